This is an optimization exercise on Yosys and OpenROAD, whose aim is small area, not a production implementation.
Where RTL was checked, it was by simulation tests only, not by an equivalence proof against the original.
The runs stand in the order in which they began. Some may have run side by side, so a run need not build on the results above it, and the first need not be the original design.
Some runs may be left out. An edit can pass the tests and still lose a function that they never use.
No functional check of the RTL was part of runs 1 and 8.
Power is estimated from default activity; no workload was simulated.

===== flow/bullet_sprite_data.mem =====
000000111111111111000000
000000111111111111000000
000000111111111111000000
000000111111111111000000
000000111111111111000000
000000111111111111000000
000000111111111111000000
000000111111111111000000

===== flow/mosquito_sprite_data.mem =====
000000000000000000000000000000000000000000000000000000000000000000000000000000000000000000000000
000000000000000000000000000000000000000000000000000000000000000000000000000000000000000000000000
000000000000000000000000000000000000000000000000000000000000000000000000000000000000000000000000
000000000000000000000000000000000000000000000000000000000000000000000000000000000000000000000000
000000000000000000000000000000000000000000000000000000000000000000000000000000000000000000000000
000000000000000000000000000000000000000000000000000000000111000111111111000000000000000000000000
000000000000000000000000000000000000000000000000000000000000000000111111000000000000000000000000
000000000000000000000000000000000000000000000000000100111100111111111111100000000000000000000000
000000000000000000000000000000000000000000000000000000000111111111000000000000000000000000000000
000000000000000000000000000000000000000000000111000000111000111111000000000000000000000000000000
000000000000000000000000000000000000000000000000000000000000000000000000000000000000000000000000
000000000000000000000000000000000000100100100100111000000111000000000000000000000000000000000000
000000000000000000000000000000000000110110110110000010000000000000101000000000000000000000000000
000000000000000000000000000100110110110110110000000010000000010010000000000000000000000000000000
000000000000000000000000000100000000110110111000000000000000010010010010010000000000000000000000
000000000000000000000000111111000111000110111000000000000000000111010010000000000000000000000000
000000000000000000000000000111000000000000000000000000000000000000000000000000000000000000000000
000000000000000000111000000101000000000000000000000000000000000000111000111000000000000000000000
000000000000000000000000000100000000000000000000000000000000000000000000000000000000000000000000
000000000000000000000000000111000000000000000000000000000000000000000000000000111111000000000000
000000000000000000000000000111000000000000000000000000000000000000000000000000000000000000000000
000000000000000000000000000000000000000000000000000000000000000000000000000000000000000000000000
000000000000000000000000000000000000000000000000000000000000000000000000000000000000000000000000
000000000000000000000000000000000000000000000000000000000000000000000000000000000000000000000000
000000000000000000000000000000000000000000000000000000000000000000000000000000000000000000000000
000000000000000000000000000000000000000000000000000000000000000000000000000000000000000000000000
000000000000000000000000000000000000000000000000000000000000000000000000000000000000000000000000
000000000000000000000000000000000000000000000000000000000000000000000000000000000000000000000000
000000000000000000000000000000000000000000000000000000000000000000000000000000000000000000000000
000000000000000000000000000000000000000000000000000000000000000000000000000000000000000000000000
000000000000000000000000000000000000000000000000000000000000000000000000000000000000000000000000
000000000000000000000000000000000000000000000000000000000000000000000000000000000000000000000000

===== flow/spider_sprite_data.mem =====
000000000000000000000000000000000000000000000000000000000000000000000000000000000000000000000011100000000000000000000000000000000000000000000000000000000000000000000000000000000000000000000000
000000000000000000000000000000000000000000000000000000000000000000000000000000000000000000000011100000000000000000000000000000000000000000000000000000000000000000000000000000000000000000000000
000000000000000000000000000000000000000000000000000000000000000000000000000000000000000000000011100000000000000000000000000000000000000000000000000000000000000000000000000000000000000000000000
000000000000000000000000000000000000000000000000000000000000000000000000000000000000000000000011100000000000000000000000000000000000000000000000000000000000000000000000000000000000000000000000
000000000000000000000000000000000000000000000000000000000000000000000000000000000000000000000011100000000000000000000000000000000000000000000000000000000000000000000000000000000000000000000000
000000000000000000000000000000000000000000000000000000000000000000000000000000000000000000000011100000000000000000000000000000000000000000000000000000000000000000000000000000000000000000000000
000000000000000000000000000000000000000000000000000000000000000000000000000000000000000000000011100000000000000000000000000000000000000000000000000000000000000000000000000000000000000000000000
000000000000000000000000000000000000000000000000000000000000000000000000000000000000000000000011100000000000000000000000000000000000000000000000000000000000000000000000000000000000000000000000
000000000000000000000000000000000000000000000000000000000000000000000000000000000000000000000011100000000000000000000000000000000000000000000000000000000000000000000000000000000000000000000000
000000000000000000000000000000000000000000000000000000000000000000000000000000000000000000000011100000000000000000000000000000000000000000000000000000000000000000000000000000000000000000000000
000000000000000000000000000000000000000000000000000000000000000000000000000000000000000000000011100000000000000000000000000000000000000000000000000000000000000000000000000000000000000000000000
000000000000000000000000000000000000000000000000000000000000000000000000000000000000000000000011100000000000000000000000000000000000000000000000000000000000000000000000000000000000000000000000
000000000000000000000000000000000000000000000000000000000000000000000000000000000000000000000011100000000000000000000000000000000000000000000000000000000000000000000000000000000000000000000000
000000000000000000000000000000000000000000000000000000000000000000000000000000000000000000000011100000000000000000000000000000000000000000000000000000000000000000000000000000000000000000000000
000000000000000000000000000000000000000000000000000000000000000000000100100000000000000000000011100000000000000000000100100000000000000000000000000000000000000000000000000000000000000000000000
000000000000000000000000000000000000000000000000000000000000000000100000000100000000000000000011100000000000000000100000000100000000000000000000000000000000000000000000000000000000000000000000
000000000000000000000000000000000000000000000000000000000000000000100000000100000000000000000011100000000000000000100000000100000000000000000000000000000000000000000000000000000000000000000000
000000000000000000000000000000000000000000000000000000000000000000100000000100000000000000000011100000000000000000100000000100000000000000000000000000000000000000000000000000000000000000000000
000000000000000000000000000000000000000000000000000000000000000000100000000100000000000000000011100000000000000000100000000100000000000000000000000000000000000000000000000000000000000000000000
000000000000000000000000000000000000000000000000000000000100000000100000000100000000000000000011100000000000000000100000000100000000100100000000000000000000000000000000000000000000000000000000
000000000000000000000000000000000000000000000000000100000000100100100000000100000000000000000011100000000000000000100000000100100100000000100000000000000000000000000000000000000000000000000000
000000000000000000000000000000000000000000000000000000000000100100000000000000000000000000000011100000000000000000000000000000100100000000000000000000000000000000000000000000000000000000000000
000000000000000000000000000000000000000000000000000100000000100100100100100000000100000000100011100100000000100100000100100100100100000000100000000000000000000000000000000000000000000000000000
000000000000000000000000000000000000000000000000000000000100000000100100100000000100100100000100100000100100100100000100100100000000100100000000000000000000000000000000000000000000000000000000
000000000000000000000000000000000000000000000000000000000100000000100100100000000100000100000100100000100000100100000100100100000000100100000000000000000000000000000000000000000000000000000000
000000000000000000000000000000000000000000000000000000000100000000100100100000000100111100000100100000100100100100000100100100000000100100000000000000000000000000000000000000000000000000000000
000000000000000000000000000000000000000000000000000000000100000000100100100000000100100100000100100000100100100100000100100100000000100100000000000000000000000000000000000000000000000000000000
000000000000000000000000000000000000000000000000000000000100000000100100100100000000100100000000000000100100000000100100100100000000100100000000000000000000000000000000000000000000000000000000
000000000000000000000000000000000000000000000000000000000000100100000100100100000100000000000000000000000000100100100100100000100100000000000000000000000000000000000000000000000000000000000000
000000000000000000000000000000000000000000000000000000000000100100000100100000000100000000000000000000000000100100000100100000100100000000000000000000000000000000000000000000000000000000000000
000000000000000000000000000000000000000000000000000000000000000000100000000000000000000000000000000000000000000000000000000100000000000000000000000000000000000000000000000000000000000000000000
000000000000000000000000000000000000000000000000000000000000000000000100100100000100000000000000000000000000100100100100100000000000000000000000000000000000000000000000000000000000000000000000
000000000000000000000000000000000000000000000000000000000000000000000100100100000100000000000000000000000000000100100100100000000000000000000000000000000000000000000000000000000000000000000000
000000000000000000000000000000000000000000000000000000000000000000100000000000000000100100000000000000100100000000000000000100000000000000000000000000000000000000000000000000000000000000000000
000000000000000000000000000000000000000000000000000000000000000000000000000000000000000000000000000000000000000000000000000000000000000000000000000000000000000000000000000000000000000000000000
000000000000000000000000000000000000000000000000000000000000100100000100100100000100000000000000000000000000100100100100100000100100000000000000000000000000000000000000000000000000000000000000
000000000000000000000000000000000000000000000000000000000000000000100100100111000000000000000000000000000000000000111100100100000000111100000000000000000000000000000000000000000000000000000000
000000000000000000000000000000000000000000000000000000000100000000000100100100000000000000000000000000000000000000100100100100000000100100000000000000000000000000000000000000000000000000000000
000000000000000000000000000000000000000000000000000000000100000000100100100000000100000000000000000000000000100100000100100100000000100100000000000000000000000000000000000000000000000000000000
000000000000000000000000000000000000000000000000000100000000100100100000000100000000000000100100100100000000000000100000000100100100000000100000000000000000000000000000000000000000000000000000
000000000000000000000000000000000000000000000000000000000000100100100000000000000000000000100100100100000000000000000000000100100100000000000000000000000000000000000000000000000000000000000000
000000000000000000000000000000000000000000000000000100000000100100100000000100000000000000000100100000000000000000100000000100100100000000100000000000000000000000000000000000000000000000000000
000000000000000000000000000000000000000000000000000000000000000000000000000000000000000000000000000000000000000000000000000000000000000000000000000000000000000000000000000000000000000000000000
000000000000000000000000000000000000000000000000000100000000100100100000000100000000000000000100100000000000000000100000000100100100000000100000000000000000000000000000000000000000000000000000
000000000000000000000000000000000000000000000000000000000100100100100000000100000000000000100100100100000000000000100000000100100100100100000000000000000000000000000000000000000000000000000000
000000000000000000000000000000000000000000000000000000000100100100100000000100000000000000100100100100000000000000100000000100100100100100000000000000000000000000000000000000000000000000000000
000000000000000000000000000000000000000000000000000000000000100100000100100000000100000000000000000000000000100100000100100000100100000000000000000000000000000000000000000000000000000000000000
000000000000000000000000000000000000000000000000000000000000100100000100100000000000100100000000000000100100000000000100100000100100000000000000000000000000000000000000000000000000000000000000
000000000000000000000000000000000000000000000000000000000000100100000100100000000000100100000000000000100100000000000100100000100100000000000000000000000000000000000000000000000000000000000000
000000000000000000000000000000000000000000000000000000000000100100000100100000000000000000100000000100000000000000000100100000100100000000000000000000000000000000000000000000000000000000000000
000000000000000000000000000000000000000000000000000000000000100100000100100000000000000000000100100000000000000000000100100000100100000000000000000000000000000000000000000000000000000000000000
000000000000000000000000000000000000000000000000000000000000000100000100100000000000000000000100100000000000000000000100100000100000000000000000000000000000000000000000000000000000000000000000
000000000000000000000000000000000000000000000000000000000000000000100000000000000000000000000000000000000000000000000000000100000000000000000000000000000000000000000000000000000000000000000000
000000000000000000000000000000000000000000000000000000000000000000100000000000000000000000000000000000000000000000000000000100000000000000000000000000000000000000000000000000000000000000000000
000000000000000000000000000000000000000000000000000000000000000000000000000000000000000000000000000000000000000000000000000000000000000000000000000000000000000000000000000000000000000000000000
000000000000000000000000000000000000000000000000000000000000000000000000000000000000000000000000000000000000000000000000000000000000000000000000000000000000000000000000000000000000000000000000
000000000000000000000000000000000000000000000000000000000000000000000000000000000000000000000000000000000000000000000000000000000000000000000000000000000000000000000000000000000000000000000000
000000000000000000000000000000000000000000000000000000000000000000000000000000000000000000000000000000000000000000000000000000000000000000000000000000000000000000000000000000000000000000000000
000000000000000000000000000000000000000000000000000000000000000000000000000000000000000000000000000000000000000000000000000000000000000000000000000000000000000000000000000000000000000000000000
000000000000000000000000000000000000000000000000000000000000000000000000000000000000000000000000000000000000000000000000000000000000000000000000000000000000000000000000000000000000000000000000
000000000000000000000000000000000000000000000000000000000000000000000000000000000000000000000000000000000000000000000000000000000000000000000000000000000000000000000000000000000000000000000000
000000000000000000000000000000000000000000000000000000000000000000000000000000000000000000000000000000000000000000000000000000000000000000000000000000000000000000000000000000000000000000000000
000000000000000000000000000000000000000000000000000000000000000000000000000000000000000000000000000000000000000000000000000000000000000000000000000000000000000000000000000000000000000000000000
000000000000000000000000000000000000000000000000000000000000000000000000000000000000000000000000000000000000000000000000000000000000000000000000000000000000000000000000000000000000000000000000

===== flow/constraint.sdc =====
create_clock -name core_clock -period 12.5 [get_ports {clk}]
set_input_delay 2.5000 -clock core_clock [delete_from_list [all_inputs] [get_ports {clk}]]
set_output_delay 2.5000 -clock core_clock [all_outputs]
set_load 0.01 [all_outputs]

===== flow/run.sh =====
#!/bin/bash
# synth_recipe.tcl (not shown) runs the flow's synth.tcl, then flattens the netlist and writes it again
# the make line also repeats each setting of config.mk as NAME=value (left out here)
make -C /OpenROAD-flow-scripts/flow DESIGN_CONFIG=/design/flow/config.mk WORK_HOME=/design/flow/orfs CLKGATE_MAP_FILE= SYNTH_SCRIPT=/design/flow/synth_recipe.tcl finish

===== flow/config.mk =====
export PLATFORM = sky130hd
export DESIGN_NAME = vga_test
export DESIGN_NICKNAME = vga_test
export VERILOG_FILES = /design/flow/design.v
export SDC_FILE = /design/flow/constraint.sdc
export NUM_CORES = 4
export LEC_CHECK = 0
export CAP_MARGIN = 20
export CORE_MARGIN = 2
export CORE_UTILIZATION = 30
export PLACE_DENSITY = 0.4
export SLEW_MARGIN = 20
export SYNTH_MEMORY_MAX_BITS = 32768

===== flow/design.v =====
`timescale 1ns / 1ps
module vga_controller(
    input clk25,  
    input rst,
    output reg hsync, vsync,
    output wire [9:0] x, y,
    output wire video_on
    );
    reg [9:0] h_count;
    reg [9:0] v_count;
    always @(posedge clk25) begin
        if (rst) begin
            h_count <= 0;
            v_count <= 0;
        end else if (h_count == 799) begin
            h_count <= 0;
            if (v_count == 524)
                v_count <= 0;
            else
                v_count <= v_count + 1;
        end else begin
            h_count <= h_count + 1;
        end
    end
    always @(posedge clk25) begin
        if (rst) begin
            hsync <= 1'b1;
            vsync <= 1'b1;
        end else begin
            hsync <= ~((h_count >= 656) && (h_count < 752));  
            vsync <= ~((v_count >= 490) && (v_count < 492));  
        end
    end
    assign x = h_count;
    assign y = v_count;
    assign video_on = (h_count < 640) && (v_count < 480);
endmodule
`timescale 1ns / 1ps
module user_sprite_controller(
    input clk25,
    input rst,
    input btn_left,
    input btn_right,
    input btn_up,
    input btn_down,
    output reg [9:0] sprite_x,
    output reg [9:0] sprite_y
);
    reg [19:0] move_counter;
    localparam SPRITE_W = 32;
    localparam SPRITE_H = 32;
    localparam SCREEN_W = 640;
    localparam SCREEN_H = 480;
    always @(posedge clk25) begin
        if (rst) begin
            move_counter <= 0;
            sprite_x <= 280;
            sprite_y <= 400;
        end else begin
            move_counter <= move_counter + 1;
            if (move_counter[5]) begin
                move_counter <= 0;
                if (btn_left  && sprite_x > 0)
                    sprite_x <= sprite_x - 1;
                else if (btn_right && sprite_x < SCREEN_W - SPRITE_W)
                    sprite_x <= sprite_x + 1;
                if (btn_up && sprite_y > 0)
                    sprite_y <= sprite_y - 1;
                else if (btn_down && sprite_y < SCREEN_H - SPRITE_H)
                    sprite_y <= sprite_y + 1;
            end
        end
    end
endmodule
`timescale 1ns / 1ps
module bullet_controller #(parameter BULLET_COUNT = 8) (
    input clk25,
    input rst,
    input btn_fire,
    input [9:0] player_x,
    input [9:0] player_y,
    input [BULLET_COUNT - 1:0] bullet_hit,
    output reg [10*BULLET_COUNT-1:0] bullet_x_flat,
    output reg [10*BULLET_COUNT-1:0] bullet_y_flat,
    output reg [BULLET_COUNT-1:0] bullet_active_flat
);
reg [19:0] bullet_timer;
reg prev_fire;
reg fired;
integer i;
always @(posedge clk25) begin
    if (rst) begin
        prev_fire <= 0;
        bullet_timer <= 0;
        bullet_active_flat <= 0;
    end else begin
        prev_fire <= btn_fire;
        fired = 0;
        if (btn_fire && !prev_fire) begin
            for (i = 0; i < BULLET_COUNT; i = i + 1) begin
                if (!bullet_active_flat[i] && !fired) begin
                    bullet_x_flat[i*10 +: 10] <= player_x + 12;
                    bullet_y_flat[i*10 +: 10] <= player_y;
                    bullet_active_flat[i] <= 1;
                    fired = 1;
                end
            end
        end
        for (i = 0; i < BULLET_COUNT; i = i + 1) begin
            if (bullet_hit[i]) begin
                bullet_active_flat[i] <= 0;
            end
        end
        bullet_timer <= bullet_timer + 1;
        if (bullet_timer[5]) begin
            bullet_timer <= 0;
            for (i = 0; i < BULLET_COUNT; i = i + 1) begin
                if (bullet_active_flat[i]) begin
                    if (bullet_y_flat[i*10 +: 10] == 0)
                        bullet_active_flat[i] <= 0;
                    else
                        bullet_y_flat[i*10 +: 10] <= bullet_y_flat[i*10 +: 10] - 1;
                end
            end
        end
    end
end
endmodule
`timescale 1ns / 1ps
module color_sprite_8 (
    input [9:0] x, y,                
    input [9:0] sprite_x, sprite_y,  
    output reg [2:0] rgb,            
    output reg valid                 
);
    reg [23:0] sprite_data [0:7];
    initial begin
        $readmemb("bullet_sprite_data.mem", sprite_data);
    end
    wire [2:0] local_x = x - sprite_x;
    wire [2:0] local_y = y - sprite_y;
    wire in_bounds = (x >= sprite_x) && (x < sprite_x + 8) &&
                     (y >= sprite_y) && (y < sprite_y + 8);
    reg [2:0] color;
    always @(*) begin
        rgb = 3'b000;
        valid = 0;
        color = 3'b000;
        if (in_bounds) begin
            color = sprite_data[local_y][(23 - local_x * 3) -: 3];
            if (color != 3'b000) begin
                rgb = color;
                valid = 1;
            end
        end
    end
endmodule
`timescale 1ns / 1ps
module color_sprite_32 #(
    parameter SPRITE_ID = 0  
)(
    input [9:0] x, y,                
    input [9:0] sprite_x, sprite_y,  
    output reg [2:0] rgb,            
    output reg valid                 
);
    reg [95:0] sprite_data [0:31];
    generate
        if (SPRITE_ID == 0) begin : user_rom
            initial $readmemb("user_sprite_data.mem", sprite_data);
        end else if (SPRITE_ID == 1) begin : fly_rom
            initial $readmemb("fly_sprite_data.mem", sprite_data);
        end else begin : mosquito_rom
            initial $readmemb("mosquito_sprite_data.mem", sprite_data);
        end
    endgenerate
    wire [5:0] local_x = x - sprite_x;
    wire [5:0] local_y = y - sprite_y;
    wire in_bounds = (x >= sprite_x) && (x < sprite_x + 32) &&
                     (y >= sprite_y) && (y < sprite_y + 32);
    reg [2:0] color;
    always @(*) begin
        rgb = 3'b000;
        valid = 0;
        color = 3'b000;
        if (in_bounds) begin
            color = sprite_data[local_y][(95 - local_x * 3) -: 3];
            if (color != 3'b000) begin
                rgb = color;
                valid = 1;
            end
        end
    end
endmodule
`timescale 1ns / 1ps
module color_sprite_64 (
    input [9:0] x, y,                
    input [9:0] sprite_x, sprite_y,  
    output reg [2:0] rgb,            
    output reg valid                 
);
    reg [191:0] sprite_data [0:63];
    initial begin
        $readmemb("spider_sprite_data.mem", sprite_data);
    end
    wire [6:0] local_x = x - sprite_x;
    wire [6:0] local_y = y - sprite_y;
    wire in_bounds = (x >= sprite_x) && (x < sprite_x + 64) &&
                     (y >= sprite_y) && (y < sprite_y + 64);
    reg [2:0] color;
    always @(*) begin
        rgb = 3'b000;
        valid = 0;
        color = 3'b000;
        if (in_bounds) begin
            color = sprite_data[local_y][(191 - local_x * 3) -: 3];
            if (color != 3'b000) begin
                rgb = color;
                valid = 1;
            end
        end
    end
endmodule
`timescale 1ns / 1ps
module fly_enemy_controller #(
    parameter FLY_COUNT = 4,
    parameter BULLET_COUNT = 8
)(
    input clk25,
    input reset,
    input [10*8-1:0] bullet_x_flat,    
    input [10*8-1:0] bullet_y_flat,
    input [7:0] bullet_active_flat,
    output reg [10*FLY_COUNT-1:0] fly_x_flat,
    output reg [10*FLY_COUNT-1:0] fly_y_flat,
    output reg [FLY_COUNT-1:0] fly_alive,
    output reg [FLY_COUNT-1:0] fly_hit,  
    output reg [BULLET_COUNT-1:0] bullet_hit
);
    integer i, j;
    reg [9:0] bullet_x[0:7], bullet_y[0:7];
    reg bullet_active[0:7];
    reg [19:0] move_counter;
    reg [FLY_COUNT-1:0] prev_alive;  
    always @(*) begin
        for (j = 0; j < 8; j = j + 1) begin
            bullet_x[j] = bullet_x_flat[j*10 +: 10];
            bullet_y[j] = bullet_y_flat[j*10 +: 10];
            bullet_active[j] = bullet_active_flat[j];
        end
    end
    always @(posedge clk25) begin
        if (reset) begin 
            move_counter <= 0;
            bullet_hit <= 0;
            fly_hit <= 0;
            for (i = 0; i < FLY_COUNT; i = i + 1) begin
                fly_x_flat[i*10 +: 10] <= 200 + i * 50;
                fly_y_flat[i*10 +: 10] <= 0;
                fly_alive[i] <= 1;
                fly_hit[i] <= 0;
            end
            prev_alive <= {FLY_COUNT{1'b1}};
        end else begin
            move_counter <= move_counter + 1;
            fly_hit <= 0;
            bullet_hit <= 0;
            if (move_counter[9]) begin
                move_counter <= 0;
                for (i = 0; i < FLY_COUNT; i = i + 1) begin
                    if (fly_alive[i]) begin
                        fly_y_flat[i*10 +: 10] <= fly_y_flat[i*10 +: 10] + 2;
                        if (fly_y_flat[i*10 +: 10] >= 480 - 32)
                            fly_y_flat[i*10 +: 10] <= 0;
                        for (j = 0; j < 8; j = j + 1) begin
                            if (bullet_active[j]) begin
                                if (bullet_x[j] >= fly_x_flat[i*10 +: 10] &&
                                    bullet_x[j] <  fly_x_flat[i*10 +: 10] + 32 &&
                                    bullet_y[j] >= fly_y_flat[i*10 +: 10] &&
                                    bullet_y[j] <  fly_y_flat[i*10 +: 10] + 32) begin
                                        fly_alive[i] <= 0;
                                        bullet_hit[j] <= 1;
                                end
                            end
                        end
                    end
                end
            end
            for (i = 0; i < FLY_COUNT; i = i + 1) begin
                if (prev_alive[i] == 1 && fly_alive[i] == 0) begin
                    fly_hit[i] <= 1;
                end
            end
        prev_alive <= fly_alive;
        end
    end
endmodule
`timescale 1ns / 1ps
module fly_sprite_drawer #(
    parameter FLY_COUNT = 16
)(
    input [9:0] x, y, 
    input [10*FLY_COUNT-1:0] fly_x_flat,
    input [10*FLY_COUNT-1:0] fly_y_flat,
    input [FLY_COUNT-1:0] fly_alive,
    output [2:0] fly_rgb_final,
    output fly_any_valid
);
    wire [9:0] fly_x[0:FLY_COUNT-1];
    wire [9:0] fly_y[0:FLY_COUNT-1];
    wire [2:0] fly_rgb[0:FLY_COUNT-1];
    wire fly_valid[0:FLY_COUNT-1];
    wire draw_fly[0:FLY_COUNT-1];
    genvar i;
    generate
        for (i = 0; i < FLY_COUNT; i = i + 1) begin : unpack
            assign fly_x[i] = fly_x_flat[i*10 +: 10];
            assign fly_y[i] = fly_y_flat[i*10 +: 10];
        end
    endgenerate
    generate
        for (i = 0; i < FLY_COUNT; i = i + 1) begin : draw
            color_sprite_32 #(.SPRITE_ID(1)) sprite (
                .x(x), .y(y),
                .sprite_x(fly_x[i]),
                .sprite_y(fly_y[i]),
                .rgb(fly_rgb[i]),
                .valid(fly_valid[i])
            );
            assign draw_fly[i] = fly_alive[i] && fly_valid[i];
        end
    endgenerate
    reg [2:0] result_rgb;
    reg valid;
    integer k;
    always @(*) begin
        result_rgb = 3'b000;
        valid = 0;
        for (k = 0; k < FLY_COUNT; k = k + 1) begin
            if (draw_fly[k] && !valid) begin
                result_rgb = fly_rgb[k];
                valid = 1;
            end
        end
    end
    assign fly_rgb_final = result_rgb;
    assign fly_any_valid = valid;
endmodule
`timescale 1ns / 1ps
module mosquito_enemy_controller #(
    parameter MOSQUITO_COUNT = 4,
    parameter BULLET_COUNT = 8
)(
    input clk25,
    input reset,
    input [10*8-1:0] bullet_x_flat,
    input [10*8-1:0] bullet_y_flat,
    input [7:0] bullet_active_flat,
    output reg [10*MOSQUITO_COUNT-1:0] mosquito_x_flat,
    output reg [10*MOSQUITO_COUNT-1:0] mosquito_y_flat,
    output reg [MOSQUITO_COUNT-1:0] mosquito_alive,
    output reg [BULLET_COUNT-1:0] bullet_hit
);
    integer i, j;
    reg [9:0] mosquito_x [0:MOSQUITO_COUNT-1];
    reg [9:0] mosquito_y [0:MOSQUITO_COUNT-1];
    reg mosquito_dir [0:MOSQUITO_COUNT-1];  
    reg [9:0] bullet_x[0:7], bullet_y[0:7];
    reg bullet_active[0:7];
    reg [19:0] move_counter;
    always @(*) begin
        for (j = 0; j < 8; j = j + 1) begin
            bullet_x[j] = bullet_x_flat[j*10 +: 10];
            bullet_y[j] = bullet_y_flat[j*10 +: 10];
            bullet_active[j] = bullet_active_flat[j];
        end
    end
    always @(posedge clk25) begin
        bullet_hit <= 0;
        if (reset) begin
            move_counter <= 0;
            for (i = 0; i < MOSQUITO_COUNT; i = i + 1) begin
                mosquito_x[i] <= 60 + i * 120;
                mosquito_y[i] <= 100;
                mosquito_alive[i] <= 1;
                mosquito_dir[i] <= 1;  
            end
        end else begin
            move_counter <= move_counter + 1;
            if (move_counter == 500) begin
                move_counter <= 0;
                for (i = 0; i < MOSQUITO_COUNT; i = i + 1) begin
                    if (mosquito_alive[i]) begin
                        if (mosquito_dir[i])
                            mosquito_x[i] <= mosquito_x[i] + 2;
                        else
                            mosquito_x[i] <= mosquito_x[i] - 2;
                        if (mosquito_x[i] <= 10)
                            mosquito_dir[i] <= 1;
                        else if (mosquito_x[i] >= 640 - 32 - 10)
                            mosquito_dir[i] <= 0;
                        for (j = 0; j < 8; j = j + 1) begin
                            if (bullet_active[j] &&
                                bullet_x[j] + 8 >= mosquito_x[i] &&
                                bullet_x[j] <= mosquito_x[i] + 31 &&
                                bullet_y[j] + 8 >= mosquito_y[i] &&
                                bullet_y[j] <= mosquito_y[i] + 31) begin
                                mosquito_alive[i] <= 0;
                                bullet_hit[j] <= 1;
                            end
                        end
                    end
                end
            end
        end
    end
    always @(*) begin
        for (i = 0; i < MOSQUITO_COUNT; i = i + 1) begin
            mosquito_x_flat[i*10 +: 10] = mosquito_x[i];
            mosquito_y_flat[i*10 +: 10] = mosquito_y[i];
        end
    end
endmodule
`timescale 1ns / 1ps
module mosquito_sprite_drawer #(
    parameter MOSQUITO_COUNT = 4
)(
    input [9:0] x, y,
    input [10*MOSQUITO_COUNT-1:0] mosquito_x_flat,
    input [10*MOSQUITO_COUNT-1:0] mosquito_y_flat,
    input [MOSQUITO_COUNT-1:0] mosquito_alive,
    output [2:0] mosquito_rgb_final,
    output mosquito_any_valid
);
    wire [9:0] mosquito_x[0:MOSQUITO_COUNT-1];
    wire [9:0] mosquito_y[0:MOSQUITO_COUNT-1];
    wire [2:0] mosquito_rgb[0:MOSQUITO_COUNT-1];
    wire mosquito_valid[0:MOSQUITO_COUNT-1];
    wire draw_mosquito[0:MOSQUITO_COUNT-1];
    genvar i;
    generate
        for (i = 0; i < MOSQUITO_COUNT; i = i + 1) begin : unpack
            assign mosquito_x[i] = mosquito_x_flat[i*10 +: 10];
            assign mosquito_y[i] = mosquito_y_flat[i*10 +: 10];
        end
    endgenerate
    generate
        for (i = 0; i < MOSQUITO_COUNT; i = i + 1) begin : draw
            color_sprite_32 #(.SPRITE_ID(2)) sprite (
                .x(x), .y(y),
                .sprite_x(mosquito_x[i]),
                .sprite_y(mosquito_y[i]),
                .rgb(mosquito_rgb[i]),
                .valid(mosquito_valid[i])
            );
            assign draw_mosquito[i] = mosquito_alive[i] && mosquito_valid[i];
        end
    endgenerate
    reg [2:0] result_rgb;
    reg valid;
    integer k;
    always @(*) begin
        result_rgb = 3'b000;
        valid = 0;
        for (k = 0; k < MOSQUITO_COUNT; k = k + 1) begin
            if (draw_mosquito[k] && !valid) begin
                result_rgb = mosquito_rgb[k];
                valid = 1;
            end
        end
    end
    assign mosquito_rgb_final = result_rgb;
    assign mosquito_any_valid = valid;
endmodule
`timescale 1ns / 1ps
module spider_enemy_controller (
    input clk25,
    input rst,
    input enable,
    input [10*8-1:0] bullet_x_flat,
    input [10*8-1:0] bullet_y_flat,
    input [7:0] bullet_active_flat,
    output reg [9:0] spider_x,
    output reg [9:0] spider_y,
    output reg spider_alive,
    output reg [7:0] bullet_hit
);
    reg [3:0] spider_hp;  
    reg [9:0] bullet_x[0:7], bullet_y[0:7];
    reg bullet_active[0:7];
    integer i;
    reg move_dir;  
    reg [19:0] move_counter;
    always @(*) begin
        for (i = 0; i < 8; i = i + 1) begin
            bullet_x[i] = bullet_x_flat[i*10 +: 10];
            bullet_y[i] = bullet_y_flat[i*10 +: 10];
            bullet_active[i] = bullet_active_flat[i];
        end
    end
    always @(posedge clk25) begin
        bullet_hit <= 8'b0;  
        if (rst || !enable) begin
            spider_x <= 320;
            spider_y <= 0;
            spider_alive <= 0;
            spider_hp <= 0;
            move_counter <= 0;
            move_dir <= 1;
        end
        else if (enable && !spider_alive) begin
            spider_alive <= 1;
            spider_hp <= 10;
            spider_x <= 320;
            spider_y <= 0;
            move_counter <= 0;
            move_dir <= 1;
        end
        else if (enable && spider_alive) begin
            move_counter <= move_counter + 1;
            if (move_counter == 500) begin
                move_counter <= 0;
                if (move_dir)
                    spider_x <= spider_x + 2;
                else
                    spider_x <= spider_x - 2;
                if (spider_x <= 10)
                    move_dir <= 1;
                else if (spider_x >= 640 - 32 - 10)
                    move_dir <= 0;
            end
            for (i = 0; i < 8; i = i + 1) begin
                if (bullet_active[i] &&
                    bullet_x[i] + 8 >= spider_x &&
                    bullet_x[i] <= spider_x + 31 &&
                    bullet_y[i] + 8 >= spider_y &&
                    bullet_y[i] <= spider_y + 31) begin  
                    bullet_hit[i] <= 1;  
                    if (spider_hp > 1) begin
                        spider_hp <= spider_hp - 1;
                    end
                    else begin
                        spider_hp <= 0;
                        spider_alive <= 0;
                    end
                end
            end
        end
    end
endmodule
`timescale 1ns / 1ps
module spider_sprite_drawer (
    input [9:0] x, y,
    input [9:0] spider_x, spider_y,
    input spider_alive,
    output [2:0] rgb,
    output valid
);
    wire [2:0] sprite_rgb;
    wire sprite_valid;
    color_sprite_64 sprite (
        .x(x), .y(y),
        .sprite_x(spider_x),
        .sprite_y(spider_y),
        .rgb(sprite_rgb),
        .valid(sprite_valid)
    );
    assign rgb   = (spider_alive && sprite_valid) ? sprite_rgb : 3'b000;
    assign valid = (spider_alive && sprite_valid);
endmodule
`timescale 1ns / 1ps
module stage_controller #(
    parameter FLY_COUNT = 4,
    parameter MOSQUITO_COUNT = 12
)(
    input clk25,
    input rst,
    input [FLY_COUNT-1:0] fly_alive,           
    input [MOSQUITO_COUNT-1:0] mosquito_alive,  
    input spider_alive,  
    output reg [1:0] stage_state,
    output reg reset_all
);
parameter STAGE_INIT   = 2'b00;
parameter STAGE_NORMAL = 2'b01;
parameter STAGE_BOSS   = 2'b10;
parameter STAGE_CLEAR   = 2'b11;
reg [25:0] clear_counter;  
reg spider_started;  
always @(posedge clk25) begin
    if (rst) begin
        stage_state <= STAGE_INIT;
        spider_started <= 0;
        reset_all <= 0;
    end else
    case (stage_state)
        STAGE_INIT: begin
            stage_state <= STAGE_NORMAL;
            spider_started <= 0;  
            reset_all <= 0;
        end
        STAGE_NORMAL: begin
            if (fly_alive == {FLY_COUNT{1'b0}} && mosquito_alive == {MOSQUITO_COUNT{1'b0}})
                stage_state <= STAGE_BOSS;
        end
        STAGE_BOSS: begin
            if (!spider_started) begin
                spider_started <= 1;  
            end else if (!spider_alive) begin
                stage_state <= STAGE_CLEAR;
                clear_counter <= 0;
            end
        end
        STAGE_CLEAR: begin
            clear_counter <= clear_counter + 1;
            if (clear_counter >= 50_000) begin
                stage_state <= STAGE_INIT;
                reset_all <= 1;
            end
        end
        default: stage_state <= STAGE_INIT;
    endcase
end
endmodule
`timescale 1ns / 1ps
module star_controller #(
    parameter STAR_COUNT = 32
)(
    input clk25,
    input rst,
    input [9:0] x, y,   
    output reg [2:0] star_rgb,
    output reg star_on
);
    localparam [320-1:0] STAR_X = {
        10'd550, 10'd500, 10'd450, 10'd400, 10'd350, 10'd300, 10'd250, 10'd200,
        10'd150, 10'd100, 10'd50,  10'd620, 10'd590, 10'd560, 10'd530, 10'd500,
        10'd470, 10'd440, 10'd410, 10'd380, 10'd350, 10'd320, 10'd290, 10'd260,
        10'd230, 10'd200, 10'd170, 10'd140, 10'd110, 10'd80,  10'd50,  10'd20 };
    localparam [320-1:0] STAR_Y_INIT = {
        10'd29, 10'd6,  10'd48, 10'd37, 10'd9,  10'd25, 10'd11, 10'd19,
        10'd56, 10'd3,  10'd61, 10'd23, 10'd45, 10'd7,  10'd21, 10'd13,
        10'd33, 10'd18, 10'd40, 10'd16, 10'd60, 10'd4,  10'd12, 10'd28,
        10'd10, 10'd20, 10'd50, 10'd1,  10'd75, 10'd8,  10'd32, 10'd5 };
    reg [9:0] star_y [0:STAR_COUNT-1];
    reg [11:0] frame_counter;
    reg initialized;
    integer i;
    always @(posedge clk25) begin
        if (rst) begin
            initialized <= 0;
            frame_counter <= 0;
            for (i = 0; i < STAR_COUNT; i = i + 1)
                star_y[i] <= STAR_Y_INIT[i*10 +: 10];
        end else if (!initialized) begin
            initialized <= 1;
        end else begin
            frame_counter <= frame_counter + 1;
            if (frame_counter == 0) begin
                for (i = 0; i < STAR_COUNT; i = i + 1) begin
                    if (star_y[i] < 479)
                        star_y[i] <= star_y[i] + 1;
                    else
                        star_y[i] <= STAR_Y_INIT[i*10 +: 10];
                end
            end
        end
    end
    always @(*) begin
        star_on = 0;
        star_rgb = 3'b000;
        for (i = 0; i < STAR_COUNT; i = i + 1) begin
            if (x == STAR_X[i*10 +: 10] && y == star_y[i]) begin
                star_on = 1;
                star_rgb = 3'b111;  
            end
        end
    end
endmodule
module clock_divider #(
    parameter div = 49_999_999
)(
    input  wire clk_in,
    input  wire reset,
    output reg  clk_out
);
    reg [25:0] counter;
    always @(posedge clk_in) begin
        if (reset) begin
            counter <= 26'd0;
            clk_out <= 1'b0;
        end else if (counter >= div) begin
            counter <= 26'd0;
            clk_out <= ~clk_out;
        end else begin
            counter <= counter + 1;
        end
    end
endmodule
module fire_sound #(
    parameter clk_100Mhz  = 100_000_000,   
    parameter NOTE_PERIOD = clk_100Mhz/20   
)(
    input  wire clk,
    input  wire reset,
    input  wire fire,        
    output wire buzz         
);
    localparam Sol_div = clk_100Mhz / 783 / 2;   
    localparam La_div  = clk_100Mhz / 880 / 2;   
    wire clk_Sol, clk_La;
    clock_divider #(.div(Sol_div)) div_sol(clk, reset, clk_Sol);
    clock_divider #(.div(La_div))  div_la(clk, reset, clk_La);
    reg        playing_r;
    reg [1:0]  state;
    reg [31:0] dur_cnt;
    always @(posedge clk) begin
        if (reset) begin
            playing_r <= 1'b0;
            state     <= 2'd0;
            dur_cnt   <= 32'd0;
        end else begin
            if (fire && !playing_r) begin
                playing_r <= 1'b1;
                state     <= 2'd0;
                dur_cnt   <= 32'd0;
            end
            if (playing_r) begin
                dur_cnt <= dur_cnt + 1;
                if (dur_cnt >= NOTE_PERIOD) begin
                    dur_cnt <= 32'd0;
                    if (state == 2'd1) begin
                        playing_r <= 1'b0;   
                    end else begin
                        state <= state + 1;
                    end
                end
            end
        end
    end
    reg buzz_tone;
    always @(*) begin
        if (!playing_r) begin
            buzz_tone = 1'b0;
        end else begin
            case (state)
                2'd0: buzz_tone = clk_Sol;   
                2'd1: buzz_tone = clk_La;    
                default: buzz_tone = 1'b0;
            endcase
        end
    end
    assign buzz = buzz_tone;
endmodule
`timescale 1ns / 1ps
module vga_test(
    input clk,                          
    input rst,                          
    input btn_right, btn_left, btn_up, btn_down,  
    input btn_fire,  
    input buzz_sw,  
    output [3:0] vga_r, vga_g, vga_b,
    output hsync, vsync, 
    output buzz
);
    integer j, k;
    genvar b, i;
    wire [9:0] x, y;  
    wire video_on;  
    wire clk25 = clk;
    wire [9:0] user_x;
    wire [9:0] user_y;
    parameter BULLET_COUNT = 8;  
    wire [9:0] bullet_x[0:BULLET_COUNT-1];
    wire [9:0] bullet_y[0:BULLET_COUNT-1];
    wire bullet_active [0:BULLET_COUNT-1];
    wire [10*BULLET_COUNT-1:0] bullet_x_flat, bullet_y_flat;
    wire [BULLET_COUNT-1:0] bullet_active_flat;
    wire [BULLET_COUNT - 1:0] bullet_hit = bullet_hit_fly | bullet_hit_mosquito | bullet_hit_spider;
    wire [2:0] user_rgb;
    wire user_valid;
    wire [2:0] bullet_rgb [0:BULLET_COUNT - 1];
    wire bullet_valid [0:BULLET_COUNT - 1];
    reg [2:0] bullet_rgb_final;
    reg any_bullet_valid;
    wire [1:0] stage_state;
    wire enable_spider = (stage_state == 2'b10);  
    wire reset_all;
    parameter FLY_COUNT = 4;
    wire [10*FLY_COUNT-1:0] fly_x_flat, fly_y_flat;
    wire [FLY_COUNT-1:0] fly_alive;
    wire [2:0] fly_rgb_final;
    wire fly_any_valid;
    wire [FLY_COUNT-1:0] fly_hit;
    wire [BULLET_COUNT-1:0] bullet_hit_fly;
    parameter MOSQUITO_COUNT = 8;
    wire [10*MOSQUITO_COUNT-1:0] mosquito_x_flat, mosquito_y_flat;
    wire [MOSQUITO_COUNT-1:0] mosquito_alive;
    wire [2:0] mosquito_rgb_final;
    wire mosquito_any_valid;
    wire [BULLET_COUNT-1:0] bullet_hit_mosquito;
    wire [9:0] spider_x, spider_y;
    wire spider_alive;
    wire [2:0] spider_rgb;
    wire spider_valid;
    wire [BULLET_COUNT-1:0] bullet_hit_spider;
    wire fire_buzz;
    wire [2:0] star_rgb; 
    wire star_on;
    vga_controller vga_inst (
        .clk25(clk25),
        .rst(rst),
        .hsync(hsync),
        .vsync(vsync),
        .x(x),
        .y(y),
        .video_on(video_on)
    );
    user_sprite_controller user_ctl (
        .clk25(clk25),
        .rst(rst),
        .btn_left(btn_left),
        .btn_right(btn_right),
        .btn_up(btn_up),
        .btn_down(btn_down),
        .sprite_x(user_x),  
        .sprite_y(user_y)  
    );
   bullet_controller #(.BULLET_COUNT(BULLET_COUNT)) bullet_ctrl (
    .clk25(clk25),
    .rst(rst),
    .btn_fire(btn_fire),
    .player_x(user_x),
    .player_y(user_y),
    .bullet_hit(bullet_hit),
    .bullet_x_flat(bullet_x_flat),
    .bullet_y_flat(bullet_y_flat),
    .bullet_active_flat(bullet_active_flat)
    );
    generate
        for (b = 0; b < BULLET_COUNT; b = b + 1) begin : bullet_unpack
            assign bullet_x[b] = bullet_x_flat[b*10 +: 10];
            assign bullet_y[b] = bullet_y_flat[b*10 +: 10];
            assign bullet_active[b] = bullet_active_flat[b];
        end
    endgenerate
    color_sprite_32 #(.SPRITE_ID(0))
    user_sprite(
        .x(x), .y(y),
        .sprite_x(user_x), .sprite_y(user_y),
        .rgb(user_rgb), .valid(user_valid)
    );
    generate
        for (i = 0; i < BULLET_COUNT; i = i + 1) begin
            color_sprite_8
            bullet_inst (
                .x(x), .y(y),
                .sprite_x(bullet_x[i]), .sprite_y(bullet_y[i]),
                .rgb(bullet_rgb[i]),
                .valid(bullet_valid[i])
            );
        end
    endgenerate
    always @(*) begin
        bullet_rgb_final = 3'b000;
        any_bullet_valid = 0;
        for (k = 0; k < BULLET_COUNT; k = k + 1) begin
            if (bullet_valid[k] && bullet_active[k] && !any_bullet_valid) begin
                bullet_rgb_final = bullet_rgb[k];
                any_bullet_valid = 1;
            end
        end
    end
stage_controller #(
    .FLY_COUNT(FLY_COUNT),
    .MOSQUITO_COUNT(MOSQUITO_COUNT)
    ) stage_ctrl (
    .clk25(clk25),
    .rst(rst),
    .fly_alive(fly_alive[FLY_COUNT*1-1:0]),
    .mosquito_alive(mosquito_alive[MOSQUITO_COUNT*1-1:0]),
    .spider_alive(spider_alive),
    .stage_state(stage_state),
    .reset_all(reset_all)
);
fly_enemy_controller #(
    .FLY_COUNT(FLY_COUNT),
    .BULLET_COUNT(BULLET_COUNT)
    ) fly_ctrl (
    .clk25(clk25),
    .reset(reset_all | rst),
    .bullet_x_flat(bullet_x_flat),
    .bullet_y_flat(bullet_y_flat),
    .bullet_active_flat(bullet_active_flat),
    .fly_x_flat(fly_x_flat),
    .fly_y_flat(fly_y_flat),
    .fly_alive(fly_alive),
    .fly_hit(fly_hit),  
    .bullet_hit(bullet_hit_fly)
);
fly_sprite_drawer #(
    .FLY_COUNT(FLY_COUNT)
    ) fly_draw (
    .x(x), .y(y),
    .fly_x_flat(fly_x_flat),
    .fly_y_flat(fly_y_flat),
    .fly_alive(fly_alive),
    .fly_rgb_final(fly_rgb_final),
    .fly_any_valid(fly_any_valid)
);
mosquito_enemy_controller #(
    .MOSQUITO_COUNT(MOSQUITO_COUNT),
    .BULLET_COUNT(BULLET_COUNT)
    ) mosquito_ctrl (
    .clk25(clk25),
    .reset(reset_all | rst),
    .bullet_x_flat(bullet_x_flat),
    .bullet_y_flat(bullet_y_flat),
    .bullet_active_flat(bullet_active_flat),
    .mosquito_x_flat(mosquito_x_flat),
    .mosquito_y_flat(mosquito_y_flat),
    .mosquito_alive(mosquito_alive),
    .bullet_hit(bullet_hit_mosquito)
);
mosquito_sprite_drawer #(
    .MOSQUITO_COUNT(MOSQUITO_COUNT)
    ) mosquito_drawer (
    .x(x), .y(y),
    .mosquito_x_flat(mosquito_x_flat),
    .mosquito_y_flat(mosquito_y_flat),
    .mosquito_alive(mosquito_alive),
    .mosquito_rgb_final(mosquito_rgb_final),
    .mosquito_any_valid(mosquito_any_valid)
);
spider_enemy_controller spider_ctrl (
    .clk25(clk25),
    .rst(rst),
    .enable(enable_spider),
    .bullet_x_flat(bullet_x_flat),
    .bullet_y_flat(bullet_y_flat),
    .bullet_active_flat(bullet_active_flat),
    .spider_x(spider_x),
    .spider_y(spider_y),
    .spider_alive(spider_alive),
    .bullet_hit(bullet_hit_spider)
);
spider_sprite_drawer spider_draw (
    .x(x), .y(y),
    .spider_x(spider_x),
    .spider_y(spider_y),
    .spider_alive(spider_alive),
    .rgb(spider_rgb),
    .valid(spider_valid)
);
star_controller star_bg (
    .clk25(clk25),
    .rst(rst),
    .x(x),
    .y(y),
    .star_rgb(star_rgb),
    .star_on(star_on)
);
fire_sound #(.clk_100Mhz(2_500_000)) sound_inst1(.clk(clk), .reset(buzz_sw | rst), .fire(btn_fire), .buzz(fire_buzz));
assign buzz = fire_buzz;
    wire [2:0] final_rgb = user_valid ? user_rgb :  
                           any_bullet_valid ? bullet_rgb_final : 
                           spider_valid ? spider_rgb :
                           mosquito_any_valid ? mosquito_rgb_final :
                           fly_any_valid ? fly_rgb_final :
                           star_on ? star_rgb :
                           3'b000;
    assign vga_r = video_on ? {4{final_rgb[2]}} : 4'b0000;
    assign vga_g = video_on ? {4{final_rgb[1]}} : 4'b0000;
    assign vga_b = video_on ? {4{final_rgb[0]}} : 4'b0000;
endmodule

===== flow/fly_sprite_data.mem =====
000000000000000000000000000000000000000000000000000000000000000000000000000000000000000000000000
000000000000000000000000000000000000000000000000000000000000000000000000000000000000000000000000
000000000000000000000000000000000000000000000000000000000000000000000000000000000000000000000000
000000000000000000000000000000000000000000000000000000000000000000000000000000000000000000000000
000000000000000000000000000000000000000000000000000000000000000000000000000000000000000000000000
000000000000000000000000000000000000000000000000000000000000000000000000000000000000000000000000
000000000000000000000000000000000000000000000000000000000000000000000000000000000000000000000000
000000000000000000000000000000000000000000000000000000000000000000000000000000000000000000000000
000000000000000000000000000000000000000000000000000000000000000000000000000000000000000000000000
000000000000000000000000000000000000000000000000000000000000000000000000000000000000000000000000
000000000000000000000000000000000000000000100100100100100000000000000000000000000000000000000000
000000000000000000000000000000000000000100100100000100100100000000000000000000000000000000000000
000000000000000000000000000000000000000000100100100100100000000000000000000000000000000000000000
000000000000000000000000000000000000000001001001001001010000000000000000000000000000000000000000
000000000000000000000000000000000000000000001001001001000000000000000000000000000000000000000000
000000000000000000000000000000000000111111010010010010010111111000000000000000000000000000000000
000000000000000000000000000000000111111111111010010010111111111111000000000000000000000000000000
000000000000000000000000000111111111111111111010010010111111111111001000000000000000000000000000
000000000000000000000000000000111111111111010010010010010111111111111111000000000000000000000000
000000000000000000000000111111111111111111010010010010010111111111111111111000000000000000000000
000000000000000000000111111111111111111010010010010010010010111111111111111111000000000000000000
000000000000000000000111111111111111111010010010010010010010111111111111111111000000000000000000
000000000000000000000111111111111111111010010010010010010010111111111111111111000000000000000000
000000000000000000000111111000111111000000010010010010010000000111111111111111000000000000000000
000000000000000000000000111000111000000000000010010010000000000000111111111111000000000000000000
000000000000000000000000000000000000000000000000000000000000000000000000000000000000000000000000
000000000000000000000000000000000000000000000000000000000000000000000000000000000000000000000000
000000000000000000000000000000000000000000000000000000000000000000000000000000000000000000000000
000000000000000000000000000000000000000000000000000000000000000000000000000000000000000000000000
000000000000000000000000000000000000000000000000000000000000000000000000000000000000000000000000
000000000000000000000000000000000000000000000000000000000000000000000000000000000000000000000000
000000000000000000000000000000000000000000000000000000000000000000000000000000000000000000000000

===== flow/user_sprite_data.mem =====
000000000000000000000000000000000000000000000000000000000000000000000000000000000000000000000000
000000000000000000000000000000000000000000000000000000000000000000000000000000000000000000000000
000000000000000000000000000000000000000000000000000000000000000000000000000000000000000000000000
000000000000000000000000000000000000000000000000000000000000000000000000000000000000000000000000
000000000000000111111111000000000000000000000000000000000000000000000000000000000000000000000000
000000000000000000000111111111000000000000000000000000000000000000000000000000000000000000000000
000000000000000000000000000000111111000000000000000000000000000000000000000000000000000000000000
000000000000111111111111000000111111000000000000000000000000000000000000000000000000000000000000
000000000000111111111111000000111111000000000000000000000000000000000000000000000000000000000000
000000000000000000000000000000111111000000000000111000000000000000000000000000000000000000000000
000000000000000000000111111111000000000000111111111111000000000000000000000000000000000000000000
000000000000000111111111000000000000000111111111111111111000000000000000000000000000000000000000
000000000000000000000000000000000000111101111011111111111111000000000000000000000000000000000000
000000000000000000000000000000000000000111111111011111011011000000000000000000000000000000000000
000000000000000000000000000000000000000111111111011111011011000000000000000000000000000000000000
000000000000000000000000000000000000000111111111011111011011000000000000000000000000000000000000
000000000000000000000000000000000000000111111111011111011011000000000000000000000000000000000000
000000000000000000000000000000000000000111111111011111011011000000000000000000000000000000000000
000000000000000000000000000000000000000111111111011111011011000000000000000000000000000000000000
000000000000000000000000000000000000000111111111011111011011000000000000000000000000000000000000
000000000000000000000000000000000000000111111111011111011011000000000000000000000000000000000000
000000000000000000000000000000000000000111111111011111011011000000000000000000000000000000000000
000000000000000000000000000000000000000111111111011111011011000000000000000000000000000000000000
000000000000000000000000000000000000000111111111011111011011000000000000000000000000000000000000
000000000000000000000000000000000000000111111111011111011011000000000000000000000000000000000000
000000000000000000000000000000000000000111111111011111011011000000000000000000000000000000000000
000000000000000000000000000000000000000111111111111111111011000000000000000000000000000000000000
000000000000000000000000000000000000000000000000000000000000000000000000000000000000000000000000
000000000000000000000000000000000000000000000000000000000000000000000000000000000000000000000000
000000000000000000000000000000000000000000000000000000000000000000000000000000000000000000000000
000000000000000000000000000000000000000000000000000000000000000000000000000000000000000000000000
000000000000000000000000000000000000000000000000000000000000000000000000000000000000000000000000

==> key figures, run 1 <==
Status
  • Status: no timing/DRC/antenna violations

Synthesis
  • Instance count of the mapped netlist: 16600
  • #FFs+latches synth: 911
  • Yosys top cell by area: ha_1
  • Asr flop ratio synth: 0
  • Post-synthesis compound-gate area fraction: 0.258
  • Post-synthesis mux area share: 0.0118
  • Largest cells by area after synthesis: ha_1, dfxtp_1, xnor2_1
  • Post-Synth Adder-Cell Area: 0.262
  • Post-Synth XOR/XNOR Area: 0.0810
  • Register area share after synthesis: 0.151
  • Largest family of logic cells by synthesized area: adder cells
  • Syn Std Cell Area: 0.133 sq mm
  • EDFF count, synth: 186
  • Top FF cell, synth: dfxtp_1
  • Yosys top cell area share: 0.254
  • Cell variety after synth: 145
  • Synth warn: 32
  • Synth Area in Simple Gates: 0.194
  • Synth Area per Inst: 7.99 sq um

Critical path
  • Crit path launch type: flop
  • R2R Setup Slk: 6.54 ns
  • Crit path DAT: 9.26 ns
  • Critical Path End: vga_r[0]
  • CP Class: reg2out
  • Setup crit end kind: primary output
  • Worst path max stage delay: 0.94 ns
  • RR Startpoint: mosquito_ctrl.mosquito_x[5][3]
  • Worst Path Max Fanout: 12
  • Req. time, crit path: 10.00 ns
  • Worst R2R End: mosquito_ctrl.bullet_hit[2]
  • Critical-path top delay cell: o21ai_0
  • CP Launch Point: vga_inst.h_count[1]
  • FF-to-FF path depth: 16

Power
  • LEAKAGE: 0.0628 uW
  • Pwr Density: 85.0 mW/mm^2
  • Worst VDD drop: 0.0981 mV

Drt
  • DR WL/cell: 30.2 um
  • Vias post-DR: 134000
  • Detailed Route WL: 686000 um
  • DRT antenna net count: 0
  • DRC Markers: 0
  • Vias per Instance: 5.90
  • First drt pass iteration count: 7
  • Iter 0 DRT Violations: 14200

Floorplan
  • Die area: 0.448 sq mm
  • Row count: 244
  • I/O Pins: 23
  • Core area: 0.441 sq mm
  • Die H: 669 um
  • Initial Utilization: 0.301
  • Die Wd: 669 um

GRT
  • Vias in the first global route: 125000
  • Largest net degree at the start of global routing: 138
  • Total grt overflow: 0
  • GR peak layer: met2
  • Initial antenna violation count: 73
  • GR Util All Layers: 0.293
  • Global Route met1 Usage: 0.408
  • GRT met3 Usage: 0.0449
  • First-pass GRT wire length: 966000 um
  • GRT met2 Usage: 0.447

Layout
  • Cell Count, Final, Fillers Out: 22700
  • Area delta synth->final: 10.9%
  • Layout cells sized above 1: 0.0691
  • Layout net count: 19400
  • Cell area after layout: 0.147 sq mm

STA
  • Final Hold Fails: 0
  • Fmax achieved: 0.0851 GHz
  • Worst rel slew slack: 0.164
  • RSZ-0062 raised after global routing: no
  • Max Transition Viols Final: 0
  • Setup TNS: 0 ns
  • Layout Skew: 0.123 ns
  • Final Cycle Share: 0.941
  • Worst-margin pin slew: 1.24 ns
  • Post-layout min period: 11.76 ns
  • Final setup vio count: 0

CTS
  • CTS buffer count: 136
  • Clock Tree Buf Depth: 4
  • Cts hold-fix bufs: 0
  • Post-CTS Resized: 0
  • CTS clock-pin slew for the worst setup and hold paths: 0.07 ns
  • CTS tree: done
  • H-tree depth: 4
  • CTS sink cnt: 911
  • CTS Root Cell: clkbuf_16
  • Worst-Skew Late Latency: 0.94 ns
  • Postcts setup bufs: 0

Placed design
  • Placed instance count: 22400
  • Detailed Place HPWL: 504000 um
  • Area post-placement: 0.143 sq mm
  • Port Buffer Count: 22
  • Gpl congestion: 0.979

Worst hold path
  • HP Class: reg2reg
  • Hold wc startpoint: spider_ctrl.bullet_hit[4]

Job
  • Max-cap viol count: 0
[layout by cell type, fill, tap and decap left out, types with 76 or more instances in the layout]
cell / n
a21oi_1: 1219
nand2b_1: 286
a21o_1: 641
o22ai_1: 89
buf_4: 554
xor2_1: 476
or3_1: 76
edfxtp_1: 186
o21a_1: 481
a311oi_1: 79
o31ai_1: 121
nor2_1: 1221
dfxtp_1: 703
xnor2_1: 652
o21ai_0: 955
a21boi_0: 91
nor3_1: 378
o211ai_1: 173
nand4_1: 360
nor4_1: 205
clkbuf_16: 139
and3_1: 212
and2_1: 80
nand2_1: 1070
a31oi_1: 214
nor2b_1: 234
ha_1: 2691
inv_1: 666
a211oi_1: 160
nand3_1: 571
[worst min-delay path by stage]
stage	end	slack (ns)	cells after the start
CTS	bullet_ctrl.bullet_active_flat[4]	0.44	2
floorplan	bullet_ctrl.bullet_timer[0]	0.42	1
finish	bullet_ctrl.bullet_active_flat[4]	0.43	2
global route	bullet_ctrl.bullet_active_flat[4]	0.46	2
global placement	sound_inst1.state[0]	0.44	1
detailed placement	sound_inst1.state[0]	0.44	1
[cell type report]
cell class,count,area (sq um)
repair buffers,587,4550
multi-input cells,14400,108000
flip-flops and latches,911,20200
clock buffers,177,3790
fillers,46800,294000
clock inverters,58,642
diodes,11,27.5
well taps,5904,7390
inverters,684,2580
[stage by stage]
step | total power [uW] | hold WS (ns) | util | setup slack [ns]
finish | 12500 | 0.433 | 0.334 | 0.743
global route | 13200 | 0.460 | 0.334 | 0.346
CTS | 12500 | 0.443 | 0.334 | 0.807
detailed placement | 8400 | 0.438 | 0.324 | 1.71
global placement | 8490 | 0.441 | 0.323 | 1.66
floorplan | 6890 | 0.420 | - | 2.51
[worst max-delay path: cells and delay by family, from the launching register on]
kind	cells	cell delay [ns]
adders and majority gates	4	1.32
buffers and inverters	6	1.85
xor gates and xnor gates	1	0.57
and+or+nand+nor	4	0.78
AOI/OAI and AO/OA	11	3.57
DFF	1	0.32
[metal layers]
| layer | part of all wire | routed length (um) |
|---|---|---|
| met1 | 0.45 | 311000 |
| met2 | 0.42 | 291000 |
| met3 | 0.074 | 50800 |
| met4 | 0.049 | 33700 |
| met5 | 0.00025 | 170 |
[cell families (layout without fill, tap and decap cells)]
group,Yosys count,count (layout)
compound gates,5153,5153
xor+xnor,1207,1207
fa+ha+maj,2752,2752
buf+inv,1388,1506
flops,911,911
mux,115,115
other cells,2,45
simple gates,5098,5098
[registers in the layout, summed over array words and instances (netlist names), 12 cells and up, named ones only]
register	count
fly_ctrl.fly_y_flat	36
star_bg.frame_counter	12
star_bg.star_y	320
mosquito_ctrl.mosquito_x	72
sound_inst1.div_la.counter	26
sound_inst1.div_sol.counter	26
bullet_ctrl.bullet_y_flat	80
bullet_ctrl.bullet_x_flat	80
mosquito_ctrl.move_counter	20
spider_ctrl.move_counter	20
sound_inst1.dur_cnt	32
stage_ctrl.clear_counter	26
[power breakdown]
part / total [uW] / switching (uW) / internal, uW
Sequential: 3240 / 153 / 3080
Combinational: 5250 / 3450 / 1800
Clock: 4030 / 1690 / 2340
[Yosys cell counts, types with 121 or more instances]
cell type and number:
ha_1 2694, nor2_1 1233, a21oi_1 1221, nand2_1 1071, o21ai_0 958, dfxtp_1 725
xnor2_1 706, inv_1 672, a21o_1 641, nand3_1 572, clkbuf_1 497, xor2_1 484
o21a_1 481, nor3_1 381, nand4_1 360, nand2b_1 287, nor2b_1 236, a31oi_1 215
nor4_1 214, and3_1 213, edfxtp_1 186, o211ai_1 173, a211oi_1 166, o31ai_1 121
==> run 2, diff against run 1 <==
==> flow/design.v (replaced) <==
`timescale 1ns / 1ps
module vga_test(
    input clk,
    input rst,
    input btn_right, btn_left, btn_up, btn_down,
    input btn_fire,
    input buzz_sw,
    output [3:0] vga_r, vga_g, vga_b,
    output hsync, vsync,
    output buzz
);
  function [15:0] addc;             
    input [15:0] a, b; input cin;
    integer i; reg c;
    begin
      c = cin;
      for (i = 0; i < 16; i = i + 1) begin
        addc[i] = a[i] ^ b[i] ^ c;
        c = (a[i] & b[i]) | (a[i] & c) | (b[i] & c);
      end
    end
  endfunction
  function [15:0] sub16; input [15:0] a, b; sub16 = addc(a, ~b, 1'b1); endfunction
  function [15:0] inc16; input [15:0] a; inc16 = addc(a, 16'd0, 1'b1); endfunction
  function [15:0] dec16; input [15:0] a; dec16 = addc(a, 16'hffff, 1'b0); endfunction
  function ge16;                    
    input [15:0] a, b;
    integer i; reg c;
    begin
      c = 1'b1;
      for (i = 0; i < 16; i = i + 1) c = (a[i] & ~b[i]) | (a[i] & c) | (~b[i] & c);
      ge16 = c;
    end
  endfunction
  function [8:0] inc9; input [8:0] a; reg [15:0] t; begin t = inc16({7'd0, a}); inc9 = t[8:0]; end endfunction
  function [2:0] rom_user;
    input [4:0] r;
    input [4:0] c;
    begin
      case ({r, c})
        10'd133: rom_user = 3'd7;
        10'd134: rom_user = 3'd7;
        10'd135: rom_user = 3'd7;
        10'd167: rom_user = 3'd7;
        10'd168: rom_user = 3'd7;
        10'd169: rom_user = 3'd7;
        10'd202: rom_user = 3'd7;
        10'd203: rom_user = 3'd7;
        10'd228: rom_user = 3'd7;
        10'd229: rom_user = 3'd7;
        10'd230: rom_user = 3'd7;
        10'd231: rom_user = 3'd7;
        10'd234: rom_user = 3'd7;
        10'd235: rom_user = 3'd7;
        10'd260: rom_user = 3'd7;
        10'd261: rom_user = 3'd7;
        10'd262: rom_user = 3'd7;
        10'd263: rom_user = 3'd7;
        10'd266: rom_user = 3'd7;
        10'd267: rom_user = 3'd7;
        10'd298: rom_user = 3'd7;
        10'd299: rom_user = 3'd7;
        10'd304: rom_user = 3'd7;
        10'd327: rom_user = 3'd7;
        10'd328: rom_user = 3'd7;
        10'd329: rom_user = 3'd7;
        10'd334: rom_user = 3'd7;
        10'd335: rom_user = 3'd7;
        10'd336: rom_user = 3'd7;
        10'd337: rom_user = 3'd7;
        10'd357: rom_user = 3'd7;
        10'd358: rom_user = 3'd7;
        10'd359: rom_user = 3'd7;
        10'd365: rom_user = 3'd7;
        10'd366: rom_user = 3'd7;
        10'd367: rom_user = 3'd7;
        10'd368: rom_user = 3'd7;
        10'd369: rom_user = 3'd7;
        10'd370: rom_user = 3'd7;
        10'd396: rom_user = 3'd7;
        10'd397: rom_user = 3'd5;
        10'd398: rom_user = 3'd7;
        10'd399: rom_user = 3'd3;
        10'd400: rom_user = 3'd7;
        10'd401: rom_user = 3'd7;
        10'd402: rom_user = 3'd7;
        10'd403: rom_user = 3'd7;
        10'd429: rom_user = 3'd7;
        10'd430: rom_user = 3'd7;
        10'd431: rom_user = 3'd7;
        10'd432: rom_user = 3'd3;
        10'd433: rom_user = 3'd7;
        10'd434: rom_user = 3'd3;
        10'd435: rom_user = 3'd3;
        10'd461: rom_user = 3'd7;
        10'd462: rom_user = 3'd7;
        10'd463: rom_user = 3'd7;
        10'd464: rom_user = 3'd3;
        10'd465: rom_user = 3'd7;
        10'd466: rom_user = 3'd3;
        10'd467: rom_user = 3'd3;
        10'd493: rom_user = 3'd7;
        10'd494: rom_user = 3'd7;
        10'd495: rom_user = 3'd7;
        10'd496: rom_user = 3'd3;
        10'd497: rom_user = 3'd7;
        10'd498: rom_user = 3'd3;
        10'd499: rom_user = 3'd3;
        10'd525: rom_user = 3'd7;
        10'd526: rom_user = 3'd7;
        10'd527: rom_user = 3'd7;
        10'd528: rom_user = 3'd3;
        10'd529: rom_user = 3'd7;
        10'd530: rom_user = 3'd3;
        10'd531: rom_user = 3'd3;
        10'd557: rom_user = 3'd7;
        10'd558: rom_user = 3'd7;
        10'd559: rom_user = 3'd7;
        10'd560: rom_user = 3'd3;
        10'd561: rom_user = 3'd7;
        10'd562: rom_user = 3'd3;
        10'd563: rom_user = 3'd3;
        10'd589: rom_user = 3'd7;
        10'd590: rom_user = 3'd7;
        10'd591: rom_user = 3'd7;
        10'd592: rom_user = 3'd3;
        10'd593: rom_user = 3'd7;
        10'd594: rom_user = 3'd3;
        10'd595: rom_user = 3'd3;
        10'd621: rom_user = 3'd7;
        10'd622: rom_user = 3'd7;
        10'd623: rom_user = 3'd7;
        10'd624: rom_user = 3'd3;
        10'd625: rom_user = 3'd7;
        10'd626: rom_user = 3'd3;
        10'd627: rom_user = 3'd3;
        10'd653: rom_user = 3'd7;
        10'd654: rom_user = 3'd7;
        10'd655: rom_user = 3'd7;
        10'd656: rom_user = 3'd3;
        10'd657: rom_user = 3'd7;
        10'd658: rom_user = 3'd3;
        10'd659: rom_user = 3'd3;
        10'd685: rom_user = 3'd7;
        10'd686: rom_user = 3'd7;
        10'd687: rom_user = 3'd7;
        10'd688: rom_user = 3'd3;
        10'd689: rom_user = 3'd7;
        10'd690: rom_user = 3'd3;
        10'd691: rom_user = 3'd3;
        10'd717: rom_user = 3'd7;
        10'd718: rom_user = 3'd7;
        10'd719: rom_user = 3'd7;
        10'd720: rom_user = 3'd3;
        10'd721: rom_user = 3'd7;
        10'd722: rom_user = 3'd3;
        10'd723: rom_user = 3'd3;
        10'd749: rom_user = 3'd7;
        10'd750: rom_user = 3'd7;
        10'd751: rom_user = 3'd7;
        10'd752: rom_user = 3'd3;
        10'd753: rom_user = 3'd7;
        10'd754: rom_user = 3'd3;
        10'd755: rom_user = 3'd3;
        10'd781: rom_user = 3'd7;
        10'd782: rom_user = 3'd7;
        10'd783: rom_user = 3'd7;
        10'd784: rom_user = 3'd3;
        10'd785: rom_user = 3'd7;
        10'd786: rom_user = 3'd3;
        10'd787: rom_user = 3'd3;
        10'd813: rom_user = 3'd7;
        10'd814: rom_user = 3'd7;
        10'd815: rom_user = 3'd7;
        10'd816: rom_user = 3'd3;
        10'd817: rom_user = 3'd7;
        10'd818: rom_user = 3'd3;
        10'd819: rom_user = 3'd3;
        10'd845: rom_user = 3'd7;
        10'd846: rom_user = 3'd7;
        10'd847: rom_user = 3'd7;
        10'd848: rom_user = 3'd7;
        10'd849: rom_user = 3'd7;
        10'd850: rom_user = 3'd7;
        10'd851: rom_user = 3'd3;
        default: rom_user = 3'd0;
      endcase
    end
  endfunction
  function [2:0] rom_fly;
    input [4:0] r;
    input [4:0] c;
    begin
      case ({r, c})
        10'd334: rom_fly = 3'd4;
        10'd335: rom_fly = 3'd4;
        10'd336: rom_fly = 3'd4;
        10'd337: rom_fly = 3'd4;
        10'd338: rom_fly = 3'd4;
        10'd365: rom_fly = 3'd4;
        10'd366: rom_fly = 3'd4;
        10'd367: rom_fly = 3'd4;
        10'd369: rom_fly = 3'd4;
        10'd370: rom_fly = 3'd4;
        10'd371: rom_fly = 3'd4;
        10'd398: rom_fly = 3'd4;
        10'd399: rom_fly = 3'd4;
        10'd400: rom_fly = 3'd4;
        10'd401: rom_fly = 3'd4;
        10'd402: rom_fly = 3'd4;
        10'd429: rom_fly = 3'd1;
        10'd430: rom_fly = 3'd1;
        10'd431: rom_fly = 3'd1;
        10'd432: rom_fly = 3'd1;
        10'd433: rom_fly = 3'd1;
        10'd434: rom_fly = 3'd2;
        10'd462: rom_fly = 3'd1;
        10'd463: rom_fly = 3'd1;
        10'd464: rom_fly = 3'd1;
        10'd465: rom_fly = 3'd1;
        10'd492: rom_fly = 3'd7;
        10'd493: rom_fly = 3'd7;
        10'd494: rom_fly = 3'd2;
        10'd495: rom_fly = 3'd2;
        10'd496: rom_fly = 3'd2;
        10'd497: rom_fly = 3'd2;
        10'd498: rom_fly = 3'd2;
        10'd499: rom_fly = 3'd7;
        10'd500: rom_fly = 3'd7;
        10'd523: rom_fly = 3'd7;
        10'd524: rom_fly = 3'd7;
        10'd525: rom_fly = 3'd7;
        10'd526: rom_fly = 3'd7;
        10'd527: rom_fly = 3'd2;
        10'd528: rom_fly = 3'd2;
        10'd529: rom_fly = 3'd2;
        10'd530: rom_fly = 3'd7;
        10'd531: rom_fly = 3'd7;
        10'd532: rom_fly = 3'd7;
        10'd533: rom_fly = 3'd7;
        10'd553: rom_fly = 3'd7;
        10'd554: rom_fly = 3'd7;
        10'd555: rom_fly = 3'd7;
        10'd556: rom_fly = 3'd7;
        10'd557: rom_fly = 3'd7;
        10'd558: rom_fly = 3'd7;
        10'd559: rom_fly = 3'd2;
        10'd560: rom_fly = 3'd2;
        10'd561: rom_fly = 3'd2;
        10'd562: rom_fly = 3'd7;
        10'd563: rom_fly = 3'd7;
        10'd564: rom_fly = 3'd7;
        10'd565: rom_fly = 3'd7;
        10'd566: rom_fly = 3'd1;
        10'd586: rom_fly = 3'd7;
        10'd587: rom_fly = 3'd7;
        10'd588: rom_fly = 3'd7;
        10'd589: rom_fly = 3'd7;
        10'd590: rom_fly = 3'd2;
        10'd591: rom_fly = 3'd2;
        10'd592: rom_fly = 3'd2;
        10'd593: rom_fly = 3'd2;
        10'd594: rom_fly = 3'd2;
        10'd595: rom_fly = 3'd7;
        10'd596: rom_fly = 3'd7;
        10'd597: rom_fly = 3'd7;
        10'd598: rom_fly = 3'd7;
        10'd599: rom_fly = 3'd7;
        10'd616: rom_fly = 3'd7;
        10'd617: rom_fly = 3'd7;
        10'd618: rom_fly = 3'd7;
        10'd619: rom_fly = 3'd7;
        10'd620: rom_fly = 3'd7;
        10'd621: rom_fly = 3'd7;
        10'd622: rom_fly = 3'd2;
        10'd623: rom_fly = 3'd2;
        10'd624: rom_fly = 3'd2;
        10'd625: rom_fly = 3'd2;
        10'd626: rom_fly = 3'd2;
        10'd627: rom_fly = 3'd7;
        10'd628: rom_fly = 3'd7;
        10'd629: rom_fly = 3'd7;
        10'd630: rom_fly = 3'd7;
        10'd631: rom_fly = 3'd7;
        10'd632: rom_fly = 3'd7;
        10'd647: rom_fly = 3'd7;
        10'd648: rom_fly = 3'd7;
        10'd649: rom_fly = 3'd7;
        10'd650: rom_fly = 3'd7;
        10'd651: rom_fly = 3'd7;
        10'd652: rom_fly = 3'd7;
        10'd653: rom_fly = 3'd2;
        10'd654: rom_fly = 3'd2;
        10'd655: rom_fly = 3'd2;
        10'd656: rom_fly = 3'd2;
        10'd657: rom_fly = 3'd2;
        10'd658: rom_fly = 3'd2;
        10'd659: rom_fly = 3'd2;
        10'd660: rom_fly = 3'd7;
        10'd661: rom_fly = 3'd7;
        10'd662: rom_fly = 3'd7;
        10'd663: rom_fly = 3'd7;
        10'd664: rom_fly = 3'd7;
        10'd665: rom_fly = 3'd7;
        10'd679: rom_fly = 3'd7;
        10'd680: rom_fly = 3'd7;
        10'd681: rom_fly = 3'd7;
        10'd682: rom_fly = 3'd7;
        10'd683: rom_fly = 3'd7;
        10'd684: rom_fly = 3'd7;
        10'd685: rom_fly = 3'd2;
        10'd686: rom_fly = 3'd2;
        10'd687: rom_fly = 3'd2;
        10'd688: rom_fly = 3'd2;
        10'd689: rom_fly = 3'd2;
        10'd690: rom_fly = 3'd2;
        10'd691: rom_fly = 3'd2;
        10'd692: rom_fly = 3'd7;
        10'd693: rom_fly = 3'd7;
        10'd694: rom_fly = 3'd7;
        10'd695: rom_fly = 3'd7;
        10'd696: rom_fly = 3'd7;
        10'd697: rom_fly = 3'd7;
        10'd711: rom_fly = 3'd7;
        10'd712: rom_fly = 3'd7;
        10'd713: rom_fly = 3'd7;
        10'd714: rom_fly = 3'd7;
        10'd715: rom_fly = 3'd7;
        10'd716: rom_fly = 3'd7;
        10'd717: rom_fly = 3'd2;
        10'd718: rom_fly = 3'd2;
        10'd719: rom_fly = 3'd2;
        10'd720: rom_fly = 3'd2;
        10'd721: rom_fly = 3'd2;
        10'd722: rom_fly = 3'd2;
        10'd723: rom_fly = 3'd2;
        10'd724: rom_fly = 3'd7;
        10'd725: rom_fly = 3'd7;
        10'd726: rom_fly = 3'd7;
        10'd727: rom_fly = 3'd7;
        10'd728: rom_fly = 3'd7;
        10'd729: rom_fly = 3'd7;
        10'd743: rom_fly = 3'd7;
        10'd744: rom_fly = 3'd7;
        10'd746: rom_fly = 3'd7;
        10'd747: rom_fly = 3'd7;
        10'd750: rom_fly = 3'd2;
        10'd751: rom_fly = 3'd2;
        10'd752: rom_fly = 3'd2;
        10'd753: rom_fly = 3'd2;
        10'd754: rom_fly = 3'd2;
        10'd757: rom_fly = 3'd7;
        10'd758: rom_fly = 3'd7;
        10'd759: rom_fly = 3'd7;
        10'd760: rom_fly = 3'd7;
        10'd761: rom_fly = 3'd7;
        10'd776: rom_fly = 3'd7;
        10'd778: rom_fly = 3'd7;
        10'd783: rom_fly = 3'd2;
        10'd784: rom_fly = 3'd2;
        10'd785: rom_fly = 3'd2;
        10'd790: rom_fly = 3'd7;
        10'd791: rom_fly = 3'd7;
        10'd792: rom_fly = 3'd7;
        10'd793: rom_fly = 3'd7;
        default: rom_fly = 3'd0;
      endcase
    end
  endfunction
  function [95:0] row_mosq;
    input [4:0] r;
    begin
      case (r)
        5'd5: row_mosq = 96'hff8e00000000000000;
        5'd6: row_mosq = 96'hfc0000000000000000;
        5'd7: row_mosq = 96'h4fff9e0000000000000;
        5'd8: row_mosq = 96'h3fe00000000000000;
        5'd9: row_mosq = 96'h3f1c0e00000000000;
        5'd11: row_mosq = 96'he07924000000000;
        5'd12: row_mosq = 96'h140010db6000000000;
        5'd13: row_mosq = 96'h120101b6da0000000;
        5'd14: row_mosq = 96'h24920001f6020000000;
        5'd15: row_mosq = 96'h4b80001f0e3f000000;
        5'd16: row_mosq = 96'h38000000;
        5'd17: row_mosq = 96'h71c00000000281c0000;
        5'd18: row_mosq = 96'h20000000;
        5'd19: row_mosq = 96'hfc0000000000038000000;
        5'd20: row_mosq = 96'h38000000;
        default: row_mosq = 96'h0;
      endcase
    end
  endfunction
  function [2:0] rom_spider;
    input [5:0] r;
    input [5:0] c;
    begin
      case ({r, c})
        12'd31: rom_spider = 3'd3;
        12'd32: rom_spider = 3'd4;
        12'd95: rom_spider = 3'd3;
        12'd96: rom_spider = 3'd4;
        12'd159: rom_spider = 3'd3;
        12'd160: rom_spider = 3'd4;
        12'd223: rom_spider = 3'd3;
        12'd224: rom_spider = 3'd4;
        12'd287: rom_spider = 3'd3;
        12'd288: rom_spider = 3'd4;
        12'd351: rom_spider = 3'd3;
        12'd352: rom_spider = 3'd4;
        12'd415: rom_spider = 3'd3;
        12'd416: rom_spider = 3'd4;
        12'd479: rom_spider = 3'd3;
        12'd480: rom_spider = 3'd4;
        12'd543: rom_spider = 3'd3;
        12'd544: rom_spider = 3'd4;
        12'd607: rom_spider = 3'd3;
        12'd608: rom_spider = 3'd4;
        12'd671: rom_spider = 3'd3;
        12'd672: rom_spider = 3'd4;
        12'd735: rom_spider = 3'd3;
        12'd736: rom_spider = 3'd4;
        12'd799: rom_spider = 3'd3;
        12'd800: rom_spider = 3'd4;
        12'd863: rom_spider = 3'd3;
        12'd864: rom_spider = 3'd4;
        12'd919: rom_spider = 3'd4;
        12'd920: rom_spider = 3'd4;
        12'd927: rom_spider = 3'd3;
        12'd928: rom_spider = 3'd4;
        12'd935: rom_spider = 3'd4;
        12'd936: rom_spider = 3'd4;
        12'd982: rom_spider = 3'd4;
        12'd985: rom_spider = 3'd4;
        12'd991: rom_spider = 3'd3;
        12'd992: rom_spider = 3'd4;
        12'd998: rom_spider = 3'd4;
        12'd1001: rom_spider = 3'd4;
        12'd1046: rom_spider = 3'd4;
        12'd1049: rom_spider = 3'd4;
        12'd1055: rom_spider = 3'd3;
        12'd1056: rom_spider = 3'd4;
        12'd1062: rom_spider = 3'd4;
        12'd1065: rom_spider = 3'd4;
        12'd1110: rom_spider = 3'd4;
        12'd1113: rom_spider = 3'd4;
        12'd1119: rom_spider = 3'd3;
        12'd1120: rom_spider = 3'd4;
        12'd1126: rom_spider = 3'd4;
        12'd1129: rom_spider = 3'd4;
        12'd1174: rom_spider = 3'd4;
        12'd1177: rom_spider = 3'd4;
        12'd1183: rom_spider = 3'd3;
        12'd1184: rom_spider = 3'd4;
        12'd1190: rom_spider = 3'd4;
        12'd1193: rom_spider = 3'd4;
        12'd1235: rom_spider = 3'd4;
        12'd1238: rom_spider = 3'd4;
        12'd1241: rom_spider = 3'd4;
        12'd1247: rom_spider = 3'd3;
        12'd1248: rom_spider = 3'd4;
        12'd1254: rom_spider = 3'd4;
        12'd1257: rom_spider = 3'd4;
        12'd1260: rom_spider = 3'd4;
        12'd1261: rom_spider = 3'd4;
        12'd1297: rom_spider = 3'd4;
        12'd1300: rom_spider = 3'd4;
        12'd1301: rom_spider = 3'd4;
        12'd1302: rom_spider = 3'd4;
        12'd1305: rom_spider = 3'd4;
        12'd1311: rom_spider = 3'd3;
        12'd1312: rom_spider = 3'd4;
        12'd1318: rom_spider = 3'd4;
        12'd1321: rom_spider = 3'd4;
        12'd1322: rom_spider = 3'd4;
        12'd1323: rom_spider = 3'd4;
        12'd1326: rom_spider = 3'd4;
        12'd1364: rom_spider = 3'd4;
        12'd1365: rom_spider = 3'd4;
        12'd1375: rom_spider = 3'd3;
        12'd1376: rom_spider = 3'd4;
        12'd1386: rom_spider = 3'd4;
        12'd1387: rom_spider = 3'd4;
        12'd1425: rom_spider = 3'd4;
        12'd1428: rom_spider = 3'd4;
        12'd1429: rom_spider = 3'd4;
        12'd1430: rom_spider = 3'd4;
        12'd1431: rom_spider = 3'd4;
        12'd1432: rom_spider = 3'd4;
        12'd1435: rom_spider = 3'd4;
        12'd1438: rom_spider = 3'd4;
        12'd1439: rom_spider = 3'd3;
        12'd1440: rom_spider = 3'd4;
        12'd1441: rom_spider = 3'd4;
        12'd1444: rom_spider = 3'd4;
        12'd1445: rom_spider = 3'd4;
        12'd1447: rom_spider = 3'd4;
        12'd1448: rom_spider = 3'd4;
        12'd1449: rom_spider = 3'd4;
        12'd1450: rom_spider = 3'd4;
        12'd1451: rom_spider = 3'd4;
        12'd1454: rom_spider = 3'd4;
        12'd1491: rom_spider = 3'd4;
        12'd1494: rom_spider = 3'd4;
        12'd1495: rom_spider = 3'd4;
        12'd1496: rom_spider = 3'd4;
        12'd1499: rom_spider = 3'd4;
        12'd1500: rom_spider = 3'd4;
        12'd1501: rom_spider = 3'd4;
        12'd1503: rom_spider = 3'd4;
        12'd1504: rom_spider = 3'd4;
        12'd1506: rom_spider = 3'd4;
        12'd1507: rom_spider = 3'd4;
        12'd1508: rom_spider = 3'd4;
        12'd1509: rom_spider = 3'd4;
        12'd1511: rom_spider = 3'd4;
        12'd1512: rom_spider = 3'd4;
        12'd1513: rom_spider = 3'd4;
        12'd1516: rom_spider = 3'd4;
        12'd1517: rom_spider = 3'd4;
        12'd1555: rom_spider = 3'd4;
        12'd1558: rom_spider = 3'd4;
        12'd1559: rom_spider = 3'd4;
        12'd1560: rom_spider = 3'd4;
        12'd1563: rom_spider = 3'd4;
        12'd1565: rom_spider = 3'd4;
        12'd1567: rom_spider = 3'd4;
        12'd1568: rom_spider = 3'd4;
        12'd1570: rom_spider = 3'd4;
        12'd1572: rom_spider = 3'd4;
        12'd1573: rom_spider = 3'd4;
        12'd1575: rom_spider = 3'd4;
        12'd1576: rom_spider = 3'd4;
        12'd1577: rom_spider = 3'd4;
        12'd1580: rom_spider = 3'd4;
        12'd1581: rom_spider = 3'd4;
        12'd1619: rom_spider = 3'd4;
        12'd1622: rom_spider = 3'd4;
        12'd1623: rom_spider = 3'd4;
        12'd1624: rom_spider = 3'd4;
        12'd1627: rom_spider = 3'd4;
        12'd1628: rom_spider = 3'd7;
        12'd1629: rom_spider = 3'd4;
        12'd1631: rom_spider = 3'd4;
        12'd1632: rom_spider = 3'd4;
        12'd1634: rom_spider = 3'd4;
        12'd1635: rom_spider = 3'd4;
        12'd1636: rom_spider = 3'd4;
        12'd1637: rom_spider = 3'd4;
        12'd1639: rom_spider = 3'd4;
        12'd1640: rom_spider = 3'd4;
        12'd1641: rom_spider = 3'd4;
        12'd1644: rom_spider = 3'd4;
        12'd1645: rom_spider = 3'd4;
        12'd1683: rom_spider = 3'd4;
        12'd1686: rom_spider = 3'd4;
        12'd1687: rom_spider = 3'd4;
        12'd1688: rom_spider = 3'd4;
        12'd1691: rom_spider = 3'd4;
        12'd1692: rom_spider = 3'd4;
        12'd1693: rom_spider = 3'd4;
        12'd1695: rom_spider = 3'd4;
        12'd1696: rom_spider = 3'd4;
        12'd1698: rom_spider = 3'd4;
        12'd1699: rom_spider = 3'd4;
        12'd1700: rom_spider = 3'd4;
        12'd1701: rom_spider = 3'd4;
        12'd1703: rom_spider = 3'd4;
        12'd1704: rom_spider = 3'd4;
        12'd1705: rom_spider = 3'd4;
        12'd1708: rom_spider = 3'd4;
        12'd1709: rom_spider = 3'd4;
        12'd1747: rom_spider = 3'd4;
        12'd1750: rom_spider = 3'd4;
        12'd1751: rom_spider = 3'd4;
        12'd1752: rom_spider = 3'd4;
        12'd1753: rom_spider = 3'd4;
        12'd1756: rom_spider = 3'd4;
        12'd1757: rom_spider = 3'd4;
        12'd1762: rom_spider = 3'd4;
        12'd1763: rom_spider = 3'd4;
        12'd1766: rom_spider = 3'd4;
        12'd1767: rom_spider = 3'd4;
        12'd1768: rom_spider = 3'd4;
        12'd1769: rom_spider = 3'd4;
        12'd1772: rom_spider = 3'd4;
        12'd1773: rom_spider = 3'd4;
        12'd1812: rom_spider = 3'd4;
        12'd1813: rom_spider = 3'd4;
        12'd1815: rom_spider = 3'd4;
        12'd1816: rom_spider = 3'd4;
        12'd1817: rom_spider = 3'd4;
        12'd1819: rom_spider = 3'd4;
        12'd1828: rom_spider = 3'd4;
        12'd1829: rom_spider = 3'd4;
        12'd1830: rom_spider = 3'd4;
        12'd1831: rom_spider = 3'd4;
        12'd1832: rom_spider = 3'd4;
        12'd1834: rom_spider = 3'd4;
        12'd1835: rom_spider = 3'd4;
        12'd1876: rom_spider = 3'd4;
        12'd1877: rom_spider = 3'd4;
        12'd1879: rom_spider = 3'd4;
        12'd1880: rom_spider = 3'd4;
        12'd1883: rom_spider = 3'd4;
        12'd1892: rom_spider = 3'd4;
        12'd1893: rom_spider = 3'd4;
        12'd1895: rom_spider = 3'd4;
        12'd1896: rom_spider = 3'd4;
        12'd1898: rom_spider = 3'd4;
        12'd1899: rom_spider = 3'd4;
        12'd1942: rom_spider = 3'd4;
        12'd1961: rom_spider = 3'd4;
        12'd2007: rom_spider = 3'd4;
        12'd2008: rom_spider = 3'd4;
        12'd2009: rom_spider = 3'd4;
        12'd2011: rom_spider = 3'd4;
        12'd2020: rom_spider = 3'd4;
        12'd2021: rom_spider = 3'd4;
        12'd2022: rom_spider = 3'd4;
        12'd2023: rom_spider = 3'd4;
        12'd2024: rom_spider = 3'd4;
        12'd2071: rom_spider = 3'd4;
        12'd2072: rom_spider = 3'd4;
        12'd2073: rom_spider = 3'd4;
        12'd2075: rom_spider = 3'd4;
        12'd2085: rom_spider = 3'd4;
        12'd2086: rom_spider = 3'd4;
        12'd2087: rom_spider = 3'd4;
        12'd2088: rom_spider = 3'd4;
        12'd2134: rom_spider = 3'd4;
        12'd2140: rom_spider = 3'd4;
        12'd2141: rom_spider = 3'd4;
        12'd2146: rom_spider = 3'd4;
        12'd2147: rom_spider = 3'd4;
        12'd2153: rom_spider = 3'd4;
        12'd2260: rom_spider = 3'd4;
        12'd2261: rom_spider = 3'd4;
        12'd2263: rom_spider = 3'd4;
        12'd2264: rom_spider = 3'd4;
        12'd2265: rom_spider = 3'd4;
        12'd2267: rom_spider = 3'd4;
        12'd2276: rom_spider = 3'd4;
        12'd2277: rom_spider = 3'd4;
        12'd2278: rom_spider = 3'd4;
        12'd2279: rom_spider = 3'd4;
        12'd2280: rom_spider = 3'd4;
        12'd2282: rom_spider = 3'd4;
        12'd2283: rom_spider = 3'd4;
        12'd2326: rom_spider = 3'd4;
        12'd2327: rom_spider = 3'd4;
        12'd2328: rom_spider = 3'd4;
        12'd2329: rom_spider = 3'd7;
        12'd2342: rom_spider = 3'd7;
        12'd2343: rom_spider = 3'd4;
        12'd2344: rom_spider = 3'd4;
        12'd2345: rom_spider = 3'd4;
        12'd2348: rom_spider = 3'd7;
        12'd2349: rom_spider = 3'd4;
        12'd2387: rom_spider = 3'd4;
        12'd2391: rom_spider = 3'd4;
        12'd2392: rom_spider = 3'd4;
        12'd2393: rom_spider = 3'd4;
        12'd2406: rom_spider = 3'd4;
        12'd2407: rom_spider = 3'd4;
        12'd2408: rom_spider = 3'd4;
        12'd2409: rom_spider = 3'd4;
        12'd2412: rom_spider = 3'd4;
        12'd2413: rom_spider = 3'd4;
        12'd2451: rom_spider = 3'd4;
        12'd2454: rom_spider = 3'd4;
        12'd2455: rom_spider = 3'd4;
        12'd2456: rom_spider = 3'd4;
        12'd2459: rom_spider = 3'd4;
        12'd2468: rom_spider = 3'd4;
        12'd2469: rom_spider = 3'd4;
        12'd2471: rom_spider = 3'd4;
        12'd2472: rom_spider = 3'd4;
        12'd2473: rom_spider = 3'd4;
        12'd2476: rom_spider = 3'd4;
        12'd2477: rom_spider = 3'd4;
        12'd2513: rom_spider = 3'd4;
        12'd2516: rom_spider = 3'd4;
        12'd2517: rom_spider = 3'd4;
        12'd2518: rom_spider = 3'd4;
        12'd2521: rom_spider = 3'd4;
        12'd2526: rom_spider = 3'd4;
        12'd2527: rom_spider = 3'd4;
        12'd2528: rom_spider = 3'd4;
        12'd2529: rom_spider = 3'd4;
        12'd2534: rom_spider = 3'd4;
        12'd2537: rom_spider = 3'd4;
        12'd2538: rom_spider = 3'd4;
        12'd2539: rom_spider = 3'd4;
        12'd2542: rom_spider = 3'd4;
        12'd2580: rom_spider = 3'd4;
        12'd2581: rom_spider = 3'd4;
        12'd2582: rom_spider = 3'd4;
        12'd2590: rom_spider = 3'd4;
        12'd2591: rom_spider = 3'd4;
        12'd2592: rom_spider = 3'd4;
        12'd2593: rom_spider = 3'd4;
        12'd2601: rom_spider = 3'd4;
        12'd2602: rom_spider = 3'd4;
        12'd2603: rom_spider = 3'd4;
        12'd2641: rom_spider = 3'd4;
        12'd2644: rom_spider = 3'd4;
        12'd2645: rom_spider = 3'd4;
        12'd2646: rom_spider = 3'd4;
        12'd2649: rom_spider = 3'd4;
        12'd2655: rom_spider = 3'd4;
        12'd2656: rom_spider = 3'd4;
        12'd2662: rom_spider = 3'd4;
        12'd2665: rom_spider = 3'd4;
        12'd2666: rom_spider = 3'd4;
        12'd2667: rom_spider = 3'd4;
        12'd2670: rom_spider = 3'd4;
        12'd2769: rom_spider = 3'd4;
        12'd2772: rom_spider = 3'd4;
        12'd2773: rom_spider = 3'd4;
        12'd2774: rom_spider = 3'd4;
        12'd2777: rom_spider = 3'd4;
        12'd2783: rom_spider = 3'd4;
        12'd2784: rom_spider = 3'd4;
        12'd2790: rom_spider = 3'd4;
        12'd2793: rom_spider = 3'd4;
        12'd2794: rom_spider = 3'd4;
        12'd2795: rom_spider = 3'd4;
        12'd2798: rom_spider = 3'd4;
        12'd2835: rom_spider = 3'd4;
        12'd2836: rom_spider = 3'd4;
        12'd2837: rom_spider = 3'd4;
        12'd2838: rom_spider = 3'd4;
        12'd2841: rom_spider = 3'd4;
        12'd2846: rom_spider = 3'd4;
        12'd2847: rom_spider = 3'd4;
        12'd2848: rom_spider = 3'd4;
        12'd2849: rom_spider = 3'd4;
        12'd2854: rom_spider = 3'd4;
        12'd2857: rom_spider = 3'd4;
        12'd2858: rom_spider = 3'd4;
        12'd2859: rom_spider = 3'd4;
        12'd2860: rom_spider = 3'd4;
        12'd2861: rom_spider = 3'd4;
        12'd2899: rom_spider = 3'd4;
        12'd2900: rom_spider = 3'd4;
        12'd2901: rom_spider = 3'd4;
        12'd2902: rom_spider = 3'd4;
        12'd2905: rom_spider = 3'd4;
        12'd2910: rom_spider = 3'd4;
        12'd2911: rom_spider = 3'd4;
        12'd2912: rom_spider = 3'd4;
        12'd2913: rom_spider = 3'd4;
        12'd2918: rom_spider = 3'd4;
        12'd2921: rom_spider = 3'd4;
        12'd2922: rom_spider = 3'd4;
        12'd2923: rom_spider = 3'd4;
        12'd2924: rom_spider = 3'd4;
        12'd2925: rom_spider = 3'd4;
        12'd2964: rom_spider = 3'd4;
        12'd2965: rom_spider = 3'd4;
        12'd2967: rom_spider = 3'd4;
        12'd2968: rom_spider = 3'd4;
        12'd2971: rom_spider = 3'd4;
        12'd2980: rom_spider = 3'd4;
        12'd2981: rom_spider = 3'd4;
        12'd2983: rom_spider = 3'd4;
        12'd2984: rom_spider = 3'd4;
        12'd2986: rom_spider = 3'd4;
        12'd2987: rom_spider = 3'd4;
        12'd3028: rom_spider = 3'd4;
        12'd3029: rom_spider = 3'd4;
        12'd3031: rom_spider = 3'd4;
        12'd3032: rom_spider = 3'd4;
        12'd3036: rom_spider = 3'd4;
        12'd3037: rom_spider = 3'd4;
        12'd3042: rom_spider = 3'd4;
        12'd3043: rom_spider = 3'd4;
        12'd3047: rom_spider = 3'd4;
        12'd3048: rom_spider = 3'd4;
        12'd3050: rom_spider = 3'd4;
        12'd3051: rom_spider = 3'd4;
        12'd3092: rom_spider = 3'd4;
        12'd3093: rom_spider = 3'd4;
        12'd3095: rom_spider = 3'd4;
        12'd3096: rom_spider = 3'd4;
        12'd3100: rom_spider = 3'd4;
        12'd3101: rom_spider = 3'd4;
        12'd3106: rom_spider = 3'd4;
        12'd3107: rom_spider = 3'd4;
        12'd3111: rom_spider = 3'd4;
        12'd3112: rom_spider = 3'd4;
        12'd3114: rom_spider = 3'd4;
        12'd3115: rom_spider = 3'd4;
        12'd3156: rom_spider = 3'd4;
        12'd3157: rom_spider = 3'd4;
        12'd3159: rom_spider = 3'd4;
        12'd3160: rom_spider = 3'd4;
        12'd3166: rom_spider = 3'd4;
        12'd3169: rom_spider = 3'd4;
        12'd3175: rom_spider = 3'd4;
        12'd3176: rom_spider = 3'd4;
        12'd3178: rom_spider = 3'd4;
        12'd3179: rom_spider = 3'd4;
        12'd3220: rom_spider = 3'd4;
        12'd3221: rom_spider = 3'd4;
        12'd3223: rom_spider = 3'd4;
        12'd3224: rom_spider = 3'd4;
        12'd3231: rom_spider = 3'd4;
        12'd3232: rom_spider = 3'd4;
        12'd3239: rom_spider = 3'd4;
        12'd3240: rom_spider = 3'd4;
        12'd3242: rom_spider = 3'd4;
        12'd3243: rom_spider = 3'd4;
        12'd3285: rom_spider = 3'd4;
        12'd3287: rom_spider = 3'd4;
        12'd3288: rom_spider = 3'd4;
        12'd3295: rom_spider = 3'd4;
        12'd3296: rom_spider = 3'd4;
        12'd3303: rom_spider = 3'd4;
        12'd3304: rom_spider = 3'd4;
        12'd3306: rom_spider = 3'd4;
        12'd3350: rom_spider = 3'd4;
        12'd3369: rom_spider = 3'd4;
        12'd3414: rom_spider = 3'd4;
        12'd3433: rom_spider = 3'd4;
        default: rom_spider = 3'd0;
      endcase
    end
  endfunction
  localparam [1:0] S_INIT = 2'd0, S_NORMAL = 2'd1, S_BOSS = 2'd2, S_CLEAR = 2'd3;
  reg [9:0] h, v;
  reg hs, vs;
  wire [9:0] x = h, y = v;
  wire [15:0] h_inc = inc16({6'd0, h});
  wire [15:0] v_inc = inc16({6'd0, v});
  always @(posedge clk) begin
    if (rst) begin
      h <= 10'd0; v <= 10'd0;
    end else if (h == 10'd799) begin
      h <= 10'd0;
      v <= (v == 10'd524) ? 10'd0 : v_inc[9:0];
    end else
      h <= h_inc[9:0];
  end
  always @(posedge clk) begin
    if (rst) begin
      hs <= 1'b1; vs <= 1'b1;
    end else begin
      hs <= ~(ge16({6'd0, h}, 16'd656) & ~ge16({6'd0, h}, 16'd752));
      vs <= ~(v[9:1] == 9'd245);
    end
  end
  assign hsync = hs;
  assign vsync = vs;
  wire video_on = ~ge16({6'd0, h}, 16'd640) & ~ge16({6'd0, v}, 16'd480);
  reg [5:0] t33;
  wire tk33 = t33[5];
  wire [15:0] t33_inc = inc16({10'd0, t33});
  always @(posedge clk)
    if (rst || tk33) t33 <= 6'd0; else t33 <= t33_inc[5:0];
  reg [9:0] px;
  reg [8:0] py;
  wire [15:0] px_inc = inc16({6'd0, px}), px_dec = dec16({6'd0, px});
  wire [15:0] py_inc = inc16({7'd0, py}), py_dec = dec16({7'd0, py});
  always @(posedge clk) begin
    if (rst) begin
      px <= 10'd280; py <= 9'd400;
    end else if (tk33) begin
      if (btn_left && px != 10'd0) px <= px_dec[9:0];
      else if (btn_right && !ge16({6'd0, px}, 16'd608)) px <= px_inc[9:0];
      if (btn_up && py != 9'd0) py <= py_dec[8:0];
      else if (btn_down && !ge16({7'd0, py}, 16'd448)) py <= py_inc[8:0];
    end
  end
  reg [1:0] st;
  reg started, rall;
  reg [15:0] kc;                   
  reg [8:0] mc;                    
  reg sp_alive;
  reg [3:0] hp;
  reg [3:0] fa;
  reg [7:0] ma;
  wire enemy_rst = rst | rall;
  wire ftick = kc[9];
  wire mtick = (mc & 9'd500) == 9'd500;
  wire [15:0] kc_inc = inc16(kc);
  wire [15:0] mc_inc = inc16({7'd0, mc});
  always @(posedge clk) begin
    if (rst) begin
      st <= S_INIT; started <= 1'b0; rall <= 1'b0;
    end else case (st)
      S_INIT: begin st <= S_NORMAL; started <= 1'b0; rall <= 1'b0; end
      S_NORMAL: if (fa == 4'd0 && ma == 8'd0) st <= S_BOSS;
      S_BOSS: if (!started) started <= 1'b1; else if (!sp_alive) st <= S_CLEAR;
      S_CLEAR: if ((kc & 16'd50000) == 16'd50000) begin st <= S_INIT; rall <= 1'b1; end
    endcase
  end
  always @(posedge clk) begin
    if (rst || st == S_BOSS || (st == S_INIT && rall) || (st != S_CLEAR && ftick)) kc <= 16'd0;
    else kc <= kc_inc;
    if (enemy_rst || st == S_CLEAR || (st == S_BOSS && !sp_alive) || mtick) mc <= 9'd0;
    else mc <= mc_inc[8:0];
  end
  reg [7:0] act;
  reg [9:0] bs [0:7];              
  reg [8:0] by [0:7];
  reg [7:0] hit;                   
  reg prev_fire;
  wire fire = btn_fire & ~prev_fire;
  wire [15:0] px20 = addc({6'd0, px}, 16'd20, 1'b0);
  wire [7:0] fire_j;
  genvar j;
  generate for (j = 0; j < 8; j = j + 1) begin : bl
    if (j == 0) assign fire_j[j] = fire & ~act[0];
    else assign fire_j[j] = fire & ~act[j] & (&act[j-1:0]);
    wire [15:0] by_dec = dec16({7'd0, by[j]});
    wire by_zero = (by[j] == 9'd0);
    always @(posedge clk) begin
      if (rst) act[j] <= 1'b0;
      else if (hit[j]) act[j] <= 1'b0;
      else if (fire_j[j]) act[j] <= 1'b1;
      else if (tk33 && act[j] && by_zero) act[j] <= 1'b0;
      if (!act[j]) begin
        bs[j] <= px20[9:0];
        by[j] <= py;
      end else if (tk33 && !by_zero)
        by[j] <= by_dec[8:0];
    end
  end endgenerate
  always @(posedge clk)
    if (rst) prev_fire <= 1'b0; else prev_fire <= btn_fire;
  reg [7:0] fy;                    
  wire [15:0] fy_inc = inc16({8'd0, fy});
  wire [3:0] fcol [0:7];
  wire [7:0] fyin;
  wire [7:0] fly_bhit;
  wire [3:0] fly_kill_m [0:7];
  generate for (j = 0; j < 8; j = j + 1) begin : fb
    wire [15:0] d = sub16({8'd0, by[j][8:1]}, {8'd0, fy});
    assign fyin[j] = (d[7:4] == 4'd0);
    genvar i;
    for (i = 0; i < 4; i = i + 1) begin : fc
      assign fcol[j][i] = ge16({6'd0, bs[j]}, 208 + 50*i) & ~ge16({6'd0, bs[j]}, 240 + 50*i);
    end
    assign fly_kill_m[j] = (act[j] & fyin[j]) ? fcol[j] : 4'd0;
    assign fly_bhit[j] = act[j] & fyin[j] & ((fcol[j] & fa) != 4'd0);
  end endgenerate
  wire [3:0] fly_kill = fly_kill_m[0] | fly_kill_m[1] | fly_kill_m[2] | fly_kill_m[3] |
                        fly_kill_m[4] | fly_kill_m[5] | fly_kill_m[6] | fly_kill_m[7];
  always @(posedge clk) begin
    if (enemy_rst) begin
      fy <= 8'd0; fa <= 4'b1111;
    end else if (ftick) begin
      fy <= ge16({8'd0, fy}, 16'd224) ? 8'd0 : fy_inc[7:0];
      fa <= fa & ~fly_kill;
    end
  end
  reg [8:0] mq [0:7];              
  reg [7:0] mdir;
  wire [7:0] xm [0:7];             
  wire [7:0] mqy, spy;
  generate for (j = 0; j < 8; j = j + 1) begin : my
    assign mqy[j] = ge16({7'd0, by[j]}, 16'd92) & ~ge16({7'd0, by[j]}, 16'd132);
    assign spy[j] = ~ge16({7'd0, by[j]}, 16'd32);
  end endgenerate
  wire [7:0] mq_kill;
  wire [7:0] mq_bhit_m [0:7];
  genvar i;
  generate for (i = 0; i < 8; i = i + 1) begin : mo
    for (j = 0; j < 8; j = j + 1) begin : pr
      wire [15:0] d = sub16({7'd0, bs[j][9:1]}, {7'd0, mq[i]});
      assign xm[i][j] = (d[8:5] == 4'd0) & ~(d[4] & (d[3] | d[2]));
    end
    wire [7:0] hv = xm[i] & act & mqy;
    assign mq_kill[i] = ma[i] & (hv != 8'd0);
    assign mq_bhit_m[i] = ma[i] ? hv : 8'd0;
    wire [15:0] m_inc = inc16({7'd0, mq[i]}), m_dec = dec16({7'd0, mq[i]});
    always @(posedge clk) begin
      if (enemy_rst) begin
        mq[i] <= 30 + 60*i; mdir[i] <= 1'b1; ma[i] <= 1'b1;
      end else if (i == 0 && st == S_BOSS && !sp_alive) begin
        mq[i] <= 9'd160; mdir[i] <= 1'b1;
      end else if (mtick) begin
        mq[i] <= mdir[i] ? m_inc[8:0] : m_dec[8:0];
        if (!ge16({7'd0, mq[i]}, 16'd6)) mdir[i] <= 1'b1;
        else if (ge16({7'd0, mq[i]}, 16'd299)) mdir[i] <= 1'b0;
        if (mq_kill[i]) ma[i] <= 1'b0;
      end
    end
  end endgenerate
  wire [7:0] mq_bhit = mq_bhit_m[0] | mq_bhit_m[1] | mq_bhit_m[2] | mq_bhit_m[3] |
                       mq_bhit_m[4] | mq_bhit_m[5] | mq_bhit_m[6] | mq_bhit_m[7];
  wire sp_on = (st == S_BOSS) & sp_alive;
  wire [7:0] sp_bhit = sp_on ? (xm[0] & act & spy) : 8'd0;
  always @(posedge clk) begin
    if (rst || st != S_BOSS) begin
      sp_alive <= 1'b0; hp <= 4'd0;
    end else if (!sp_alive) begin
      sp_alive <= 1'b1; hp <= 4'd10;
    end else if (sp_bhit != 8'd0) begin
      if (hp[3:1] != 3'd0) hp <= dec16({12'd0, hp});
      else begin hp <= 4'd0; sp_alive <= 1'b0; end
    end
  end
  always @(posedge clk)
    hit <= (enemy_rst ? 8'd0 : ((ftick ? fly_bhit : 8'd0) | (mtick ? mq_bhit : 8'd0))) |
           (rst ? 8'd0 : sp_bhit);
  reg [11:0] fc;                   
  wire [15:0] fc_inc = inc16({4'd0, fc});
  always @(posedge clk) if (rst) fc <= 12'hfff; else fc <= fc_inc[11:0];
  wire swin = (fc != 12'd0) & ~ge16({4'd0, fc}, 16'd33) ;    
  reg [8:0] ring [0:31];
  wire star_on;
  wire [8:0] ring_init [0:31];
  assign ring_init[0] = 9'd5;   
  assign ring_init[1] = 9'd4;   
  assign ring_init[2] = 9'd48;   
  assign ring_init[3] = 9'd12;   
  assign ring_init[4] = 9'd3;   
  assign ring_init[5] = 9'd28;   
  assign ring_init[6] = 9'd29;   
  assign ring_init[7] = 9'd10;   
  assign ring_init[8] = 9'd19;   
  assign ring_init[9] = 9'd20;   
  assign ring_init[10] = 9'd60;   
  assign ring_init[11] = 9'd50;   
  assign ring_init[12] = 9'd25;   
  assign ring_init[13] = 9'd23;   
  assign ring_init[14] = 9'd45;   
  assign ring_init[15] = 9'd75;   
  assign ring_init[16] = 9'd37;   
  assign ring_init[17] = 9'd7;   
  assign ring_init[18] = 9'd61;   
  assign ring_init[19] = 9'd21;   
  assign ring_init[20] = 9'd6;   
  assign ring_init[21] = 9'd13;   
  assign ring_init[22] = 9'd56;   
  assign ring_init[23] = 9'd33;   
  assign ring_init[24] = 9'd1;   
  assign ring_init[25] = 9'd18;   
  assign ring_init[26] = 9'd11;   
  assign ring_init[27] = 9'd40;   
  assign ring_init[28] = 9'd8;   
  assign ring_init[29] = 9'd16;   
  assign ring_init[30] = 9'd32;   
  assign ring_init[31] = 9'd9;   
  wire own0 = OWN0[h[4:0]];
  localparam [31:0] OWN0 = 32'h04555154;
  wire vis0 = (h == 10'd50) | (h == 10'd100) | (h == 10'd150) | (h == 10'd200) | (h == 10'd250) | (h == 10'd300) | (h == 10'd400) | (h == 10'd450) | (h == 10'd500) | (h == 10'd550) | (h == 10'd590);
  reg [8:0] tinit0;
  always @* begin
    case (h[4:0])
      5'd2: tinit0 = 9'd48;
      5'd4: tinit0 = 9'd3;
      5'd6: tinit0 = 9'd29;
      5'd8: tinit0 = 9'd19;
      5'd12: tinit0 = 9'd25;
      5'd14: tinit0 = 9'd45;
      5'd16: tinit0 = 9'd37;
      5'd18: tinit0 = 9'd61;
      5'd20: tinit0 = 9'd6;
      5'd22: tinit0 = 9'd56;
      5'd26: tinit0 = 9'd11;
      default: tinit0 = 9'bx;
    endcase
  end
  wire [8:0] tq0 = ring[0];
  wire [8:0] tu0 = (swin & own0) ? ((tq0 == 9'd479) ? tinit0 : inc9(tq0)) : tq0;
  wire ton0 = vis0 & (y == {1'b0, tu0});
  wire own1 = OWN1[h[4:0]];
  localparam [31:0] OWN1 = 32'h55555555;
  wire vis1 = (h == 10'd110) | (h == 10'd170) | (h == 10'd200) | (h == 10'd230) | (h == 10'd260) | (h == 10'd290) | (h == 10'd320) | (h == 10'd350) | (h == 10'd380) | (h == 10'd410) | (h == 10'd440) | (h == 10'd470) | (h == 10'd500) | (h == 10'd530) | (h == 10'd560) | (h == 10'd620);
  reg [8:0] tinit1;
  always @* begin
    case (h[4:0])
      5'd0: tinit1 = 9'd4;
      5'd2: tinit1 = 9'd12;
      5'd4: tinit1 = 9'd28;
      5'd6: tinit1 = 9'd10;
      5'd8: tinit1 = 9'd20;
      5'd10: tinit1 = 9'd50;
      5'd12: tinit1 = 9'd23;
      5'd14: tinit1 = 9'd75;
      5'd16: tinit1 = 9'd7;
      5'd18: tinit1 = 9'd21;
      5'd20: tinit1 = 9'd13;
      5'd22: tinit1 = 9'd33;
      5'd24: tinit1 = 9'd18;
      5'd26: tinit1 = 9'd40;
      5'd28: tinit1 = 9'd16;
      5'd30: tinit1 = 9'd9;
      default: tinit1 = 9'bx;
    endcase
  end
  wire [8:0] tq1 = ring[1];
  wire [8:0] tu1 = (swin & own1) ? ((tq1 == 9'd479) ? tinit1 : inc9(tq1)) : tq1;
  wire ton1 = vis1 & (y == {1'b0, tu1});
  wire own2 = OWN2[h[4:0]];
  localparam [31:0] OWN2 = 32'h40151000;
  wire vis2 = (h == 10'd20) | (h == 10'd50) | (h == 10'd80) | (h == 10'd140) | (h == 10'd350);
  reg [8:0] tinit2;
  always @* begin
    case (h[4:0])
      5'd12: tinit2 = 9'd1;
      5'd16: tinit2 = 9'd8;
      5'd18: tinit2 = 9'd32;
      5'd20: tinit2 = 9'd5;
      5'd30: tinit2 = 9'd60;
      default: tinit2 = 9'bx;
    endcase
  end
  wire [8:0] tq2 = ring[12];
  wire [8:0] tu2 = (swin & own2) ? ((tq2 == 9'd479) ? tinit2 : inc9(tq2)) : tq2;
  wire ton2 = vis2 & (y == {1'b0, tu2});
  assign star_on = ton0 | ton1 | ton2;
  integer k;
  always @(posedge clk) begin
    for (k = 0; k < 32; k = k + 1) begin
      if (rst) ring[k] <= ring_init[k];
      else ring[k] <= ring[(k + 1) % 32];
    end
    if (!rst) ring[31] <= tu0;
    if (!rst) ring[0] <= tu1;
    if (!rst) ring[11] <= tu2;
  end
  reg [10:0] csol, cla;
  reg tsol, tla, playing, note;
  reg [16:0] dur;
  wire srst = rst | buzz_sw;
  wire [15:0] csol_inc = inc16({5'd0, csol}), cla_inc = inc16({5'd0, cla}), dur_inc = inc16(dur[15:0]);
  always @(posedge clk) begin
    if (srst) begin
      csol <= 11'd0; tsol <= 1'b0; cla <= 11'd0; tla <= 1'b0;
    end else begin
      if (ge16({5'd0, csol}, 16'd1596)) begin csol <= 11'd0; tsol <= ~tsol; end else csol <= csol_inc[10:0];
      if (ge16({5'd0, cla}, 16'd1420)) begin cla <= 11'd0; tla <= ~tla; end else cla <= cla_inc[10:0];
    end
  end
  wire dur_end = (dur & 17'd125000) == 17'd125000;
  always @(posedge clk) begin
    if (srst) begin
      playing <= 1'b0; note <= 1'b0; dur <= 17'd0;
    end else begin
      if (btn_fire && !playing) begin
        playing <= 1'b1; note <= 1'b0; dur <= 17'd0;
      end
      if (playing) begin
        if (dur_end) begin
          dur <= 17'd0;
          if (note) playing <= 1'b0; else note <= 1'b1;
        end else
          dur <= {dur[16] ^ (&dur[15:0]), dur_inc[15:0]};
      end
    end
  end
  assign buzz = playing & (note ? tla : tsol);
  wire [15:0] ux = sub16({6'd0, x}, {6'd0, px});
  wire [15:0] uy = sub16({6'd0, y}, {7'd0, py});
  wire [2:0] ucol = (ux[9:5] == 5'd0 && uy[9:5] == 5'd0) ? rom_user(uy[4:0], ux[4:0]) : 3'd0;
  wire [7:0] bv;
  generate for (j = 0; j < 8; j = j + 1) begin : bd
    wire [15:0] dx = sub16({6'd0, bs[j]}, {6'd0, x});
    wire [15:0] dy = sub16({6'd0, y}, {7'd0, by[j]});
    assign bv[j] = act[j] & (dx[9:3] == 7'd0) & (dx[2:0] >= 3'd3) & (dx[2:0] <= 3'd6) & (dy[9:3] == 7'd0);
  end endgenerate
  wire bval = (bv != 8'd0);
  wire [15:0] sx = sub16({7'd0, x[9:1]}, {7'd0, mq[0]});
  wire [2:0] scol = (sp_alive && y[9:6] == 4'd0 && sx[8:5] == 4'd0) ? rom_spider(y[5:0], {sx[4:0], x[0]}) : 3'd0;
  wire [15:0] qy = sub16({6'd0, y}, 16'd100);
  wire [95:0] qrow = (qy[9:5] == 5'd0) ? row_mosq(qy[4:0]) : 96'd0;
  wire [2:0] qpair [0:15];
  generate for (j = 0; j < 16; j = j + 1) begin : qp
    assign qpair[j] = x[0] ? qrow[6*j+5:6*j+3] : qrow[6*j+2:6*j];
  end endgenerate
  wire [2:0] qcol [0:7];
  generate for (i = 0; i < 8; i = i + 1) begin : qd
    wire [15:0] dx = sub16({7'd0, x[9:1]}, {7'd0, mq[i]});
    assign qcol[i] = (ma[i] && dx[8:4] == 5'd0) ? qpair[dx[3:0]] : 3'd0;
  end endgenerate
  wire [2:0] mcol = (qcol[0] != 0) ? qcol[0] : (qcol[1] != 0) ? qcol[1] : (qcol[2] != 0) ? qcol[2] :
                    (qcol[3] != 0) ? qcol[3] : (qcol[4] != 0) ? qcol[4] : (qcol[5] != 0) ? qcol[5] :
                    (qcol[6] != 0) ? qcol[6] : qcol[7];
  wire [15:0] fdy = sub16({6'd0, y}, {7'd0, fy, 1'b0});
  wire [3:0] fin;
  generate for (i = 0; i < 4; i = i + 1) begin : fd
    assign fin[i] = fa[i] & ge16({6'd0, x}, 200 + 50*i) & ~ge16({6'd0, x}, 232 + 50*i);
  end endgenerate
  wire [4:0] flx = fin[0] ? x[4:0] - 5'd8 : fin[1] ? x[4:0] - 5'd26 : fin[2] ? x[4:0] - 5'd12 : x[4:0] - 5'd30;
  wire [2:0] fcolr = (fin != 4'd0 && fdy[9:5] == 5'd0) ? rom_fly(fdy[4:0], flx) : 3'd0;
  wire [2:0] rgb = (ucol != 0) ? ucol : bval ? 3'd7 : (scol != 0) ? scol : (mcol != 0) ? mcol :
                   (fcolr != 0) ? fcolr : star_on ? 3'd7 : 3'd0;
  assign vga_r = {4{video_on & rgb[2]}};
  assign vga_g = {4{video_on & rgb[1]}};
  assign vga_b = {4{video_on & rgb[0]}};
endmodule
--- a/flow/config.mk
+++ b/flow/config.mk
@@ -5,6 +5,7 @@
 export SDC_FILE = /design/flow/constraint.sdc
 export NUM_CORES = 4
 export LEC_CHECK = 0
+export ABC_AREA = 1
 export CAP_MARGIN = 20
 export CORE_MARGIN = 2
 export CORE_UTILIZATION = 30
removed: flow/bullet_sprite_data.mem
removed: flow/fly_sprite_data.mem
removed: flow/mosquito_sprite_data.mem
removed: flow/spider_sprite_data.mem
removed: flow/user_sprite_data.mem
==> run 2 against run 1 <==
Against the previous run:
- die area decreased by 57%
- utilization up 0.50 points
- first-iteration DRC count down 66%
- via count down 63%
- non-clock buffer count shrank 355
- count of clock-buffer cells in the layout fell by 60
- sequential cell count fell by 205
- sequential power shrank 24%
- synthesized cell count shrank 59%
- register-to-register slack got worse by 0.68 ns
- worst setup slack gained 0.65 ns
- sequential share of layout area grew 11 points
- largest cell class unchanged
==> key figures, run 2 <==
Critical path
  • Crit path launch type: flop
  • Worst Path Max Fanout: 19
  • CP Class: reg2out
  • R2R Setup Slk: 5.86 ns
  • Worst path max stage delay: 0.76 ns
  • Critical-path top delay cell: dfxtp_1
  • Crit path top cell by count: nand2_1
  • Setup crit end kind: primary output
  • Crit path DAT: 8.60 ns
  • Req. time, crit path: 10.00 ns

STA
  • Fmax achieved: 0.0901 GHz
  • Worst rel slew slack: 0.147
  • Final setup vio count: 0
  • RSZ-0062 raised after global routing: no
  • Setup TNS: 0 ns
  • Final Cycle Share: 0.888
  • Setup ws final: 1.40 ns
  • Post-layout min period: 11.10 ns
  • Fin Hold WS: 0.366 ns
  • Max Transition Viols Final: 0
  • Layout Skew: 0.0708 ns
  • Final Hold Fails: 0
  • Worst-margin pin slew: 1.28 ns

CTS
  • H-tree depth: 3
  • Cts hold-fix bufs: 0
  • Clock Tree Buf Depth: 3
  • Worst-Skew Late Latency: 0.77 ns
  • CTS buffer count: 90
  • CTS Root Cell: clkbuf_16
  • Postcts setup bufs: 0
  • Post-CTS Resized: 0
  • CTS tree: done
  • CTS sink cnt: 706
  • CTS clock-pin slew for the worst setup and hold paths: 0.06 ns

Floorplan
  • Row count: 160
  • Initial Utilization: 0.302
  • I/O Pins: 23
  • Core area: 0.190 sq mm
  • Die area: 0.194 sq mm
  • Die H: 441 um
  • Die Wd: 441 um

Layout
  • Layout net count: 7949
  • Max reg flops: 288
  • Top Registers: ring x288, bs x80
  • Cell area after layout: 0.0643 sq mm
  • Fillcell total: 20000
  • Fin util: 0.339
  • Area delta synth->final: 12.3%
  • Most common cell after layout, fill and taps aside: inv_1
  • Largest Register: ring
  • Layout cells sized above 1: 0.0732
  • Most frequent cells in the layout: inv_1, nor2_1, nand2_1

Drt
  • Vias per Instance: 5.19
  • First drt pass iteration count: 8
  • DRT antenna net count: 0
  • DRC Markers: 0
  • Vias post-DR: 49600
  • DR WL/cell: 25.9 um
  • Detailed Route WL: 248000 um
  • Iter 0 DRT Violations: 4812

GRT
  • GR Util All Layers: 0.255
  • Largest net degree at the start of global routing: 108
  • First-pass GRT wire length: 356000 um
  • Vias in the first global route: 48300
  • Total grt overflow: 0
  • Initial antenna violation count: 9

Synthesis
  • Synth Area per Inst: 8.32 sq um
  • Asr flop ratio synth: 0
  • Top FF cell, synth: dfxtp_1
  • Register area share after synthesis: 0.274
  • Yosys top cell area share: 0.210
  • Yosys top cell by area: fa_1
  • Most instantiated cells after synthesis: inv_1, nor2_1, nand2_1
  • Syn Std Cell Area: 0.0572 sq mm
  • EDFF count, synth: 152
  • #FFs+latches synth: 706
  • Instance count of the mapped netlist: 6882
  • Synth warn: 5
  • Top-count cell post-synth: inv_1
  • Cell variety after synth: 80
  • Largest cells by area after synthesis: fa_1, dfxtp_1, ha_1

Placed design
  • Area post-placement: 0.0613 sq mm
  • Gpl congestion: 0.976
  • Port Buffer Count: 22
  • Detailed Place HPWL: 182000 um
  • Dpl ws: 2.21 ns

Worst hold path
  • HP Class: reg2reg

Status
  • Status: no timing/DRC/antenna violations

Job
  • Max-cap viol count: 0

Power
  • Worst VDD drop: 0.105 mV
  • LEAKAGE: 0.0274 uW
  • Pwr Density: 91.3 mW/mm^2
[run 2: through the flow]
step                      total power, uW  std cells
after floorplan                      2970       6882
after global placement               3250       9391
after detailed placement             3260       9392
after CTS                            5950       9550
after global routing                 6140       9551
final                                5870       9561
[run 2: critical path, delay by kind of cell (launching register included)]
family                   cells  cell delay (ns)
AO/OA/AOI/OAI                1             0.29
adder cells (fa/ha/maj)      6             1.39
buffers and inverters        5             1.40
flip-flops                   1             0.76
AND/OR/NAND/NOR             32             4.00
[run 2: logic make-up (layout without fill, tap and decap cells)]
group	Yosys count	count (layout)	synth area share
AOI/OAI and AO/OA	1264	1264	0.136
xor gates and xnor gates	169	169	0.0259
adders and majority gates	968	968	0.290
buffers and inverters	1371	1528	0.0915
DFF	706	706	0.274
muxes	16	16	0.00291
other	0	11	0
and+or+nand+nor	2388	2388	0.180
[run 2: cell type report]
type                    count  area, sq um  area share
multi-input cells        4805        36400       0.566
flip-flops and latches    706        15700       0.244
inverters                1138         4280      0.0666
well taps                2511         3140      0.0489
clock buffers             117         2470      0.0385
repair buffers            232         1810      0.0281
clock inverters            41          502     0.00780
diodes                     11         27.5    0.000428
[run 2: final timing paths]
kind,start,endpoint,cells after the start
hold reg to reg,ring[10][0],ring[9][0],2
setup / recovery,v[3],vga_r[3],44
hold / removal,ring[10][0],ring[9][0],2
setup reg to reg,bs[7][2],hit[7],20
[run 2: routing by layer]
layer / wire, um / share of wire / track usage
met3: 18800 / 0.076 / 0.0545
met5: 0 / 0 / 0
met2: 107000 / 0.43 / 0.388
met1: 112000 / 0.45 / 0.353
met4: 9890 / 0.040 / 0.0942
[run 2: power breakdown]
group / total, uW / internal (uW) / switching (uW)
Clock: 2650 / 1500 / 1150
Combinational: 775 / 236 / 539
Sequential: 2450 / 2400 / 50.0
Total: 5870 / 4130 / 1740
==> run 3, diff against run 2 <==
--- a/flow/design.v
+++ b/flow/design.v
@@ -909,7 +909,7 @@
   wire fire = btn_fire & ~prev_fire;
   wire [15:0] px20 = addc({6'd0, px}, 16'd20, 1'b0);
   wire [7:0] fire_j;
-  genvar j;
+  genvar j, i;
   generate for (j = 0; j < 8; j = j + 1) begin : bl
     if (j == 0) assign fire_j[j] = fire & ~act[0];
     else assign fire_j[j] = fire & ~act[j] & (&act[j-1:0]);
@@ -938,7 +938,6 @@
   generate for (j = 0; j < 8; j = j + 1) begin : fb
     wire [15:0] d = sub16({8'd0, by[j][8:1]}, {8'd0, fy});
     assign fyin[j] = (d[7:4] == 4'd0);
-    genvar i;
     for (i = 0; i < 4; i = i + 1) begin : fc
       assign fcol[j][i] = ge16({6'd0, bs[j]}, 208 + 50*i) & ~ge16({6'd0, bs[j]}, 240 + 50*i);
     end
@@ -963,14 +962,37 @@
     assign mqy[j] = ge16({7'd0, by[j]}, 16'd92) & ~ge16({7'd0, by[j]}, 16'd132);
     assign spy[j] = ~ge16({7'd0, by[j]}, 16'd32);
   end endgenerate
+  function xov;
+    input [8:0] a, m;
+    reg [15:0] d;
+    begin
+      d = sub16({7'd0, a}, {7'd0, m});
+      xov = (d[8:5] == 4'd0) & ~(d[4] & (d[3] | d[2]));
+    end
+  endfunction
+  generate for (j = 0; j < 8; j = j + 1) begin : x0
+    assign xm[0][j] = xov(bs[j][9:1], mq[0]);
+  end endgenerate
+  reg [2:0] rc;                    
+  reg [7:1] mask [0:7];
+  wire [9:0] eng_s = fire ? px20[9:0] : bs[rc];
+  wire [7:1] eng_x;
+  generate for (i = 1; i < 8; i = i + 1) begin : en
+    assign eng_x[i] = xov(eng_s[9:1], mq[i]);
+  end endgenerate
+  wire [15:0] rc_inc = inc16({13'd0, rc});
+  always @(posedge clk)
+    if (rst) rc <= 3'd0; else if (!fire) rc <= rc_inc[2:0];
+  generate for (j = 0; j < 8; j = j + 1) begin : mk
+    always @(posedge clk)
+      if (fire ? fire_j[j] : (rc == j)) mask[j] <= eng_x;
+    for (i = 1; i < 8; i = i + 1) begin : mb
+      assign xm[i][j] = mask[j][i];
+    end
+  end endgenerate
   wire [7:0] mq_kill;
   wire [7:0] mq_bhit_m [0:7];
-  genvar i;
   generate for (i = 0; i < 8; i = i + 1) begin : mo
-    for (j = 0; j < 8; j = j + 1) begin : pr
-      wire [15:0] d = sub16({7'd0, bs[j][9:1]}, {7'd0, mq[i]});
-      assign xm[i][j] = (d[8:5] == 4'd0) & ~(d[4] & (d[3] | d[2]));
-    end
     wire [7:0] hv = xm[i] & act & mqy;
     assign mq_kill[i] = ma[i] & (hv != 8'd0);
     assign mq_bhit_m[i] = ma[i] ? hv : 8'd0;
@@ -1011,39 +1033,6 @@
   wire swin = (fc != 12'd0) & ~ge16({4'd0, fc}, 16'd33) ;    
   reg [8:0] ring [0:31];
   wire star_on;
-  wire [8:0] ring_init [0:31];
-  assign ring_init[0] = 9'd5;   
-  assign ring_init[1] = 9'd4;   
-  assign ring_init[2] = 9'd48;   
-  assign ring_init[3] = 9'd12;   
-  assign ring_init[4] = 9'd3;   
-  assign ring_init[5] = 9'd28;   
-  assign ring_init[6] = 9'd29;   
-  assign ring_init[7] = 9'd10;   
-  assign ring_init[8] = 9'd19;   
-  assign ring_init[9] = 9'd20;   
-  assign ring_init[10] = 9'd60;   
-  assign ring_init[11] = 9'd50;   
-  assign ring_init[12] = 9'd25;   
-  assign ring_init[13] = 9'd23;   
-  assign ring_init[14] = 9'd45;   
-  assign ring_init[15] = 9'd75;   
-  assign ring_init[16] = 9'd37;   
-  assign ring_init[17] = 9'd7;   
-  assign ring_init[18] = 9'd61;   
-  assign ring_init[19] = 9'd21;   
-  assign ring_init[20] = 9'd6;   
-  assign ring_init[21] = 9'd13;   
-  assign ring_init[22] = 9'd56;   
-  assign ring_init[23] = 9'd33;   
-  assign ring_init[24] = 9'd1;   
-  assign ring_init[25] = 9'd18;   
-  assign ring_init[26] = 9'd11;   
-  assign ring_init[27] = 9'd40;   
-  assign ring_init[28] = 9'd8;   
-  assign ring_init[29] = 9'd16;   
-  assign ring_init[30] = 9'd32;   
-  assign ring_init[31] = 9'd9;   
   wire own0 = OWN0[h[4:0]];
   localparam [31:0] OWN0 = 32'h04555154;
   wire vis0 = (h == 10'd50) | (h == 10'd100) | (h == 10'd150) | (h == 10'd200) | (h == 10'd250) | (h == 10'd300) | (h == 10'd400) | (h == 10'd450) | (h == 10'd500) | (h == 10'd550) | (h == 10'd590);
@@ -1112,16 +1101,53 @@
   wire [8:0] tq2 = ring[12];
   wire [8:0] tu2 = (swin & own2) ? ((tq2 == 9'd479) ? tinit2 : inc9(tq2)) : tq2;
   wire ton2 = vis2 & (y == {1'b0, tu2});
-  assign star_on = ton0 | ton1 | ton2;
+  reg initing;
+  always @(posedge clk) if (rst) initing <= 1'b1; else if (h == 10'd799) initing <= 1'b0;
+  reg [8:0] ins;
+  always @* begin
+    case (h[4:0])
+      5'd0: ins = 9'd33;
+      5'd1: ins = 9'd10;
+      5'd2: ins = 9'd6;
+      5'd3: ins = 9'd5;
+      5'd4: ins = 9'd49;
+      5'd5: ins = 9'd13;
+      5'd6: ins = 9'd4;
+      5'd7: ins = 9'd29;
+      5'd8: ins = 9'd30;
+      5'd9: ins = 9'd11;
+      5'd10: ins = 9'd20;
+      5'd11: ins = 9'd21;
+      5'd12: ins = 9'd61;
+      5'd13: ins = 9'd51;
+      5'd14: ins = 9'd26;
+      5'd15: ins = 9'd24;
+      5'd16: ins = 9'd46;
+      5'd17: ins = 9'd76;
+      5'd18: ins = 9'd38;
+      5'd19: ins = 9'd8;
+      5'd20: ins = 9'd62;
+      5'd21: ins = 9'd22;
+      5'd22: ins = 9'd7;
+      5'd23: ins = 9'd14;
+      5'd24: ins = 9'd57;
+      5'd25: ins = 9'd34;
+      5'd26: ins = 9'd2;
+      5'd27: ins = 9'd19;
+      5'd28: ins = 9'd12;
+      5'd29: ins = 9'd41;
+      5'd30: ins = 9'd9;
+      5'd31: ins = 9'd17;
+    endcase
+  end
+  assign star_on = (ton0 | ton1 | ton2) & ~initing;
   integer k;
   always @(posedge clk) begin
-    for (k = 0; k < 32; k = k + 1) begin
-      if (rst) ring[k] <= ring_init[k];
-      else ring[k] <= ring[(k + 1) % 32];
-    end
-    if (!rst) ring[31] <= tu0;
-    if (!rst) ring[0] <= tu1;
-    if (!rst) ring[11] <= tu2;
+    for (k = 0; k < 32; k = k + 1) ring[k] <= ring[(k + 1) % 32];
+    ring[31] <= tu0;
+    ring[0] <= tu1;
+    ring[11] <= tu2;
+    ring[29] <= initing ? ins : ring[30];
   end
   reg [10:0] csol, cla;
   reg tsol, tla, playing, note;
@@ -1172,14 +1198,20 @@
   generate for (j = 0; j < 16; j = j + 1) begin : qp
     assign qpair[j] = x[0] ? qrow[6*j+5:6*j+3] : qrow[6*j+2:6*j];
   end endgenerate
-  wire [2:0] qcol [0:7];
+  wire [15:0] qnz;
+  generate for (j = 0; j < 16; j = j + 1) begin : qn
+    assign qnz[j] = (qpair[j] != 3'd0);
+  end endgenerate
+  wire [7:0] qc;
+  wire [3:0] qlx [0:7];
   generate for (i = 0; i < 8; i = i + 1) begin : qd
     wire [15:0] dx = sub16({7'd0, x[9:1]}, {7'd0, mq[i]});
-    assign qcol[i] = (ma[i] && dx[8:4] == 5'd0) ? qpair[dx[3:0]] : 3'd0;
+    assign qlx[i] = dx[3:0];
+    assign qc[i] = ma[i] & (dx[8:4] == 5'd0) & qnz[dx[3:0]];
   end endgenerate
-  wire [2:0] mcol = (qcol[0] != 0) ? qcol[0] : (qcol[1] != 0) ? qcol[1] : (qcol[2] != 0) ? qcol[2] :
-                    (qcol[3] != 0) ? qcol[3] : (qcol[4] != 0) ? qcol[4] : (qcol[5] != 0) ? qcol[5] :
-                    (qcol[6] != 0) ? qcol[6] : qcol[7];
+  wire [3:0] qwin = qc[0] ? qlx[0] : qc[1] ? qlx[1] : qc[2] ? qlx[2] : qc[3] ? qlx[3] :
+                    qc[4] ? qlx[4] : qc[5] ? qlx[5] : qc[6] ? qlx[6] : qlx[7];
+  wire [2:0] mcol = (qc != 8'd0) ? qpair[qwin] : 3'd0;
   wire [15:0] fdy = sub16({6'd0, y}, {7'd0, fy, 1'b0});
   wire [3:0] fin;
   generate for (i = 0; i < 4; i = i + 1) begin : fd
==> run 3 against run 2 <==
Against the previous run:
- clock power up 11%
- synthesized area is 15% lower
- routed wire length down 26%
- hold slack lost 0.067 ns
- count of clock-buffer cells in the layout increased by 11
- critical path type unchanged
- highest routed layer is now met5
==> key figures, run 3 <==
STA
  • Max Transition Viols Final: 0
  • Worst rel slew slack: 0.167
  • Final Cycle Share: 0.897
  • Post-layout min period: 11.21 ns
  • Worst-margin pin slew: 1.24 ns
  • Setup ws final: 1.29 ns
  • RSZ-0062 raised after global routing: no
  • Setup TNS: 0 ns
  • Fmax achieved: 0.0892 GHz
  • Final Hold Fails: 0
  • Layout Skew: 0.0517 ns
  • Final setup vio count: 0

Synthesis
  • Yosys top cell area share: 0.233
  • Top-count cell post-synth: nand2_1
  • Yosys top cell by area: dfxtp_1
  • EDFF count, synth: 208
  • Largest cells by area after synthesis: dfxtp_1, edfxtp_1, fa_1
  • Syn Std Cell Area: 0.0486 sq mm
  • Instance count of the mapped netlist: 5583
  • Cell variety after synth: 80
  • Synth Area per Inst: 8.71 sq um
  • Synth warn: 6
  • #FFs+latches synth: 773
  • Asr flop ratio synth: 0
  • Most instantiated cells after synthesis: nand2_1, inv_1, dfxtp_1
  • Register area share after synthesis: 0.361
  • Top FF cell, synth: dfxtp_1

Drt
  • DRT antenna net count: 0
  • First drt pass iteration count: 6
  • DR WL/cell: 23.2 um
  • Iter 0 DRT Violations: 3491
  • Detailed Route WL: 183000 um
  • DRC Markers: 0
  • Vias per Instance: 5.10
  • Vias post-DR: 40400

Layout
  • Fin util: 0.343
  • Layout cells sized above 1: 0.0790
  • Most frequent cells in the layout: nand2_1, inv_1, dfxtp_1
  • Layout net count: 6361
  • Max reg flops: 288
  • Cell Count, Final, Fillers Out: 7910
  • Area delta synth->final: 13.5%
  • Most common cell after layout, fill and taps aside: nand2_1
  • Largest Register: ring
  • Fillcell total: 16900
  • Top Registers: ring x288, bs x80

GRT
  • Largest net degree at the start of global routing: 93
  • Initial antenna violation count: 8
  • GR Util All Layers: 0.221
  • Total grt overflow: 0
  • First-pass GRT wire length: 269000 um
  • Vias in the first global route: 39500

Placed design
  • Dpl ws: 2.00 ns
  • Placed instance count: 7728
  • Detailed Place HPWL: 139000 um
  • Gpl congestion: 0.985
  • Port Buffer Count: 22

Critical path
  • Setup crit end kind: primary output
  • Critical path cell sequence: inv_1 -> buf_4 -> fa_1 -> inv_1 -> fa_1 -> fa_1 -> fa_1 -> fa_1 -> fa_1 -> fa_1 -> fa_1 -> nand4_1 -> a2111oi_1 -> o2111ai_1 -> o41ai_1 -> nor2_1 -> nand2_1 -> nor2b_1 -> nand2_1 -> nand2_1 -> a21oi_1 -> clkdlybuf4s50_1
  • Worst Path Max Fanout: 11
  • Crit path launch type: flop
  • CP Class: reg2out
  • Worst path max stage delay: 0.87 ns
  • Crit path DAT: 8.71 ns
  • Req. time, crit path: 10.00 ns
  • Crit path top cell by count: fa_1
  • Critical-path top delay cell: a2111oi_1

Floorplan
  • Die Wd: 407 um
  • I/O Pins: 23
  • Core area: 0.161 sq mm
  • Initial Utilization: 0.302
  • Die area: 0.165 sq mm
  • Die H: 407 um
  • Row count: 147

CTS
  • CTS tree: done
  • Post-CTS Resized: 0
  • H-tree depth: 3
  • CTS sink cnt: 773
  • CTS clock-pin slew for the worst setup and hold paths: 0.06 ns
  • Worst-Skew Late Latency: 0.76 ns
  • Cts hold-fix bufs: 0
  • CTS Root Cell: clkbuf_16
  • Clock Tree Buf Depth: 3
  • CTS buffer count: 94
  • Postcts setup bufs: 0

Power
  • LEAKAGE: 0.0232 uW
  • Design Power: 6700 uW
  • Worst VDD drop: 0.139 mV
  • Pwr Density: 121 mW/mm^2

Worst hold path
  • HP Class: reg2reg

Status
  • Status: no timing/DRC/antenna violations

Job
  • Max-cap viol count: 0
[run 3: kinds of logic (layout without fill, tap and decap cells)]
logic type / Yosys count / in the layout / share of synthesized area
xor gates and xnor gates: 106 / 106 / 0.0191
muxes: 5 / 5 / 0.00111
AOI/OAI and AO/OA: 1148 / 1148 / 0.144
adders and majority gates: 694 / 694 / 0.225
and+or+nand+nor: 1907 / 1907 / 0.174
buffers and inverters: 950 / 1115 / 0.0757
DFF: 773 / 773 / 0.361
other: 0 / 2 / 0
[run 3: final timing paths]
check | cells after the start | slack, ns | from | endpoint
max | 22 | 1.29 | h[1] | vga_r[0]
max reg2reg | 22 | 6.21 | mq[0][1] | hit[1]
min reg2reg | 0 | 0.30 | ring[7][8] | ring[6][8]
min | 0 | 0.30 | ring[7][8] | ring[6][8]
[run 3: layout make-up]
type                       count  area [sq um]  area share
inverter                     801          3020      0.0546
antenna                        2          5.00   0.0000907
tap                         2160          2700      0.0490
sequential                   773         17600       0.318
multi-input combinational   3860         27500       0.498
timing repair buffer         136          1080      0.0195
clock inverter                50           718      0.0130
clock buffer                 128          2640      0.0478
[run 3: power breakdown]
group | switching [uW] | internal, uW
registers | 70.9 | 2730
clock network | 1200 | 1750
logic | 651 | 299
[run 3: stage by stage]
step	area, sq um	hold WS [ns]
6_report	55200	0.298
5_1_grt	55200	0.309
4_1_cts	55200	0.289
3_5_place_dp	51800	0.312
3_3_place_gp	51800	0.310
2_1_floorplan	48600	0.310
[run 3: worst max-delay path: cells and delay by family (launching register included)]
family | cells | cell delay (ns)
compound gates | 4 | 1.97
fa+ha+maj | 8 | 3.00
buf+inv | 4 | 1.93
flops | 1 | 0.41
simple gates | 6 | 0.68
[run 3: layer usage]
metal  track usage  vias up  wire (um)  share of wire
met5             0        -         27        0.00015
met4        0.0718        4       6070          0.033
met3        0.0296      274       9370          0.051
met2         0.361     1183      84200           0.46
met1         0.301    19800      83500           0.46
li1              -    19100          -              -
==> run 4, diff against run 3 <==
--- a/flow/design.v
+++ b/flow/design.v
@@ -32,6 +32,17 @@
       ge16 = c;
     end
   endfunction
+  function [8:0] updn9;             
+    input [8:0] a; input up;
+    integer i; reg c;
+    begin
+      c = 1'b1;
+      for (i = 0; i < 9; i = i + 1) begin
+        updn9[i] = a[i] ^ c;
+        c = c & ~(a[i] ^ up);
+      end
+    end
+  endfunction
   function [8:0] inc9; input [8:0] a; reg [15:0] t; begin t = inc16({7'd0, a}); inc9 = t[8:0]; end endfunction
   function [2:0] rom_user;
     input [4:0] r;
@@ -932,12 +943,12 @@
   reg [7:0] fy;                    
   wire [15:0] fy_inc = inc16({8'd0, fy});
   wire [3:0] fcol [0:7];
+  wire [15:0] fy16 = addc({8'd0, fy}, 16'd16, 1'b0);
   wire [7:0] fyin;
   wire [7:0] fly_bhit;
   wire [3:0] fly_kill_m [0:7];
   generate for (j = 0; j < 8; j = j + 1) begin : fb
-    wire [15:0] d = sub16({8'd0, by[j][8:1]}, {8'd0, fy});
-    assign fyin[j] = (d[7:4] == 4'd0);
+    assign fyin[j] = ge16({8'd0, by[j][8:1]}, {8'd0, fy}) & ~ge16({8'd0, by[j][8:1]}, fy16);
     for (i = 0; i < 4; i = i + 1) begin : fc
       assign fcol[j][i] = ge16({6'd0, bs[j]}, 208 + 50*i) & ~ge16({6'd0, bs[j]}, 240 + 50*i);
     end
@@ -962,23 +973,18 @@
     assign mqy[j] = ge16({7'd0, by[j]}, 16'd92) & ~ge16({7'd0, by[j]}, 16'd132);
     assign spy[j] = ~ge16({7'd0, by[j]}, 16'd32);
   end endgenerate
-  function xov;
-    input [8:0] a, m;
-    reg [15:0] d;
-    begin
-      d = sub16({7'd0, a}, {7'd0, m});
-      xov = (d[8:5] == 4'd0) & ~(d[4] & (d[3] | d[2]));
-    end
-  endfunction
+  wire [15:0] m0p20 = addc({7'd0, mq[0]}, 16'd20, 1'b0);
   generate for (j = 0; j < 8; j = j + 1) begin : x0
-    assign xm[0][j] = xov(bs[j][9:1], mq[0]);
+    assign xm[0][j] = ge16({7'd0, bs[j][9:1]}, {7'd0, mq[0]}) & ~ge16({7'd0, bs[j][9:1]}, {6'd0, m0p20[9:0]});
   end endgenerate
   reg [2:0] rc;                    
   reg [7:1] mask [0:7];
   wire [9:0] eng_s = fire ? px20[9:0] : bs[rc];
   wire [7:1] eng_x;
+  wire [15:0] eng_a19 = sub16({7'd0, eng_s[9:1]}, 16'd19);
+  wire eng_lo = ~ge16({7'd0, eng_s[9:1]}, 16'd19);
   generate for (i = 1; i < 8; i = i + 1) begin : en
-    assign eng_x[i] = xov(eng_s[9:1], mq[i]);
+    assign eng_x[i] = ge16({7'd0, eng_s[9:1]}, {7'd0, mq[i]}) & (eng_lo | ge16({7'd0, mq[i]}, {7'd0, eng_a19[8:0]}));
   end endgenerate
   wire [15:0] rc_inc = inc16({13'd0, rc});
   always @(posedge clk)
@@ -996,14 +1002,13 @@
     wire [7:0] hv = xm[i] & act & mqy;
     assign mq_kill[i] = ma[i] & (hv != 8'd0);
     assign mq_bhit_m[i] = ma[i] ? hv : 8'd0;
-    wire [15:0] m_inc = inc16({7'd0, mq[i]}), m_dec = dec16({7'd0, mq[i]});
     always @(posedge clk) begin
       if (enemy_rst) begin
         mq[i] <= 30 + 60*i; mdir[i] <= 1'b1; ma[i] <= 1'b1;
       end else if (i == 0 && st == S_BOSS && !sp_alive) begin
         mq[i] <= 9'd160; mdir[i] <= 1'b1;
       end else if (mtick) begin
-        mq[i] <= mdir[i] ? m_inc[8:0] : m_dec[8:0];
+        mq[i] <= updn9(mq[i], mdir[i]);
         if (!ge16({7'd0, mq[i]}, 16'd6)) mdir[i] <= 1'b1;
         else if (ge16({7'd0, mq[i]}, 16'd299)) mdir[i] <= 1'b0;
         if (mq_kill[i]) ma[i] <= 1'b0;
@@ -1030,124 +1035,65 @@
   reg [11:0] fc;                   
   wire [15:0] fc_inc = inc16({4'd0, fc});
   always @(posedge clk) if (rst) fc <= 12'hfff; else fc <= fc_inc[11:0];
-  wire swin = (fc != 12'd0) & ~ge16({4'd0, fc}, 16'd33) ;    
   reg [8:0] ring [0:31];
   wire star_on;
-  wire own0 = OWN0[h[4:0]];
-  localparam [31:0] OWN0 = 32'h04555154;
-  wire vis0 = (h == 10'd50) | (h == 10'd100) | (h == 10'd150) | (h == 10'd200) | (h == 10'd250) | (h == 10'd300) | (h == 10'd400) | (h == 10'd450) | (h == 10'd500) | (h == 10'd550) | (h == 10'd590);
-  reg [8:0] tinit0;
+  wire [8:0] head_in = ring[12];
+  reg [8:0] head_init;
+  reg [1:0] head_tap;
   always @* begin
     case (h[4:0])
-      5'd2: tinit0 = 9'd48;
-      5'd4: tinit0 = 9'd3;
-      5'd6: tinit0 = 9'd29;
-      5'd8: tinit0 = 9'd19;
-      5'd12: tinit0 = 9'd25;
-      5'd14: tinit0 = 9'd45;
-      5'd16: tinit0 = 9'd37;
-      5'd18: tinit0 = 9'd61;
-      5'd20: tinit0 = 9'd6;
-      5'd22: tinit0 = 9'd56;
-      5'd26: tinit0 = 9'd11;
-      default: tinit0 = 9'bx;
+      5'd0: begin head_init = 9'd25; head_tap = 2'd0; end
+      5'd1: begin head_init = 9'd23; head_tap = 2'd1; end
+      5'd2: begin head_init = 9'd45; head_tap = 2'd0; end
+      5'd3: begin head_init = 9'd75; head_tap = 2'd1; end
+      5'd4: begin head_init = 9'd37; head_tap = 2'd0; end
+      5'd5: begin head_init = 9'd7; head_tap = 2'd1; end
+      5'd6: begin head_init = 9'd61; head_tap = 2'd0; end
+      5'd7: begin head_init = 9'd21; head_tap = 2'd1; end
+      5'd8: begin head_init = 9'd6; head_tap = 2'd0; end
+      5'd9: begin head_init = 9'd13; head_tap = 2'd1; end
+      5'd10: begin head_init = 9'd56; head_tap = 2'd0; end
+      5'd11: begin head_init = 9'd33; head_tap = 2'd1; end
+      5'd12: begin head_init = 9'd1; head_tap = 2'd2; end
+      5'd13: begin head_init = 9'd18; head_tap = 2'd1; end
+      5'd14: begin head_init = 9'd11; head_tap = 2'd0; end
+      5'd15: begin head_init = 9'd40; head_tap = 2'd1; end
+      5'd16: begin head_init = 9'd8; head_tap = 2'd2; end
+      5'd17: begin head_init = 9'd16; head_tap = 2'd1; end
+      5'd18: begin head_init = 9'd32; head_tap = 2'd2; end
+      5'd19: begin head_init = 9'd9; head_tap = 2'd1; end
+      5'd20: begin head_init = 9'd5; head_tap = 2'd2; end
+      5'd21: begin head_init = 9'd4; head_tap = 2'd1; end
+      5'd22: begin head_init = 9'd48; head_tap = 2'd0; end
+      5'd23: begin head_init = 9'd12; head_tap = 2'd1; end
+      5'd24: begin head_init = 9'd3; head_tap = 2'd0; end
+      5'd25: begin head_init = 9'd28; head_tap = 2'd1; end
+      5'd26: begin head_init = 9'd29; head_tap = 2'd0; end
+      5'd27: begin head_init = 9'd10; head_tap = 2'd1; end
+      5'd28: begin head_init = 9'd19; head_tap = 2'd0; end
+      5'd29: begin head_init = 9'd20; head_tap = 2'd1; end
+      5'd30: begin head_init = 9'd60; head_tap = 2'd2; end
+      5'd31: begin head_init = 9'd50; head_tap = 2'd1; end
     endcase
   end
-  wire [8:0] tq0 = ring[0];
-  wire [8:0] tu0 = (swin & own0) ? ((tq0 == 9'd479) ? tinit0 : inc9(tq0)) : tq0;
-  wire ton0 = vis0 & (y == {1'b0, tu0});
-  wire own1 = OWN1[h[4:0]];
-  localparam [31:0] OWN1 = 32'h55555555;
+  wire head_en = (head_tap == 2'd0 & (ge16({4'd0, fc}, 16'd4085) | ~ge16({4'd0, fc}, 16'd21))) |
+                 (head_tap == 2'd1 & (ge16({4'd0, fc}, 16'd4086) | ~ge16({4'd0, fc}, 16'd22))) |
+                 (head_tap == 2'd2 & (ge16({4'd0, fc}, 16'd1) & ~ge16({4'd0, fc}, 16'd33)));
+  wire [8:0] head_base = initing ? head_init : head_in;
+  wire [8:0] head_out = (initing | head_en) ? ((head_base == 9'd479) ? head_init : inc9(head_base)) : head_base;
+  wire vis0 = (h == 10'd50) | (h == 10'd100) | (h == 10'd150) | (h == 10'd200) | (h == 10'd250) | (h == 10'd300) | (h == 10'd400) | (h == 10'd450) | (h == 10'd500) | (h == 10'd550) | (h == 10'd590);
+  wire ton0 = vis0 & (y == {1'b0, ring[0]});
   wire vis1 = (h == 10'd110) | (h == 10'd170) | (h == 10'd200) | (h == 10'd230) | (h == 10'd260) | (h == 10'd290) | (h == 10'd320) | (h == 10'd350) | (h == 10'd380) | (h == 10'd410) | (h == 10'd440) | (h == 10'd470) | (h == 10'd500) | (h == 10'd530) | (h == 10'd560) | (h == 10'd620);
-  reg [8:0] tinit1;
-  always @* begin
-    case (h[4:0])
-      5'd0: tinit1 = 9'd4;
-      5'd2: tinit1 = 9'd12;
-      5'd4: tinit1 = 9'd28;
-      5'd6: tinit1 = 9'd10;
-      5'd8: tinit1 = 9'd20;
-      5'd10: tinit1 = 9'd50;
-      5'd12: tinit1 = 9'd23;
-      5'd14: tinit1 = 9'd75;
-      5'd16: tinit1 = 9'd7;
-      5'd18: tinit1 = 9'd21;
-      5'd20: tinit1 = 9'd13;
-      5'd22: tinit1 = 9'd33;
-      5'd24: tinit1 = 9'd18;
-      5'd26: tinit1 = 9'd40;
-      5'd28: tinit1 = 9'd16;
-      5'd30: tinit1 = 9'd9;
-      default: tinit1 = 9'bx;
-    endcase
-  end
-  wire [8:0] tq1 = ring[1];
-  wire [8:0] tu1 = (swin & own1) ? ((tq1 == 9'd479) ? tinit1 : inc9(tq1)) : tq1;
-  wire ton1 = vis1 & (y == {1'b0, tu1});
-  wire own2 = OWN2[h[4:0]];
-  localparam [31:0] OWN2 = 32'h40151000;
+  wire ton1 = vis1 & (y == {1'b0, ring[1]});
   wire vis2 = (h == 10'd20) | (h == 10'd50) | (h == 10'd80) | (h == 10'd140) | (h == 10'd350);
-  reg [8:0] tinit2;
-  always @* begin
-    case (h[4:0])
-      5'd12: tinit2 = 9'd1;
-      5'd16: tinit2 = 9'd8;
-      5'd18: tinit2 = 9'd32;
-      5'd20: tinit2 = 9'd5;
-      5'd30: tinit2 = 9'd60;
-      default: tinit2 = 9'bx;
-    endcase
-  end
-  wire [8:0] tq2 = ring[12];
-  wire [8:0] tu2 = (swin & own2) ? ((tq2 == 9'd479) ? tinit2 : inc9(tq2)) : tq2;
-  wire ton2 = vis2 & (y == {1'b0, tu2});
+  wire ton2 = vis2 & (y == {1'b0, head_out});
   reg initing;
   always @(posedge clk) if (rst) initing <= 1'b1; else if (h == 10'd799) initing <= 1'b0;
-  reg [8:0] ins;
-  always @* begin
-    case (h[4:0])
-      5'd0: ins = 9'd33;
-      5'd1: ins = 9'd10;
-      5'd2: ins = 9'd6;
-      5'd3: ins = 9'd5;
-      5'd4: ins = 9'd49;
-      5'd5: ins = 9'd13;
-      5'd6: ins = 9'd4;
-      5'd7: ins = 9'd29;
-      5'd8: ins = 9'd30;
-      5'd9: ins = 9'd11;
-      5'd10: ins = 9'd20;
-      5'd11: ins = 9'd21;
-      5'd12: ins = 9'd61;
-      5'd13: ins = 9'd51;
-      5'd14: ins = 9'd26;
-      5'd15: ins = 9'd24;
-      5'd16: ins = 9'd46;
-      5'd17: ins = 9'd76;
-      5'd18: ins = 9'd38;
-      5'd19: ins = 9'd8;
-      5'd20: ins = 9'd62;
-      5'd21: ins = 9'd22;
-      5'd22: ins = 9'd7;
-      5'd23: ins = 9'd14;
-      5'd24: ins = 9'd57;
-      5'd25: ins = 9'd34;
-      5'd26: ins = 9'd2;
-      5'd27: ins = 9'd19;
-      5'd28: ins = 9'd12;
-      5'd29: ins = 9'd41;
-      5'd30: ins = 9'd9;
-      5'd31: ins = 9'd17;
-    endcase
-  end
   assign star_on = (ton0 | ton1 | ton2) & ~initing;
   integer k;
   always @(posedge clk) begin
     for (k = 0; k < 32; k = k + 1) ring[k] <= ring[(k + 1) % 32];
-    ring[31] <= tu0;
-    ring[0] <= tu1;
-    ring[11] <= tu2;
-    ring[29] <= initing ? ins : ring[30];
+    ring[11] <= head_out;
   end
   reg [10:0] csol, cla;
   reg tsol, tla, playing, note;
--- a/flow/config.mk
+++ b/flow/config.mk
@@ -8,7 +8,9 @@
 export ABC_AREA = 1
 export CAP_MARGIN = 20
 export CORE_MARGIN = 2
-export CORE_UTILIZATION = 30
-export PLACE_DENSITY = 0.4
+export CORE_UTILIZATION = 55
+export CTS_BUF_LIST = sky130_fd_sc_hd__clkbuf_4
+export GPL_TIMING_DRIVEN = 0
+export PLACE_DENSITY = 0.65
 export SLEW_MARGIN = 20
 export SYNTH_MEMORY_MAX_BITS = 32768
==> run 4 against run 3 <==
Against the previous run:
- via count increased by 11%
- worst setup slack lost 0.41 ns
- highest routed layer unchanged
- synthesized area is 4.2% lower
- hold slack got worse by 0.013 ns
- routed wire length fell by 5.8%
- sequential share of layout area up 2.1 points
==> key figures, run 4 <==
Critical path
  • R2R Setup Slk: 5.37 ns
  • Worst Path Max Fanout: 19
  • Crit path launch type: flop
  • Crit-path leading delay family: adder cells
  • Worst R2R End: mask[6][4]
  • Setup crit end kind: primary output
  • Critical-path top delay cell: a2111oi_1
  • Crit path DAT: 9.12 ns
  • Worst path max stage delay: 1.07 ns
  • RR Startpoint: rc[0]
  • FF-to-FF path depth: 26
  • CP Class: reg2out
  • Critical path cell sequence: inv_2 -> fa_1 -> inv_1 -> fa_1 -> fa_1 -> fa_1 -> fa_1 -> fa_1 -> fa_1 -> fa_1 -> nand4_1 -> a2111oi_1 -> o2111ai_1 -> nand4_1 -> or2_2 -> nor2_1 -> nand2_1 -> nor2_1 -> a21oi_1 -> buf_4 -> clkdlybuf4s50_1
  • Req. time, crit path: 10.00 ns
  • Crit path top cell by count: fa_1
  • Worst path bufs/invs: 4

Floorplan
  • Die Wd: 295 um
  • Initial Utilization: 0.557
  • Row count: 106
  • I/O Pins: 23
  • Core area: 0.0837 sq mm
  • Die H: 295 um
  • Die area: 0.0870 sq mm

Power
  • Pwr Density: 120 mW/mm^2
  • Worst VDD drop: 0.115 mV
  • LEAKAGE: 0.0215 uW

Synthesis
  • EDFF count, synth: 208
  • Yosys top cell by area: dfxtp_1
  • Syn Std Cell Area: 0.0466 sq mm
  • #FFs+latches synth: 762
  • Cell variety after synth: 83
  • Register area share after synthesis: 0.372
  • Asr flop ratio synth: 0
  • Yosys top cell area share: 0.238
  • Largest cells by area after synthesis: dfxtp_1, edfxtp_1, fa_1
  • Top-count cell post-synth: nand2_1
  • Synth warn: 6
  • Instance count of the mapped netlist: 5666
  • Synth Area per Inst: 8.22 sq um
  • Top FF cell, synth: dfxtp_1
  • Most instantiated cells after synthesis: nand2_1, inv_1, dfxtp_1

STA
  • Final setup vio count: 0
  • RSZ-0062 raised after global routing: no
  • Final Cycle Share: 0.930
  • Worst-margin pin slew: 1.27 ns
  • Max Transition Viols Final: 0
  • Worst rel slew slack: 0.151
  • Post-layout min period: 11.62 ns
  • Setup TNS: 0 ns
  • Layout Skew: 0.118 ns
  • Final Hold Fails: 0
  • Fmax achieved: 0.0861 GHz

Worst hold path
  • Hold depth: 0
  • Hold wc startpoint: ring[5][2]
  • HP Class: reg2reg
  • Hold path endpoint: ring[4][2]

CTS
  • Post-CTS Resized: 0
  • CTS clock-pin slew for the worst setup and hold paths: 0.07 ns
  • CTS buffer count: 197
  • CTS Root Cell: clkbuf_4
  • H-tree depth: 4
  • Cts hold-fix bufs: 0
  • CTS tree: done
  • Clock Tree Buf Depth: 3
  • Worst-Skew Late Latency: 1.22 ns
  • CTS sink cnt: 762
  • Postcts setup bufs: 0

Layout
  • Max reg flops: 288
  • Layout cells sized above 1: 0.0828
  • Area delta synth->final: 9.70%
  • Top Registers: ring x288, bs x80
  • Area occupied by multi-input gates: 0.0256 sq mm
  • Largest Register: ring
  • Fillcell total: 7433
  • Sequential cell area: 0.0173 sq mm
  • Most frequent cells in the layout: nand2_1, inv_1, dfxtp_1
  • Most common cell after layout, fill and taps aside: nand2_1
  • Layout net count: 6377
  • Cell Count, Final, Fillers Out: 7203

Drt
  • DR WL/cell: 24.0 um
  • DRC Markers: 0
  • Detailed Route WL: 173000 um
  • Vias per Instance: 6.22
  • First drt pass iteration count: 10
  • Vias post-DR: 44800
  • Iter 0 DRT Violations: 5762
  • DRT antenna net count: 0

Placed design
  • Port Buffer Count: 22
  • Detailed Place HPWL: 131000 um
  • Gpl congestion: 1.05
  • Placed instance count: 6830

GRT
  • Largest net degree at the start of global routing: 22
  • GRT met3 Usage: 0.113
  • Vias in the first global route: 42500
  • First-pass GRT wire length: 257000 um
  • GR Util All Layers: 0.394
  • Total grt overflow: 0
  • Initial antenna violation count: 5
  • GRT met2 Usage: 0.592
  • Global Route met1 Usage: 0.504
  • GR peak layer: met2

Job
  • Max-cap viol count: 0

Status
  • Status: no timing/DRC/antenna violations
## run 4: cell types whose count changed after synthesis, moves of 19 or more
cell / previous run / this run
o221ai_1: 27 / 162
nand2_1: 821 / 939
fa_1: 305 / 191
ha_1: 382 / 280
nand3_1: 188 / 256
nor2_1: 530 / 468
o22ai_1: 82 / 128
o21ai_0: 383 / 424
clkbuf_1: 109 / 149
inv_1: 741 / 713
a21oi_1: 281 / 305
nor3_1: 93 / 112
## run 4: stage by stage
stage          cell area (sq um)   util  power (uW)  hold slack, ns  setup WS, ns
2_1_floorplan              46600      -        3500           0.310          4.20
3_3_place_gp               48200  0.576        3870           0.310          1.56
3_5_place_dp               48400  0.578        3890           0.312          2.23
4_1_cts                    51000  0.610        6150           0.316         0.999
5_1_grt                    51100  0.610        6410           0.316         0.790
6_report                   51100  0.611        6160           0.286         0.881
## run 4: worst max path at each step
| stage | depth (start not counted) | to | start | slack (ns) |
|---|---|---|---|---|
| CTS | 21 | vga_b[3] | h[1] | 1.0 |
| finish | 21 | vga_b[2] | h[1] | 0.88 |
| global route | 21 | vga_b[2] | h[1] | 0.79 |
| detailed placement | 21 | vga_b[3] | h[1] | 2.23 |
| global placement | 21 | vga_b[3] | h[1] | 1.56 |
| floorplan | 29 | vga_b[1] | h[2] | 4.20 |
## run 4: final cells by class
| class | count | area share |
|---|---|---|
| flip-flops and latches | 762 | 0.339 |
| multi-input cells | 3950 | 0.501 |
| repair buffers | 33 | 0.00708 |
| clock inverters | 69 | 0.00940 |
| plain buffers | 184 | 0.0151 |
| clock buffers | 294 | 0.0432 |
| well taps | 1134 | 0.0278 |
| diodes | 7 | 0.000343 |
| inverters | 770 | 0.0567 |
## run 4: power by group
group          switching, uW  internal [uW]  leakage [uW]
Clock                   1140           1140       0.00159
Sequential               101           2740       0.00667
Combinational            740            305        0.0132
## run 4: layer usage
layer	vias to the layer above	part of all wire
li1	20300	-
met5	-	0.000093
met3	598	0.12
met2	2772	0.43
met4	2	0.068
met1	21100	0.39
## run 4: logic make-up (layout without fill, tap and decap cells)
group / count (synthesis) / count (layout) / synth area share
compound gates: 1391 / 1391 / 0.189
xor+xnor: 79 / 79 / 0.0149
fa+ha+maj: 471 / 471 / 0.157
buf+inv: 954 / 1350 / 0.0785
flops: 762 / 762 / 0.372
mux: 3 / 3 / 0.000645
other cells: 0 / 7 / 0
simple gates: 2006 / 2006 / 0.187
==> run 5, diff against run 4 <==
--- a/flow/config.mk
+++ b/flow/config.mk
@@ -8,9 +8,7 @@
 export ABC_AREA = 1
 export CAP_MARGIN = 20
 export CORE_MARGIN = 2
-export CORE_UTILIZATION = 55
-export CTS_BUF_LIST = sky130_fd_sc_hd__clkbuf_4
-export GPL_TIMING_DRIVEN = 0
-export PLACE_DENSITY = 0.65
+export CORE_UTILIZATION = 30
+export PLACE_DENSITY = 0.4
 export SLEW_MARGIN = 20
 export SYNTH_MEMORY_MAX_BITS = 32768
==> run 5 against run 4 <==
Against the previous run:
- still clean
- design area up 2.8%
- count of clock-buffer cells in the layout down 168
- clock skew down 0.078 ns
- synthesized cell count unchanged
- synthesized area unchanged
- combinational power about the same
- global-route usage down 16 points
- register-to-register slack better by 0.30 ns
- critical path depth down 2
- sequential power about the same
- non-clock buffer count down 100
- final cell count up 8.5%
- critical path type unchanged
- critical endpoint is now vga_b[1]
==> key figures, run 5 <==
Synthesis
  • EDFF count, synth: 208
  • Register area share after synthesis: 0.372
  • Yosys top cell by area: dfxtp_1
  • Yosys top cell area share: 0.238
  • Top-count cell post-synth: nand2_1
  • Synth Area per Inst: 8.22 sq um
  • Instance count of the mapped netlist: 5666
  • Cell variety after synth: 83
  • Syn Std Cell Area: 0.0466 sq mm
  • Largest cells by area after synthesis: dfxtp_1, edfxtp_1, fa_1
  • Top FF cell, synth: dfxtp_1
  • Asr flop ratio synth: 0
  • Most instantiated cells after synthesis: nand2_1, inv_1, dfxtp_1
  • #FFs+latches synth: 762
  • Synth warn: 6

Critical path
  • CP Class: reg2out
  • Critical-path top delay cell: clkinv_1
  • Crit-path leading delay family: adder cells
  • Crit path DAT: 8.67 ns
  • Req. time, crit path: 10.00 ns
  • Setup crit end kind: primary output
  • Worst Path Max Fanout: 21
  • Critical path cell sequence: clkinv_1 -> o221ai_1 -> o21ai_0 -> fa_1 -> fa_1 -> fa_1 -> fa_1 -> fa_1 -> fa_1 -> o211ai_1 -> a2111oi_0 -> o2111ai_1 -> nand4_1 -> or2_2 -> nor2_1 -> nand2_1 -> nor2_1 -> a21oi_1 -> clkdlybuf4s50_1
  • Crit path top cell by count: fa_1
  • Worst path max stage delay: 1.20 ns
  • Crit path launch type: flop
  • Worst path bufs/invs: 2

STA
  • Final Cycle Share: 0.893
  • Worst rel slew slack: 0.232
  • Layout Skew: 0.0392 ns
  • Max Transition Viols Final: 0
  • Final Hold Fails: 0
  • Fin Hold WS: 0.318 ns
  • Setup TNS: 0 ns
  • RSZ-0062 raised after global routing: no
  • Worst-margin pin slew: 1.15 ns
  • Fmax achieved: 0.0895 GHz
  • Post-layout min period: 11.17 ns
  • Final setup vio count: 0

Layout
  • Fillcell total: 16200
  • N_diodes: 0
  • Layout net count: 6172
  • Top Registers: ring x288, bs x80
  • Area delta synth->final: 12.7%
  • Max reg flops: 288
  • Cell Count, Final, Fillers Out: 7813
  • Layout cells sized above 1: 0.0653
  • Largest Register: ring
  • Most frequent cells in the layout: nand2_1, inv_1, dfxtp_1
  • Cell area after layout: 0.0525 sq mm
  • Most common cell after layout, fill and taps aside: nand2_1

Power
  • Clock power share: 0.418
  • Internal power: 4710 uW
  • LEAKAGE: 0.0215 uW
  • Sw Share: 0.298
  • Logic gate share of total power: 0.161
  • Sw Pwr: 2000 uW
  • Share of power burned in registers: 0.422
  • Worst VDD drop: 0.103 mV
  • Design Power: 6710 uW
  • Pwr Density: 128 mW/mm^2

CTS
  • CTS Root Cell: clkbuf_16
  • Worst-Skew Late Latency: 0.71 ns
  • CTS sink cnt: 762
  • H-tree depth: 3
  • Post-CTS Resized: 0
  • Postcts setup bufs: 0
  • CTS tree: done
  • Clock Tree Buf Depth: 3
  • Cts hold-fix bufs: 0
  • CTS buffer count: 92
  • CTS clock-pin slew for the worst setup and hold paths: 0.06 ns

Drt
  • Detailed Route WL: 189000 um
  • Vias per Instance: 5.39
  • Vias post-DR: 42100
  • Iter 0 DRT Violations: 4264
  • DRC Markers: 0
  • First drt pass iteration count: 7
  • DRT antenna net count: 0
  • DR WL/cell: 24.2 um

Floorplan
  • Initial Utilization: 0.302
  • Die H: 398 um
  • Die area: 0.158 sq mm
  • Die Wd: 398 um
  • Core area: 0.154 sq mm
  • Row count: 144
  • I/O Pins: 23

Placed design
  • Port Buffer Count: 22
  • Gpl congestion: 0.985
  • Area post-placement: 0.0493 sq mm
  • Placed instance count: 7642
  • Detailed Place HPWL: 144000 um

GRT
  • GR Util All Layers: 0.235
  • Vias in the first global route: 41100
  • Total grt overflow: 0
  • First-pass GRT wire length: 277000 um
  • Largest net degree at the start of global routing: 49
  • Initial antenna violation count: 6

Status
  • Status: no timing/DRC/antenna violations

Job
  • Max-cap viol count: 0

Worst hold path
  • HP Class: reg2reg
[run 5: cell counts after synthesis]
No cell type changed its count.
[run 5: power by group through the flow]
stage          Sequential [uW]  Combinational [uW]  Clock (uW)
6_report                  2830                1080        2800
3_3_place_gp              2890                1060           0
2_1_floorplan             2840                 658           0
3_5_place_dp              2890                1050           0
4_1_cts                   2840                1060        2900
5_1_grt                   2860                1170        3000
[run 5: routing by layer]
layer  part of all wire  GRT usage  vias up  wire (um)
met2               0.45      0.375     1415      84900
met5            0.00011          0        -         21
li1                   -          -    19800          -
met3              0.059     0.0334      286      11100
met4              0.036     0.0810        4       6830
met1               0.45      0.324    20600      85800
[run 5: worst reg2reg max path, delay by kind of cell (launching register included)]
family | cells | cell delay [ns]
adder cells (fa/ha/maj) | 8 | 2.20
buffers and inverters | 6 | 1.53
AO/OA/AOI/OAI | 5 | 1.42
AND/OR/NAND/NOR | 4 | 1.01
flip-flops | 1 | 0.34
[run 5: path summary, 6_finish.rpt]
path | from | end | slack, ns | cells after the start
setup / recovery | v[1] | vga_b[1] | 1.33 | 19
hold / removal | ring[7][1] | ring[6][1] | 0.32 | 0
setup reg to reg | rc[0] | mask[4][1] | 5.67 | 23
hold reg to reg | ring[7][1] | ring[6][1] | 0.32 | 0
[run 5: cell type report]
| class | instances | area (sq um) | area share |
|---|---|---|---|
| Multi-Input combinational cell | 3950 | 25600 | 0.488 |
| Sequential cell | 762 | 17300 | 0.330 |
| Clock buffer | 126 | 2640 | 0.0504 |
| Timing Repair Buffer | 117 | 928 | 0.0177 |
| Inverter | 770 | 2900 | 0.0551 |
| Tap cell | 2044 | 2560 | 0.0487 |
| Clock inverter | 44 | 529 | 0.0101 |
[run 5: logic make-up (layout without fill, tap and decap cells)]
| family | after synthesis | in the layout | share of synthesized area |
|---|---|---|---|
| and+or+nand+nor | 2006 | 2006 | 0.187 |
| AOI/OAI and AO/OA | 1391 | 1391 | 0.189 |
| buffers and inverters | 954 | 1057 | 0.0785 |
| DFF | 762 | 762 | 0.372 |
| adders and majority gates | 471 | 471 | 0.157 |
| xor gates and xnor gates | 79 | 79 | 0.0149 |
| muxes | 3 | 3 | 0.000645 |
[run 5: stage by stage]
step            util  setup WS [ns]
2_1_floorplan      -           4.20
3_3_place_gp   0.320           2.17
3_5_place_dp   0.320           2.13
4_1_cts        0.341           1.34
5_1_grt        0.341          0.937
6_report       0.341           1.33
==> run 6, diff against run 5 <==
--- a/flow/config.mk
+++ b/flow/config.mk
@@ -8,7 +8,11 @@
 export ABC_AREA = 1
 export CAP_MARGIN = 20
 export CORE_MARGIN = 2
-export CORE_UTILIZATION = 30
-export PLACE_DENSITY = 0.4
+export CORE_UTILIZATION = 55
+export CTS_BUF_LIST = sky130_fd_sc_hd__clkbuf_8
+export CTS_CLUSTER_DIAMETER = 120
+export CTS_CLUSTER_SIZE = 12
+export GPL_TIMING_DRIVEN = 0
+export PLACE_DENSITY = 0.65
 export SLEW_MARGIN = 20
 export SYNTH_MEMORY_MAX_BITS = 32768
==> run 6 against run 5 <==
Against the previous run:
- still clean
- combinational power about the same
- synthesized cell count unchanged
- clock skew increased by 0.028 ns
- count of clock-buffer cells in the layout decreased by 53
- non-clock buffer count increased by 101
- utilization increased by 25 points
- via count increased by 4.6%
==> key figures, run 6 <==
Power
  • Internal power: 3600 uW
  • Worst VDD drop: 0.119 mV
  • Clock power share: 0.274
  • Logic gate share of total power: 0.196
  • LEAKAGE: 0.0206 uW
  • Pwr Density: 108 mW/mm^2
  • Sw Share: 0.327
  • Share of power burned in registers: 0.530
  • Sw Pwr: 1750 uW
  • Design Power: 5340 uW

Drt
  • Vias post-DR: 44000
  • First drt pass iteration count: 7
  • DRC Markers: 0
  • Detailed Route WL: 171000 um
  • Iter 0 DRT Violations: 5666
  • DRT antenna net count: 0
  • Vias per Instance: 6.34
  • DR WL/cell: 24.6 um

GRT
  • First-pass GRT wire length: 254000 um
  • Total grt overflow: 0
  • Initial antenna violation count: 4
  • GR Util All Layers: 0.389
  • Vias in the first global route: 41300
  • Largest net degree at the start of global routing: 20

Status
  • Status: no timing/DRC/antenna violations

STA
  • Layout Skew: 0.0675 ns
  • Final setup vio count: 0
  • Max Transition Viols Final: 0
  • Setup TNS: 0 ns
  • Worst-margin pin slew: 1.23 ns
  • RSZ-0062 raised after global routing: no
  • Post-layout min period: 11.16 ns
  • Worst rel slew slack: 0.178
  • Fmax achieved: 0.0896 GHz
  • Setup ws final: 1.34 ns
  • Final Hold Fails: 0
  • Final Cycle Share: 0.893

Floorplan
  • Die H: 295 um
  • Die area: 0.0870 sq mm
  • Initial Utilization: 0.557
  • Row count: 106
  • Core area: 0.0837 sq mm
  • I/O Pins: 23
  • Die Wd: 295 um

Synthesis
  • Largest cells by area after synthesis: dfxtp_1, edfxtp_1, fa_1
  • EDFF count, synth: 208
  • Yosys top cell by area: dfxtp_1
  • Asr flop ratio synth: 0
  • Syn Std Cell Area: 0.0466 sq mm
  • Synth Area per Inst: 8.22 sq um
  • Cell variety after synth: 83
  • Most instantiated cells after synthesis: nand2_1, inv_1, dfxtp_1
  • Yosys top cell area share: 0.238
  • #FFs+latches synth: 762
  • Top-count cell post-synth: nand2_1
  • Top FF cell, synth: dfxtp_1
  • Synth warn: 6
  • Register area share after synthesis: 0.372
  • Instance count of the mapped netlist: 5666

Critical path
  • Worst path max stage delay: 1.09 ns
  • CP Depth: 21
  • Critical path cell sequence: inv_2 -> fa_1 -> inv_1 -> fa_1 -> fa_1 -> fa_1 -> fa_1 -> fa_1 -> fa_1 -> fa_1 -> nand4_1 -> a2111oi_1 -> o2111ai_1 -> nand4_1 -> or2_2 -> nor2_1 -> nand2_1 -> nor2_1 -> a21oi_1 -> buf_4 -> clkdlybuf4s50_1
  • Crit path launch type: flop
  • R2R Setup Slk: 5.40 ns
  • CP Class: reg2out
  • Crit-path leading delay family: adder cells
  • Critical-path top delay cell: a2111oi_1
  • Req. time, crit path: 10.00 ns
  • Worst R2R End: mask[6][4]
  • Critical Path End: vga_b[2]
  • Crit path top cell by count: fa_1
  • Setup crit end kind: primary output
  • FF-to-FF path depth: 25
  • RR Startpoint: rc[0]
  • CP Launch Point: h[1]
  • Worst Path Max Fanout: 19
  • Worst path bufs/invs: 4
  • Crit path DAT: 8.66 ns

Layout
  • Area occupied by multi-input gates: 0.0256 sq mm
  • Cell area after layout: 0.0496 sq mm
  • Top Registers: ring x288, bs x80
  • Fillcell total: 7554
  • Sequential cell area: 0.0173 sq mm
  • Most common cell after layout, fill and taps aside: nand2_1
  • Layout cells sized above 1: 0.0448
  • Cell Count, Final, Fillers Out: 6945
  • Layout net count: 6254
  • Most frequent cells in the layout: nand2_1, inv_1, dfxtp_1
  • Area delta synth->final: 6.57%
  • Largest Register: ring
  • Max reg flops: 288

CTS
  • CTS clock-pin slew for the worst setup and hold paths: 0.09 ns
  • CTS tree: done
  • CTS sink cnt: 762
  • CTS buffer count: 73
  • Worst-Skew Late Latency: 0.76 ns
  • Cts hold-fix bufs: 0
  • Postcts setup bufs: 0
  • H-tree depth: 3
  • CTS Root Cell: clkbuf_8
  • Clock Tree Buf Depth: 3
  • Post-CTS Resized: 0

Worst hold path
  • Hold depth: 0
  • HP Class: reg2reg

Placed design
  • Gpl congestion: 1.05
  • Area post-placement: 0.0484 sq mm
  • Detailed Place HPWL: 131000 um
  • Port Buffer Count: 22
  • Dpl ws: 2.23 ns
  • Placed instance count: 6830

Job
  • Max-cap viol count: 0
run 6: metal layers:
layer,global-route usage,routed length (um),part of all wire
met5,0,15,0.000088
met4,0.226,11600,0.068
met3,0.0984,20200,0.12
met2,0.585,72700,0.43
met1,0.509,66400,0.39
run 6: cell families (layout without fill, tap and decap cells):
family                   count (synthesis)  after routing  synth area share
AND/OR/NAND/NOR                       2006           2006             0.187
XOR/XNOR                                79             79            0.0149
multiplexers                             3              3          0.000645
other                                    0              2                 0
buffers and inverters                  954           1097            0.0785
adder cells (fa/ha/maj)                471            471             0.157
AO/OA/AOI/OAI                         1391           1391             0.189
flip-flops                             762            762             0.372
run 6: power groups by stage:
stage / logic, uW / registers [uW] / clock network, uW
floorplan: 658 / 2840 / 0
global placement: 988 / 2890 / 0
detailed placement: 998 / 2890 / 0
CTS: 1000 / 2840 / 1480
global route: 1130 / 2850 / 1570
finish: 1050 / 2830 / 1460
run 6: cell type report:
type,instances,area share
multi-input cells,3950,0.516
flip-flops and latches,762,0.349
inverters,770,0.0583
well taps,1134,0.0286
clock buffers,73,0.0202
plain buffers,184,0.0156
repair buffers,34,0.00774
clock inverters,36,0.00439
diodes,2,0.000101
run 6: how the worst min path moves through the flow:
stage                     start     endpoint  slack (ns)
finish              ring[30][1]  ring[29][1]        0.28
global route        ring[21][3]  ring[20][3]        0.31
CTS                 ring[30][1]  ring[29][1]        0.31
detailed placement  ring[26][5]  ring[25][5]        0.31
global placement    ring[23][1]  ring[22][1]        0.31
floorplan           ring[11][0]  ring[10][0]        0.31
run 6: stage by stage:
step,hold slack [ns],utilization
after floorplan,0.310,-
after global placement,0.310,0.576
after detailed placement,0.312,0.578
after CTS,0.308,0.592
after global routing,0.307,0.593
final,0.277,0.593
==> run 7, diff against run 6 <==
--- a/flow/design.v
+++ b/flow/design.v
@@ -404,438 +404,270 @@
   function [2:0] rom_spider;
     input [5:0] r;
     input [5:0] c;
+    reg [4:0] f;
+    reg [2:0] lft, rgt; reg ex;
     begin
-      case ({r, c})
-        12'd31: rom_spider = 3'd3;
-        12'd32: rom_spider = 3'd4;
-        12'd95: rom_spider = 3'd3;
-        12'd96: rom_spider = 3'd4;
-        12'd159: rom_spider = 3'd3;
-        12'd160: rom_spider = 3'd4;
-        12'd223: rom_spider = 3'd3;
-        12'd224: rom_spider = 3'd4;
-        12'd287: rom_spider = 3'd3;
-        12'd288: rom_spider = 3'd4;
-        12'd351: rom_spider = 3'd3;
-        12'd352: rom_spider = 3'd4;
-        12'd415: rom_spider = 3'd3;
-        12'd416: rom_spider = 3'd4;
-        12'd479: rom_spider = 3'd3;
-        12'd480: rom_spider = 3'd4;
-        12'd543: rom_spider = 3'd3;
-        12'd544: rom_spider = 3'd4;
-        12'd607: rom_spider = 3'd3;
-        12'd608: rom_spider = 3'd4;
-        12'd671: rom_spider = 3'd3;
-        12'd672: rom_spider = 3'd4;
-        12'd735: rom_spider = 3'd3;
-        12'd736: rom_spider = 3'd4;
-        12'd799: rom_spider = 3'd3;
-        12'd800: rom_spider = 3'd4;
-        12'd863: rom_spider = 3'd3;
-        12'd864: rom_spider = 3'd4;
-        12'd919: rom_spider = 3'd4;
-        12'd920: rom_spider = 3'd4;
-        12'd927: rom_spider = 3'd3;
-        12'd928: rom_spider = 3'd4;
-        12'd935: rom_spider = 3'd4;
-        12'd936: rom_spider = 3'd4;
-        12'd982: rom_spider = 3'd4;
-        12'd985: rom_spider = 3'd4;
-        12'd991: rom_spider = 3'd3;
-        12'd992: rom_spider = 3'd4;
-        12'd998: rom_spider = 3'd4;
-        12'd1001: rom_spider = 3'd4;
-        12'd1046: rom_spider = 3'd4;
-        12'd1049: rom_spider = 3'd4;
-        12'd1055: rom_spider = 3'd3;
-        12'd1056: rom_spider = 3'd4;
-        12'd1062: rom_spider = 3'd4;
-        12'd1065: rom_spider = 3'd4;
-        12'd1110: rom_spider = 3'd4;
-        12'd1113: rom_spider = 3'd4;
-        12'd1119: rom_spider = 3'd3;
-        12'd1120: rom_spider = 3'd4;
-        12'd1126: rom_spider = 3'd4;
-        12'd1129: rom_spider = 3'd4;
-        12'd1174: rom_spider = 3'd4;
-        12'd1177: rom_spider = 3'd4;
-        12'd1183: rom_spider = 3'd3;
-        12'd1184: rom_spider = 3'd4;
-        12'd1190: rom_spider = 3'd4;
-        12'd1193: rom_spider = 3'd4;
-        12'd1235: rom_spider = 3'd4;
-        12'd1238: rom_spider = 3'd4;
-        12'd1241: rom_spider = 3'd4;
-        12'd1247: rom_spider = 3'd3;
-        12'd1248: rom_spider = 3'd4;
-        12'd1254: rom_spider = 3'd4;
-        12'd1257: rom_spider = 3'd4;
-        12'd1260: rom_spider = 3'd4;
-        12'd1261: rom_spider = 3'd4;
-        12'd1297: rom_spider = 3'd4;
-        12'd1300: rom_spider = 3'd4;
-        12'd1301: rom_spider = 3'd4;
-        12'd1302: rom_spider = 3'd4;
-        12'd1305: rom_spider = 3'd4;
-        12'd1311: rom_spider = 3'd3;
-        12'd1312: rom_spider = 3'd4;
-        12'd1318: rom_spider = 3'd4;
-        12'd1321: rom_spider = 3'd4;
-        12'd1322: rom_spider = 3'd4;
-        12'd1323: rom_spider = 3'd4;
-        12'd1326: rom_spider = 3'd4;
-        12'd1364: rom_spider = 3'd4;
-        12'd1365: rom_spider = 3'd4;
-        12'd1375: rom_spider = 3'd3;
-        12'd1376: rom_spider = 3'd4;
-        12'd1386: rom_spider = 3'd4;
-        12'd1387: rom_spider = 3'd4;
-        12'd1425: rom_spider = 3'd4;
-        12'd1428: rom_spider = 3'd4;
-        12'd1429: rom_spider = 3'd4;
-        12'd1430: rom_spider = 3'd4;
-        12'd1431: rom_spider = 3'd4;
-        12'd1432: rom_spider = 3'd4;
-        12'd1435: rom_spider = 3'd4;
-        12'd1438: rom_spider = 3'd4;
-        12'd1439: rom_spider = 3'd3;
-        12'd1440: rom_spider = 3'd4;
-        12'd1441: rom_spider = 3'd4;
-        12'd1444: rom_spider = 3'd4;
-        12'd1445: rom_spider = 3'd4;
-        12'd1447: rom_spider = 3'd4;
-        12'd1448: rom_spider = 3'd4;
-        12'd1449: rom_spider = 3'd4;
-        12'd1450: rom_spider = 3'd4;
-        12'd1451: rom_spider = 3'd4;
-        12'd1454: rom_spider = 3'd4;
-        12'd1491: rom_spider = 3'd4;
-        12'd1494: rom_spider = 3'd4;
-        12'd1495: rom_spider = 3'd4;
-        12'd1496: rom_spider = 3'd4;
-        12'd1499: rom_spider = 3'd4;
-        12'd1500: rom_spider = 3'd4;
-        12'd1501: rom_spider = 3'd4;
-        12'd1503: rom_spider = 3'd4;
-        12'd1504: rom_spider = 3'd4;
-        12'd1506: rom_spider = 3'd4;
-        12'd1507: rom_spider = 3'd4;
-        12'd1508: rom_spider = 3'd4;
-        12'd1509: rom_spider = 3'd4;
-        12'd1511: rom_spider = 3'd4;
-        12'd1512: rom_spider = 3'd4;
-        12'd1513: rom_spider = 3'd4;
-        12'd1516: rom_spider = 3'd4;
-        12'd1517: rom_spider = 3'd4;
-        12'd1555: rom_spider = 3'd4;
-        12'd1558: rom_spider = 3'd4;
-        12'd1559: rom_spider = 3'd4;
-        12'd1560: rom_spider = 3'd4;
-        12'd1563: rom_spider = 3'd4;
-        12'd1565: rom_spider = 3'd4;
-        12'd1567: rom_spider = 3'd4;
-        12'd1568: rom_spider = 3'd4;
-        12'd1570: rom_spider = 3'd4;
-        12'd1572: rom_spider = 3'd4;
-        12'd1573: rom_spider = 3'd4;
-        12'd1575: rom_spider = 3'd4;
-        12'd1576: rom_spider = 3'd4;
-        12'd1577: rom_spider = 3'd4;
-        12'd1580: rom_spider = 3'd4;
-        12'd1581: rom_spider = 3'd4;
-        12'd1619: rom_spider = 3'd4;
-        12'd1622: rom_spider = 3'd4;
-        12'd1623: rom_spider = 3'd4;
-        12'd1624: rom_spider = 3'd4;
-        12'd1627: rom_spider = 3'd4;
-        12'd1628: rom_spider = 3'd7;
-        12'd1629: rom_spider = 3'd4;
-        12'd1631: rom_spider = 3'd4;
-        12'd1632: rom_spider = 3'd4;
-        12'd1634: rom_spider = 3'd4;
-        12'd1635: rom_spider = 3'd4;
-        12'd1636: rom_spider = 3'd4;
-        12'd1637: rom_spider = 3'd4;
-        12'd1639: rom_spider = 3'd4;
-        12'd1640: rom_spider = 3'd4;
-        12'd1641: rom_spider = 3'd4;
-        12'd1644: rom_spider = 3'd4;
-        12'd1645: rom_spider = 3'd4;
-        12'd1683: rom_spider = 3'd4;
-        12'd1686: rom_spider = 3'd4;
-        12'd1687: rom_spider = 3'd4;
-        12'd1688: rom_spider = 3'd4;
-        12'd1691: rom_spider = 3'd4;
-        12'd1692: rom_spider = 3'd4;
-        12'd1693: rom_spider = 3'd4;
-        12'd1695: rom_spider = 3'd4;
-        12'd1696: rom_spider = 3'd4;
-        12'd1698: rom_spider = 3'd4;
-        12'd1699: rom_spider = 3'd4;
-        12'd1700: rom_spider = 3'd4;
-        12'd1701: rom_spider = 3'd4;
-        12'd1703: rom_spider = 3'd4;
-        12'd1704: rom_spider = 3'd4;
-        12'd1705: rom_spider = 3'd4;
-        12'd1708: rom_spider = 3'd4;
-        12'd1709: rom_spider = 3'd4;
-        12'd1747: rom_spider = 3'd4;
-        12'd1750: rom_spider = 3'd4;
-        12'd1751: rom_spider = 3'd4;
-        12'd1752: rom_spider = 3'd4;
-        12'd1753: rom_spider = 3'd4;
-        12'd1756: rom_spider = 3'd4;
-        12'd1757: rom_spider = 3'd4;
-        12'd1762: rom_spider = 3'd4;
-        12'd1763: rom_spider = 3'd4;
-        12'd1766: rom_spider = 3'd4;
-        12'd1767: rom_spider = 3'd4;
-        12'd1768: rom_spider = 3'd4;
-        12'd1769: rom_spider = 3'd4;
-        12'd1772: rom_spider = 3'd4;
-        12'd1773: rom_spider = 3'd4;
-        12'd1812: rom_spider = 3'd4;
-        12'd1813: rom_spider = 3'd4;
-        12'd1815: rom_spider = 3'd4;
-        12'd1816: rom_spider = 3'd4;
-        12'd1817: rom_spider = 3'd4;
-        12'd1819: rom_spider = 3'd4;
-        12'd1828: rom_spider = 3'd4;
-        12'd1829: rom_spider = 3'd4;
-        12'd1830: rom_spider = 3'd4;
-        12'd1831: rom_spider = 3'd4;
-        12'd1832: rom_spider = 3'd4;
-        12'd1834: rom_spider = 3'd4;
-        12'd1835: rom_spider = 3'd4;
-        12'd1876: rom_spider = 3'd4;
-        12'd1877: rom_spider = 3'd4;
-        12'd1879: rom_spider = 3'd4;
-        12'd1880: rom_spider = 3'd4;
-        12'd1883: rom_spider = 3'd4;
-        12'd1892: rom_spider = 3'd4;
-        12'd1893: rom_spider = 3'd4;
-        12'd1895: rom_spider = 3'd4;
-        12'd1896: rom_spider = 3'd4;
-        12'd1898: rom_spider = 3'd4;
-        12'd1899: rom_spider = 3'd4;
-        12'd1942: rom_spider = 3'd4;
-        12'd1961: rom_spider = 3'd4;
-        12'd2007: rom_spider = 3'd4;
-        12'd2008: rom_spider = 3'd4;
-        12'd2009: rom_spider = 3'd4;
-        12'd2011: rom_spider = 3'd4;
-        12'd2020: rom_spider = 3'd4;
-        12'd2021: rom_spider = 3'd4;
-        12'd2022: rom_spider = 3'd4;
-        12'd2023: rom_spider = 3'd4;
-        12'd2024: rom_spider = 3'd4;
-        12'd2071: rom_spider = 3'd4;
-        12'd2072: rom_spider = 3'd4;
-        12'd2073: rom_spider = 3'd4;
-        12'd2075: rom_spider = 3'd4;
-        12'd2085: rom_spider = 3'd4;
-        12'd2086: rom_spider = 3'd4;
-        12'd2087: rom_spider = 3'd4;
-        12'd2088: rom_spider = 3'd4;
-        12'd2134: rom_spider = 3'd4;
-        12'd2140: rom_spider = 3'd4;
-        12'd2141: rom_spider = 3'd4;
-        12'd2146: rom_spider = 3'd4;
-        12'd2147: rom_spider = 3'd4;
-        12'd2153: rom_spider = 3'd4;
-        12'd2260: rom_spider = 3'd4;
-        12'd2261: rom_spider = 3'd4;
-        12'd2263: rom_spider = 3'd4;
-        12'd2264: rom_spider = 3'd4;
-        12'd2265: rom_spider = 3'd4;
-        12'd2267: rom_spider = 3'd4;
-        12'd2276: rom_spider = 3'd4;
-        12'd2277: rom_spider = 3'd4;
-        12'd2278: rom_spider = 3'd4;
-        12'd2279: rom_spider = 3'd4;
-        12'd2280: rom_spider = 3'd4;
-        12'd2282: rom_spider = 3'd4;
-        12'd2283: rom_spider = 3'd4;
-        12'd2326: rom_spider = 3'd4;
-        12'd2327: rom_spider = 3'd4;
-        12'd2328: rom_spider = 3'd4;
-        12'd2329: rom_spider = 3'd7;
-        12'd2342: rom_spider = 3'd7;
-        12'd2343: rom_spider = 3'd4;
-        12'd2344: rom_spider = 3'd4;
-        12'd2345: rom_spider = 3'd4;
-        12'd2348: rom_spider = 3'd7;
-        12'd2349: rom_spider = 3'd4;
-        12'd2387: rom_spider = 3'd4;
-        12'd2391: rom_spider = 3'd4;
-        12'd2392: rom_spider = 3'd4;
-        12'd2393: rom_spider = 3'd4;
-        12'd2406: rom_spider = 3'd4;
-        12'd2407: rom_spider = 3'd4;
-        12'd2408: rom_spider = 3'd4;
-        12'd2409: rom_spider = 3'd4;
-        12'd2412: rom_spider = 3'd4;
-        12'd2413: rom_spider = 3'd4;
-        12'd2451: rom_spider = 3'd4;
-        12'd2454: rom_spider = 3'd4;
-        12'd2455: rom_spider = 3'd4;
-        12'd2456: rom_spider = 3'd4;
-        12'd2459: rom_spider = 3'd4;
-        12'd2468: rom_spider = 3'd4;
-        12'd2469: rom_spider = 3'd4;
-        12'd2471: rom_spider = 3'd4;
-        12'd2472: rom_spider = 3'd4;
-        12'd2473: rom_spider = 3'd4;
-        12'd2476: rom_spider = 3'd4;
-        12'd2477: rom_spider = 3'd4;
-        12'd2513: rom_spider = 3'd4;
-        12'd2516: rom_spider = 3'd4;
-        12'd2517: rom_spider = 3'd4;
-        12'd2518: rom_spider = 3'd4;
-        12'd2521: rom_spider = 3'd4;
-        12'd2526: rom_spider = 3'd4;
-        12'd2527: rom_spider = 3'd4;
-        12'd2528: rom_spider = 3'd4;
-        12'd2529: rom_spider = 3'd4;
-        12'd2534: rom_spider = 3'd4;
-        12'd2537: rom_spider = 3'd4;
-        12'd2538: rom_spider = 3'd4;
-        12'd2539: rom_spider = 3'd4;
-        12'd2542: rom_spider = 3'd4;
-        12'd2580: rom_spider = 3'd4;
-        12'd2581: rom_spider = 3'd4;
-        12'd2582: rom_spider = 3'd4;
-        12'd2590: rom_spider = 3'd4;
-        12'd2591: rom_spider = 3'd4;
-        12'd2592: rom_spider = 3'd4;
-        12'd2593: rom_spider = 3'd4;
-        12'd2601: rom_spider = 3'd4;
-        12'd2602: rom_spider = 3'd4;
-        12'd2603: rom_spider = 3'd4;
-        12'd2641: rom_spider = 3'd4;
-        12'd2644: rom_spider = 3'd4;
-        12'd2645: rom_spider = 3'd4;
-        12'd2646: rom_spider = 3'd4;
-        12'd2649: rom_spider = 3'd4;
-        12'd2655: rom_spider = 3'd4;
-        12'd2656: rom_spider = 3'd4;
-        12'd2662: rom_spider = 3'd4;
-        12'd2665: rom_spider = 3'd4;
-        12'd2666: rom_spider = 3'd4;
-        12'd2667: rom_spider = 3'd4;
-        12'd2670: rom_spider = 3'd4;
-        12'd2769: rom_spider = 3'd4;
-        12'd2772: rom_spider = 3'd4;
-        12'd2773: rom_spider = 3'd4;
-        12'd2774: rom_spider = 3'd4;
-        12'd2777: rom_spider = 3'd4;
-        12'd2783: rom_spider = 3'd4;
-        12'd2784: rom_spider = 3'd4;
-        12'd2790: rom_spider = 3'd4;
-        12'd2793: rom_spider = 3'd4;
-        12'd2794: rom_spider = 3'd4;
-        12'd2795: rom_spider = 3'd4;
-        12'd2798: rom_spider = 3'd4;
-        12'd2835: rom_spider = 3'd4;
-        12'd2836: rom_spider = 3'd4;
-        12'd2837: rom_spider = 3'd4;
-        12'd2838: rom_spider = 3'd4;
-        12'd2841: rom_spider = 3'd4;
-        12'd2846: rom_spider = 3'd4;
-        12'd2847: rom_spider = 3'd4;
-        12'd2848: rom_spider = 3'd4;
-        12'd2849: rom_spider = 3'd4;
-        12'd2854: rom_spider = 3'd4;
-        12'd2857: rom_spider = 3'd4;
-        12'd2858: rom_spider = 3'd4;
-        12'd2859: rom_spider = 3'd4;
-        12'd2860: rom_spider = 3'd4;
-        12'd2861: rom_spider = 3'd4;
-        12'd2899: rom_spider = 3'd4;
-        12'd2900: rom_spider = 3'd4;
-        12'd2901: rom_spider = 3'd4;
-        12'd2902: rom_spider = 3'd4;
-        12'd2905: rom_spider = 3'd4;
-        12'd2910: rom_spider = 3'd4;
-        12'd2911: rom_spider = 3'd4;
-        12'd2912: rom_spider = 3'd4;
-        12'd2913: rom_spider = 3'd4;
-        12'd2918: rom_spider = 3'd4;
-        12'd2921: rom_spider = 3'd4;
-        12'd2922: rom_spider = 3'd4;
-        12'd2923: rom_spider = 3'd4;
-        12'd2924: rom_spider = 3'd4;
-        12'd2925: rom_spider = 3'd4;
-        12'd2964: rom_spider = 3'd4;
-        12'd2965: rom_spider = 3'd4;
-        12'd2967: rom_spider = 3'd4;
-        12'd2968: rom_spider = 3'd4;
-        12'd2971: rom_spider = 3'd4;
-        12'd2980: rom_spider = 3'd4;
-        12'd2981: rom_spider = 3'd4;
-        12'd2983: rom_spider = 3'd4;
-        12'd2984: rom_spider = 3'd4;
-        12'd2986: rom_spider = 3'd4;
-        12'd2987: rom_spider = 3'd4;
-        12'd3028: rom_spider = 3'd4;
-        12'd3029: rom_spider = 3'd4;
-        12'd3031: rom_spider = 3'd4;
-        12'd3032: rom_spider = 3'd4;
-        12'd3036: rom_spider = 3'd4;
-        12'd3037: rom_spider = 3'd4;
-        12'd3042: rom_spider = 3'd4;
-        12'd3043: rom_spider = 3'd4;
-        12'd3047: rom_spider = 3'd4;
-        12'd3048: rom_spider = 3'd4;
-        12'd3050: rom_spider = 3'd4;
-        12'd3051: rom_spider = 3'd4;
-        12'd3092: rom_spider = 3'd4;
-        12'd3093: rom_spider = 3'd4;
-        12'd3095: rom_spider = 3'd4;
-        12'd3096: rom_spider = 3'd4;
-        12'd3100: rom_spider = 3'd4;
-        12'd3101: rom_spider = 3'd4;
-        12'd3106: rom_spider = 3'd4;
-        12'd3107: rom_spider = 3'd4;
-        12'd3111: rom_spider = 3'd4;
-        12'd3112: rom_spider = 3'd4;
-        12'd3114: rom_spider = 3'd4;
-        12'd3115: rom_spider = 3'd4;
-        12'd3156: rom_spider = 3'd4;
-        12'd3157: rom_spider = 3'd4;
-        12'd3159: rom_spider = 3'd4;
-        12'd3160: rom_spider = 3'd4;
-        12'd3166: rom_spider = 3'd4;
-        12'd3169: rom_spider = 3'd4;
-        12'd3175: rom_spider = 3'd4;
-        12'd3176: rom_spider = 3'd4;
-        12'd3178: rom_spider = 3'd4;
-        12'd3179: rom_spider = 3'd4;
-        12'd3220: rom_spider = 3'd4;
-        12'd3221: rom_spider = 3'd4;
-        12'd3223: rom_spider = 3'd4;
-        12'd3224: rom_spider = 3'd4;
-        12'd3231: rom_spider = 3'd4;
-        12'd3232: rom_spider = 3'd4;
-        12'd3239: rom_spider = 3'd4;
-        12'd3240: rom_spider = 3'd4;
-        12'd3242: rom_spider = 3'd4;
-        12'd3243: rom_spider = 3'd4;
-        12'd3285: rom_spider = 3'd4;
-        12'd3287: rom_spider = 3'd4;
-        12'd3288: rom_spider = 3'd4;
-        12'd3295: rom_spider = 3'd4;
-        12'd3296: rom_spider = 3'd4;
-        12'd3303: rom_spider = 3'd4;
-        12'd3304: rom_spider = 3'd4;
-        12'd3306: rom_spider = 3'd4;
-        12'd3350: rom_spider = 3'd4;
-        12'd3369: rom_spider = 3'd4;
-        12'd3414: rom_spider = 3'd4;
-        12'd3433: rom_spider = 3'd4;
-        default: rom_spider = 3'd0;
+      f = c[5] ? ~c[4:0] : c[4:0];
+      case ({r, f})
+        11'd31: lft = 3'd3;
+        11'd63: lft = 3'd3;
+        11'd95: lft = 3'd3;
+        11'd127: lft = 3'd3;
+        11'd159: lft = 3'd3;
+        11'd191: lft = 3'd3;
+        11'd223: lft = 3'd3;
+        11'd255: lft = 3'd3;
+        11'd287: lft = 3'd3;
+        11'd319: lft = 3'd3;
+        11'd351: lft = 3'd3;
+        11'd383: lft = 3'd3;
+        11'd415: lft = 3'd3;
+        11'd447: lft = 3'd3;
+        11'd471: lft = 3'd4;
+        11'd472: lft = 3'd4;
+        11'd479: lft = 3'd3;
+        11'd502: lft = 3'd4;
+        11'd505: lft = 3'd4;
+        11'd511: lft = 3'd3;
+        11'd534: lft = 3'd4;
+        11'd537: lft = 3'd4;
+        11'd543: lft = 3'd3;
+        11'd566: lft = 3'd4;
+        11'd569: lft = 3'd4;
+        11'd575: lft = 3'd3;
+        11'd598: lft = 3'd4;
+        11'd601: lft = 3'd4;
+        11'd607: lft = 3'd3;
+        11'd627: lft = 3'd4;
+        11'd630: lft = 3'd4;
+        11'd633: lft = 3'd4;
+        11'd639: lft = 3'd3;
+        11'd657: lft = 3'd4;
+        11'd660: lft = 3'd4;
+        11'd661: lft = 3'd4;
+        11'd662: lft = 3'd4;
+        11'd665: lft = 3'd4;
+        11'd671: lft = 3'd3;
+        11'd692: lft = 3'd4;
+        11'd693: lft = 3'd4;
+        11'd703: lft = 3'd3;
+        11'd721: lft = 3'd4;
+        11'd724: lft = 3'd4;
+        11'd725: lft = 3'd4;
+        11'd726: lft = 3'd4;
+        11'd727: lft = 3'd4;
+        11'd728: lft = 3'd4;
+        11'd731: lft = 3'd4;
+        11'd734: lft = 3'd4;
+        11'd735: lft = 3'd3;
+        11'd755: lft = 3'd4;
+        11'd758: lft = 3'd4;
+        11'd759: lft = 3'd4;
+        11'd760: lft = 3'd4;
+        11'd763: lft = 3'd4;
+        11'd764: lft = 3'd4;
+        11'd765: lft = 3'd4;
+        11'd767: lft = 3'd4;
+        11'd787: lft = 3'd4;
+        11'd790: lft = 3'd4;
+        11'd791: lft = 3'd4;
+        11'd792: lft = 3'd4;
+        11'd795: lft = 3'd4;
+        11'd797: lft = 3'd4;
+        11'd799: lft = 3'd4;
+        11'd819: lft = 3'd4;
+        11'd822: lft = 3'd4;
+        11'd823: lft = 3'd4;
+        11'd824: lft = 3'd4;
+        11'd827: lft = 3'd4;
+        11'd828: lft = 3'd7;
+        11'd829: lft = 3'd4;
+        11'd831: lft = 3'd4;
+        11'd851: lft = 3'd4;
+        11'd854: lft = 3'd4;
+        11'd855: lft = 3'd4;
+        11'd856: lft = 3'd4;
+        11'd859: lft = 3'd4;
+        11'd860: lft = 3'd4;
+        11'd861: lft = 3'd4;
+        11'd863: lft = 3'd4;
+        11'd883: lft = 3'd4;
+        11'd886: lft = 3'd4;
+        11'd887: lft = 3'd4;
+        11'd888: lft = 3'd4;
+        11'd889: lft = 3'd4;
+        11'd892: lft = 3'd4;
+        11'd893: lft = 3'd4;
+        11'd916: lft = 3'd4;
+        11'd917: lft = 3'd4;
+        11'd919: lft = 3'd4;
+        11'd920: lft = 3'd4;
+        11'd921: lft = 3'd4;
+        11'd923: lft = 3'd4;
+        11'd948: lft = 3'd4;
+        11'd949: lft = 3'd4;
+        11'd951: lft = 3'd4;
+        11'd952: lft = 3'd4;
+        11'd955: lft = 3'd4;
+        11'd982: lft = 3'd4;
+        11'd1015: lft = 3'd4;
+        11'd1016: lft = 3'd4;
+        11'd1017: lft = 3'd4;
+        11'd1019: lft = 3'd4;
+        11'd1047: lft = 3'd4;
+        11'd1048: lft = 3'd4;
+        11'd1049: lft = 3'd4;
+        11'd1051: lft = 3'd4;
+        11'd1078: lft = 3'd4;
+        11'd1084: lft = 3'd4;
+        11'd1085: lft = 3'd4;
+        11'd1140: lft = 3'd4;
+        11'd1141: lft = 3'd4;
+        11'd1143: lft = 3'd4;
+        11'd1144: lft = 3'd4;
+        11'd1145: lft = 3'd4;
+        11'd1147: lft = 3'd4;
+        11'd1174: lft = 3'd4;
+        11'd1175: lft = 3'd4;
+        11'd1176: lft = 3'd4;
+        11'd1177: lft = 3'd7;
+        11'd1203: lft = 3'd4;
+        11'd1207: lft = 3'd4;
+        11'd1208: lft = 3'd4;
+        11'd1209: lft = 3'd4;
+        11'd1235: lft = 3'd4;
+        11'd1238: lft = 3'd4;
+        11'd1239: lft = 3'd4;
+        11'd1240: lft = 3'd4;
+        11'd1243: lft = 3'd4;
+        11'd1265: lft = 3'd4;
+        11'd1268: lft = 3'd4;
+        11'd1269: lft = 3'd4;
+        11'd1270: lft = 3'd4;
+        11'd1273: lft = 3'd4;
+        11'd1278: lft = 3'd4;
+        11'd1279: lft = 3'd4;
+        11'd1300: lft = 3'd4;
+        11'd1301: lft = 3'd4;
+        11'd1302: lft = 3'd4;
+        11'd1310: lft = 3'd4;
+        11'd1311: lft = 3'd4;
+        11'd1329: lft = 3'd4;
+        11'd1332: lft = 3'd4;
+        11'd1333: lft = 3'd4;
+        11'd1334: lft = 3'd4;
+        11'd1337: lft = 3'd4;
+        11'd1343: lft = 3'd4;
+        11'd1393: lft = 3'd4;
+        11'd1396: lft = 3'd4;
+        11'd1397: lft = 3'd4;
+        11'd1398: lft = 3'd4;
+        11'd1401: lft = 3'd4;
+        11'd1407: lft = 3'd4;
+        11'd1427: lft = 3'd4;
+        11'd1428: lft = 3'd4;
+        11'd1429: lft = 3'd4;
+        11'd1430: lft = 3'd4;
+        11'd1433: lft = 3'd4;
+        11'd1438: lft = 3'd4;
+        11'd1439: lft = 3'd4;
+        11'd1459: lft = 3'd4;
+        11'd1460: lft = 3'd4;
+        11'd1461: lft = 3'd4;
+        11'd1462: lft = 3'd4;
+        11'd1465: lft = 3'd4;
+        11'd1470: lft = 3'd4;
+        11'd1471: lft = 3'd4;
+        11'd1492: lft = 3'd4;
+        11'd1493: lft = 3'd4;
+        11'd1495: lft = 3'd4;
+        11'd1496: lft = 3'd4;
+        11'd1499: lft = 3'd4;
+        11'd1524: lft = 3'd4;
+        11'd1525: lft = 3'd4;
+        11'd1527: lft = 3'd4;
+        11'd1528: lft = 3'd4;
+        11'd1532: lft = 3'd4;
+        11'd1533: lft = 3'd4;
+        11'd1556: lft = 3'd4;
+        11'd1557: lft = 3'd4;
+        11'd1559: lft = 3'd4;
+        11'd1560: lft = 3'd4;
+        11'd1564: lft = 3'd4;
+        11'd1565: lft = 3'd4;
+        11'd1588: lft = 3'd4;
+        11'd1589: lft = 3'd4;
+        11'd1591: lft = 3'd4;
+        11'd1592: lft = 3'd4;
+        11'd1598: lft = 3'd4;
+        11'd1620: lft = 3'd4;
+        11'd1621: lft = 3'd4;
+        11'd1623: lft = 3'd4;
+        11'd1624: lft = 3'd4;
+        11'd1631: lft = 3'd4;
+        11'd1653: lft = 3'd4;
+        11'd1655: lft = 3'd4;
+        11'd1656: lft = 3'd4;
+        11'd1663: lft = 3'd4;
+        11'd1686: lft = 3'd4;
+        11'd1718: lft = 3'd4;
+        default: lft = 3'd0;
       endcase
+      ex = 1'b0; rgt = 3'd0;
+      case ({r, f})
+        11'd31: begin ex = 1'b1; rgt = 3'd4; end
+        11'd63: begin ex = 1'b1; rgt = 3'd4; end
+        11'd95: begin ex = 1'b1; rgt = 3'd4; end
+        11'd127: begin ex = 1'b1; rgt = 3'd4; end
+        11'd159: begin ex = 1'b1; rgt = 3'd4; end
+        11'd191: begin ex = 1'b1; rgt = 3'd4; end
+        11'd223: begin ex = 1'b1; rgt = 3'd4; end
+        11'd255: begin ex = 1'b1; rgt = 3'd4; end
+        11'd287: begin ex = 1'b1; rgt = 3'd4; end
+        11'd319: begin ex = 1'b1; rgt = 3'd4; end
+        11'd351: begin ex = 1'b1; rgt = 3'd4; end
+        11'd383: begin ex = 1'b1; rgt = 3'd4; end
+        11'd415: begin ex = 1'b1; rgt = 3'd4; end
+        11'd447: begin ex = 1'b1; rgt = 3'd4; end
+        11'd479: begin ex = 1'b1; rgt = 3'd4; end
+        11'd511: begin ex = 1'b1; rgt = 3'd4; end
+        11'd543: begin ex = 1'b1; rgt = 3'd4; end
+        11'd575: begin ex = 1'b1; rgt = 3'd4; end
+        11'd607: begin ex = 1'b1; rgt = 3'd4; end
+        11'd626: begin ex = 1'b1; rgt = 3'd4; end
+        11'd639: begin ex = 1'b1; rgt = 3'd4; end
+        11'd671: begin ex = 1'b1; rgt = 3'd4; end
+        11'd703: begin ex = 1'b1; rgt = 3'd4; end
+        11'd730: begin ex = 1'b1; rgt = 3'd4; end
+        11'd735: begin ex = 1'b1; rgt = 3'd4; end
+        11'd754: begin ex = 1'b1; rgt = 3'd4; end
+        11'd762: begin ex = 1'b1; rgt = 3'd4; end
+        11'd786: begin ex = 1'b1; rgt = 3'd4; end
+        11'd794: begin ex = 1'b1; rgt = 3'd4; end
+        11'd818: begin ex = 1'b1; rgt = 3'd4; end
+        11'd826: begin ex = 1'b1; rgt = 3'd4; end
+        11'd828: begin ex = 1'b1; rgt = 3'd4; end
+        11'd850: begin ex = 1'b1; rgt = 3'd4; end
+        11'd858: begin ex = 1'b1; rgt = 3'd4; end
+        11'd882: begin ex = 1'b1; rgt = 3'd4; end
+        11'd922: begin ex = 1'b1; rgt = 3'd4; end
+        11'd954: begin ex = 1'b1; rgt = 3'd4; end
+        11'd1018: begin ex = 1'b1; rgt = 3'd4; end
+        11'd1050: begin ex = 1'b1; rgt = 3'd4; end
+        11'd1051: begin ex = 1'b1; rgt = 3'd0; end
+        11'd1146: begin ex = 1'b1; rgt = 3'd4; end
+        11'd1170: begin ex = 1'b1; rgt = 3'd4; end
+        11'd1171: begin ex = 1'b1; rgt = 3'd7; end
+        11'd1202: begin ex = 1'b1; rgt = 3'd4; end
+        11'd1206: begin ex = 1'b1; rgt = 3'd4; end
+        11'd1234: begin ex = 1'b1; rgt = 3'd4; end
+        11'd1242: begin ex = 1'b1; rgt = 3'd4; end
+        11'd1426: begin ex = 1'b1; rgt = 3'd4; end
+        11'd1458: begin ex = 1'b1; rgt = 3'd4; end
+        11'd1498: begin ex = 1'b1; rgt = 3'd4; end
+        default: begin ex = 1'b0; rgt = 3'd0; end
+      endcase
+      rom_spider = (c[5] & ex) ? rgt : lft;
     end
   endfunction
   localparam [1:0] S_INIT = 2'd0, S_NORMAL = 2'd1, S_BOSS = 2'd2, S_CLEAR = 2'd3;
@@ -847,19 +679,16 @@
   always @(posedge clk) begin
     if (rst) begin
       h <= 10'd0; v <= 10'd0;
-    end else if (h == 10'd799) begin
+    end else if ((h & 10'd799) == 10'd799) begin
       h <= 10'd0;
-      v <= (v == 10'd524) ? 10'd0 : v_inc[9:0];
+      v <= ((v & 10'd524) == 10'd524) ? 10'd0 : v_inc[9:0];
     end else
       h <= h_inc[9:0];
   end
-  always @(posedge clk) begin
-    if (rst) begin
-      hs <= 1'b1; vs <= 1'b1;
-    end else begin
-      hs <= ~(ge16({6'd0, h}, 16'd656) & ~ge16({6'd0, h}, 16'd752));
-      vs <= ~(v[9:1] == 9'd245);
-    end
+  wire hline0 = (h == 10'd0);
+  always @* begin
+    hs = ~(ge16({6'd0, h}, 16'd657) & ~ge16({6'd0, h}, 16'd753));
+    vs = ~(hline0 ? (v == 10'd491 || v == 10'd492) : (v[9:1] == 9'd245));
   end
   assign hsync = hs;
   assign vsync = vs;
@@ -878,9 +707,9 @@
       px <= 10'd280; py <= 9'd400;
     end else if (tk33) begin
       if (btn_left && px != 10'd0) px <= px_dec[9:0];
-      else if (btn_right && !ge16({6'd0, px}, 16'd608)) px <= px_inc[9:0];
+      else if (btn_right && !((px & 10'd608) == 10'd608)) px <= px_inc[9:0];
       if (btn_up && py != 9'd0) py <= py_dec[8:0];
-      else if (btn_down && !ge16({7'd0, py}, 16'd448)) py <= py_inc[8:0];
+      else if (btn_down && !((py & 9'd448) == 9'd448)) py <= py_inc[8:0];
     end
   end
   reg [1:0] st;
@@ -961,7 +790,7 @@
     if (enemy_rst) begin
       fy <= 8'd0; fa <= 4'b1111;
     end else if (ftick) begin
-      fy <= ge16({8'd0, fy}, 16'd224) ? 8'd0 : fy_inc[7:0];
+      fy <= ((fy & 8'd224) == 8'd224) ? 8'd0 : fy_inc[7:0];
       fa <= fa & ~fly_kill;
     end
   end
@@ -1080,7 +909,7 @@
                  (head_tap == 2'd1 & (ge16({4'd0, fc}, 16'd4086) | ~ge16({4'd0, fc}, 16'd22))) |
                  (head_tap == 2'd2 & (ge16({4'd0, fc}, 16'd1) & ~ge16({4'd0, fc}, 16'd33)));
   wire [8:0] head_base = initing ? head_init : head_in;
-  wire [8:0] head_out = (initing | head_en) ? ((head_base == 9'd479) ? head_init : inc9(head_base)) : head_base;
+  wire [8:0] head_out = (initing | head_en) ? (((head_base & 9'd479) == 9'd479) ? head_init : inc9(head_base)) : head_base;
   wire vis0 = (h == 10'd50) | (h == 10'd100) | (h == 10'd150) | (h == 10'd200) | (h == 10'd250) | (h == 10'd300) | (h == 10'd400) | (h == 10'd450) | (h == 10'd500) | (h == 10'd550) | (h == 10'd590);
   wire ton0 = vis0 & (y == {1'b0, ring[0]});
   wire vis1 = (h == 10'd110) | (h == 10'd170) | (h == 10'd200) | (h == 10'd230) | (h == 10'd260) | (h == 10'd290) | (h == 10'd320) | (h == 10'd350) | (h == 10'd380) | (h == 10'd410) | (h == 10'd440) | (h == 10'd470) | (h == 10'd500) | (h == 10'd530) | (h == 10'd560) | (h == 10'd620);
@@ -1104,8 +933,8 @@
     if (srst) begin
       csol <= 11'd0; tsol <= 1'b0; cla <= 11'd0; tla <= 1'b0;
     end else begin
-      if (ge16({5'd0, csol}, 16'd1596)) begin csol <= 11'd0; tsol <= ~tsol; end else csol <= csol_inc[10:0];
-      if (ge16({5'd0, cla}, 16'd1420)) begin cla <= 11'd0; tla <= ~tla; end else cla <= cla_inc[10:0];
+      if ((csol & 11'd1596) == 11'd1596) begin csol <= 11'd0; tsol <= ~tsol; end else csol <= csol_inc[10:0];
+      if ((cla & 11'd1420) == 11'd1420) begin cla <= 11'd0; tla <= ~tla; end else cla <= cla_inc[10:0];
     end
   end
   wire dur_end = (dur & 17'd125000) == 17'd125000;
==> run 7 against run 6 <==
Against the previous run:
- still clean
- design area shrank 0.64%
- global-route usage shrank 0.94 points
- hold slack better by 0.030 ns
- final cell count fell by 1.2%
- clock skew increased by 0.0097 ns
- sequential power is essentially flat
- count of clock-buffer cells in the layout grew 1
- worst setup slack worse by 0.18 ns
- register-to-register slack got worse by 0.33 ns
- combinational power barely moved
- critical endpoint is now vga_b[3]
- largest cell class unchanged
==> key figures, run 7 <==
CTS
  • Clock Tree Buf Depth: 3
  • CTS buffer count: 74
  • Postcts setup bufs: 0
  • CTS Root Cell: clkbuf_8
  • H-tree depth: 3
  • Post-CTS Resized: 0
  • CTS sink cnt: 760
  • Cts hold-fix bufs: 0
  • CTS clock-pin slew for the worst setup and hold paths: 0.12 ns
  • Worst-Skew Late Latency: 0.81 ns
  • CTS tree: done

Floorplan
  • Core area: 0.0834 sq mm
  • Die H: 294 um
  • Row count: 106
  • Initial Utilization: 0.555
  • I/O Pins: 23
  • Die area: 0.0865 sq mm
  • Die Wd: 294 um

Placed design
  • Detailed Place HPWL: 128000 um
  • Port Buffer Count: 22
  • Gpl congestion: 1.07

Synthesis
  • Register area share after synthesis: 0.374
  • Cell variety after synth: 78
  • Yosys top cell by area: dfxtp_1
  • Post-Synth Adder-Cell Area: 0.158
  • Top FF cell, synth: dfxtp_1
  • Yosys top cell area share: 0.239
  • #FFs+latches synth: 760
  • Largest family of logic cells by synthesized area: compound AO/OA/AOI/OAI gates
  • Asr flop ratio synth: 0
  • Synth warn: 6
  • Top-count cell post-synth: nand2_1
  • Post-Synth XOR/XNOR Area: 0.0161
  • Instance count of the mapped netlist: 5629
  • Syn Std Cell Area: 0.0463 sq mm
  • Synth Area in Simple Gates: 0.183
  • Post-synthesis compound-gate area fraction: 0.187
  • Largest cells by area after synthesis: dfxtp_1, edfxtp_1, fa_1
  • Synth Area per Inst: 8.22 sq um
  • Post-synthesis mux area share: 0.000919
  • Most instantiated cells after synthesis: nand2_1, inv_1, dfxtp_1
  • EDFF count, synth: 208

Drt
  • Vias post-DR: 43300
  • DR WL/cell: 24.3 um
  • Iter 0 DRT Violations: 5383
  • DRT antenna net count: 0
  • Detailed Route WL: 167000 um
  • DRC Markers: 0
  • First drt pass iteration count: 9
  • Vias per Instance: 6.32

STA
  • Worst rel slew slack: 0.118
  • Final setup vio count: 0
  • Final Hold Fails: 0
  • Layout Skew: 0.0773 ns
  • RSZ-0062 raised after global routing: no
  • Post-layout min period: 11.34 ns
  • Fmax achieved: 0.0881 GHz
  • Max Transition Viols Final: 0
  • Worst-margin pin slew: 1.31 ns
  • Setup TNS: 0 ns
  • Final Cycle Share: 0.908

Critical path
  • Req. time, crit path: 10.00 ns
  • Setup crit end kind: primary output
  • Crit path launch type: flop
  • Critical-path top delay cell: clkbuf_1
  • Worst Path Max Fanout: 12
  • Crit path top cell by count: fa_1
  • Crit path DAT: 8.84 ns
  • CP Class: reg2out
  • Critical path cell sequence: buf_4 -> clkbuf_1 -> o21ai_0 -> fa_1 -> fa_1 -> fa_1 -> fa_1 -> fa_1 -> fa_1 -> o211ai_1 -> a2111oi_0 -> nand3_1 -> nand4_1 -> nor2_1 -> nand2_1 -> nor2_1 -> a21oi_1 -> buf_4 -> clkdlybuf4s50_1
  • Worst path max stage delay: 0.97 ns

Layout
  • Most common cell after layout, fill and taps aside: nand2_1
  • Max reg flops: 288
  • Layout net count: 6215
  • Fin util: 0.591
  • Most frequent cells in the layout: nand2_1, inv_1, dfxtp_1
  • Area delta synth->final: 6.60%
  • Top Registers: ring x288, bs x80
  • Largest Register: ring
  • Layout cells sized above 1: 0.0436

Status
  • Status: no timing/DRC/antenna violations

Worst hold path
  • HP Class: reg2reg

GRT
  • GR Util All Layers: 0.380
  • Largest net degree at the start of global routing: 20
  • Vias in the first global route: 39700
  • Total grt overflow: 0
  • First-pass GRT wire length: 247000 um
  • Initial antenna violation count: 6

Job
  • Max-cap viol count: 0

Power
  • LEAKAGE: 0.0206 uW
  • Pwr Density: 109 mW/mm^2
  • Worst VDD drop: 0.117 mV
## run 7: changes by cell type in the layout (fill, tap and decap cells not counted), moves of 8 or more
cell,delta
a31oi_1,+11
inv_1,+29
nand3_1,-18
nand4_1,+8
nor2_1,-12
nor3_1,-13
o21ai_0,+17
o21ai_1,-12
o221ai_1,+8
## run 7: critical path, delay by kind of cell, from the launching register on
family,cells,cell delay [ns]
compound gates,4,1.76
fa+ha+maj,6,2.54
buf+inv,4,2.01
flops,1,0.86
simple gates,5,0.85
## run 7: final cells by class
| class | instances | area (sq um) |
|---|---|---|
| Buffer | 185 | 792 |
| Antenna cell | 5 | 12.5 |
| Tap cell | 1080 | 1350 |
| Clock buffer | 74 | 1020 |
| Sequential cell | 760 | 17300 |
| Inverter | 788 | 2960 |
| Fill cell | 7693 | 34100 |
| Clock inverter | 38 | 263 |
| Timing Repair Buffer | 33 | 353 |
| Multi-Input combinational cell | 3896 | 25300 |
## run 7: metal layers
metal | up-vias | share of wire | track usage
met5 | - | 0.00042 | 0.00227
met4 | 8 | 0.055 | 0.191
met3 | 487 | 0.12 | 0.0959
met2 | 2650 | 0.42 | 0.564
met1 | 20500 | 0.40 | 0.513
li1 | 19700 | - | -
## run 7: report_power, final
part           internal (uW)  switching (uW)  total [uW]
Combinational            324             744        1070
Sequential              2730            93.4        2820
Clock                    587             922        1510
Total                   3640            1760        5400
## run 7: path summary, 6_finish.rpt
kind / cells past startpoint / slack (ns) / startpoint / endpoint
setup / recovery: 19 / 1.16 / v[2] / vga_b[3]
hold / removal: 0 / 0.31 / ring[23][7] / ring[22][7]
setup reg to reg: 27 / 5.07 / rc[2] / mask[1][5]
hold reg to reg: 0 / 0.31 / ring[23][7] / ring[22][7]
## run 7: stage by stage
step	worst slack, ns	hold slack (ns)	cell area [sq um]	instances	power, uW
floorplan	4.18	0.310	46300	5629	3540
global placement	1.70	0.310	47800	6731	3890
detailed placement	2.16	0.312	48000	6741	3900
CTS	1.30	0.318	49300	6853	5390
global route	0.732	0.324	49300	6856	5610
finish	1.16	0.307	49300	6859	5400
## run 7: logic make-up after synthesis
family | count (synthesis)
and+or+nand+nor | 1957
AOI/OAI and AO/OA | 1381
buffers and inverters | 973
DFF | 760
adders and majority gates | 469
xor gates and xnor gates | 85
muxes | 4
==> run 8, diff against run 7 <==
--- a/flow/design.v
+++ b/flow/design.v
@@ -867,44 +867,59 @@
   reg [8:0] ring [0:31];
   wire star_on;
   wire [8:0] head_in = ring[12];
-  reg [8:0] head_init;
-  reg [1:0] head_tap;
-  always @* begin
-    case (h[4:0])
-      5'd0: begin head_init = 9'd25; head_tap = 2'd0; end
-      5'd1: begin head_init = 9'd23; head_tap = 2'd1; end
-      5'd2: begin head_init = 9'd45; head_tap = 2'd0; end
-      5'd3: begin head_init = 9'd75; head_tap = 2'd1; end
-      5'd4: begin head_init = 9'd37; head_tap = 2'd0; end
-      5'd5: begin head_init = 9'd7; head_tap = 2'd1; end
-      5'd6: begin head_init = 9'd61; head_tap = 2'd0; end
-      5'd7: begin head_init = 9'd21; head_tap = 2'd1; end
-      5'd8: begin head_init = 9'd6; head_tap = 2'd0; end
-      5'd9: begin head_init = 9'd13; head_tap = 2'd1; end
-      5'd10: begin head_init = 9'd56; head_tap = 2'd0; end
-      5'd11: begin head_init = 9'd33; head_tap = 2'd1; end
-      5'd12: begin head_init = 9'd1; head_tap = 2'd2; end
-      5'd13: begin head_init = 9'd18; head_tap = 2'd1; end
-      5'd14: begin head_init = 9'd11; head_tap = 2'd0; end
-      5'd15: begin head_init = 9'd40; head_tap = 2'd1; end
-      5'd16: begin head_init = 9'd8; head_tap = 2'd2; end
-      5'd17: begin head_init = 9'd16; head_tap = 2'd1; end
-      5'd18: begin head_init = 9'd32; head_tap = 2'd2; end
-      5'd19: begin head_init = 9'd9; head_tap = 2'd1; end
-      5'd20: begin head_init = 9'd5; head_tap = 2'd2; end
-      5'd21: begin head_init = 9'd4; head_tap = 2'd1; end
-      5'd22: begin head_init = 9'd48; head_tap = 2'd0; end
-      5'd23: begin head_init = 9'd12; head_tap = 2'd1; end
-      5'd24: begin head_init = 9'd3; head_tap = 2'd0; end
-      5'd25: begin head_init = 9'd28; head_tap = 2'd1; end
-      5'd26: begin head_init = 9'd29; head_tap = 2'd0; end
-      5'd27: begin head_init = 9'd10; head_tap = 2'd1; end
-      5'd28: begin head_init = 9'd19; head_tap = 2'd0; end
-      5'd29: begin head_init = 9'd20; head_tap = 2'd1; end
-      5'd30: begin head_init = 9'd60; head_tap = 2'd2; end
-      5'd31: begin head_init = 9'd50; head_tap = 2'd1; end
-    endcase
-  end
+  wire [8:0] head_init = ({9{h[4:0] == 5'd0}} & 9'd25) |
+    ({9{h[4:0] == 5'd1}} & 9'd23) |
+    ({9{h[4:0] == 5'd2}} & 9'd45) |
+    ({9{h[4:0] == 5'd3}} & 9'd75) |
+    ({9{h[4:0] == 5'd4}} & 9'd37) |
+    ({9{h[4:0] == 5'd5}} & 9'd7) |
+    ({9{h[4:0] == 5'd6}} & 9'd61) |
+    ({9{h[4:0] == 5'd7}} & 9'd21) |
+    ({9{h[4:0] == 5'd8}} & 9'd6) |
+    ({9{h[4:0] == 5'd9}} & 9'd13) |
+    ({9{h[4:0] == 5'd10}} & 9'd56) |
+    ({9{h[4:0] == 5'd11}} & 9'd33) |
+    ({9{h[4:0] == 5'd12}} & 9'd1) |
+    ({9{h[4:0] == 5'd13}} & 9'd18) |
+    ({9{h[4:0] == 5'd14}} & 9'd11) |
+    ({9{h[4:0] == 5'd15}} & 9'd40) |
+    ({9{h[4:0] == 5'd16}} & 9'd8) |
+    ({9{h[4:0] == 5'd17}} & 9'd16) |
+    ({9{h[4:0] == 5'd18}} & 9'd32) |
+    ({9{h[4:0] == 5'd19}} & 9'd9) |
+    ({9{h[4:0] == 5'd20}} & 9'd5) |
+    ({9{h[4:0] == 5'd21}} & 9'd4) |
+    ({9{h[4:0] == 5'd22}} & 9'd48) |
+    ({9{h[4:0] == 5'd23}} & 9'd12) |
+    ({9{h[4:0] == 5'd24}} & 9'd3) |
+    ({9{h[4:0] == 5'd25}} & 9'd28) |
+    ({9{h[4:0] == 5'd26}} & 9'd29) |
+    ({9{h[4:0] == 5'd27}} & 9'd10) |
+    ({9{h[4:0] == 5'd28}} & 9'd19) |
+    ({9{h[4:0] == 5'd29}} & 9'd20) |
+    ({9{h[4:0] == 5'd30}} & 9'd60) |
+    ({9{h[4:0] == 5'd31}} & 9'd50);
+  wire [1:0] head_tap = ({2{h[4:0] == 5'd1}} & 2'd1) |
+    ({2{h[4:0] == 5'd3}} & 2'd1) |
+    ({2{h[4:0] == 5'd5}} & 2'd1) |
+    ({2{h[4:0] == 5'd7}} & 2'd1) |
+    ({2{h[4:0] == 5'd9}} & 2'd1) |
+    ({2{h[4:0] == 5'd11}} & 2'd1) |
+    ({2{h[4:0] == 5'd12}} & 2'd2) |
+    ({2{h[4:0] == 5'd13}} & 2'd1) |
+    ({2{h[4:0] == 5'd15}} & 2'd1) |
+    ({2{h[4:0] == 5'd16}} & 2'd2) |
+    ({2{h[4:0] == 5'd17}} & 2'd1) |
+    ({2{h[4:0] == 5'd18}} & 2'd2) |
+    ({2{h[4:0] == 5'd19}} & 2'd1) |
+    ({2{h[4:0] == 5'd20}} & 2'd2) |
+    ({2{h[4:0] == 5'd21}} & 2'd1) |
+    ({2{h[4:0] == 5'd23}} & 2'd1) |
+    ({2{h[4:0] == 5'd25}} & 2'd1) |
+    ({2{h[4:0] == 5'd27}} & 2'd1) |
+    ({2{h[4:0] == 5'd29}} & 2'd1) |
+    ({2{h[4:0] == 5'd30}} & 2'd2) |
+    ({2{h[4:0] == 5'd31}} & 2'd1);
   wire head_en = (head_tap == 2'd0 & (ge16({4'd0, fc}, 16'd4085) | ~ge16({4'd0, fc}, 16'd21))) |
                  (head_tap == 2'd1 & (ge16({4'd0, fc}, 16'd4086) | ~ge16({4'd0, fc}, 16'd22))) |
                  (head_tap == 2'd2 & (ge16({4'd0, fc}, 16'd1) & ~ge16({4'd0, fc}, 16'd33)));
--- a/flow/config.mk
+++ b/flow/config.mk
@@ -8,11 +8,11 @@
 export ABC_AREA = 1
 export CAP_MARGIN = 20
 export CORE_MARGIN = 2
-export CORE_UTILIZATION = 55
+export CORE_UTILIZATION = 65
 export CTS_BUF_LIST = sky130_fd_sc_hd__clkbuf_8
 export CTS_CLUSTER_DIAMETER = 120
 export CTS_CLUSTER_SIZE = 12
 export GPL_TIMING_DRIVEN = 0
-export PLACE_DENSITY = 0.65
+export PLACE_DENSITY = 0.75
 export SLEW_MARGIN = 20
 export SYNTH_MEMORY_MAX_BITS = 32768
==> run 8 against run 7 <==
Against the previous run:
- non-clock buffer count is 6 higher
- global-route usage grew 7.4 points
- register-to-register slack better by 0.28 ns
- via count increased by 4.2%
- routed wire length increased by 2.6%
- utilization increased by 10 points
- sequential power hardly changed
- final cell count is 1.4% lower
- combinational power about the same
- design area hardly changed
- clock skew decreased by 0.012 ns
- largest power group unchanged
==> key figures, run 8 <==
Status
  • Status: no timing/DRC/antenna violations

STA
  • Setup ws final: 1.15 ns
  • Worst rel slew slack: 0.124
  • Setup TNS: 0 ns
  • Final Cycle Share: 0.908
  • Post-layout min period: 11.35 ns
  • Worst-margin pin slew: 1.31 ns
  • Layout Skew: 0.0651 ns
  • RSZ-0062 raised after global routing: no
  • Fmax achieved: 0.0881 GHz
  • Max Transition Viols Final: 0
  • Final setup vio count: 0
  • Final Hold Fails: 0

Layout
  • Top Registers: ring x288, bs x80
  • Area delta synth->final: 6.02%
  • Area occupied by multi-input gates: 0.0256 sq mm
  • Most frequent cells in the layout: nand2_1, inv_1, dfxtp_1
  • Largest Register: ring
  • Layout net count: 6253
  • Layout cells sized above 1: 0.0514
  • Sequential cell area: 0.0171 sq mm
  • Cell area after layout: 0.0493 sq mm
  • Fillcell total: 5739
  • Most common cell after layout, fill and taps aside: nand2_1
  • Max reg flops: 288

Power
  • Worst VDD drop: 0.126 mV
  • Design Power: 5410 uW
  • Pwr Density: 110 mW/mm^2
  • LEAKAGE: 0.0209 uW

Drt
  • DRT antenna net count: 0
  • Vias post-DR: 45200
  • DR WL/cell: 25.3 um
  • DRC Markers: 0
  • Detailed Route WL: 171000 um
  • Vias per Instance: 6.68
  • First drt pass iteration count: 14
  • Iter 0 DRT Violations: 7083

Floorplan
  • Initial Utilization: 0.654
  • Die Wd: 271 um
  • I/O Pins: 23
  • Die area: 0.0737 sq mm
  • Row count: 98
  • Die H: 271 um
  • Core area: 0.0711 sq mm

Critical path
  • Worst path max stage delay: 0.83 ns
  • CP Launch Point: v[2]
  • Critical Path End: vga_g[3]
  • Crit path launch type: flop
  • FF-to-FF path depth: 24
  • Setup crit end kind: primary output
  • Crit path DAT: 8.85 ns
  • Worst Path Max Fanout: 13
  • R2R Setup Slk: 5.35 ns
  • RR Startpoint: rc[0]
  • Req. time, crit path: 10.00 ns
  • Critical-path top delay cell: dfxtp_1
  • CP Class: reg2out
  • Worst R2R End: mask[6][7]
  • Crit path top cell by count: nand2_1

CTS
  • Cts hold-fix bufs: 0
  • CTS buffer count: 72
  • CTS sink cnt: 751
  • Post-CTS Resized: 0
  • H-tree depth: 3
  • CTS tree: done
  • CTS clock-pin slew for the worst setup and hold paths: 0.10 ns
  • Clock Tree Buf Depth: 3
  • Worst-Skew Late Latency: 0.76 ns
  • CTS Root Cell: clkbuf_8
  • Postcts setup bufs: 0

Worst hold path
  • HP Class: reg2reg
  • Hold wc startpoint: ring[10][7]

Synthesis
  • Largest cells by area after synthesis: dfxtp_1, edfxtp_1, fa_1
  • Top-count cell post-synth: nand2_1
  • Syn Std Cell Area: 0.0465 sq mm
  • Register area share after synthesis: 0.368
  • Yosys top cell by area: dfxtp_1
  • Cell variety after synth: 76
  • Synth warn: 6
  • Asr flop ratio synth: 0
  • EDFF count, synth: 208
  • Synth Area per Inst: 8.19 sq um
  • Top FF cell, synth: dfxtp_1
  • Most instantiated cells after synthesis: nand2_1, inv_1, dfxtp_1
  • Instance count of the mapped netlist: 5675
  • #FFs+latches synth: 751
  • Yosys top cell area share: 0.234

Placed design
  • Gpl congestion: 1.10
  • Area post-placement: 0.0481 sq mm
  • Port Buffer Count: 22
  • Dpl ws: 2.13 ns
  • Detailed Place HPWL: 127000 um

GRT
  • First-pass GRT wire length: 254000 um
  • Initial antenna violation count: 4
  • Total grt overflow: 0
  • GR Util All Layers: 0.454
  • Vias in the first global route: 42500
  • Largest net degree at the start of global routing: 20

Job
  • Max-cap viol count: 0
run 8: area by class of cell:
| class | instances | share of cell area |
|---|---|---|
| multi-input combinational | 3942 | 0.519 |
| sequential | 751 | 0.347 |
| inverter | 788 | 0.0601 |
| tap | 950 | 0.0241 |
| clock buffer | 72 | 0.0201 |
| buffer | 194 | 0.0177 |
| timing repair buffer | 30 | 0.00726 |
| clock inverter | 36 | 0.00429 |
| antenna | 2 | 0.000102 |
run 8: cell families (layout without fill, tap and decap cells):
| group | count (synthesis) | in the layout | synth area share |
|---|---|---|---|
| flops | 751 | 751 | 0.368 |
| compound gates | 1326 | 1326 | 0.182 |
| other cells | 0 | 2 | 0 |
| buf+inv | 982 | 1120 | 0.0824 |
| mux | 2 | 2 | 0.000430 |
| xor+xnor | 75 | 75 | 0.0143 |
| fa+ha+maj | 466 | 466 | 0.156 |
| simple gates | 2073 | 2073 | 0.197 |
run 8: through the flow:
step | hold WS, ns | utilization | instances
final | 0.275 | 0.693 | 6765
after global placement | 0.310 | 0.674 | 6647
after global routing | 0.282 | 0.693 | 6764
after floorplan | 0.310 | - | 5675
after CTS | 0.269 | 0.693 | 6761
after detailed placement | 0.312 | 0.676 | 6653
run 8: power by group:
part / internal [uW] / leakage, uW / switching [uW]
registers: 2740 / 0.00659 / 115
clock network: 545 / 0.000711 / 924
logic: 322 / 0.0136 / 768
total: 3600 / 0.0209 / 1810
run 8: worst min path at each step:
stage,cells past startpoint,endpoint,slack [ns]
floorplan,0,ring[10][0],0.31
global route,0,ring[9][7],0.28
detailed placement,0,ring[22][6],0.31
finish,0,ring[9][7],0.27
global placement,0,ring[1][3],0.31
CTS,0,ring[9][7],0.27
run 8: worst max-delay path, delay by kind of cell, from the launching register on:
kind | cells | cell delay [ns]
AOI/OAI and AO/OA | 3 | 1.41
DFF | 1 | 0.83
and+or+nand+nor | 21 | 2.73
adders and majority gates | 6 | 1.31
buffers and inverters | 10 | 1.83
run 8: metal layers:
metal  wire length (um)  up-vias  global-route usage
li1                   -    19800                   -
met1              61000    21000               0.558
met2              72400     3488               0.682
met3              24800      855               0.161
met4              12900        0               0.282
met5                  0        -                   0
==> run 9, diff against run 8 <==
--- a/flow/design.v
+++ b/flow/design.v
@@ -714,7 +714,8 @@
   end
   reg [1:0] st;
   reg started, rall;
-  reg [15:0] kc;                   
+  reg [7:0] fy;                    
+  reg [9:0] kc;                    
   reg [8:0] mc;                    
   reg sp_alive;
   reg [3:0] hp;
@@ -723,7 +724,7 @@
   wire enemy_rst = rst | rall;
   wire ftick = kc[9];
   wire mtick = (mc & 9'd500) == 9'd500;
-  wire [15:0] kc_inc = inc16(kc);
+  wire [15:0] kc_inc = inc16({6'd0, kc});
   wire [15:0] mc_inc = inc16({7'd0, mc});
   always @(posedge clk) begin
     if (rst) begin
@@ -732,12 +733,12 @@
       S_INIT: begin st <= S_NORMAL; started <= 1'b0; rall <= 1'b0; end
       S_NORMAL: if (fa == 4'd0 && ma == 8'd0) st <= S_BOSS;
       S_BOSS: if (!started) started <= 1'b1; else if (!sp_alive) st <= S_CLEAR;
-      S_CLEAR: if ((kc & 16'd50000) == 16'd50000) begin st <= S_INIT; rall <= 1'b1; end
+      S_CLEAR: if ((fy[5:0] & 6'd48) == 6'd48   && (kc & 10'd848) == 10'd848) begin st <= S_INIT; rall <= 1'b1; end
     endcase
   end
   always @(posedge clk) begin
-    if (rst || st == S_BOSS || (st == S_INIT && rall) || (st != S_CLEAR && ftick)) kc <= 16'd0;
-    else kc <= kc_inc;
+    if (rst || st == S_BOSS || (st == S_INIT && rall) || (st != S_CLEAR && ftick)) kc <= 10'd0;
+    else kc <= kc_inc[9:0];
     if (enemy_rst || st == S_CLEAR || (st == S_BOSS && !sp_alive) || mtick) mc <= 9'd0;
     else mc <= mc_inc[8:0];
   end
@@ -769,7 +770,6 @@
   end endgenerate
   always @(posedge clk)
     if (rst) prev_fire <= 1'b0; else prev_fire <= btn_fire;
-  reg [7:0] fy;                    
   wire [15:0] fy_inc = inc16({8'd0, fy});
   wire [3:0] fcol [0:7];
   wire [15:0] fy16 = addc({8'd0, fy}, 16'd16, 1'b0);
@@ -789,6 +789,10 @@
   always @(posedge clk) begin
     if (enemy_rst) begin
       fy <= 8'd0; fa <= 4'b1111;
+    end else if (st == S_BOSS) begin
+      fy <= 8'd0;                  
+    end else if (st == S_CLEAR) begin
+      if (kc == 10'd1023) fy <= fy_inc[7:0];    
     end else if (ftick) begin
       fy <= ((fy & 8'd224) == 8'd224) ? 8'd0 : fy_inc[7:0];
       fa <= fa & ~fly_kill;
--- a/flow/config.mk
+++ b/flow/config.mk
@@ -8,11 +8,11 @@
 export ABC_AREA = 1
 export CAP_MARGIN = 20
 export CORE_MARGIN = 2
-export CORE_UTILIZATION = 65
+export CORE_UTILIZATION = 55
 export CTS_BUF_LIST = sky130_fd_sc_hd__clkbuf_8
 export CTS_CLUSTER_DIAMETER = 120
 export CTS_CLUSTER_SIZE = 12
 export GPL_TIMING_DRIVEN = 0
-export PLACE_DENSITY = 0.75
+export PLACE_DENSITY = 0.65
 export SLEW_MARGIN = 20
 export SYNTH_MEMORY_MAX_BITS = 32768
==> run 9 against run 8 <==
Against the previous run:
- sequential share of layout area increased by 0.13 points
- non-clock buffer count decreased by 29
- global-route usage fell by 7.8 points
- first-iteration DRC count decreased by 27%
- register-to-register slack improved by 0.18 ns
- sequential cell count fell by 6
- combinational power about the same
- largest cell class unchanged
==> key figures, run 9 <==
STA
  • Setup TNS: 0 ns
  • Final setup vio count: 0
  • Layout Skew: 0.0580 ns
  • Final Cycle Share: 0.903
  • RSZ-0062 raised after global routing: no
  • Max Transition Viols Final: 0
  • Worst rel slew slack: 0.163
  • Final Hold Fails: 0
  • Worst-margin pin slew: 1.26 ns
  • Post-layout min period: 11.28 ns
  • Fmax achieved: 0.0886 GHz

CTS
  • Postcts setup bufs: 0
  • CTS buffer count: 72
  • Cts hold-fix bufs: 0
  • CTS sink cnt: 745
  • H-tree depth: 3
  • CTS Root Cell: clkbuf_8
  • CTS tree: done
  • CTS clock-pin slew for the worst setup and hold paths: 0.10 ns
  • Worst-Skew Late Latency: 0.79 ns
  • Post-CTS Resized: 0
  • Clock Tree Buf Depth: 3

Synthesis
  • #FFs+latches synth: 745
  • EDFF count, synth: 208
  • Largest cells by area after synthesis: dfxtp_1, edfxtp_1, fa_1
  • Register area share after synthesis: 0.371
  • Top FF cell, synth: dfxtp_1
  • Cell variety after synth: 74
  • Syn Std Cell Area: 0.0459 sq mm
  • Yosys top cell area share: 0.234
  • Top-count cell post-synth: nand2_1
  • Instance count of the mapped netlist: 5623
  • Asr flop ratio synth: 0
  • Most instantiated cells after synthesis: nand2_1, inv_1, dfxtp_1
  • Yosys top cell by area: dfxtp_1
  • Synth Area per Inst: 8.16 sq um
  • Synth warn: 6

Critical path
  • Worst R2R End: mask[7][3]
  • FF-to-FF path depth: 25
  • CP Class: reg2out
  • Worst Path Max Fanout: 22
  • R2R Setup Slk: 5.53 ns
  • Critical Path End: vga_g[3]
  • Crit path launch type: flop
  • CP Launch Point: h[1]
  • Critical-path top delay cell: o21ai_0
  • Setup crit end kind: primary output
  • Crit path top cell by count: nand2_1
  • Crit path DAT: 8.78 ns
  • Worst path max stage delay: 0.87 ns
  • Req. time, crit path: 10.00 ns
  • RR Startpoint: rc[0]

GRT
  • First-pass GRT wire length: 244000 um
  • Total grt overflow: 0
  • Vias in the first global route: 40100
  • Largest net degree at the start of global routing: 23
  • Initial antenna violation count: 3
  • GR Util All Layers: 0.376

Power
  • Design Power: 5320 uW
  • Pwr Density: 109 mW/mm^2
  • Logic gate share of total power: 0.200
  • Internal power: 3590 uW
  • Share of power burned in registers: 0.529
  • Sw Pwr: 1740 uW
  • Sw Share: 0.326
  • Worst VDD drop: 0.105 mV
  • LEAKAGE: 0.0207 uW
  • Clock power share: 0.271

Layout
  • Largest Register: ring
  • Most frequent cells in the layout: nand2_1, inv_1, dfxtp_1
  • Max reg flops: 288
  • Top Registers: ring x288, bs x80
  • Layout net count: 6192
  • Fin util: 0.592
  • Layout cells sized above 1: 0.0436
  • Fillcell total: 7503
  • Most common cell after layout, fill and taps aside: nand2_1
  • Cell Count, Final, Fillers Out: 6834
  • Area delta synth->final: 6.31%

Floorplan
  • Die H: 293 um
  • Die Wd: 293 um
  • Core area: 0.0824 sq mm
  • I/O Pins: 23
  • Row count: 105
  • Initial Utilization: 0.557
  • Die area: 0.0857 sq mm

Drt
  • Vias per Instance: 6.27
  • Detailed Route WL: 163000 um
  • DR WL/cell: 23.8 um
  • DRT antenna net count: 0
  • DRC Markers: 0
  • Iter 0 DRT Violations: 5184
  • First drt pass iteration count: 8
  • Vias post-DR: 42900

Placed design
  • Detailed Place HPWL: 126000 um
  • Gpl congestion: 1.09
  • Port Buffer Count: 22
  • Placed instance count: 6720

Worst hold path
  • HP Class: reg2reg
  • Hold wc startpoint: ring[19][0]

Job
  • Max-cap viol count: 0

Status
  • Status: no timing/DRC/antenna violations
## run 9: cell types whose count changed in the layout (fill, tap and decap cells not counted), sizes merged, moves of 13 or more
cell / change
nand3: -13
xor2: -13
nand2: +29
clkbuf: -19
nor3: +31
nor2: -34
o21ai: +33
inv: -16
## run 9: metrics by stage
step,worst slack [ns],cell area (sq um),hold slack [ns]
detailed placement,2.01,47500,0.312
floorplan,4.09,45900,0.310
finish,1.22,48800,0.288
global placement,1.52,47400,0.310
CTS,1.14,48700,0.305
global route,0.881,48800,0.310
## run 9: cell families after synthesis
family          after synthesis  share of synthesized area
xor+xnor                     69                     0.0132
flops                       745                      0.371
simple gates               2056                      0.194
compound gates             1347                      0.185
buf+inv                     945                     0.0799
fa+ha+maj                   460                      0.157
mux                           1                   0.000218
## run 9: critical path, delay by kind of cell, from the launching register on
family | cells | cell delay (ns)
adder cells (fa/ha/maj) | 8 | 2.58
AND/OR/NAND/NOR | 17 | 2.28
buffers and inverters | 7 | 1.46
AO/OA/AOI/OAI | 2 | 1.01
flip-flops | 1 | 0.61
## run 9: per-layer routing
metal / GRT usage / share of wire / wire length [um] / vias to the layer above
met1: 0.502 / 0.41 / 66000 / 20200
li1: - / - / - / 19700
met4: 0.197 / 0.057 / 9320 / 2
met2: 0.574 / 0.43 / 70300 / 2491
met5: 0 / 0.000080 / 13 / -
met3: 0.0804 / 0.11 / 17300 / 455
## run 9: cell type report
class,count,area [sq um],share of cell area
Multi-Input combinational cell,3933,25200,0.517
Sequential cell,745,17000,0.349
Inverter,777,2920,0.0599
Tap cell,1070,1340,0.0275
Clock buffer,73,1000,0.0206
Buffer,168,753,0.0154
Timing Repair Buffer,27,298,0.00611
Clock inverter,36,206,0.00423
Antenna cell,5,12.5,0.000257
## run 9: worst min-delay path by stage
stage / end / slack, ns / cells past startpoint
2_1_floorplan: ring[10][0] / 0.31 / 0
3_3_place_gp: ring[30][0] / 0.31 / 0
3_5_place_dp: ring[10][7] / 0.31 / 0
4_1_cts: ring[18][0] / 0.30 / 0
5_1_grt: ring[18][0] / 0.31 / 0
6_report: ring[18][0] / 0.29 / 0
## run 9: power by group through the flow
stage,logic [uW],clock network [uW],registers [uW]
3_3_place_gp,1020,0,2870
2_1_floorplan,703,0,2820
5_1_grt,1160,1550,2840
3_5_place_dp,1030,0,2870
6_report,1060,1440,2810
4_1_cts,1030,1470,2820
==> run 10, diff against run 9 <==
--- a/flow/design.v
+++ b/flow/design.v
@@ -764,7 +764,7 @@
       if (!act[j]) begin
         bs[j] <= px20[9:0];
         by[j] <= py;
-      end else if (tk33 && !by_zero)
+      end else if (tk33)           
         by[j] <= by_dec[8:0];
     end
   end endgenerate
@@ -981,20 +981,16 @@
   generate for (j = 0; j < 8; j = j + 1) begin : bd
     wire [15:0] dx = sub16({6'd0, bs[j]}, {6'd0, x});
     wire [15:0] dy = sub16({6'd0, y}, {7'd0, by[j]});
-    assign bv[j] = act[j] & (dx[9:3] == 7'd0) & (dx[2:0] >= 3'd3) & (dx[2:0] <= 3'd6) & (dy[9:3] == 7'd0);
+    assign bv[j] = act[j] & (dx[9:3] == 7'd0) & (dx[2] ^ (dx[1] & dx[0])) & (dy[9:3] == 7'd0);
   end endgenerate
   wire bval = (bv != 8'd0);
   wire [15:0] sx = sub16({7'd0, x[9:1]}, {7'd0, mq[0]});
   wire [2:0] scol = (sp_alive && y[9:6] == 4'd0 && sx[8:5] == 4'd0) ? rom_spider(y[5:0], {sx[4:0], x[0]}) : 3'd0;
   wire [15:0] qy = sub16({6'd0, y}, 16'd100);
   wire [95:0] qrow = (qy[9:5] == 5'd0) ? row_mosq(qy[4:0]) : 96'd0;
-  wire [2:0] qpair [0:15];
-  generate for (j = 0; j < 16; j = j + 1) begin : qp
-    assign qpair[j] = x[0] ? qrow[6*j+5:6*j+3] : qrow[6*j+2:6*j];
-  end endgenerate
-  wire [15:0] qnz;
+  wire [15:0] qnz;                 
   generate for (j = 0; j < 16; j = j + 1) begin : qn
-    assign qnz[j] = (qpair[j] != 3'd0);
+    assign qnz[j] = x[0] ? (qrow[6*j+5:6*j+3] != 3'd0) : (qrow[6*j+2:6*j] != 3'd0);
   end endgenerate
   wire [7:0] qc;
   wire [3:0] qlx [0:7];
@@ -1005,13 +1001,16 @@
   end endgenerate
   wire [3:0] qwin = qc[0] ? qlx[0] : qc[1] ? qlx[1] : qc[2] ? qlx[2] : qc[3] ? qlx[3] :
                     qc[4] ? qlx[4] : qc[5] ? qlx[5] : qc[6] ? qlx[6] : qlx[7];
-  wire [2:0] mcol = (qc != 8'd0) ? qpair[qwin] : 3'd0;
+  wire [4:0] qcx = {qwin, x[0]};
+  wire [2:0] mcol = (qc != 8'd0) ? qrow[qcx*3 +: 3] : 3'd0;
   wire [15:0] fdy = sub16({6'd0, y}, {7'd0, fy, 1'b0});
   wire [3:0] fin;
   generate for (i = 0; i < 4; i = i + 1) begin : fd
     assign fin[i] = fa[i] & ge16({6'd0, x}, 200 + 50*i) & ~ge16({6'd0, x}, 232 + 50*i);
   end endgenerate
-  wire [4:0] flx = fin[0] ? x[4:0] - 5'd8 : fin[1] ? x[4:0] - 5'd26 : fin[2] ? x[4:0] - 5'd12 : x[4:0] - 5'd30;
+  wire [4:0] foff = fin[0] ? 5'd24 : fin[1] ? 5'd6 : fin[2] ? 5'd20 : 5'd2;    
+  wire [15:0] flx16 = addc({11'd0, x[4:0]}, {11'd0, foff}, 1'b0);
+  wire [4:0] flx = flx16[4:0];
   wire [2:0] fcolr = (fin != 4'd0 && fdy[9:5] == 5'd0) ? rom_fly(fdy[4:0], flx) : 3'd0;
   wire [2:0] rgb = (ucol != 0) ? ucol : bval ? 3'd7 : (scol != 0) ? scol : (mcol != 0) ? mcol :
                    (fcolr != 0) ? fcolr : star_on ? 3'd7 : 3'd0;
==> run 10 against run 9 <==
Against the previous run:
- largest cell class unchanged
- combinational power hardly changed
- sequential share of layout area is 0.17 points higher
- synthesized area is 0.60% lower
- first-iteration DRC count is 2.8% lower
- sequential power is 1% higher
- maximum frequency is 4.3% lower
- total power is 1.4% higher
- sequential cell count stayed put
- count of clock-buffer cells in the layout stayed put
- global-route usage is 0.37 points higher
- via count is 0.30% lower
- clock skew is 0.022 ns higher
==> key figures, run 10 <==
Status
  • Status: no timing/DRC/antenna violations

STA
  • Fin Hold WS: 0.258 ns
  • Worst-margin pin slew: 1.26 ns
  • RSZ-0062 raised after global routing: no
  • Final Cycle Share: 0.943
  • Setup ws final: 0.715 ns
  • Post-layout min period: 11.79 ns
  • Final Hold Fails: 0
  • Layout Skew: 0.0801 ns
  • Final setup vio count: 0
  • Worst rel slew slack: 0.136
  • Setup TNS: 0 ns
  • Max Transition Viols Final: 0
  • Fmax achieved: 0.0849 GHz

Power
  • Share of power burned in registers: 0.529
  • Sw Pwr: 1760 uW
  • Worst VDD drop: 0.128 mV
  • Internal power: 3630 uW
  • Pwr Density: 111 mW/mm^2
  • Sw Share: 0.327
  • LEAKAGE: 0.0203 uW
  • Logic gate share of total power: 0.200
  • Clock power share: 0.271

Synthesis
  • #FFs+latches synth: 745
  • Post-synthesis compound-gate area fraction: 0.187
  • Post-Synth XOR/XNOR Area: 0.0144
  • Largest cells by area after synthesis: dfxtp_1, edfxtp_1, fa_1
  • Synth Area per Inst: 8.19 sq um
  • Synth Area in Simple Gates: 0.190
  • Top FF cell, synth: dfxtp_1
  • Syn Std Cell Area: 0.0456 sq mm
  • Post-synthesis mux area share: 0
  • Synth warn: 6
  • Asr flop ratio synth: 0
  • Cell variety after synth: 74
  • Yosys top cell area share: 0.236
  • EDFF count, synth: 208
  • Instance count of the mapped netlist: 5570
  • Top-count cell post-synth: nand2_1
  • Register area share after synthesis: 0.373
  • Post-Synth Adder-Cell Area: 0.155
  • Most instantiated cells after synthesis: nand2_1, inv_1, dfxtp_1
  • Yosys top cell by area: dfxtp_1
  • Largest family of logic cells by synthesized area: simple AND/OR/NAND/NOR gates

Layout
  • Most frequent cells in the layout: nand2_1, inv_1, dfxtp_1
  • Max reg flops: 288
  • Layout net count: 6128
  • Area delta synth->final: 6.42%
  • Fin util: 0.591
  • Largest Register: ring
  • Top Registers: ring x288, bs x80
  • Most common cell after layout, fill and taps aside: nand2_1
  • Layout cells sized above 1: 0.0421

Floorplan
  • Die area: 0.0852 sq mm
  • Die H: 292 um
  • Row count: 105
  • Core area: 0.0821 sq mm
  • I/O Pins: 23
  • Die Wd: 292 um
  • Initial Utilization: 0.555

Critical path
  • Req. time, crit path: 10.00 ns
  • CP Class: reg2out
  • Worst Path Max Fanout: 13
  • Crit path DAT: 9.29 ns
  • Setup crit end kind: primary output
  • Crit path launch type: flop

CTS
  • Post-CTS Resized: 0
  • CTS clock-pin slew for the worst setup and hold paths: 0.10 ns
  • Cts hold-fix bufs: 0
  • Worst-Skew Late Latency: 0.81 ns
  • Clock Tree Buf Depth: 3
  • CTS tree: done
  • CTS Root Cell: clkbuf_8
  • H-tree depth: 3
  • Postcts setup bufs: 0
  • CTS sink cnt: 745
  • CTS buffer count: 72

Drt
  • DRC Markers: 0
  • Iter 0 DRT Violations: 5037
  • Vias post-DR: 42700
  • First drt pass iteration count: 8
  • Vias per Instance: 6.31
  • DR WL/cell: 24.2 um
  • Detailed Route WL: 164000 um
  • DRT antenna net count: 0

Job
  • Max-cap viol count: 0

Placed design
  • Gpl congestion: 1.05
  • Detailed Place HPWL: 126000 um
  • Dpl ws: 1.87 ns
  • Port Buffer Count: 22

GRT
  • Total grt overflow: 0
  • Largest net degree at the start of global routing: 20
  • Vias in the first global route: 40000
  • Initial antenna violation count: 1
  • GR Util All Layers: 0.380
  • First-pass GRT wire length: 245000 um

Worst hold path
  • HP Class: reg2reg
==> run 10: power groups by stage <==
stage	Clock [uW]	Sequential [uW]	Combinational, uW
6_report	1460	2850	1080
5_1_grt	1570	2880	1170
4_1_cts	1490	2860	1030
3_5_place_dp	0	2910	1030
3_3_place_gp	0	2900	1020
2_1_floorplan	0	2850	709
==> run 10: metrics by stage <==
step / total power, uW / std cells / area (sq um)
finish: 5400 / 6779 / 48500
global route: 5620 / 6778 / 48500
CTS: 5380 / 6777 / 48500
detailed placement: 3930 / 6667 / 47300
global placement: 3930 / 6662 / 47200
floorplan: 3560 / 5570 / 45600
==> run 10: cell families after synthesis <==
kind of cell / Yosys count
simple gates: 2010
compound gates: 1349
buf+inv: 943
flops: 745
fa+ha+maj: 449
xor+xnor: 74
==> run 10: path summary, 6_finish.rpt <==
kind | cells after the start | end | slack (ns) | start
worst min-delay path | 0 | ring[29][3] | 0.26 | ring[30][3]
worst min register to register | 0 | ring[29][3] | 0.26 | ring[30][3]
worst max-delay path | 21 | vga_b[3] | 0.71 | v[1]
worst max register to register | 27 | mask[2][5] | 5.05 | rc[0]
==> run 10: area by class of cell <==
| type | instances | area, sq um |
|---|---|---|
| Timing Repair Buffer | 27 | 282 |
| Inverter | 764 | 2870 |
| Clock inverter | 37 | 239 |
| Multi-Input combinational cell | 3882 | 25000 |
| Clock buffer | 73 | 1000 |
| Fill cell | 7586 | 33600 |
| Buffer | 179 | 806 |
| Tap cell | 1070 | 1340 |
| Sequential cell | 745 | 17000 |
| Antenna cell | 2 | 5.00 |
==> run 10: critical path: stages, from the launching register on <==
cell,delay (ns)
dfxtp_1,0.75
clkbuf_2,0.68
inv_1,0.33
clkbuf_2,0.55
o221ai_1,0.32
o21ai_0,0.16
fa_1,0.46
fa_1,0.40
fa_1,0.40
fa_1,0.40
fa_1,0.43
fa_1,0.50
o211ai_1,0.07
a2111oi_0,1.01
nand3_1,0.23
nand2_1,0.13
nor4_1,0.15
nand2_1,0.13
nor2_1,0.06
a21oi_1,0.54
buf_4,0.21
clkdlybuf4s50_1,0.53
==> run 10: layer usage <==
layer / part of all wire / up-vias / track usage
met5: 0 / - / 0
met4: 0.065 / 0 / 0.222
met3: 0.11 / 557 / 0.0991
met2: 0.43 / 2540 / 0.573
met1: 0.39 / 20100 / 0.492
li1: - / 19500 / -
==> run 11, diff against run 10 <==
--- a/flow/config.mk
+++ b/flow/config.mk
@@ -9,9 +9,9 @@
 export CAP_MARGIN = 20
 export CORE_MARGIN = 2
 export CORE_UTILIZATION = 55
-export CTS_BUF_LIST = sky130_fd_sc_hd__clkbuf_8
+export CTS_BUF_LIST = sky130_fd_sc_hd__clkbuf_4 sky130_fd_sc_hd__clkbuf_8 sky130_fd_sc_hd__clkbuf_16
 export CTS_CLUSTER_DIAMETER = 120
-export CTS_CLUSTER_SIZE = 12
+export CTS_CLUSTER_SIZE = 20
 export GPL_TIMING_DRIVEN = 0
 export PLACE_DENSITY = 0.65
 export SLEW_MARGIN = 20
==> run 11 against run 10 <==
Against the previous run:
- still clean on timing, DRC and antenna
- hold slack improved by 0.063 ns
- total power rose by 2.5%
- synthesized area did not move
- register-to-register slack got worse by 0.05 ns
- sequential power barely moved
- design area rose by 0.36%
- first-iteration DRC count rose by 9.9%
- sequential cell count did not move
- final cell count fell by 0.59%
==> key figures, run 11 <==
Critical path
  • Crit path DAT: 9.11 ns
  • CP Class: reg2out
  • Crit path launch type: flop
  • Worst path max stage delay: 0.96 ns
  • Critical-path top delay cell: a2111oi_0
  • Worst Path Max Fanout: 13
  • Critical path cell sequence: clkbuf_2 -> inv_1 -> clkbuf_2 -> o221ai_1 -> o21ai_0 -> fa_1 -> fa_1 -> fa_1 -> fa_1 -> fa_1 -> fa_1 -> o211ai_1 -> a2111oi_0 -> nand3_1 -> nand2_1 -> nor4_1 -> nand2_1 -> nor2_1 -> a21oi_1 -> buf_4 -> clkdlybuf4s50_1
  • Req. time, crit path: 10.00 ns
  • Setup crit end kind: primary output
  • Crit path top cell by count: fa_1

Drt
  • DRT antenna net count: 0
  • DR WL/cell: 24.3 um
  • DRC Markers: 0
  • Vias per Instance: 6.33
  • Detailed Route WL: 163000 um
  • Vias post-DR: 42700
  • Iter 0 DRT Violations: 5536
  • First drt pass iteration count: 6

GRT
  • Largest net degree at the start of global routing: 22
  • Vias in the first global route: 39900
  • GR Util All Layers: 0.377
  • Total grt overflow: 0
  • First-pass GRT wire length: 245000 um
  • Initial antenna violation count: 0

Power
  • Logic gate share of total power: 0.196
  • Pwr Density: 114 mW/mm^2
  • Worst VDD drop: 0.140 mV
  • Share of power burned in registers: 0.515
  • Sw Share: 0.315
  • Sw Pwr: 1740 uW
  • LEAKAGE: 0.0203 uW
  • Clock power share: 0.289
  • Internal power: 3790 uW

Layout
  • Top Registers: ring x288, bs x80
  • Layout cells sized above 1: 0.0402
  • Most frequent cells in the layout: nand2_1, inv_1, dfxtp_1
  • Max reg flops: 288
  • Largest Register: ring
  • Layout net count: 6101
  • Cell area after layout: 0.0487 sq mm
  • Most common cell after layout, fill and taps aside: nand2_1
  • Area delta synth->final: 6.80%

Floorplan
  • Die area: 0.0852 sq mm
  • Die H: 292 um
  • Initial Utilization: 0.555
  • Row count: 105
  • Core area: 0.0821 sq mm
  • I/O Pins: 23
  • Die Wd: 292 um

Synthesis
  • #FFs+latches synth: 745
  • Synth warn: 6
  • Most instantiated cells after synthesis: nand2_1, inv_1, dfxtp_1
  • Instance count of the mapped netlist: 5570
  • Synth Area per Inst: 8.19 sq um
  • Register area share after synthesis: 0.373
  • Asr flop ratio synth: 0
  • Yosys top cell area share: 0.236
  • Yosys top cell by area: dfxtp_1
  • Syn Std Cell Area: 0.0456 sq mm
  • Largest cells by area after synthesis: dfxtp_1, edfxtp_1, fa_1
  • Top-count cell post-synth: nand2_1
  • Top FF cell, synth: dfxtp_1
  • Cell variety after synth: 74
  • EDFF count, synth: 208

CTS
  • CTS clock-pin slew for the worst setup and hold paths: 0.10 ns
  • H-tree depth: 2
  • CTS Root Cell: clkbuf_16
  • CTS buffer count: 45
  • CTS tree: done
  • Cts hold-fix bufs: 0
  • Clock Tree Buf Depth: 3
  • Worst-Skew Late Latency: 0.66 ns
  • Post-CTS Resized: 0
  • Postcts setup bufs: 0
  • CTS sink cnt: 745

Placed design
  • Area post-placement: 0.0473 sq mm
  • Gpl congestion: 1.05
  • Detailed Place HPWL: 126000 um
  • Port Buffer Count: 22

Status
  • Status: no timing/DRC/antenna violations

STA
  • Setup TNS: 0 ns
  • Post-layout min period: 11.61 ns
  • Final Hold Fails: 0
  • Final Cycle Share: 0.929
  • Max Transition Viols Final: 0
  • Worst rel slew slack: 0.119
  • Worst-margin pin slew: 1.32 ns
  • Final setup vio count: 0
  • Fmax achieved: 0.0862 GHz
  • RSZ-0062 raised after global routing: no
  • Layout Skew: 0.0344 ns

Job
  • Max-cap viol count: 0

Worst hold path
  • HP Class: reg2reg
==> run 11: cell counts after synthesis <==
Identical to the previous run, type by type.
==> run 11: area by class of cell <==
class | count | area, sq um
repair buffers | 27 | 282
flip-flops and latches | 745 | 17000
well taps | 1070 | 1340
diodes | 2 | 5.00
multi-input cells | 3882 | 25000
clock buffers | 62 | 1270
fillers | 7537 | 33400
clock inverters | 8 | 146
inverters | 764 | 2870
plain buffers | 179 | 806
==> run 11: critical path: cells and delay by family, from the launching register on <==
family	cells	cell delay, ns
adder cells (fa/ha/maj)	6	2.58
AO/OA/AOI/OAI	5	2.10
buffers and inverters	5	2.26
AND/OR/NAND/NOR	5	0.70
flip-flops	1	0.76
==> run 11: cell families (layout without fill, tap and decap cells) <==
logic type / after synthesis / count (layout) / synth area share
simple gates: 2010 / 2010 / 0.190
compound gates: 1349 / 1349 / 0.187
buf+inv: 943 / 1040 / 0.0802
flops: 745 / 745 / 0.373
fa+ha+maj: 449 / 449 / 0.155
xor+xnor: 74 / 74 / 0.0144
other cells: 0 / 2 / 0
==> run 11: power groups by stage <==
stage               sequential, uW  combinational (uW)  clock (uW)
floorplan                     2850                 709           0
global placement              2900                1020           0
detailed placement            2910                1030           0
CTS                           2860                1030        1620
global route                  2880                1170        1700
finish                        2850                1080        1600
==> run 11: final timing paths <==
path                             startpoint          end  slack [ns]  depth (start not counted)
worst max-delay path                   v[1]     vga_b[3]        0.89                         21
worst min-delay path            ring[16][5]  ring[15][5]        0.32                          0
worst max register to register        rc[0]   mask[2][5]        5.00                         27
worst min register to register  ring[16][5]  ring[15][5]        0.32                          0
==> run 11: through the flow <==
step                 util  hold WS, ns  std cells  setup slack (ns)  power, uW
floorplan               -        0.310       5570              4.15       3560
finish              0.593        0.322       6739             0.893       5530
CTS                 0.593        0.320       6737              1.16       5510
global placement    0.574        0.310       6662              1.33       3930
global route        0.593        0.326       6737             0.582       5750
detailed placement  0.576        0.312       6667              1.87       3930
==> run 11: routing by layer <==
metal | vias up | part of all wire | global-route usage
li1 | 19500 | - | -
met1 | 20200 | 0.40 | 0.497
met2 | 2507 | 0.43 | 0.574
met3 | 504 | 0.11 | 0.0836
met4 | 0 | 0.065 | 0.210
met5 | - | 0 | 0
==> run 12, diff against run 11 <==
--- a/flow/config.mk
+++ b/flow/config.mk
@@ -9,9 +9,9 @@
 export CAP_MARGIN = 20
 export CORE_MARGIN = 2
 export CORE_UTILIZATION = 55
-export CTS_BUF_LIST = sky130_fd_sc_hd__clkbuf_4 sky130_fd_sc_hd__clkbuf_8 sky130_fd_sc_hd__clkbuf_16
-export CTS_CLUSTER_DIAMETER = 120
-export CTS_CLUSTER_SIZE = 20
+export CTS_BUF_LIST = sky130_fd_sc_hd__clkbuf_8
+export CTS_CLUSTER_DIAMETER = 100
+export CTS_CLUSTER_SIZE = 14
 export GPL_TIMING_DRIVEN = 0
 export PLACE_DENSITY = 0.65
 export SLEW_MARGIN = 20
==> run 12 against run 11 <==
Against the previous run:
- still clean on timing, DRC and antenna
- sequential share of layout area is 0.27 points higher
- synthesized cell count unchanged
- synthesized area is the same
- die area unchanged
- global-route usage up 0.064 points
- clock skew grew 0.018 ns
- register-to-register slack worse by 0.05 ns
- critical path depth unchanged
- non-clock buffer count did not move
- worst setup slack got worse by 0.047 ns
- clock power down 18%
- critical path type unchanged
- largest cell class unchanged
- largest power group unchanged
- highest routed layer is now met5
==> key figures, run 12 <==
Synthesis
  • Synth Area per Inst: 8.19 sq um
  • Largest cells by area after synthesis: dfxtp_1, edfxtp_1, fa_1
  • Instance count of the mapped netlist: 5570
  • Top FF cell, synth: dfxtp_1
  • Register area share after synthesis: 0.373
  • Syn Std Cell Area: 0.0456 sq mm
  • Yosys top cell area share: 0.236
  • Asr flop ratio synth: 0
  • Most instantiated cells after synthesis: nand2_1, inv_1, dfxtp_1
  • Synth warn: 6
  • Yosys top cell by area: dfxtp_1
  • #FFs+latches synth: 745
  • Top-count cell post-synth: nand2_1
  • EDFF count, synth: 208
  • Cell variety after synth: 74

Power
  • Pwr Density: 109 mW/mm^2
  • Worst VDD drop: 0.128 mV
  • LEAKAGE: 0.0202 uW

CTS
  • Post-CTS Resized: 0
  • CTS sink cnt: 745
  • Cts hold-fix bufs: 0
  • H-tree depth: 2
  • CTS clock-pin slew for the worst setup and hold paths: 0.11 ns
  • Clock Tree Buf Depth: 3
  • Postcts setup bufs: 0
  • CTS buffer count: 61
  • CTS Root Cell: clkbuf_8
  • Worst-Skew Late Latency: 0.81 ns
  • CTS tree: done

STA
  • Layout Skew: 0.0526 ns
  • Fmax achieved: 0.0858 GHz
  • Worst-margin pin slew: 1.31 ns
  • Final setup vio count: 0
  • Final Hold Fails: 0
  • Post-layout min period: 11.65 ns
  • Worst rel slew slack: 0.126
  • Final Cycle Share: 0.932
  • Setup ws final: 0.846 ns
  • Max Transition Viols Final: 0
  • Setup TNS: 0 ns
  • RSZ-0062 raised after global routing: no

Layout
  • Area occupied by multi-input gates: 0.0250 sq mm
  • Layout cells sized above 1: 0.0401
  • Most common cell after layout, fill and taps aside: nand2_1
  • Sequential cell area: 0.0170 sq mm
  • Largest Register: ring
  • Fillcell total: 7618
  • Layout net count: 6117
  • Max reg flops: 288
  • Top Registers: ring x288, bs x80
  • Area delta synth->final: 5.98%
  • Most frequent cells in the layout: nand2_1, inv_1, dfxtp_1

Floorplan
  • I/O Pins: 23
  • Die Wd: 292 um
  • Initial Utilization: 0.555
  • Die area: 0.0852 sq mm
  • Core area: 0.0821 sq mm
  • Row count: 105
  • Die H: 292 um

Drt
  • Vias per Instance: 6.33
  • DRC Markers: 0
  • Vias post-DR: 42800
  • First drt pass iteration count: 9
  • DRT antenna net count: 0
  • Iter 0 DRT Violations: 5346
  • Detailed Route WL: 164000 um
  • DR WL/cell: 24.2 um

GRT
  • Largest net degree at the start of global routing: 20
  • Initial antenna violation count: 3
  • Total grt overflow: 0
  • First-pass GRT wire length: 245000 um
  • GR Util All Layers: 0.377
  • Vias in the first global route: 40000

Worst hold path
  • HP Class: reg2reg

Placed design
  • Gpl congestion: 1.05
  • Dpl ws: 1.87 ns
  • Port Buffer Count: 22
  • Detailed Place HPWL: 126000 um

Critical path
  • Worst Path Max Fanout: 13
  • Req. time, crit path: 10.00 ns
  • Crit path launch type: flop
  • Crit path DAT: 9.15 ns
  • Setup crit end kind: primary output
  • CP Class: reg2out

Job
  • Max-cap viol count: 0

Status
  • Status: no timing/DRC/antenna violations
-- run 12: cell count changes in the layout (fill, tap and decap cells not counted), sizes merged --
cell / delta
clkbuf: +1
clkinv: -2
inv: +24
-- run 12: worst paths after layout --
check               from          end  slack (ns)  depth (start not counted)
max                 v[1]     vga_b[3]        0.85                         21
min reg2reg  ring[26][2]  ring[25][2]        0.32                          0
min          ring[26][2]  ring[25][2]        0.32                          0
max reg2reg        rc[0]   mask[0][4]        4.95                         27
-- run 12: stage by stage --
step	std cells	power, uW	hold WS, ns	util	instance area (sq um)
after global placement	6662	3930	0.310	0.574	47200
after floorplan	5570	3560	0.310	-	45600
final	6762	5260	0.323	0.589	48300
after global routing	6761	5470	0.324	0.588	48300
after detailed placement	6667	3930	0.312	0.576	47300
after CTS	6760	5230	0.327	0.588	48300
-- run 12: area by class of cell --
class,instances,area share
Timing Repair Buffer,27,0.00583
Sequential cell,745,0.352
Tap cell,1070,0.0277
Buffer,179,0.0167
Inverter,764,0.0594
Antenna cell,2,0.000104
Clock buffer,63,0.0179
Clock inverter,30,0.00368
Multi-Input combinational cell,3882,0.517
-- run 12: power by group --
part           internal [uW]  switching [uW]
combinational            327             757
sequential              2730             118
clock                    473             849
total                   3530            1720
-- run 12: critical path, cell delays in order, from the launching register on --
cell             delay [ns]
dfxtp_1                0.77
clkbuf_2               0.66
inv_1                  0.32
clkbuf_2               0.53
o221ai_1               0.31
o21ai_0                0.16
fa_1                   0.46
fa_1                   0.40
fa_1                   0.40
fa_1                   0.40
fa_1                   0.43
fa_1                   0.50
o211ai_1               0.07
a2111oi_0              0.92
nand3_1                0.22
nand2_1                0.12
nor4_1                 0.15
nand2_1                0.13
nor2_1                 0.06
a21oi_1                0.58
buf_4                  0.21
clkdlybuf4s50_1        0.53
-- run 12: logic make-up (layout without fill, tap and decap cells) --
group | count (synthesis) | after routing | share of synthesized area
buffers and inverters | 943 | 1063 | 0.0802
XOR/XNOR | 74 | 74 | 0.0144
flip-flops | 745 | 745 | 0.373
adder cells (fa/ha/maj) | 449 | 449 | 0.155
other | 0 | 2 | 0
AO/OA/AOI/OAI | 1349 | 1349 | 0.187
AND/OR/NAND/NOR | 2010 | 2010 | 0.190
-- run 12: routing by layer --
layer / vias to the layer above / share of wire / global-route usage
met4: 4 / 0.065 / 0.208
met3: 569 / 0.12 / 0.0900
met5: - / 0.00015 / 0
met1: 20200 / 0.39 / 0.494
li1: 19500 / - / -
met2: 2582 / 0.43 / 0.576

static timing again, ports no longer ideal:
The results above use ideal ports. As a check the final layouts listed here were re-extracted and re-timed, cells and wires unchanged. Step 1 sets driving cells, clkbuf_16 on the clock port and buf_2 on the other inputs (assumed; they add their load-dependent delay and slew). Step 2 also shifts input and output timing later by t, the mid clock arrival at the registers, as if the neighbouring blocks saw the same clock. Three values: ideal ports, drivers, drivers and shift; two values: the first two.
run | shift t [ns] | setup WS [ns] | hold WS [ns]
run 1 | 0.996 | 0.743 / 0.623 / 1.619 | 0.433 / 0.433 / 0.433
run 2 | 0.816 | 1.395 / 1.312 / 2.127 | 0.366 / 0.366 / 0.366
run 3 | 0.813 | 1.290 / 1.204 / 2.017 | 0.298 / 0.298 / 0.298
run 4 | 1.234 | 0.881 / 0.807 / 2.041 | 0.286 / 0.286 / 0.286
run 5 | 0.768 | 1.333 / 1.256 / 2.024 | 0.318 / 0.318 / 0.318
run 6 | 0.799 | 1.335 / 1.268 / 2.067 | 0.277 / 0.277 / 0.277
run 7 | 0.830 | 1.155 / 1.089 / 1.918 | 0.307 / 0.307 / 0.307
run 8 | 0.799 | 1.153 / 1.088 / 1.887 | 0.275 / 0.275 / 0.275
run 9 | 0.829 | 1.218 / 1.149 / 1.978 | 0.288 / 0.288 / 0.288
run 10 | 0.845 | 0.715 / 0.645 / 1.490 | 0.258 / 0.258 / 0.258
run 11 | 0.717 | 0.893 / 0.819 / 1.536 | 0.322 / 0.322 / 0.322
run 12 | 0.842 | 0.846 / 0.777 / 1.619 | 0.323 / 0.323 / 0.323
After both steps setup and hold are still met in every run listed.
